This is an optimization exercise on Yosys and OpenROAD, whose aim is small area and a short achievable clock period, not a production implementation. In this exercise RTL edits were held to simulation tests only and were not proved equivalent to the original. Runs are listed by start time; runs that overlapped did not see each other's results, and the first one shown may already differ from the original design. The series may have gaps, and a smaller design here may also do less where the tests do not look. Power and IR drop assume default switching activity.

==> design/flow/design.v <==
module Adder (
input  wire [31:0] A ,
input  wire [31:0] B ,
output wire [31:0] C
) ;
assign C = A + B ;
endmodule 
module MUX #(
parameter	M_WIDTH = 32
)(
input	wire sel ,
input	wire [M_WIDTH-1:0] in1 ,
input	wire [M_WIDTH-1:0] in2 ,
output  reg  [M_WIDTH-1:0] out ) ;
always @ (*)
	begin 
		case (sel)
			1'b0 : out = in1 ;
			1'b1 : out = in2 ;
		endcase 
    end
endmodule
module Shift_Left #(
parameter	I_WIDTH = 32
)(
input	wire  [I_WIDTH-1:0] in ,
output  wire  [I_WIDTH-1:0] out  ) ;
assign	out = in << 2;
endmodule
module Sign_Extend (
input  wire [15:0] Instr ,
output reg  [31:0] SignImm
);
wire result ;
assign result = Instr [15] ; 
always @ (*)
	begin
		if (result==1)
			SignImm = {16'hFFFF,Instr} ;
		else 
			SignImm = {16'h0000,Instr} ;
	end
endmodule 
module PC (
input wire CLK ,
input wire RST ,
input wire [31:0] i_PC ,
output reg [31:0] o_pc
);
reg [31:0] reg_pc ;
always @ ( posedge CLK or negedge RST )
	begin
		if (!RST)
			o_pc <= 32'h0000;
		else 
			o_pc <= i_PC ;
	end
endmodule
module ALU (
input	wire [31:0]	SrcA ,
input	wire [31:0]	SrcB ,
input	wire [2:0]	ALUControl ,
output	reg  [31:0]	ALUResult ,
output	wire	    zero
);
wire  [31:0] and_o;
wire  [31:0] or_o;
wire  [31:0] add_o;
wire  [31:0] sub_o;
wire  [31:0] mul_o;
wire SLT_o;
assign and_o = SrcA & SrcB ; 
assign or_o  = SrcA | SrcB ;
assign add_o = SrcA + SrcB ;
assign sub_o = SrcA - SrcB ;
assign mul_o = SrcA * SrcB ;
assign SLT_o = sub_o[31] ;
always @ (*)
	begin
		case (ALUControl)
			3'b000 : ALUResult = and_o;
			3'b001 : ALUResult = or_o;
			3'b010 : ALUResult = add_o;
			3'b100 : ALUResult = sub_o;
			3'b101 : ALUResult = mul_o;
			3'b110 : ALUResult = SLT_o;
			default : ALUResult = 32'd4;
        endcase
    end
assign zero = (ALUResult == 32'h0000);
endmodule 
module Register_File	#(
parameter	WIDTH = 32,
parameter	DEPTH = 100
)(
input	wire	Clk,
input 	wire 	Rst,
input	wire	WE3,
input	wire	[$clog2 (DEPTH)-1:0]	A1,
input	wire	[$clog2 (DEPTH)-1:0]	A2,
input	wire	[$clog2 (DEPTH)-1:0]	A3,
input	wire	[WIDTH-1:0]	WD3,
output	reg		[WIDTH-1:0]	RD1,
output	reg		[WIDTH-1:0]	RD2 	) ;
reg	[WIDTH-1:0]	Reg_File [0:DEPTH-1];
integer i;
always @ (*)
	begin
		RD1 = Reg_File	[A1] ;
		RD2 = Reg_File	[A2];
	end
always @ (posedge Clk or negedge Rst)
	begin
		i=0;
		if (!Rst)
			begin
				for (i=0 ; i < DEPTH;i=i+1)
					begin
						Reg_File [i] <= { (WIDTH) {1'b0} };
					end
			end
		else if (WE3)
			Reg_File[A3] <= WD3;
	end
endmodule
module Control_Unit (
input	wire	[5:0]	Opcode , 
input	wire	[5:0]	Funct  ,
output	reg     [2:0]	ALUControl ,
output	reg     MemtoReg,
output	reg     MemtoWrite,
output	reg     Branch,
output	reg     AluSrc,
output	reg     RegDst,
output	reg     RegWrite,
output	reg     Jump				);
reg [1:0]	ALUOP;
always @ (*)
	begin
		case (Opcode) 
            6'b10_0011 :begin
							Jump=0;
							MemtoWrite=0;
							RegWrite=1'b1;
							RegDst=0;
							AluSrc=1'b1;
							MemtoReg=1'b1;
							Branch=0;
							ALUOP=2'b00;
			            end
			6'b10_1011 :begin
							Jump=0;
							MemtoWrite=1'b1;
							RegWrite=0;
							RegDst=0;
							AluSrc=1'b1;
							MemtoReg=1'b1;
							Branch=0;
							ALUOP=2'b00;
			            end
			6'b00_0000 :begin
							Jump=0;
							MemtoWrite=0;
							RegWrite=1'b1;
							RegDst=1'b1;
							AluSrc=0;
							MemtoReg=0;
							Branch=0;
							ALUOP=2'b10;
			            end
			6'b00_1000 :begin
							Jump=0;
							MemtoWrite=0;
							RegWrite=1'b1;
							RegDst=0;
							AluSrc=1'b1;
							MemtoReg=0;
							Branch=0;
							ALUOP=2'b00;
			            end
			6'b00_0100 :begin
							Jump=0;
							MemtoWrite=0;
							RegWrite=0;
							RegDst=0;
							AluSrc=0;
							MemtoReg=0;
							Branch=1'b1;
							ALUOP=2'b01;
						end
			6'b00_0010 :begin
							Jump=1'b1;
							MemtoWrite=0;
							RegWrite=0;
							RegDst=0;
							AluSrc=0;
							MemtoReg=0;
							Branch=0;
							ALUOP=2'b00;
			            end 
            default :	begin
							Jump=0;
							MemtoWrite=0;
							RegWrite=0;
							RegDst=0;
							AluSrc=0;
							MemtoReg=0;
							Branch=0;
							ALUOP=2'b00;
						end
        endcase
	end
always @ (*)
	begin
		case (ALUOP)
			2'b00 	: ALUControl = 3'b010;
			2'b01 	: ALUControl = 3'b100;
			2'b10 	:	begin
							case (Funct)
								6'b10_0000	:	ALUControl = 3'b010 ;
								6'b10_0010	:	ALUControl = 3'b100 ;
								6'b10_1010	:	ALUControl = 3'b110 ;
								6'b01_1100	:	ALUControl = 3'b101 ;
								default : ALUControl = 3'b010;
							endcase
						end
			default : ALUControl = 3'b010;
		endcase
	end
endmodule 
module Data_Path (
input  wire          Clk_DP,
input  wire          Reset_DP,
input  wire          RegWrite_DP,
input  wire          RegDst_DP,
input  wire          ALUSrc_DP,
input  wire          MemtoReg_DP,
input  wire          PCSrc_DP,
input  wire          Jump_DP,
input  wire  [2:0]   ALUControl_DP,
input  wire  [31:0]  Instr_DP,
input  wire  [31:0]  ReadData_DP,
output wire          Zero_DP,
output wire  [31:0]  PC_DP,
output wire  [31:0]  ALUOut_DP,
output wire  [31:0]  WriteData_DP
);
wire [31:0] RD1_SrcA;
wire [4:0]  Mux1_OUT_A3;
wire [31:0] MUX0_SrcB;
wire [31:0] SignImm_MUX0_Sleft;
wire [31:0] Sleft_Adder0;
wire [31:0] PCBranch;
wire [31:0] PCPlus4;
wire [31:0] PCJump;
wire [27:0] Instr_shift;
wire [27:0] Out_shift0;
wire [31:0] MUX2_OUT;
wire [31:0] MUX3_OUT;
wire [31:0] Result_ReadData;
assign Instr_shift = {2'b00,Instr_DP[25:0]};
assign PCJump = {PCPlus4[31:28],Out_shift0};
Register_File #(.WIDTH(32),.DEPTH(32)) R_File(
	.Clk(Clk_DP),
    .Rst(Reset_DP),
	.WE3(RegWrite_DP),
	.A1 (Instr_DP[25:21]),
	.A2 (Instr_DP[20:16]),
	.A3 (Mux1_OUT_A3),
	.WD3(Result_ReadData),
	.RD1(RD1_SrcA),
	.RD2(WriteData_DP)
);
MUX #(.M_WIDTH(32)) Mux0(
	.sel (ALUSrc_DP) ,
	.in1 (WriteData_DP) ,
	.in2 (SignImm_MUX0_Sleft) ,
	.out (MUX0_SrcB)
);
MUX #(.M_WIDTH(5)) Mux1(
	.sel (RegDst_DP) ,
	.in1 (Instr_DP[20:16]) ,
	.in2 (Instr_DP[15:11]) ,
	.out (Mux1_OUT_A3)
);
MUX #(.M_WIDTH(32)) Mux2(
	.sel (PCSrc_DP) ,
	.in1 (PCPlus4) ,
	.in2 (PCBranch) ,
	.out (MUX2_OUT)
);
MUX #(.M_WIDTH(32)) Mux3(
	.sel (Jump_DP) ,
	.in1 (MUX2_OUT) ,
	.in2 (PCJump) ,
	.out (MUX3_OUT)
);
MUX #(.M_WIDTH(32)) Mux4(
	.sel (MemtoReg_DP) ,
	.in1 (ALUOut_DP) ,
	.in2 (ReadData_DP) ,
	.out (Result_ReadData)
);
ALU  Alu (
	.SrcA(RD1_SrcA),
	.SrcB(MUX0_SrcB),
	.ALUControl(ALUControl_DP),
	.ALUResult(ALUOut_DP),
	.zero(Zero_DP)
);
Sign_Extend S_Extend (
	.Instr(Instr_DP[15:0]),
	.SignImm(SignImm_MUX0_Sleft)
);
Shift_Left #(.I_WIDTH(28)) S_Left0 (
	.in(Instr_shift),
	.out(Out_shift0)
);
Shift_Left #(.I_WIDTH(32)) S_Left1 (
	.in(SignImm_MUX0_Sleft),
	.out(Sleft_Adder0)
);
Adder Add0 (
	.A(Sleft_Adder0),
	.B(PCPlus4),
	.C(PCBranch)
);
Adder Add1 (
	.A(PC_DP),
	.B(32'd4),
	.C(PCPlus4)
);
PC Pc1 (
	.CLK(Clk_DP),
	.RST(Reset_DP),
	.i_PC(MUX3_OUT),
	.o_pc(PC_DP)
);
endmodule
module MIPS_Core (
input  wire          Clk_M,
input  wire          Reset_M,
output wire  [31:0]  PC_M,
input  wire  [31:0]  Instr_M,
output wire          MemWrite_M,
output wire  [31:0]  ALUOut_M,
output wire  [31:0]  WriteData_M,
input  wire  [31:0]  ReadData_M
);
wire MemtoReg_M;
wire Branch_M;
wire ALUSrc_M;
wire Zero_M;
wire PCSrc_M;
wire RegDst_M;
wire RegWrite_M;
wire Jump_M;
wire [2:0] ALUControl_M;
assign PCSrc_M = Zero_M & Branch_M;
Control_Unit C_Unit(
    .Opcode(Instr_M[31:26]) ,
    .Funct(Instr_M[5:0])  ,
    .ALUControl(ALUControl_M) ,
    .MemtoReg(MemtoReg_M),
    .MemtoWrite(MemWrite_M),
    .Branch(Branch_M),
    .AluSrc(ALUSrc_M),
    .RegDst(RegDst_M),
    .RegWrite(RegWrite_M),
    .Jump(Jump_M)
);
Data_Path D_Path(
    .Clk_DP(Clk_M),
    .Reset_DP(Reset_M),
    .RegWrite_DP(RegWrite_M),
    .RegDst_DP(RegDst_M),
    .ALUSrc_DP(ALUSrc_M),
    .MemtoReg_DP(MemtoReg_M),
    .PCSrc_DP(PCSrc_M),
    .Jump_DP(Jump_M),
    .ALUControl_DP(ALUControl_M),
    .Instr_DP(Instr_M),
    .ReadData_DP(ReadData_M),
    .Zero_DP(Zero_M),
    .PC_DP(PC_M),
    .ALUOut_DP(ALUOut_M),
    .WriteData_DP(WriteData_M)
);
endmodule
==> design/flow/run.sh <==
#!/bin/bash
# synth_recipe.tcl (not shown) runs the flow's synth.tcl, then flattens the netlist and writes it again
# the make line also repeats each setting of config.mk as NAME=value (left out here)
make -C /OpenROAD-flow-scripts/flow DESIGN_CONFIG=/design/flow/config.mk WORK_HOME=/design/flow/orfs CLKGATE_MAP_FILE= SYNTH_SCRIPT=/design/flow/synth_recipe.tcl finish
==> design/flow/config.mk <==
export PLATFORM = sky130hd
export DESIGN_NAME = MIPS_Core
export DESIGN_NICKNAME = MIPS_Core
export VERILOG_FILES = /design/flow/design.v
export SDC_FILE = /design/flow/constraint.sdc
export NUM_CORES = 4
export LEC_CHECK = 0
export CAP_MARGIN = 20
export CORE_MARGIN = 2
export CORE_UTILIZATION = 30
export SLEW_MARGIN = 20
==> design/flow/constraint.sdc <==
create_clock -name core_clock -period 22.0 [get_ports {Clk_M}]
set_input_delay 4.4000 -clock core_clock [delete_from_list [all_inputs] [get_ports {Clk_M}]]
set_output_delay 4.4000 -clock core_clock [all_outputs]
set_load 0.01 [all_outputs]
==> results of run 1 <==
==> synthesized netlist by cell type, drive strengths merged, types with 26 or more instances <==
cell type / count / area share
nor3: 76 / 0.0052
mux2i: 68 / 0.0092
buf: 185 / 0.013
nor2b: 26 / 0.0022
a221oi: 66 / 0.0078
nor4: 39 / 0.0034
nand3: 192 / 0.013
clkbuf: 474 / 0.024
xnor2: 115 / 0.014
a21oi: 239 / 0.017
o21ai: 1116 / 0.076
inv: 643 / 0.033
dfrtp: 1054 / 0.36
nand2: 1532 / 0.078
nor2: 553 / 0.029
mux2: 49 / 0.0076
nand2b: 43 / 0.0037
nand4: 138 / 0.012
fa: 411 / 0.11
xor2: 28 / 0.0033
ha: 250 / 0.042
a22o: 64 / 0.0076
and3: 85 / 0.0072
a22oi: 684 / 0.070
a21o: 50 / 0.0051
==> sequential cells by signal, summed over array words and instances (netlist names) <==
| name | flops |
|---|---|
| D_Path.Pc1.o_pc | 30 |
| D_Path.R_File.Reg_File | 1024 |
==> per-stage QoR <==
step           std cells  power, W
3_3_place_gp       11800   0.00275
4_1_cts            12000   0.00479
2_1_floorplan       8607   0.00242
5_1_grt            12000   0.00494
3_5_place_dp       11800   0.00277
6_report           12000   0.00483
==> where the power goes <==
part           internal, W  total, W  switching [W]
Combinational     0.000245  0.000736       0.000490
Sequential         0.00198   0.00203      0.0000503
Clock              0.00116   0.00207       0.000904
==> worst paths after layout <==
check | depth (start not counted) | slack (ps) | to | from
worst max-delay path | 39 | 410 | ALUOut_M[31] | Instr_M[19]
worst min-delay path | 2 | 510 | D_Path.R_File.Reg_File[10][29] | D_Path.R_File.Reg_File[10][29]
worst max register to register | 37 | 9950 | D_Path.Pc1.o_pc[26] | D_Path.R_File.Reg_File[2][8]
worst min register to register | 2 | 510 | D_Path.R_File.Reg_File[10][29] | D_Path.R_File.Reg_File[10][29]
max in group asynchronous | 4 | 14920 | D_Path.Pc1.o_pc[2] | Reset_M
min in group asynchronous | 1 | 3650 | D_Path.R_File.Reg_File[18][19] | Reset_M
==> worst reg2reg max path: cells and delay by family, from the launching register on <==
kind                     cells  cell delay [ps]
buffers and inverters        8             1320
multiplexers                 1              310
AND/OR/NAND/NOR              6             1420
flip-flops                   1              640
adder cells (fa/ha/maj)      9             4020
XOR/XNOR                     1              470
AO/OA/AOI/OAI               12             3680
==> routing by layer <==
metal	vias to the layer above	routed length, µm	track usage
met4	60	33800	0.205
met1	37000	162000	0.437
met2	6594	166000	0.452
met3	1758	66100	0.142
met5	-	394	0.00232
li1	29900	-	-
==> area by class of cell <==
class	count	area [µm²]	share of cell area
clock inverters	47	732	0.00859
well taps	3202	4010	0.0470
multi-input cells	6239	43100	0.505
inverters	655	2460	0.0289
clock buffers	156	3140	0.0368
diodes	32	80.1	0.000940
flip-flops and latches	1054	26400	0.309
repair buffers	618	5380	0.0631
==> cell families (layout without fill, tap and decap cells) <==
| logic type | Yosys count | after routing |
|---|---|---|
| AOI/OAI and AO/OA | 2487 | 2487 |
| DFF | 1054 | 1054 |
| other | 1 | 34 |
| xor gates and xnor gates | 151 | 151 |
| buffers and inverters | 1314 | 1476 |
| muxes | 117 | 117 |
| adders and majority gates | 661 | 661 |
| and+or+nand+nor | 2821 | 2821 |
==> results.json, run 1 <==
{
  "cp_max_fo": 25,
  "vias": 75300,
  "status": "no timing/DRC/antenna violations",
  "maxSlewViolCount": 0,
  "rows": 181,
  "wl_per_cell_um": 35.7,
  "synth_top_family_by_area": "compound AO/OA/AOI/OAI gates",
  "skew_ps": 50.0,
  "clock_sinks": 1054,
  "endpoint_kind": "output pin",
  "p_leak_nw": 38.1,
  "maxSlewHeadroom": 0.0909,
  "slowest_stage": "a21oi_1",
  "cts_setup_buffers": 0,
  "top_level_ports": 163,
  "dp_hpwl_um": 299000,
  "synth_area_mm2": 0.0736,
  "start_util": 0.302,
  "synth_edf_count": 0,
  "core_area_mm2": 0.244,
  "postSynthCellCount": 8606,
  "routed_wl_um": 429000,
  "die_area_mm2": 0.249,
  "antenna_left": 0,
  "htreeDepth": 3,
  "rsz0062_at_grt": "no",
  "port_buffers": 160,
  "finalSetupViolations": 0,
  "synthFlopType": "dfrtp_1",
  "postPlaceCellArea_mm2": 0.0812,
  "final_cell_mix": "1496 x nand2_1, 1095 x o21ai_0, 1054 x dfrtp_1",
  "place_congestion": 1.06,
  "yosys-mux-area-fraction": 0.0168,
  "worstPathRequired_ps": 17600,
  "grt_pass1_vias": 71600,
  "grt_util_all_layers": 0.335,
  "area_growth_pct": 15.7,
  "cts_made_buffers": 109,
  "cts_resized": 0,
  "drt_iter0_drc": 13100,
  "hp-class": "reg -> reg",
  "n_fill_cell": 25000,
  "tns_ps": 0,
  "drc_errors": 0,
  "cp_common_cell": "fa_1",
  "cp_data_arrival_time_ps": 17190,
  "worst_pin_slew_ps": 1360,
  "cts.root.buffer_cell": "clkbuf_16",
  "peakVddDrop_v": 0.0000654,
  "path_delay_family": "adder cells",
  "grt_antenna_before_repair": 42,
  "synthXorXnorAreaFrac": 0.0195,
  "ys_types": 98,
  "cp_num_buf_inv": 12,
  "synth-compound-area-share": 0.213,
  "post-place-ws_ps": 817,
  "synth_warnings": 8,
  "power_density_mw_per_mm2": 56.7,
  "ys_seq_elements": 1054,
  "maxCapViolCount": 0,
  "final_layout_size_suffix_gt1_frac": 0.101,
  "cpPeakStageDelay_ps": 880,
  "cts_hold_buf": 0,
  "cts_tree": "built",
  "critPathKind": "in -> out",
  "vias_per_cell": 6.28,
  "die_h_um": 499,
  "nNetsFinal": 9404,
  "setup_ws_ps": 410,
  "die_w_um": 499,
  "clock_path_buffers": 3,
  "grt_max_degree": 172,
  "postLayoutCellArea_mm2": 0.0852,
  "fin_crit_sh": 0.981,
  "clock_latency_ps": 810,
  "finalHoldViolations": 0,
  "syn_avg_cell_area_um2": 8.56,
  "async_flop_share": 1.00,
  "overflow": 0,
  "final_common_cell": "nand2_1",
  "grt_pass1_wl_um": 588000,
  "max_freq_ghz": 0.0463,
  "synth-simple-area-share": 0.168,
  "synthAdderAreaFrac": 0.154,
  "cts.reportedPaths.clkPinSlew_ps": 70,
  "ys_seq_area_frac": 0.358,
  "fin_hold_ws_ps": 508,
  "period_minus_slack_ps": 21590,
  "dr.pass1.iters": 10,
  "worst_setup_path_start_kind": "primary input",
  "final_util": 0.350
}
==> run 2: too many edits to list; what changed since run 1 <==
design/flow/design.v: 389 -> 1521 lines; modules unchanged: 5
  Adder: edited, 7 -> 30 lines
  MUX: edited, 15 -> 9 lines
  AOI222: new, 6 lines
  AOI22: new, 6 lines
  NAND4: new, 6 lines
  NAND3: new, 6 lines
  OR3: new, 6 lines
  FA: new, 7 lines
  HA: new, 7 lines
  BENC: new, 8 lines
  BPP: new, 6 lines
  ALU: edited, 33 -> 14 lines
  Multiplier: new, 553 lines, not shown
  RF_Decode: new, 14 lines
  RF_Read: new, 518 lines, shown in part
  MIPS_Core: edited, 50 -> 75 lines
  removed: Register_File
==> module Adder as of run 2 <==
module Adder #(
parameter W = 32
)(
input  wire [W-1:0] A ,
input  wire [W-1:0] B ,
input  wire         Cin ,
output wire [W-1:0] C
) ;
localparam L = $clog2(W);
wire [W-1:0] g [0:L];
wire [W-1:0] p [0:L];
assign g[0] = (A & B) | {{(W-1){1'b0}}, Cin & (A[0] ^ B[0])};
assign p[0] = A ^ B;
genvar l, k;
generate
    for (l = 0; l < L; l = l + 1) begin : lvl
        for (k = 0; k < W; k = k + 1) begin : bit_
            if (((k >> l) & 1) == 1) begin : comb
                localparam integer J = ((k >> l) << l) - 1;
                assign g[l+1][k] = g[l][k] | (p[l][k] & g[l][J]);
                assign p[l+1][k] = p[l][k] & p[l][J];
            end else begin : pass
                assign g[l+1][k] = g[l][k];
                assign p[l+1][k] = p[l][k];
            end
        end
    end
endgenerate
assign C = p[0] ^ {g[L][W-2:0], Cin};
endmodule
==> module MUX as of run 2 <==
module MUX #(
parameter	M_WIDTH = 32
)(
input	wire sel ,
input	wire [M_WIDTH-1:0] in1 ,
input	wire [M_WIDTH-1:0] in2 ,
output  wire [M_WIDTH-1:0] out ) ;
assign out = sel ? in2 : in1 ;
endmodule
==> module AOI222 as of run 2 <==
module AOI222 (
input  wire a0, b0, a1, b1, a2, b2,
output wire y
);
assign y = ~((a0 & b0) | (a1 & b1) | (a2 & b2));
endmodule
==> module AOI22 as of run 2 <==
module AOI22 (
input  wire a0, b0, a1, b1,
output wire y
);
assign y = ~((a0 & b0) | (a1 & b1));
endmodule
==> module NAND4 as of run 2 <==
module NAND4 (
input  wire a, b, c, d,
output wire y
);
assign y = ~(a & b & c & d);
endmodule
==> module NAND3 as of run 2 <==
module NAND3 (
input  wire a, b, c,
output wire y
);
assign y = ~(a & b & c);
endmodule
==> module OR3 as of run 2 <==
module OR3 (
input  wire a, b, c,
output wire y
);
assign y = a | b | c;
endmodule
==> module FA as of run 2 <==
module FA (
input  wire a, b, c,
output wire s, co
);
assign s  = a ^ b ^ c;
assign co = (a & b) | (a & c) | (b & c);
endmodule
==> module HA as of run 2 <==
module HA (
input  wire a, b,
output wire s, co
);
assign s  = a ^ b;
assign co = a & b;
endmodule
==> module BENC as of run 2 <==
module BENC (
input  wire b2, b1, b0,
output wire one, two, neg
);
assign one = b1 ^ b0;
assign two = (b2 & ~b1 & ~b0) | (~b2 & b1 & b0);
assign neg = b2;
endmodule
==> module BPP as of run 2 <==
module BPP (
input  wire one, two, neg, a, am,
output wire p
);
assign p = ((one & a) | (two & am)) ^ neg;
endmodule
==> module ALU as of run 2 <==
module ALU (
input  wire [31:0] SrcA,
input  wire [31:0] SrcB,
input  wire        Sub,
output wire [31:0] Sum,
output wire [31:0] Prod
);
Adder #(.W(32)) AddSub (.A(SrcA), .B(SrcB ^ {32{Sub}}), .Cin(Sub), .C(Sum));
Multiplier Mul (
    .A(SrcB),
    .B(SrcA),
    .P(Prod)
);
endmodule
==> module RF_Decode as of run 2 <==
module RF_Decode (
input  wire [4:0]  A,
input  wire [31:0] V,
output wire [31:0] Sel
);
wire [3:0] lo = 4'd1 << A[1:0];
wire [7:0] hi = 8'd1 << A[4:2];
genvar i;
generate
    for (i = 0; i < 32; i = i + 1) begin : s_
        assign Sel[i] = V[i] & lo[i % 4] & hi[i / 4];
    end
endgenerate
endmodule
==> module RF_Read as of run 2, first 22 of 518 lines <==
module RF_Read (
input  wire [1023:0] Q,
input  wire [31:0]   Sel,
output wire [31:0]   RD
);
wire g0_0; AOI222 u0_0 (.a0(Sel[0]), .b0(Q[0]), .a1(Sel[1]), .b1(Q[32]), .a2(Sel[2]), .b2(Q[64]), .y(g0_0));
wire g0_1; AOI222 u0_1 (.a0(Sel[3]), .b0(Q[96]), .a1(Sel[4]), .b1(Q[128]), .a2(Sel[5]), .b2(Q[160]), .y(g0_1));
wire g0_2; AOI222 u0_2 (.a0(Sel[6]), .b0(Q[192]), .a1(Sel[7]), .b1(Q[224]), .a2(Sel[8]), .b2(Q[256]), .y(g0_2));
wire g0_3; AOI222 u0_3 (.a0(Sel[9]), .b0(Q[288]), .a1(Sel[10]), .b1(Q[320]), .a2(Sel[11]), .b2(Q[352]), .y(g0_3));
wire g0_4; AOI222 u0_4 (.a0(Sel[12]), .b0(Q[384]), .a1(Sel[13]), .b1(Q[416]), .a2(Sel[14]), .b2(Q[448]), .y(g0_4));
wire g0_5; AOI222 u0_5 (.a0(Sel[15]), .b0(Q[480]), .a1(Sel[16]), .b1(Q[512]), .a2(Sel[17]), .b2(Q[544]), .y(g0_5));
wire g0_6; AOI222 u0_6 (.a0(Sel[18]), .b0(Q[576]), .a1(Sel[19]), .b1(Q[608]), .a2(Sel[20]), .b2(Q[640]), .y(g0_6));
wire g0_7; AOI222 u0_7 (.a0(Sel[21]), .b0(Q[672]), .a1(Sel[22]), .b1(Q[704]), .a2(Sel[23]), .b2(Q[736]), .y(g0_7));
wire g0_8; AOI222 u0_8 (.a0(Sel[24]), .b0(Q[768]), .a1(Sel[25]), .b1(Q[800]), .a2(Sel[26]), .b2(Q[832]), .y(g0_8));
wire g0_9; AOI222 u0_9 (.a0(Sel[27]), .b0(Q[864]), .a1(Sel[28]), .b1(Q[896]), .a2(Sel[29]), .b2(Q[928]), .y(g0_9));
wire g0_10; AOI22 u0_10 (.a0(Sel[30]), .b0(Q[960]), .a1(Sel[31]), .b1(Q[992]), .y(g0_10));
wire h0_0, h0_1, h0_2;
NAND4 n0_0 (.a(g0_0), .b(g0_1), .c(g0_2), .d(g0_3), .y(h0_0));
NAND4 n0_1 (.a(g0_4), .b(g0_5), .c(g0_6), .d(g0_7), .y(h0_1));
NAND3 n0_2 (.a(g0_8), .b(g0_9), .c(g0_10), .y(h0_2));
OR3 o0 (.a(h0_0), .b(h0_1), .c(h0_2), .y(RD[0]));
wire g1_0; AOI222 u1_0 (.a0(Sel[0]), .b0(Q[1]), .a1(Sel[1]), .b1(Q[33]), .a2(Sel[2]), .b2(Q[65]), .y(g1_0));
==> module MIPS_Core as of run 2 <==
module MIPS_Core (
input  wire          Clk_M,
input  wire          Reset_M,
output wire  [31:0]  PC_M,
input  wire  [31:0]  Instr_M,
output wire          MemWrite_M,
output wire  [31:0]  ALUOut_M,
output wire  [31:0]  WriteData_M,
input  wire  [31:0]  ReadData_M
);
wire [5:0]  op    = Instr_M[31:26];
wire [5:0]  funct = Instr_M[5:0];
wire [31:0] simm  = {{16{Instr_M[15]}}, Instr_M[15:0]};
wire is_r    = (op == 6'b00_0000);
wire is_addi = (op == 6'b00_1000);
wire is_lw   = (op == 6'b10_0011);
wire is_sw   = (op == 6'b10_1011);
wire is_beq  = (op == 6'b00_0100);
wire is_j    = (op == 6'b00_0010);
wire f_sub = (funct == 6'b10_0010);
wire f_slt = (funct == 6'b10_1010);
wire f_mul = (funct == 6'b01_1100);
wire        reg_write = is_r | is_addi | is_lw;
wire [4:0]  wr_addr   = is_r ? Instr_M[15:11] : Instr_M[20:16];
wire [31:0] rs_val, rt_val;
wire [31:0] wr_data;
reg [31:0] mem [0:31];
reg [31:0] valid;
always @(posedge Clk_M or negedge Reset_M)
    if (!Reset_M)
        valid <= 32'd0;
    else if (reg_write)
        valid[wr_addr] <= 1'b1;
always @(posedge Clk_M)
    if (reg_write)
        mem[wr_addr] <= wr_data;
wire [1023:0] mem_q;
genvar gi;
generate
    for (gi = 0; gi < 32; gi = gi + 1) begin : q_
        assign mem_q[32*gi +: 32] = mem[gi];
    end
endgenerate
wire [31:0] sel1, sel2;
RF_Decode Dec1 (.A(Instr_M[25:21]), .V(valid), .Sel(sel1));
RF_Decode Dec2 (.A(Instr_M[20:16]), .V(valid), .Sel(sel2));
RF_Read Rd1 (.Q(mem_q), .Sel(sel1), .RD(rs_val));
RF_Read Rd2 (.Q(mem_q), .Sel(sel2), .RD(rt_val));
wire [31:0] addr;
Adder #(.W(32)) AddrAdd (.A(rs_val), .B(simm), .Cin(1'b0), .C(addr));
wire        r_sub = f_sub | f_slt;
wire [31:0] sum, prod;
ALU Alu (
    .SrcA(rs_val),
    .SrcB(rt_val),
    .Sub(r_sub),
    .Sum(sum),
    .Prod(prod)
);
wire [31:0] other = is_lw ? ReadData_M : is_r ? (f_slt ? {31'd0, sum[31]} : sum) : addr;
assign ALUOut_M    = addr;
assign WriteData_M = rt_val;
assign MemWrite_M  = is_sw;
assign wr_data     = (is_r & f_mul) ? prod : other;
reg  [31:0] pc;
wire [31:0] pc4     = pc + 32'd4;
wire [31:0] pc_br   = pc4 + {simm[29:0], 2'b00};
wire        take_br = is_beq & (rs_val == rt_val);
wire [31:0] pc_next = is_j    ? {pc4[31:28], Instr_M[25:0], 2'b00} :
                      take_br ? pc_br : pc4;
always @(posedge Clk_M or negedge Reset_M)
    if (!Reset_M) pc <= 32'd0;
    else          pc <= pc_next;
assign PC_M = pc;
endmodule
--- a/design/flow/config.mk
+++ b/design/flow/config.mk
@@ -9,3 +9,4 @@
 export CORE_MARGIN = 2
 export CORE_UTILIZATION = 30
 export SLEW_MARGIN = 20
+export SYNTH_HIERARCHICAL = 1
==> run 2 against run 1 <==
  * Critical endpoint is now ALUOut_M[27]
  * Core utilization grew 0.24 points
  * Still clean
  * Critical path depth shrank 19
  * Final cell count shrank 37%
  * Worst hold slack gained 6.4 ps
  * Non-clock buffer count shrank 239
==> results.json, run 2 <==
{
  "grt_antenna_before_repair": 21,
  "drt_iter0_drc": 9910,
  "overflow": 0,
  "clock_sinks": 1086,
  "place_congestion": 0.915,
  "slowest_stage": "clkdlybuf4s50_1",
  "setup_ws_ps": 6280,
  "endpoint_kind": "output pin",
  "synth_area_mm2": 0.0617,
  "cp_num_buf_inv": 6,
  "fin_crit_sh": 0.714,
  "rows": 166,
  "power_density_mw_per_mm2": 79.0,
  "worst_pin_slew_ps": 1240,
  "synthFlopType": "edfxtp_1",
  "core_area_mm2": 0.205,
  "post-place-ws_ps": 6400,
  "syn_avg_cell_area_um2": 14.3,
  "ys_seq_area_frac": 0.523,
  "area_growth_pct": 16.7,
  "cts.reportedPaths.clkPinSlew_ps": 60,
  "cp_cell_sequence": "clkdlybuf4s50_1, and3b_2, and3_1, buf_4, a222oi_1, nand4_1, or3_1, inv_1, fa_1, inv_1, fa_1, a211oi_1, o211ai_1, a32oi_1, o21ai_2, a21boi_2, inv_2, a41o_1, xor2_1, clkdlybuf4s50_1",
  "synth_area_leaders": "edfxtp_1 50%, a222oi_1 10%, fa_1 7.0%, a22oi_2 6.5%, xnor2_1 5.2%",
  "period_minus_slack_ps": 15720,
  "cp_data_arrival_time_ps": 11320,
  "top_level_ports": 163,
  "clock_path_buffers": 3,
  "final_layout_size_suffix_gt1_frac": 0.192,
  "vias": 49000,
  "finalSetupViolations": 0,
  "maxSlewViolCount": 0,
  "rr_worst_depth": 24,
  "cts_hold_buf": 0,
  "status": "no timing/DRC/antenna violations",
  "grt_util_all_layers": 0.238,
  "fin_hold_ws_ps": 515,
  "max_freq_ghz": 0.0636,
  "die_h_um": 458,
  "antenna_left": 0,
  "worstHoldPathCells": 1,
  "die_w_um": 458,
  "worst_setup_path_start_kind": "primary input",
  "cts_made_buffers": 105,
  "start_util": 0.302,
  "final_common_cell": "edfxtp_1",
  "synth_top_area_frac": 0.498,
  "tns_ps": 0,
  "postSynthCellCount": 4323,
  "path_delay_family": "compound AO/OA/AOI/OAI gates",
  "hp-class": "reg -> reg",
  "cp_max_fo": 17,
  "final_util": 0.352,
  "finalHoldViolations": 0,
  "cts_resized": 0,
  "maxSlewHeadroom": 0.173,
  "rsz0062_at_grt": "no",
  "port_buffers": 160,
  "worstPathRequired_ps": 17600,
  "clock_latency_ps": 770,
  "yosysTopAreaCell": "edfxtp_1",
  "routed_wl_um": 259000,
  "ys_top_cells_by_count": "1024 x edfxtp_1, 640 x a222oi_1, 367 x xnor2_1, 320 x a22oi_2, 215 x fa_1",
  "skew_ps": 65.3,
  "cts.root.buffer_cell": "clkbuf_16",
  "grt_pass1_vias": 47900,
  "htreeDepth": 3,
  "cts_tree": "built",
  "maxCapViolCount": 0,
  "dp_hpwl_um": 166000,
  "wl_per_cell_um": 34.4,
  "ys_seq_elements": 1086,
  "cts_setup_buffers": 0,
  "synth_edf_count": 1024,
  "n_fill_cell": 19500,
  "nNetsFinal": 5183,
  "critPathKind": "in -> out",
  "drc_errors": 0,
  "largest_reg_flops": 1024,
  "grt_pass1_wl_um": 358000,
  "async_flop_share": 0.0571,
  "cpPeakStageDelay_ps": 830,
  "vias_per_cell": 6.51,
  "p_leak_nw": 24.7,
  "peakVddDrop_v": 0.0000650,
  "yosysMostFrequentCell": "edfxtp_1",
  "top_register": "mem",
  "dr.pass1.iters": 15,
  "final_cell_mix": "1024 x edfxtp_1, 640 x a222oi_1, 366 x xnor2_1",
  "ys_types": 89,
  "reg.largest.list": "mem x1024, valid x32, pc x30",
  "cp.depth": 20,
  "die_area_mm2": 0.209,
  "grt_max_degree": 63,
  "synth_warnings": 8
}
-- run 2: cell count changes after synthesis, moves of 576 or more --
cell	previous run	this run
a22oi_1	683	2
o21ai_0	1105	42
nand2_1	1530	155
inv_1	639	63
a222oi_1	12	640
edfxtp_1	0	1024
dfrtp_1	1054	62
-- run 2: per-module statistics from Yosys, one instance, submodules excluded, a selection --
module,times used,cells,flops+latches
ALU,1,36,0
AOI22,64,1,0
AOI222,640,1,0
BENC,16,5,0
BPP,256,2,0
FA,196,1,0
HA,29,1,0
Multiplier,1,61,0
NAND3,64,1,0
-- run 2: cell type report --
type,count,area (µm²),share of cell area
sequential,1086,32300,0.448
multi-input combinational,3107,29400,0.409
tap,2688,3360,0.0467
timing repair buffer,379,3240,0.0449
clock buffer,132,2750,0.0382
clock inverter,61,687,0.00953
inverter,66,248,0.00344
antenna,8,20.0,0.000278
-- run 2: cell families (layout without fill, tap and decap cells) --
logic type	Yosys count	in the layout	synth area share
flops	1086	1086	0.523
buf+inv	136	638	0.0108
other cells	2	16	0.000122
compound gates	1356	1356	0.215
simple gates	858	858	0.0749
fa+ha+maj	372	372	0.102
mux	16	16	0.00272
xor+xnor	497	497	0.0713
-- run 2: per-layer routing --
metal	global-route usage	share of wire
met1	0.291	0.35
met2	0.375	0.45
met3	0.0628	0.13
met4	0.144	0.072
met5	0	0.00011
-- run 2: power by group --
part	total (W)	internal [W]	switching, W
Combinational	0.00144	0.000519	0.000919
Sequential	0.00243	0.00237	0.0000549
Clock	0.00182	0.00100	0.000823
-- run 2: through the flow --
step / instances / cell area (µm²) / total power (W)
after floorplan: 4329 / 61800 / 0.00331
after global placement: 7326 / 68600 / 0.00386
after CTS: 7519 / 72000 / 0.00568
after detailed placement: 7326 / 68600 / 0.00388
final: 7527 / 72000 / 0.00569
after global routing: 7520 / 72000 / 0.00588
-- run 2: worst paths after layout --
check	to	from	slack [ps]
min	valid[22]	valid[22]	510
max	ALUOut_M[27]	Instr_M[25]	6280
max in group asynchronous	valid[1]	Reset_M	17450
min in group asynchronous	pc[13]	Reset_M	3840
max reg2reg	mem[0][26]	valid[15]	12110
min reg2reg	valid[22]	valid[22]	510
==> run 3: changes to the inputs <==
--- a/design/flow/design.v
+++ b/design/flow/design.v
@@ -9,24 +9,34 @@
 localparam L = $clog2(W);
 wire [W-1:0] g [0:L];
 wire [W-1:0] p [0:L];
-assign g[0] = (A & B) | {{(W-1){1'b0}}, Cin & (A[0] ^ B[0])};
-assign p[0] = A ^ B;
+FA fa0 (.a(A[0]), .b(B[0]), .c(Cin), .s(C[0]), .co(g[0][0]));
+assign p[0][0] = 1'b0;
 genvar l, k;
 generate
+    for (k = 1; k < W; k = k + 1) begin : pg
+        HA ha (.a(A[k]), .b(B[k]), .s(p[0][k]), .co(g[0][k]));
+    end
     for (l = 0; l < L; l = l + 1) begin : lvl
         for (k = 0; k < W; k = k + 1) begin : bit_
             if (((k >> l) & 1) == 1) begin : comb
                 localparam integer J = ((k >> l) << l) - 1;
-                assign g[l+1][k] = g[l][k] | (p[l][k] & g[l][J]);
-                assign p[l+1][k] = p[l][k] & p[l][J];
+                if (J < (1 << l)) begin : last
+                    GCELL gc (.gh(g[l][k]), .ph(p[l][k]), .gl(g[l][J]), .g(g[l+1][k]));
+                    assign p[l+1][k] = 1'b0;
+                end else begin : mid
+                    PGCELL pgc (.gh(g[l][k]), .ph(p[l][k]), .gl(g[l][J]), .pl(p[l][J]),
+                                .g(g[l+1][k]), .p(p[l+1][k]));
+                end
             end else begin : pass
                 assign g[l+1][k] = g[l][k];
                 assign p[l+1][k] = p[l][k];
             end
         end
     end
+    for (k = 1; k < W; k = k + 1) begin : sum
+        XOR2 x (.a(p[0][k]), .b(g[L][k-1]), .y(C[k]));
+    end
 endgenerate
-assign C = p[0] ^ {g[L][W-2:0], Cin};
 endmodule
 module MUX #(
 parameter	M_WIDTH = 32
@@ -95,6 +105,37 @@
 );
 assign p = ((one & a) | (two & am)) ^ neg;
 endmodule
+module PGCELL (
+input  wire gh, ph, gl, pl,
+output wire g, p
+);
+assign g = gh | (ph & gl);
+assign p = ph & pl;
+endmodule
+module GCELL (
+input  wire gh, ph, gl,
+output wire g
+);
+assign g = gh | (ph & gl);
+endmodule
+module XOR2 (
+input  wire a, b,
+output wire y
+);
+assign y = a ^ b;
+endmodule
+module AND4 (
+input  wire a, b, c, d,
+output wire y
+);
+assign y = a & b & c & d;
+endmodule
+module AND3 (
+input  wire a, b, c,
+output wire y
+);
+assign y = a & b & c;
+endmodule
 module Shift_Left #(
 parameter	I_WIDTH = 32
 )(
@@ -729,10 +770,10 @@
 wire g0_9; AOI222 u0_9 (.a0(Sel[27]), .b0(Q[864]), .a1(Sel[28]), .b1(Q[896]), .a2(Sel[29]), .b2(Q[928]), .y(g0_9));
 wire g0_10; AOI22 u0_10 (.a0(Sel[30]), .b0(Q[960]), .a1(Sel[31]), .b1(Q[992]), .y(g0_10));
 wire h0_0, h0_1, h0_2;
-NAND4 n0_0 (.a(g0_0), .b(g0_1), .c(g0_2), .d(g0_3), .y(h0_0));
-NAND4 n0_1 (.a(g0_4), .b(g0_5), .c(g0_6), .d(g0_7), .y(h0_1));
-NAND3 n0_2 (.a(g0_8), .b(g0_9), .c(g0_10), .y(h0_2));
-OR3 o0 (.a(h0_0), .b(h0_1), .c(h0_2), .y(RD[0]));
+AND4 n0_0 (.a(g0_0), .b(g0_1), .c(g0_2), .d(g0_3), .y(h0_0));
+AND4 n0_1 (.a(g0_4), .b(g0_5), .c(g0_6), .d(g0_7), .y(h0_1));
+AND3 n0_2 (.a(g0_8), .b(g0_9), .c(g0_10), .y(h0_2));
+NAND3 o0 (.a(h0_0), .b(h0_1), .c(h0_2), .y(RD[0]));
 wire g1_0; AOI222 u1_0 (.a0(Sel[0]), .b0(Q[1]), .a1(Sel[1]), .b1(Q[33]), .a2(Sel[2]), .b2(Q[65]), .y(g1_0));
 wire g1_1; AOI222 u1_1 (.a0(Sel[3]), .b0(Q[97]), .a1(Sel[4]), .b1(Q[129]), .a2(Sel[5]), .b2(Q[161]), .y(g1_1));
 wire g1_2; AOI222 u1_2 (.a0(Sel[6]), .b0(Q[193]), .a1(Sel[7]), .b1(Q[225]), .a2(Sel[8]), .b2(Q[257]), .y(g1_2));
@@ -745,10 +786,10 @@
 wire g1_9; AOI222 u1_9 (.a0(Sel[27]), .b0(Q[865]), .a1(Sel[28]), .b1(Q[897]), .a2(Sel[29]), .b2(Q[929]), .y(g1_9));
 wire g1_10; AOI22 u1_10 (.a0(Sel[30]), .b0(Q[961]), .a1(Sel[31]), .b1(Q[993]), .y(g1_10));
 wire h1_0, h1_1, h1_2;
-NAND4 n1_0 (.a(g1_0), .b(g1_1), .c(g1_2), .d(g1_3), .y(h1_0));
-NAND4 n1_1 (.a(g1_4), .b(g1_5), .c(g1_6), .d(g1_7), .y(h1_1));
-NAND3 n1_2 (.a(g1_8), .b(g1_9), .c(g1_10), .y(h1_2));
-OR3 o1 (.a(h1_0), .b(h1_1), .c(h1_2), .y(RD[1]));
+AND4 n1_0 (.a(g1_0), .b(g1_1), .c(g1_2), .d(g1_3), .y(h1_0));
+AND4 n1_1 (.a(g1_4), .b(g1_5), .c(g1_6), .d(g1_7), .y(h1_1));
+AND3 n1_2 (.a(g1_8), .b(g1_9), .c(g1_10), .y(h1_2));
+NAND3 o1 (.a(h1_0), .b(h1_1), .c(h1_2), .y(RD[1]));
 wire g2_0; AOI222 u2_0 (.a0(Sel[0]), .b0(Q[2]), .a1(Sel[1]), .b1(Q[34]), .a2(Sel[2]), .b2(Q[66]), .y(g2_0));
 wire g2_1; AOI222 u2_1 (.a0(Sel[3]), .b0(Q[98]), .a1(Sel[4]), .b1(Q[130]), .a2(Sel[5]), .b2(Q[162]), .y(g2_1));
 wire g2_2; AOI222 u2_2 (.a0(Sel[6]), .b0(Q[194]), .a1(Sel[7]), .b1(Q[226]), .a2(Sel[8]), .b2(Q[258]), .y(g2_2));
@@ -761,10 +802,10 @@
 wire g2_9; AOI222 u2_9 (.a0(Sel[27]), .b0(Q[866]), .a1(Sel[28]), .b1(Q[898]), .a2(Sel[29]), .b2(Q[930]), .y(g2_9));
 wire g2_10; AOI22 u2_10 (.a0(Sel[30]), .b0(Q[962]), .a1(Sel[31]), .b1(Q[994]), .y(g2_10));
 wire h2_0, h2_1, h2_2;
-NAND4 n2_0 (.a(g2_0), .b(g2_1), .c(g2_2), .d(g2_3), .y(h2_0));
-NAND4 n2_1 (.a(g2_4), .b(g2_5), .c(g2_6), .d(g2_7), .y(h2_1));
-NAND3 n2_2 (.a(g2_8), .b(g2_9), .c(g2_10), .y(h2_2));
-OR3 o2 (.a(h2_0), .b(h2_1), .c(h2_2), .y(RD[2]));
+AND4 n2_0 (.a(g2_0), .b(g2_1), .c(g2_2), .d(g2_3), .y(h2_0));
+AND4 n2_1 (.a(g2_4), .b(g2_5), .c(g2_6), .d(g2_7), .y(h2_1));
+AND3 n2_2 (.a(g2_8), .b(g2_9), .c(g2_10), .y(h2_2));
+NAND3 o2 (.a(h2_0), .b(h2_1), .c(h2_2), .y(RD[2]));
 wire g3_0; AOI222 u3_0 (.a0(Sel[0]), .b0(Q[3]), .a1(Sel[1]), .b1(Q[35]), .a2(Sel[2]), .b2(Q[67]), .y(g3_0));
 wire g3_1; AOI222 u3_1 (.a0(Sel[3]), .b0(Q[99]), .a1(Sel[4]), .b1(Q[131]), .a2(Sel[5]), .b2(Q[163]), .y(g3_1));
 wire g3_2; AOI222 u3_2 (.a0(Sel[6]), .b0(Q[195]), .a1(Sel[7]), .b1(Q[227]), .a2(Sel[8]), .b2(Q[259]), .y(g3_2));
@@ -777,10 +818,10 @@
 wire g3_9; AOI222 u3_9 (.a0(Sel[27]), .b0(Q[867]), .a1(Sel[28]), .b1(Q[899]), .a2(Sel[29]), .b2(Q[931]), .y(g3_9));
 wire g3_10; AOI22 u3_10 (.a0(Sel[30]), .b0(Q[963]), .a1(Sel[31]), .b1(Q[995]), .y(g3_10));
 wire h3_0, h3_1, h3_2;
-NAND4 n3_0 (.a(g3_0), .b(g3_1), .c(g3_2), .d(g3_3), .y(h3_0));
-NAND4 n3_1 (.a(g3_4), .b(g3_5), .c(g3_6), .d(g3_7), .y(h3_1));
-NAND3 n3_2 (.a(g3_8), .b(g3_9), .c(g3_10), .y(h3_2));
-OR3 o3 (.a(h3_0), .b(h3_1), .c(h3_2), .y(RD[3]));
+AND4 n3_0 (.a(g3_0), .b(g3_1), .c(g3_2), .d(g3_3), .y(h3_0));
+AND4 n3_1 (.a(g3_4), .b(g3_5), .c(g3_6), .d(g3_7), .y(h3_1));
+AND3 n3_2 (.a(g3_8), .b(g3_9), .c(g3_10), .y(h3_2));
+NAND3 o3 (.a(h3_0), .b(h3_1), .c(h3_2), .y(RD[3]));
 wire g4_0; AOI222 u4_0 (.a0(Sel[0]), .b0(Q[4]), .a1(Sel[1]), .b1(Q[36]), .a2(Sel[2]), .b2(Q[68]), .y(g4_0));
 wire g4_1; AOI222 u4_1 (.a0(Sel[3]), .b0(Q[100]), .a1(Sel[4]), .b1(Q[132]), .a2(Sel[5]), .b2(Q[164]), .y(g4_1));
 wire g4_2; AOI222 u4_2 (.a0(Sel[6]), .b0(Q[196]), .a1(Sel[7]), .b1(Q[228]), .a2(Sel[8]), .b2(Q[260]), .y(g4_2));
@@ -793,10 +834,10 @@
 wire g4_9; AOI222 u4_9 (.a0(Sel[27]), .b0(Q[868]), .a1(Sel[28]), .b1(Q[900]), .a2(Sel[29]), .b2(Q[932]), .y(g4_9));
 wire g4_10; AOI22 u4_10 (.a0(Sel[30]), .b0(Q[964]), .a1(Sel[31]), .b1(Q[996]), .y(g4_10));
 wire h4_0, h4_1, h4_2;
-NAND4 n4_0 (.a(g4_0), .b(g4_1), .c(g4_2), .d(g4_3), .y(h4_0));
-NAND4 n4_1 (.a(g4_4), .b(g4_5), .c(g4_6), .d(g4_7), .y(h4_1));
-NAND3 n4_2 (.a(g4_8), .b(g4_9), .c(g4_10), .y(h4_2));
-OR3 o4 (.a(h4_0), .b(h4_1), .c(h4_2), .y(RD[4]));
+AND4 n4_0 (.a(g4_0), .b(g4_1), .c(g4_2), .d(g4_3), .y(h4_0));
+AND4 n4_1 (.a(g4_4), .b(g4_5), .c(g4_6), .d(g4_7), .y(h4_1));
+AND3 n4_2 (.a(g4_8), .b(g4_9), .c(g4_10), .y(h4_2));
+NAND3 o4 (.a(h4_0), .b(h4_1), .c(h4_2), .y(RD[4]));
 wire g5_0; AOI222 u5_0 (.a0(Sel[0]), .b0(Q[5]), .a1(Sel[1]), .b1(Q[37]), .a2(Sel[2]), .b2(Q[69]), .y(g5_0));
 wire g5_1; AOI222 u5_1 (.a0(Sel[3]), .b0(Q[101]), .a1(Sel[4]), .b1(Q[133]), .a2(Sel[5]), .b2(Q[165]), .y(g5_1));
 wire g5_2; AOI222 u5_2 (.a0(Sel[6]), .b0(Q[197]), .a1(Sel[7]), .b1(Q[229]), .a2(Sel[8]), .b2(Q[261]), .y(g5_2));
@@ -809,10 +850,10 @@
 wire g5_9; AOI222 u5_9 (.a0(Sel[27]), .b0(Q[869]), .a1(Sel[28]), .b1(Q[901]), .a2(Sel[29]), .b2(Q[933]), .y(g5_9));
 wire g5_10; AOI22 u5_10 (.a0(Sel[30]), .b0(Q[965]), .a1(Sel[31]), .b1(Q[997]), .y(g5_10));
 wire h5_0, h5_1, h5_2;
-NAND4 n5_0 (.a(g5_0), .b(g5_1), .c(g5_2), .d(g5_3), .y(h5_0));
-NAND4 n5_1 (.a(g5_4), .b(g5_5), .c(g5_6), .d(g5_7), .y(h5_1));
-NAND3 n5_2 (.a(g5_8), .b(g5_9), .c(g5_10), .y(h5_2));
-OR3 o5 (.a(h5_0), .b(h5_1), .c(h5_2), .y(RD[5]));
+AND4 n5_0 (.a(g5_0), .b(g5_1), .c(g5_2), .d(g5_3), .y(h5_0));
+AND4 n5_1 (.a(g5_4), .b(g5_5), .c(g5_6), .d(g5_7), .y(h5_1));
+AND3 n5_2 (.a(g5_8), .b(g5_9), .c(g5_10), .y(h5_2));
+NAND3 o5 (.a(h5_0), .b(h5_1), .c(h5_2), .y(RD[5]));
 wire g6_0; AOI222 u6_0 (.a0(Sel[0]), .b0(Q[6]), .a1(Sel[1]), .b1(Q[38]), .a2(Sel[2]), .b2(Q[70]), .y(g6_0));
 wire g6_1; AOI222 u6_1 (.a0(Sel[3]), .b0(Q[102]), .a1(Sel[4]), .b1(Q[134]), .a2(Sel[5]), .b2(Q[166]), .y(g6_1));
 wire g6_2; AOI222 u6_2 (.a0(Sel[6]), .b0(Q[198]), .a1(Sel[7]), .b1(Q[230]), .a2(Sel[8]), .b2(Q[262]), .y(g6_2));
@@ -825,10 +866,10 @@
 wire g6_9; AOI222 u6_9 (.a0(Sel[27]), .b0(Q[870]), .a1(Sel[28]), .b1(Q[902]), .a2(Sel[29]), .b2(Q[934]), .y(g6_9));
 wire g6_10; AOI22 u6_10 (.a0(Sel[30]), .b0(Q[966]), .a1(Sel[31]), .b1(Q[998]), .y(g6_10));
 wire h6_0, h6_1, h6_2;
-NAND4 n6_0 (.a(g6_0), .b(g6_1), .c(g6_2), .d(g6_3), .y(h6_0));
-NAND4 n6_1 (.a(g6_4), .b(g6_5), .c(g6_6), .d(g6_7), .y(h6_1));
-NAND3 n6_2 (.a(g6_8), .b(g6_9), .c(g6_10), .y(h6_2));
-OR3 o6 (.a(h6_0), .b(h6_1), .c(h6_2), .y(RD[6]));
+AND4 n6_0 (.a(g6_0), .b(g6_1), .c(g6_2), .d(g6_3), .y(h6_0));
+AND4 n6_1 (.a(g6_4), .b(g6_5), .c(g6_6), .d(g6_7), .y(h6_1));
+AND3 n6_2 (.a(g6_8), .b(g6_9), .c(g6_10), .y(h6_2));
+NAND3 o6 (.a(h6_0), .b(h6_1), .c(h6_2), .y(RD[6]));
 wire g7_0; AOI222 u7_0 (.a0(Sel[0]), .b0(Q[7]), .a1(Sel[1]), .b1(Q[39]), .a2(Sel[2]), .b2(Q[71]), .y(g7_0));
 wire g7_1; AOI222 u7_1 (.a0(Sel[3]), .b0(Q[103]), .a1(Sel[4]), .b1(Q[135]), .a2(Sel[5]), .b2(Q[167]), .y(g7_1));
 wire g7_2; AOI222 u7_2 (.a0(Sel[6]), .b0(Q[199]), .a1(Sel[7]), .b1(Q[231]), .a2(Sel[8]), .b2(Q[263]), .y(g7_2));
@@ -841,10 +882,10 @@
 wire g7_9; AOI222 u7_9 (.a0(Sel[27]), .b0(Q[871]), .a1(Sel[28]), .b1(Q[903]), .a2(Sel[29]), .b2(Q[935]), .y(g7_9));
 wire g7_10; AOI22 u7_10 (.a0(Sel[30]), .b0(Q[967]), .a1(Sel[31]), .b1(Q[999]), .y(g7_10));
 wire h7_0, h7_1, h7_2;
-NAND4 n7_0 (.a(g7_0), .b(g7_1), .c(g7_2), .d(g7_3), .y(h7_0));
-NAND4 n7_1 (.a(g7_4), .b(g7_5), .c(g7_6), .d(g7_7), .y(h7_1));
-NAND3 n7_2 (.a(g7_8), .b(g7_9), .c(g7_10), .y(h7_2));
-OR3 o7 (.a(h7_0), .b(h7_1), .c(h7_2), .y(RD[7]));
+AND4 n7_0 (.a(g7_0), .b(g7_1), .c(g7_2), .d(g7_3), .y(h7_0));
+AND4 n7_1 (.a(g7_4), .b(g7_5), .c(g7_6), .d(g7_7), .y(h7_1));
+AND3 n7_2 (.a(g7_8), .b(g7_9), .c(g7_10), .y(h7_2));
+NAND3 o7 (.a(h7_0), .b(h7_1), .c(h7_2), .y(RD[7]));
 wire g8_0; AOI222 u8_0 (.a0(Sel[0]), .b0(Q[8]), .a1(Sel[1]), .b1(Q[40]), .a2(Sel[2]), .b2(Q[72]), .y(g8_0));
 wire g8_1; AOI222 u8_1 (.a0(Sel[3]), .b0(Q[104]), .a1(Sel[4]), .b1(Q[136]), .a2(Sel[5]), .b2(Q[168]), .y(g8_1));
 wire g8_2; AOI222 u8_2 (.a0(Sel[6]), .b0(Q[200]), .a1(Sel[7]), .b1(Q[232]), .a2(Sel[8]), .b2(Q[264]), .y(g8_2));
@@ -857,10 +898,10 @@
 wire g8_9; AOI222 u8_9 (.a0(Sel[27]), .b0(Q[872]), .a1(Sel[28]), .b1(Q[904]), .a2(Sel[29]), .b2(Q[936]), .y(g8_9));
 wire g8_10; AOI22 u8_10 (.a0(Sel[30]), .b0(Q[968]), .a1(Sel[31]), .b1(Q[1000]), .y(g8_10));
 wire h8_0, h8_1, h8_2;
-NAND4 n8_0 (.a(g8_0), .b(g8_1), .c(g8_2), .d(g8_3), .y(h8_0));
-NAND4 n8_1 (.a(g8_4), .b(g8_5), .c(g8_6), .d(g8_7), .y(h8_1));
-NAND3 n8_2 (.a(g8_8), .b(g8_9), .c(g8_10), .y(h8_2));
-OR3 o8 (.a(h8_0), .b(h8_1), .c(h8_2), .y(RD[8]));
+AND4 n8_0 (.a(g8_0), .b(g8_1), .c(g8_2), .d(g8_3), .y(h8_0));
+AND4 n8_1 (.a(g8_4), .b(g8_5), .c(g8_6), .d(g8_7), .y(h8_1));
+AND3 n8_2 (.a(g8_8), .b(g8_9), .c(g8_10), .y(h8_2));
+NAND3 o8 (.a(h8_0), .b(h8_1), .c(h8_2), .y(RD[8]));
 wire g9_0; AOI222 u9_0 (.a0(Sel[0]), .b0(Q[9]), .a1(Sel[1]), .b1(Q[41]), .a2(Sel[2]), .b2(Q[73]), .y(g9_0));
 wire g9_1; AOI222 u9_1 (.a0(Sel[3]), .b0(Q[105]), .a1(Sel[4]), .b1(Q[137]), .a2(Sel[5]), .b2(Q[169]), .y(g9_1));
 wire g9_2; AOI222 u9_2 (.a0(Sel[6]), .b0(Q[201]), .a1(Sel[7]), .b1(Q[233]), .a2(Sel[8]), .b2(Q[265]), .y(g9_2));
@@ -873,10 +914,10 @@
 wire g9_9; AOI222 u9_9 (.a0(Sel[27]), .b0(Q[873]), .a1(Sel[28]), .b1(Q[905]), .a2(Sel[29]), .b2(Q[937]), .y(g9_9));
 wire g9_10; AOI22 u9_10 (.a0(Sel[30]), .b0(Q[969]), .a1(Sel[31]), .b1(Q[1001]), .y(g9_10));
 wire h9_0, h9_1, h9_2;
-NAND4 n9_0 (.a(g9_0), .b(g9_1), .c(g9_2), .d(g9_3), .y(h9_0));
-NAND4 n9_1 (.a(g9_4), .b(g9_5), .c(g9_6), .d(g9_7), .y(h9_1));
-NAND3 n9_2 (.a(g9_8), .b(g9_9), .c(g9_10), .y(h9_2));
-OR3 o9 (.a(h9_0), .b(h9_1), .c(h9_2), .y(RD[9]));
+AND4 n9_0 (.a(g9_0), .b(g9_1), .c(g9_2), .d(g9_3), .y(h9_0));
+AND4 n9_1 (.a(g9_4), .b(g9_5), .c(g9_6), .d(g9_7), .y(h9_1));
+AND3 n9_2 (.a(g9_8), .b(g9_9), .c(g9_10), .y(h9_2));
+NAND3 o9 (.a(h9_0), .b(h9_1), .c(h9_2), .y(RD[9]));
 wire g10_0; AOI222 u10_0 (.a0(Sel[0]), .b0(Q[10]), .a1(Sel[1]), .b1(Q[42]), .a2(Sel[2]), .b2(Q[74]), .y(g10_0));
 wire g10_1; AOI222 u10_1 (.a0(Sel[3]), .b0(Q[106]), .a1(Sel[4]), .b1(Q[138]), .a2(Sel[5]), .b2(Q[170]), .y(g10_1));
 wire g10_2; AOI222 u10_2 (.a0(Sel[6]), .b0(Q[202]), .a1(Sel[7]), .b1(Q[234]), .a2(Sel[8]), .b2(Q[266]), .y(g10_2));
@@ -889,10 +930,10 @@
 wire g10_9; AOI222 u10_9 (.a0(Sel[27]), .b0(Q[874]), .a1(Sel[28]), .b1(Q[906]), .a2(Sel[29]), .b2(Q[938]), .y(g10_9));
 wire g10_10; AOI22 u10_10 (.a0(Sel[30]), .b0(Q[970]), .a1(Sel[31]), .b1(Q[1002]), .y(g10_10));
 wire h10_0, h10_1, h10_2;
-NAND4 n10_0 (.a(g10_0), .b(g10_1), .c(g10_2), .d(g10_3), .y(h10_0));
-NAND4 n10_1 (.a(g10_4), .b(g10_5), .c(g10_6), .d(g10_7), .y(h10_1));
-NAND3 n10_2 (.a(g10_8), .b(g10_9), .c(g10_10), .y(h10_2));
-OR3 o10 (.a(h10_0), .b(h10_1), .c(h10_2), .y(RD[10]));
+AND4 n10_0 (.a(g10_0), .b(g10_1), .c(g10_2), .d(g10_3), .y(h10_0));
+AND4 n10_1 (.a(g10_4), .b(g10_5), .c(g10_6), .d(g10_7), .y(h10_1));
+AND3 n10_2 (.a(g10_8), .b(g10_9), .c(g10_10), .y(h10_2));
+NAND3 o10 (.a(h10_0), .b(h10_1), .c(h10_2), .y(RD[10]));
 wire g11_0; AOI222 u11_0 (.a0(Sel[0]), .b0(Q[11]), .a1(Sel[1]), .b1(Q[43]), .a2(Sel[2]), .b2(Q[75]), .y(g11_0));
 wire g11_1; AOI222 u11_1 (.a0(Sel[3]), .b0(Q[107]), .a1(Sel[4]), .b1(Q[139]), .a2(Sel[5]), .b2(Q[171]), .y(g11_1));
 wire g11_2; AOI222 u11_2 (.a0(Sel[6]), .b0(Q[203]), .a1(Sel[7]), .b1(Q[235]), .a2(Sel[8]), .b2(Q[267]), .y(g11_2));
@@ -905,10 +946,10 @@
 wire g11_9; AOI222 u11_9 (.a0(Sel[27]), .b0(Q[875]), .a1(Sel[28]), .b1(Q[907]), .a2(Sel[29]), .b2(Q[939]), .y(g11_9));
 wire g11_10; AOI22 u11_10 (.a0(Sel[30]), .b0(Q[971]), .a1(Sel[31]), .b1(Q[1003]), .y(g11_10));
 wire h11_0, h11_1, h11_2;
-NAND4 n11_0 (.a(g11_0), .b(g11_1), .c(g11_2), .d(g11_3), .y(h11_0));
-NAND4 n11_1 (.a(g11_4), .b(g11_5), .c(g11_6), .d(g11_7), .y(h11_1));
-NAND3 n11_2 (.a(g11_8), .b(g11_9), .c(g11_10), .y(h11_2));
-OR3 o11 (.a(h11_0), .b(h11_1), .c(h11_2), .y(RD[11]));
+AND4 n11_0 (.a(g11_0), .b(g11_1), .c(g11_2), .d(g11_3), .y(h11_0));
+AND4 n11_1 (.a(g11_4), .b(g11_5), .c(g11_6), .d(g11_7), .y(h11_1));
+AND3 n11_2 (.a(g11_8), .b(g11_9), .c(g11_10), .y(h11_2));
+NAND3 o11 (.a(h11_0), .b(h11_1), .c(h11_2), .y(RD[11]));
 wire g12_0; AOI222 u12_0 (.a0(Sel[0]), .b0(Q[12]), .a1(Sel[1]), .b1(Q[44]), .a2(Sel[2]), .b2(Q[76]), .y(g12_0));
 wire g12_1; AOI222 u12_1 (.a0(Sel[3]), .b0(Q[108]), .a1(Sel[4]), .b1(Q[140]), .a2(Sel[5]), .b2(Q[172]), .y(g12_1));
 wire g12_2; AOI222 u12_2 (.a0(Sel[6]), .b0(Q[204]), .a1(Sel[7]), .b1(Q[236]), .a2(Sel[8]), .b2(Q[268]), .y(g12_2));
@@ -921,10 +962,10 @@
 wire g12_9; AOI222 u12_9 (.a0(Sel[27]), .b0(Q[876]), .a1(Sel[28]), .b1(Q[908]), .a2(Sel[29]), .b2(Q[940]), .y(g12_9));
 wire g12_10; AOI22 u12_10 (.a0(Sel[30]), .b0(Q[972]), .a1(Sel[31]), .b1(Q[1004]), .y(g12_10));
 wire h12_0, h12_1, h12_2;
-NAND4 n12_0 (.a(g12_0), .b(g12_1), .c(g12_2), .d(g12_3), .y(h12_0));
-NAND4 n12_1 (.a(g12_4), .b(g12_5), .c(g12_6), .d(g12_7), .y(h12_1));
-NAND3 n12_2 (.a(g12_8), .b(g12_9), .c(g12_10), .y(h12_2));
-OR3 o12 (.a(h12_0), .b(h12_1), .c(h12_2), .y(RD[12]));
+AND4 n12_0 (.a(g12_0), .b(g12_1), .c(g12_2), .d(g12_3), .y(h12_0));
+AND4 n12_1 (.a(g12_4), .b(g12_5), .c(g12_6), .d(g12_7), .y(h12_1));
+AND3 n12_2 (.a(g12_8), .b(g12_9), .c(g12_10), .y(h12_2));
+NAND3 o12 (.a(h12_0), .b(h12_1), .c(h12_2), .y(RD[12]));
 wire g13_0; AOI222 u13_0 (.a0(Sel[0]), .b0(Q[13]), .a1(Sel[1]), .b1(Q[45]), .a2(Sel[2]), .b2(Q[77]), .y(g13_0));
 wire g13_1; AOI222 u13_1 (.a0(Sel[3]), .b0(Q[109]), .a1(Sel[4]), .b1(Q[141]), .a2(Sel[5]), .b2(Q[173]), .y(g13_1));
 wire g13_2; AOI222 u13_2 (.a0(Sel[6]), .b0(Q[205]), .a1(Sel[7]), .b1(Q[237]), .a2(Sel[8]), .b2(Q[269]), .y(g13_2));
@@ -937,10 +978,10 @@
 wire g13_9; AOI222 u13_9 (.a0(Sel[27]), .b0(Q[877]), .a1(Sel[28]), .b1(Q[909]), .a2(Sel[29]), .b2(Q[941]), .y(g13_9));
 wire g13_10; AOI22 u13_10 (.a0(Sel[30]), .b0(Q[973]), .a1(Sel[31]), .b1(Q[1005]), .y(g13_10));
 wire h13_0, h13_1, h13_2;
-NAND4 n13_0 (.a(g13_0), .b(g13_1), .c(g13_2), .d(g13_3), .y(h13_0));
-NAND4 n13_1 (.a(g13_4), .b(g13_5), .c(g13_6), .d(g13_7), .y(h13_1));
-NAND3 n13_2 (.a(g13_8), .b(g13_9), .c(g13_10), .y(h13_2));
-OR3 o13 (.a(h13_0), .b(h13_1), .c(h13_2), .y(RD[13]));
+AND4 n13_0 (.a(g13_0), .b(g13_1), .c(g13_2), .d(g13_3), .y(h13_0));
+AND4 n13_1 (.a(g13_4), .b(g13_5), .c(g13_6), .d(g13_7), .y(h13_1));
+AND3 n13_2 (.a(g13_8), .b(g13_9), .c(g13_10), .y(h13_2));
+NAND3 o13 (.a(h13_0), .b(h13_1), .c(h13_2), .y(RD[13]));
 wire g14_0; AOI222 u14_0 (.a0(Sel[0]), .b0(Q[14]), .a1(Sel[1]), .b1(Q[46]), .a2(Sel[2]), .b2(Q[78]), .y(g14_0));
 wire g14_1; AOI222 u14_1 (.a0(Sel[3]), .b0(Q[110]), .a1(Sel[4]), .b1(Q[142]), .a2(Sel[5]), .b2(Q[174]), .y(g14_1));
 wire g14_2; AOI222 u14_2 (.a0(Sel[6]), .b0(Q[206]), .a1(Sel[7]), .b1(Q[238]), .a2(Sel[8]), .b2(Q[270]), .y(g14_2));
@@ -953,10 +994,10 @@
 wire g14_9; AOI222 u14_9 (.a0(Sel[27]), .b0(Q[878]), .a1(Sel[28]), .b1(Q[910]), .a2(Sel[29]), .b2(Q[942]), .y(g14_9));
 wire g14_10; AOI22 u14_10 (.a0(Sel[30]), .b0(Q[974]), .a1(Sel[31]), .b1(Q[1006]), .y(g14_10));
 wire h14_0, h14_1, h14_2;
-NAND4 n14_0 (.a(g14_0), .b(g14_1), .c(g14_2), .d(g14_3), .y(h14_0));
-NAND4 n14_1 (.a(g14_4), .b(g14_5), .c(g14_6), .d(g14_7), .y(h14_1));
-NAND3 n14_2 (.a(g14_8), .b(g14_9), .c(g14_10), .y(h14_2));
-OR3 o14 (.a(h14_0), .b(h14_1), .c(h14_2), .y(RD[14]));
+AND4 n14_0 (.a(g14_0), .b(g14_1), .c(g14_2), .d(g14_3), .y(h14_0));
+AND4 n14_1 (.a(g14_4), .b(g14_5), .c(g14_6), .d(g14_7), .y(h14_1));
+AND3 n14_2 (.a(g14_8), .b(g14_9), .c(g14_10), .y(h14_2));
+NAND3 o14 (.a(h14_0), .b(h14_1), .c(h14_2), .y(RD[14]));
 wire g15_0; AOI222 u15_0 (.a0(Sel[0]), .b0(Q[15]), .a1(Sel[1]), .b1(Q[47]), .a2(Sel[2]), .b2(Q[79]), .y(g15_0));
 wire g15_1; AOI222 u15_1 (.a0(Sel[3]), .b0(Q[111]), .a1(Sel[4]), .b1(Q[143]), .a2(Sel[5]), .b2(Q[175]), .y(g15_1));
 wire g15_2; AOI222 u15_2 (.a0(Sel[6]), .b0(Q[207]), .a1(Sel[7]), .b1(Q[239]), .a2(Sel[8]), .b2(Q[271]), .y(g15_2));
@@ -969,10 +1010,10 @@
 wire g15_9; AOI222 u15_9 (.a0(Sel[27]), .b0(Q[879]), .a1(Sel[28]), .b1(Q[911]), .a2(Sel[29]), .b2(Q[943]), .y(g15_9));
 wire g15_10; AOI22 u15_10 (.a0(Sel[30]), .b0(Q[975]), .a1(Sel[31]), .b1(Q[1007]), .y(g15_10));
 wire h15_0, h15_1, h15_2;
-NAND4 n15_0 (.a(g15_0), .b(g15_1), .c(g15_2), .d(g15_3), .y(h15_0));
-NAND4 n15_1 (.a(g15_4), .b(g15_5), .c(g15_6), .d(g15_7), .y(h15_1));
-NAND3 n15_2 (.a(g15_8), .b(g15_9), .c(g15_10), .y(h15_2));
-OR3 o15 (.a(h15_0), .b(h15_1), .c(h15_2), .y(RD[15]));
+AND4 n15_0 (.a(g15_0), .b(g15_1), .c(g15_2), .d(g15_3), .y(h15_0));
+AND4 n15_1 (.a(g15_4), .b(g15_5), .c(g15_6), .d(g15_7), .y(h15_1));
+AND3 n15_2 (.a(g15_8), .b(g15_9), .c(g15_10), .y(h15_2));
+NAND3 o15 (.a(h15_0), .b(h15_1), .c(h15_2), .y(RD[15]));
 wire g16_0; AOI222 u16_0 (.a0(Sel[0]), .b0(Q[16]), .a1(Sel[1]), .b1(Q[48]), .a2(Sel[2]), .b2(Q[80]), .y(g16_0));
 wire g16_1; AOI222 u16_1 (.a0(Sel[3]), .b0(Q[112]), .a1(Sel[4]), .b1(Q[144]), .a2(Sel[5]), .b2(Q[176]), .y(g16_1));
 wire g16_2; AOI222 u16_2 (.a0(Sel[6]), .b0(Q[208]), .a1(Sel[7]), .b1(Q[240]), .a2(Sel[8]), .b2(Q[272]), .y(g16_2));
@@ -985,10 +1026,10 @@
 wire g16_9; AOI222 u16_9 (.a0(Sel[27]), .b0(Q[880]), .a1(Sel[28]), .b1(Q[912]), .a2(Sel[29]), .b2(Q[944]), .y(g16_9));
 wire g16_10; AOI22 u16_10 (.a0(Sel[30]), .b0(Q[976]), .a1(Sel[31]), .b1(Q[1008]), .y(g16_10));
 wire h16_0, h16_1, h16_2;
-NAND4 n16_0 (.a(g16_0), .b(g16_1), .c(g16_2), .d(g16_3), .y(h16_0));
-NAND4 n16_1 (.a(g16_4), .b(g16_5), .c(g16_6), .d(g16_7), .y(h16_1));
-NAND3 n16_2 (.a(g16_8), .b(g16_9), .c(g16_10), .y(h16_2));
-OR3 o16 (.a(h16_0), .b(h16_1), .c(h16_2), .y(RD[16]));
+AND4 n16_0 (.a(g16_0), .b(g16_1), .c(g16_2), .d(g16_3), .y(h16_0));
+AND4 n16_1 (.a(g16_4), .b(g16_5), .c(g16_6), .d(g16_7), .y(h16_1));
+AND3 n16_2 (.a(g16_8), .b(g16_9), .c(g16_10), .y(h16_2));
+NAND3 o16 (.a(h16_0), .b(h16_1), .c(h16_2), .y(RD[16]));
 wire g17_0; AOI222 u17_0 (.a0(Sel[0]), .b0(Q[17]), .a1(Sel[1]), .b1(Q[49]), .a2(Sel[2]), .b2(Q[81]), .y(g17_0));
 wire g17_1; AOI222 u17_1 (.a0(Sel[3]), .b0(Q[113]), .a1(Sel[4]), .b1(Q[145]), .a2(Sel[5]), .b2(Q[177]), .y(g17_1));
 wire g17_2; AOI222 u17_2 (.a0(Sel[6]), .b0(Q[209]), .a1(Sel[7]), .b1(Q[241]), .a2(Sel[8]), .b2(Q[273]), .y(g17_2));
@@ -1001,10 +1042,10 @@
 wire g17_9; AOI222 u17_9 (.a0(Sel[27]), .b0(Q[881]), .a1(Sel[28]), .b1(Q[913]), .a2(Sel[29]), .b2(Q[945]), .y(g17_9));
 wire g17_10; AOI22 u17_10 (.a0(Sel[30]), .b0(Q[977]), .a1(Sel[31]), .b1(Q[1009]), .y(g17_10));
 wire h17_0, h17_1, h17_2;
-NAND4 n17_0 (.a(g17_0), .b(g17_1), .c(g17_2), .d(g17_3), .y(h17_0));
-NAND4 n17_1 (.a(g17_4), .b(g17_5), .c(g17_6), .d(g17_7), .y(h17_1));
-NAND3 n17_2 (.a(g17_8), .b(g17_9), .c(g17_10), .y(h17_2));
-OR3 o17 (.a(h17_0), .b(h17_1), .c(h17_2), .y(RD[17]));
+AND4 n17_0 (.a(g17_0), .b(g17_1), .c(g17_2), .d(g17_3), .y(h17_0));
+AND4 n17_1 (.a(g17_4), .b(g17_5), .c(g17_6), .d(g17_7), .y(h17_1));
+AND3 n17_2 (.a(g17_8), .b(g17_9), .c(g17_10), .y(h17_2));
+NAND3 o17 (.a(h17_0), .b(h17_1), .c(h17_2), .y(RD[17]));
 wire g18_0; AOI222 u18_0 (.a0(Sel[0]), .b0(Q[18]), .a1(Sel[1]), .b1(Q[50]), .a2(Sel[2]), .b2(Q[82]), .y(g18_0));
 wire g18_1; AOI222 u18_1 (.a0(Sel[3]), .b0(Q[114]), .a1(Sel[4]), .b1(Q[146]), .a2(Sel[5]), .b2(Q[178]), .y(g18_1));
 wire g18_2; AOI222 u18_2 (.a0(Sel[6]), .b0(Q[210]), .a1(Sel[7]), .b1(Q[242]), .a2(Sel[8]), .b2(Q[274]), .y(g18_2));
@@ -1017,10 +1058,10 @@
 wire g18_9; AOI222 u18_9 (.a0(Sel[27]), .b0(Q[882]), .a1(Sel[28]), .b1(Q[914]), .a2(Sel[29]), .b2(Q[946]), .y(g18_9));
 wire g18_10; AOI22 u18_10 (.a0(Sel[30]), .b0(Q[978]), .a1(Sel[31]), .b1(Q[1010]), .y(g18_10));
 wire h18_0, h18_1, h18_2;
-NAND4 n18_0 (.a(g18_0), .b(g18_1), .c(g18_2), .d(g18_3), .y(h18_0));
-NAND4 n18_1 (.a(g18_4), .b(g18_5), .c(g18_6), .d(g18_7), .y(h18_1));
-NAND3 n18_2 (.a(g18_8), .b(g18_9), .c(g18_10), .y(h18_2));
-OR3 o18 (.a(h18_0), .b(h18_1), .c(h18_2), .y(RD[18]));
+AND4 n18_0 (.a(g18_0), .b(g18_1), .c(g18_2), .d(g18_3), .y(h18_0));
+AND4 n18_1 (.a(g18_4), .b(g18_5), .c(g18_6), .d(g18_7), .y(h18_1));
+AND3 n18_2 (.a(g18_8), .b(g18_9), .c(g18_10), .y(h18_2));
+NAND3 o18 (.a(h18_0), .b(h18_1), .c(h18_2), .y(RD[18]));
 wire g19_0; AOI222 u19_0 (.a0(Sel[0]), .b0(Q[19]), .a1(Sel[1]), .b1(Q[51]), .a2(Sel[2]), .b2(Q[83]), .y(g19_0));
 wire g19_1; AOI222 u19_1 (.a0(Sel[3]), .b0(Q[115]), .a1(Sel[4]), .b1(Q[147]), .a2(Sel[5]), .b2(Q[179]), .y(g19_1));
 wire g19_2; AOI222 u19_2 (.a0(Sel[6]), .b0(Q[211]), .a1(Sel[7]), .b1(Q[243]), .a2(Sel[8]), .b2(Q[275]), .y(g19_2));
@@ -1033,10 +1074,10 @@
 wire g19_9; AOI222 u19_9 (.a0(Sel[27]), .b0(Q[883]), .a1(Sel[28]), .b1(Q[915]), .a2(Sel[29]), .b2(Q[947]), .y(g19_9));
 wire g19_10; AOI22 u19_10 (.a0(Sel[30]), .b0(Q[979]), .a1(Sel[31]), .b1(Q[1011]), .y(g19_10));
 wire h19_0, h19_1, h19_2;
-NAND4 n19_0 (.a(g19_0), .b(g19_1), .c(g19_2), .d(g19_3), .y(h19_0));
-NAND4 n19_1 (.a(g19_4), .b(g19_5), .c(g19_6), .d(g19_7), .y(h19_1));
-NAND3 n19_2 (.a(g19_8), .b(g19_9), .c(g19_10), .y(h19_2));
-OR3 o19 (.a(h19_0), .b(h19_1), .c(h19_2), .y(RD[19]));
+AND4 n19_0 (.a(g19_0), .b(g19_1), .c(g19_2), .d(g19_3), .y(h19_0));
+AND4 n19_1 (.a(g19_4), .b(g19_5), .c(g19_6), .d(g19_7), .y(h19_1));
+AND3 n19_2 (.a(g19_8), .b(g19_9), .c(g19_10), .y(h19_2));
+NAND3 o19 (.a(h19_0), .b(h19_1), .c(h19_2), .y(RD[19]));
 wire g20_0; AOI222 u20_0 (.a0(Sel[0]), .b0(Q[20]), .a1(Sel[1]), .b1(Q[52]), .a2(Sel[2]), .b2(Q[84]), .y(g20_0));
 wire g20_1; AOI222 u20_1 (.a0(Sel[3]), .b0(Q[116]), .a1(Sel[4]), .b1(Q[148]), .a2(Sel[5]), .b2(Q[180]), .y(g20_1));
 wire g20_2; AOI222 u20_2 (.a0(Sel[6]), .b0(Q[212]), .a1(Sel[7]), .b1(Q[244]), .a2(Sel[8]), .b2(Q[276]), .y(g20_2));
@@ -1049,10 +1090,10 @@
 wire g20_9; AOI222 u20_9 (.a0(Sel[27]), .b0(Q[884]), .a1(Sel[28]), .b1(Q[916]), .a2(Sel[29]), .b2(Q[948]), .y(g20_9));
 wire g20_10; AOI22 u20_10 (.a0(Sel[30]), .b0(Q[980]), .a1(Sel[31]), .b1(Q[1012]), .y(g20_10));
 wire h20_0, h20_1, h20_2;
-NAND4 n20_0 (.a(g20_0), .b(g20_1), .c(g20_2), .d(g20_3), .y(h20_0));
-NAND4 n20_1 (.a(g20_4), .b(g20_5), .c(g20_6), .d(g20_7), .y(h20_1));
-NAND3 n20_2 (.a(g20_8), .b(g20_9), .c(g20_10), .y(h20_2));
-OR3 o20 (.a(h20_0), .b(h20_1), .c(h20_2), .y(RD[20]));
+AND4 n20_0 (.a(g20_0), .b(g20_1), .c(g20_2), .d(g20_3), .y(h20_0));
+AND4 n20_1 (.a(g20_4), .b(g20_5), .c(g20_6), .d(g20_7), .y(h20_1));
+AND3 n20_2 (.a(g20_8), .b(g20_9), .c(g20_10), .y(h20_2));
+NAND3 o20 (.a(h20_0), .b(h20_1), .c(h20_2), .y(RD[20]));
 wire g21_0; AOI222 u21_0 (.a0(Sel[0]), .b0(Q[21]), .a1(Sel[1]), .b1(Q[53]), .a2(Sel[2]), .b2(Q[85]), .y(g21_0));
 wire g21_1; AOI222 u21_1 (.a0(Sel[3]), .b0(Q[117]), .a1(Sel[4]), .b1(Q[149]), .a2(Sel[5]), .b2(Q[181]), .y(g21_1));
 wire g21_2; AOI222 u21_2 (.a0(Sel[6]), .b0(Q[213]), .a1(Sel[7]), .b1(Q[245]), .a2(Sel[8]), .b2(Q[277]), .y(g21_2));
@@ -1065,10 +1106,10 @@
 wire g21_9; AOI222 u21_9 (.a0(Sel[27]), .b0(Q[885]), .a1(Sel[28]), .b1(Q[917]), .a2(Sel[29]), .b2(Q[949]), .y(g21_9));
 wire g21_10; AOI22 u21_10 (.a0(Sel[30]), .b0(Q[981]), .a1(Sel[31]), .b1(Q[1013]), .y(g21_10));
 wire h21_0, h21_1, h21_2;
-NAND4 n21_0 (.a(g21_0), .b(g21_1), .c(g21_2), .d(g21_3), .y(h21_0));
-NAND4 n21_1 (.a(g21_4), .b(g21_5), .c(g21_6), .d(g21_7), .y(h21_1));
-NAND3 n21_2 (.a(g21_8), .b(g21_9), .c(g21_10), .y(h21_2));
-OR3 o21 (.a(h21_0), .b(h21_1), .c(h21_2), .y(RD[21]));
+AND4 n21_0 (.a(g21_0), .b(g21_1), .c(g21_2), .d(g21_3), .y(h21_0));
+AND4 n21_1 (.a(g21_4), .b(g21_5), .c(g21_6), .d(g21_7), .y(h21_1));
+AND3 n21_2 (.a(g21_8), .b(g21_9), .c(g21_10), .y(h21_2));
+NAND3 o21 (.a(h21_0), .b(h21_1), .c(h21_2), .y(RD[21]));
 wire g22_0; AOI222 u22_0 (.a0(Sel[0]), .b0(Q[22]), .a1(Sel[1]), .b1(Q[54]), .a2(Sel[2]), .b2(Q[86]), .y(g22_0));
 wire g22_1; AOI222 u22_1 (.a0(Sel[3]), .b0(Q[118]), .a1(Sel[4]), .b1(Q[150]), .a2(Sel[5]), .b2(Q[182]), .y(g22_1));
 wire g22_2; AOI222 u22_2 (.a0(Sel[6]), .b0(Q[214]), .a1(Sel[7]), .b1(Q[246]), .a2(Sel[8]), .b2(Q[278]), .y(g22_2));
@@ -1081,10 +1122,10 @@
 wire g22_9; AOI222 u22_9 (.a0(Sel[27]), .b0(Q[886]), .a1(Sel[28]), .b1(Q[918]), .a2(Sel[29]), .b2(Q[950]), .y(g22_9));
 wire g22_10; AOI22 u22_10 (.a0(Sel[30]), .b0(Q[982]), .a1(Sel[31]), .b1(Q[1014]), .y(g22_10));
 wire h22_0, h22_1, h22_2;
-NAND4 n22_0 (.a(g22_0), .b(g22_1), .c(g22_2), .d(g22_3), .y(h22_0));
-NAND4 n22_1 (.a(g22_4), .b(g22_5), .c(g22_6), .d(g22_7), .y(h22_1));
-NAND3 n22_2 (.a(g22_8), .b(g22_9), .c(g22_10), .y(h22_2));
-OR3 o22 (.a(h22_0), .b(h22_1), .c(h22_2), .y(RD[22]));
+AND4 n22_0 (.a(g22_0), .b(g22_1), .c(g22_2), .d(g22_3), .y(h22_0));
+AND4 n22_1 (.a(g22_4), .b(g22_5), .c(g22_6), .d(g22_7), .y(h22_1));
+AND3 n22_2 (.a(g22_8), .b(g22_9), .c(g22_10), .y(h22_2));
+NAND3 o22 (.a(h22_0), .b(h22_1), .c(h22_2), .y(RD[22]));
 wire g23_0; AOI222 u23_0 (.a0(Sel[0]), .b0(Q[23]), .a1(Sel[1]), .b1(Q[55]), .a2(Sel[2]), .b2(Q[87]), .y(g23_0));
 wire g23_1; AOI222 u23_1 (.a0(Sel[3]), .b0(Q[119]), .a1(Sel[4]), .b1(Q[151]), .a2(Sel[5]), .b2(Q[183]), .y(g23_1));
 wire g23_2; AOI222 u23_2 (.a0(Sel[6]), .b0(Q[215]), .a1(Sel[7]), .b1(Q[247]), .a2(Sel[8]), .b2(Q[279]), .y(g23_2));
@@ -1097,10 +1138,10 @@
 wire g23_9; AOI222 u23_9 (.a0(Sel[27]), .b0(Q[887]), .a1(Sel[28]), .b1(Q[919]), .a2(Sel[29]), .b2(Q[951]), .y(g23_9));
 wire g23_10; AOI22 u23_10 (.a0(Sel[30]), .b0(Q[983]), .a1(Sel[31]), .b1(Q[1015]), .y(g23_10));
 wire h23_0, h23_1, h23_2;
-NAND4 n23_0 (.a(g23_0), .b(g23_1), .c(g23_2), .d(g23_3), .y(h23_0));
-NAND4 n23_1 (.a(g23_4), .b(g23_5), .c(g23_6), .d(g23_7), .y(h23_1));
-NAND3 n23_2 (.a(g23_8), .b(g23_9), .c(g23_10), .y(h23_2));
-OR3 o23 (.a(h23_0), .b(h23_1), .c(h23_2), .y(RD[23]));
+AND4 n23_0 (.a(g23_0), .b(g23_1), .c(g23_2), .d(g23_3), .y(h23_0));
+AND4 n23_1 (.a(g23_4), .b(g23_5), .c(g23_6), .d(g23_7), .y(h23_1));
+AND3 n23_2 (.a(g23_8), .b(g23_9), .c(g23_10), .y(h23_2));
+NAND3 o23 (.a(h23_0), .b(h23_1), .c(h23_2), .y(RD[23]));
 wire g24_0; AOI222 u24_0 (.a0(Sel[0]), .b0(Q[24]), .a1(Sel[1]), .b1(Q[56]), .a2(Sel[2]), .b2(Q[88]), .y(g24_0));
 wire g24_1; AOI222 u24_1 (.a0(Sel[3]), .b0(Q[120]), .a1(Sel[4]), .b1(Q[152]), .a2(Sel[5]), .b2(Q[184]), .y(g24_1));
 wire g24_2; AOI222 u24_2 (.a0(Sel[6]), .b0(Q[216]), .a1(Sel[7]), .b1(Q[248]), .a2(Sel[8]), .b2(Q[280]), .y(g24_2));
@@ -1113,10 +1154,10 @@
 wire g24_9; AOI222 u24_9 (.a0(Sel[27]), .b0(Q[888]), .a1(Sel[28]), .b1(Q[920]), .a2(Sel[29]), .b2(Q[952]), .y(g24_9));
 wire g24_10; AOI22 u24_10 (.a0(Sel[30]), .b0(Q[984]), .a1(Sel[31]), .b1(Q[1016]), .y(g24_10));
 wire h24_0, h24_1, h24_2;
-NAND4 n24_0 (.a(g24_0), .b(g24_1), .c(g24_2), .d(g24_3), .y(h24_0));
-NAND4 n24_1 (.a(g24_4), .b(g24_5), .c(g24_6), .d(g24_7), .y(h24_1));
-NAND3 n24_2 (.a(g24_8), .b(g24_9), .c(g24_10), .y(h24_2));
-OR3 o24 (.a(h24_0), .b(h24_1), .c(h24_2), .y(RD[24]));
+AND4 n24_0 (.a(g24_0), .b(g24_1), .c(g24_2), .d(g24_3), .y(h24_0));
+AND4 n24_1 (.a(g24_4), .b(g24_5), .c(g24_6), .d(g24_7), .y(h24_1));
+AND3 n24_2 (.a(g24_8), .b(g24_9), .c(g24_10), .y(h24_2));
+NAND3 o24 (.a(h24_0), .b(h24_1), .c(h24_2), .y(RD[24]));
 wire g25_0; AOI222 u25_0 (.a0(Sel[0]), .b0(Q[25]), .a1(Sel[1]), .b1(Q[57]), .a2(Sel[2]), .b2(Q[89]), .y(g25_0));
 wire g25_1; AOI222 u25_1 (.a0(Sel[3]), .b0(Q[121]), .a1(Sel[4]), .b1(Q[153]), .a2(Sel[5]), .b2(Q[185]), .y(g25_1));
 wire g25_2; AOI222 u25_2 (.a0(Sel[6]), .b0(Q[217]), .a1(Sel[7]), .b1(Q[249]), .a2(Sel[8]), .b2(Q[281]), .y(g25_2));
@@ -1129,10 +1170,10 @@
 wire g25_9; AOI222 u25_9 (.a0(Sel[27]), .b0(Q[889]), .a1(Sel[28]), .b1(Q[921]), .a2(Sel[29]), .b2(Q[953]), .y(g25_9));
 wire g25_10; AOI22 u25_10 (.a0(Sel[30]), .b0(Q[985]), .a1(Sel[31]), .b1(Q[1017]), .y(g25_10));
 wire h25_0, h25_1, h25_2;
-NAND4 n25_0 (.a(g25_0), .b(g25_1), .c(g25_2), .d(g25_3), .y(h25_0));
-NAND4 n25_1 (.a(g25_4), .b(g25_5), .c(g25_6), .d(g25_7), .y(h25_1));
-NAND3 n25_2 (.a(g25_8), .b(g25_9), .c(g25_10), .y(h25_2));
-OR3 o25 (.a(h25_0), .b(h25_1), .c(h25_2), .y(RD[25]));
+AND4 n25_0 (.a(g25_0), .b(g25_1), .c(g25_2), .d(g25_3), .y(h25_0));
+AND4 n25_1 (.a(g25_4), .b(g25_5), .c(g25_6), .d(g25_7), .y(h25_1));
+AND3 n25_2 (.a(g25_8), .b(g25_9), .c(g25_10), .y(h25_2));
+NAND3 o25 (.a(h25_0), .b(h25_1), .c(h25_2), .y(RD[25]));
 wire g26_0; AOI222 u26_0 (.a0(Sel[0]), .b0(Q[26]), .a1(Sel[1]), .b1(Q[58]), .a2(Sel[2]), .b2(Q[90]), .y(g26_0));
 wire g26_1; AOI222 u26_1 (.a0(Sel[3]), .b0(Q[122]), .a1(Sel[4]), .b1(Q[154]), .a2(Sel[5]), .b2(Q[186]), .y(g26_1));
 wire g26_2; AOI222 u26_2 (.a0(Sel[6]), .b0(Q[218]), .a1(Sel[7]), .b1(Q[250]), .a2(Sel[8]), .b2(Q[282]), .y(g26_2));
@@ -1145,10 +1186,10 @@
 wire g26_9; AOI222 u26_9 (.a0(Sel[27]), .b0(Q[890]), .a1(Sel[28]), .b1(Q[922]), .a2(Sel[29]), .b2(Q[954]), .y(g26_9));
 wire g26_10; AOI22 u26_10 (.a0(Sel[30]), .b0(Q[986]), .a1(Sel[31]), .b1(Q[1018]), .y(g26_10));
 wire h26_0, h26_1, h26_2;
-NAND4 n26_0 (.a(g26_0), .b(g26_1), .c(g26_2), .d(g26_3), .y(h26_0));
-NAND4 n26_1 (.a(g26_4), .b(g26_5), .c(g26_6), .d(g26_7), .y(h26_1));
-NAND3 n26_2 (.a(g26_8), .b(g26_9), .c(g26_10), .y(h26_2));
-OR3 o26 (.a(h26_0), .b(h26_1), .c(h26_2), .y(RD[26]));
+AND4 n26_0 (.a(g26_0), .b(g26_1), .c(g26_2), .d(g26_3), .y(h26_0));
+AND4 n26_1 (.a(g26_4), .b(g26_5), .c(g26_6), .d(g26_7), .y(h26_1));
+AND3 n26_2 (.a(g26_8), .b(g26_9), .c(g26_10), .y(h26_2));
+NAND3 o26 (.a(h26_0), .b(h26_1), .c(h26_2), .y(RD[26]));
 wire g27_0; AOI222 u27_0 (.a0(Sel[0]), .b0(Q[27]), .a1(Sel[1]), .b1(Q[59]), .a2(Sel[2]), .b2(Q[91]), .y(g27_0));
 wire g27_1; AOI222 u27_1 (.a0(Sel[3]), .b0(Q[123]), .a1(Sel[4]), .b1(Q[155]), .a2(Sel[5]), .b2(Q[187]), .y(g27_1));
 wire g27_2; AOI222 u27_2 (.a0(Sel[6]), .b0(Q[219]), .a1(Sel[7]), .b1(Q[251]), .a2(Sel[8]), .b2(Q[283]), .y(g27_2));
@@ -1161,10 +1202,10 @@
 wire g27_9; AOI222 u27_9 (.a0(Sel[27]), .b0(Q[891]), .a1(Sel[28]), .b1(Q[923]), .a2(Sel[29]), .b2(Q[955]), .y(g27_9));
 wire g27_10; AOI22 u27_10 (.a0(Sel[30]), .b0(Q[987]), .a1(Sel[31]), .b1(Q[1019]), .y(g27_10));
 wire h27_0, h27_1, h27_2;
-NAND4 n27_0 (.a(g27_0), .b(g27_1), .c(g27_2), .d(g27_3), .y(h27_0));
-NAND4 n27_1 (.a(g27_4), .b(g27_5), .c(g27_6), .d(g27_7), .y(h27_1));
-NAND3 n27_2 (.a(g27_8), .b(g27_9), .c(g27_10), .y(h27_2));
-OR3 o27 (.a(h27_0), .b(h27_1), .c(h27_2), .y(RD[27]));
+AND4 n27_0 (.a(g27_0), .b(g27_1), .c(g27_2), .d(g27_3), .y(h27_0));
+AND4 n27_1 (.a(g27_4), .b(g27_5), .c(g27_6), .d(g27_7), .y(h27_1));
+AND3 n27_2 (.a(g27_8), .b(g27_9), .c(g27_10), .y(h27_2));
+NAND3 o27 (.a(h27_0), .b(h27_1), .c(h27_2), .y(RD[27]));
 wire g28_0; AOI222 u28_0 (.a0(Sel[0]), .b0(Q[28]), .a1(Sel[1]), .b1(Q[60]), .a2(Sel[2]), .b2(Q[92]), .y(g28_0));
 wire g28_1; AOI222 u28_1 (.a0(Sel[3]), .b0(Q[124]), .a1(Sel[4]), .b1(Q[156]), .a2(Sel[5]), .b2(Q[188]), .y(g28_1));
 wire g28_2; AOI222 u28_2 (.a0(Sel[6]), .b0(Q[220]), .a1(Sel[7]), .b1(Q[252]), .a2(Sel[8]), .b2(Q[284]), .y(g28_2));
@@ -1177,10 +1218,10 @@
 wire g28_9; AOI222 u28_9 (.a0(Sel[27]), .b0(Q[892]), .a1(Sel[28]), .b1(Q[924]), .a2(Sel[29]), .b2(Q[956]), .y(g28_9));
 wire g28_10; AOI22 u28_10 (.a0(Sel[30]), .b0(Q[988]), .a1(Sel[31]), .b1(Q[1020]), .y(g28_10));
 wire h28_0, h28_1, h28_2;
-NAND4 n28_0 (.a(g28_0), .b(g28_1), .c(g28_2), .d(g28_3), .y(h28_0));
-NAND4 n28_1 (.a(g28_4), .b(g28_5), .c(g28_6), .d(g28_7), .y(h28_1));
-NAND3 n28_2 (.a(g28_8), .b(g28_9), .c(g28_10), .y(h28_2));
-OR3 o28 (.a(h28_0), .b(h28_1), .c(h28_2), .y(RD[28]));
+AND4 n28_0 (.a(g28_0), .b(g28_1), .c(g28_2), .d(g28_3), .y(h28_0));
+AND4 n28_1 (.a(g28_4), .b(g28_5), .c(g28_6), .d(g28_7), .y(h28_1));
+AND3 n28_2 (.a(g28_8), .b(g28_9), .c(g28_10), .y(h28_2));
+NAND3 o28 (.a(h28_0), .b(h28_1), .c(h28_2), .y(RD[28]));
 wire g29_0; AOI222 u29_0 (.a0(Sel[0]), .b0(Q[29]), .a1(Sel[1]), .b1(Q[61]), .a2(Sel[2]), .b2(Q[93]), .y(g29_0));
 wire g29_1; AOI222 u29_1 (.a0(Sel[3]), .b0(Q[125]), .a1(Sel[4]), .b1(Q[157]), .a2(Sel[5]), .b2(Q[189]), .y(g29_1));
 wire g29_2; AOI222 u29_2 (.a0(Sel[6]), .b0(Q[221]), .a1(Sel[7]), .b1(Q[253]), .a2(Sel[8]), .b2(Q[285]), .y(g29_2));
@@ -1193,10 +1234,10 @@
 wire g29_9; AOI222 u29_9 (.a0(Sel[27]), .b0(Q[893]), .a1(Sel[28]), .b1(Q[925]), .a2(Sel[29]), .b2(Q[957]), .y(g29_9));
 wire g29_10; AOI22 u29_10 (.a0(Sel[30]), .b0(Q[989]), .a1(Sel[31]), .b1(Q[1021]), .y(g29_10));
 wire h29_0, h29_1, h29_2;
-NAND4 n29_0 (.a(g29_0), .b(g29_1), .c(g29_2), .d(g29_3), .y(h29_0));
-NAND4 n29_1 (.a(g29_4), .b(g29_5), .c(g29_6), .d(g29_7), .y(h29_1));
-NAND3 n29_2 (.a(g29_8), .b(g29_9), .c(g29_10), .y(h29_2));
-OR3 o29 (.a(h29_0), .b(h29_1), .c(h29_2), .y(RD[29]));
+AND4 n29_0 (.a(g29_0), .b(g29_1), .c(g29_2), .d(g29_3), .y(h29_0));
+AND4 n29_1 (.a(g29_4), .b(g29_5), .c(g29_6), .d(g29_7), .y(h29_1));
+AND3 n29_2 (.a(g29_8), .b(g29_9), .c(g29_10), .y(h29_2));
+NAND3 o29 (.a(h29_0), .b(h29_1), .c(h29_2), .y(RD[29]));
 wire g30_0; AOI222 u30_0 (.a0(Sel[0]), .b0(Q[30]), .a1(Sel[1]), .b1(Q[62]), .a2(Sel[2]), .b2(Q[94]), .y(g30_0));
 wire g30_1; AOI222 u30_1 (.a0(Sel[3]), .b0(Q[126]), .a1(Sel[4]), .b1(Q[158]), .a2(Sel[5]), .b2(Q[190]), .y(g30_1));
 wire g30_2; AOI222 u30_2 (.a0(Sel[6]), .b0(Q[222]), .a1(Sel[7]), .b1(Q[254]), .a2(Sel[8]), .b2(Q[286]), .y(g30_2));
@@ -1209,10 +1250,10 @@
 wire g30_9; AOI222 u30_9 (.a0(Sel[27]), .b0(Q[894]), .a1(Sel[28]), .b1(Q[926]), .a2(Sel[29]), .b2(Q[958]), .y(g30_9));
 wire g30_10; AOI22 u30_10 (.a0(Sel[30]), .b0(Q[990]), .a1(Sel[31]), .b1(Q[1022]), .y(g30_10));
 wire h30_0, h30_1, h30_2;
-NAND4 n30_0 (.a(g30_0), .b(g30_1), .c(g30_2), .d(g30_3), .y(h30_0));
-NAND4 n30_1 (.a(g30_4), .b(g30_5), .c(g30_6), .d(g30_7), .y(h30_1));
-NAND3 n30_2 (.a(g30_8), .b(g30_9), .c(g30_10), .y(h30_2));
-OR3 o30 (.a(h30_0), .b(h30_1), .c(h30_2), .y(RD[30]));
+AND4 n30_0 (.a(g30_0), .b(g30_1), .c(g30_2), .d(g30_3), .y(h30_0));
+AND4 n30_1 (.a(g30_4), .b(g30_5), .c(g30_6), .d(g30_7), .y(h30_1));
+AND3 n30_2 (.a(g30_8), .b(g30_9), .c(g30_10), .y(h30_2));
+NAND3 o30 (.a(h30_0), .b(h30_1), .c(h30_2), .y(RD[30]));
 wire g31_0; AOI222 u31_0 (.a0(Sel[0]), .b0(Q[31]), .a1(Sel[1]), .b1(Q[63]), .a2(Sel[2]), .b2(Q[95]), .y(g31_0));
 wire g31_1; AOI222 u31_1 (.a0(Sel[3]), .b0(Q[127]), .a1(Sel[4]), .b1(Q[159]), .a2(Sel[5]), .b2(Q[191]), .y(g31_1));
 wire g31_2; AOI222 u31_2 (.a0(Sel[6]), .b0(Q[223]), .a1(Sel[7]), .b1(Q[255]), .a2(Sel[8]), .b2(Q[287]), .y(g31_2));
@@ -1225,10 +1266,10 @@
 wire g31_9; AOI222 u31_9 (.a0(Sel[27]), .b0(Q[895]), .a1(Sel[28]), .b1(Q[927]), .a2(Sel[29]), .b2(Q[959]), .y(g31_9));
 wire g31_10; AOI22 u31_10 (.a0(Sel[30]), .b0(Q[991]), .a1(Sel[31]), .b1(Q[1023]), .y(g31_10));
 wire h31_0, h31_1, h31_2;
-NAND4 n31_0 (.a(g31_0), .b(g31_1), .c(g31_2), .d(g31_3), .y(h31_0));
-NAND4 n31_1 (.a(g31_4), .b(g31_5), .c(g31_6), .d(g31_7), .y(h31_1));
-NAND3 n31_2 (.a(g31_8), .b(g31_9), .c(g31_10), .y(h31_2));
-OR3 o31 (.a(h31_0), .b(h31_1), .c(h31_2), .y(RD[31]));
+AND4 n31_0 (.a(g31_0), .b(g31_1), .c(g31_2), .d(g31_3), .y(h31_0));
+AND4 n31_1 (.a(g31_4), .b(g31_5), .c(g31_6), .d(g31_7), .y(h31_1));
+AND3 n31_2 (.a(g31_8), .b(g31_9), .c(g31_10), .y(h31_2));
+NAND3 o31 (.a(h31_0), .b(h31_1), .c(h31_2), .y(RD[31]));
 endmodule
 module Control_Unit (
 input	wire	[5:0]	Opcode , 
==> design/flow/flow/run.sh (new file) <==
#!/bin/bash
# Layout: the standard flow (standard.sh) unchanged, except that ORFS's
# timing repair aims at a setup slack of 10 ns rather than 0, so that it keeps
# speeding up the critical paths past what the 22 ns clock needs. The SDC,
# the clock period and every other step are the standard ones.
set -euo pipefail
export SETUP_SLACK_MARGIN=10
bash standard.sh > standard.log 2>&1
==> design/flow/standard.sh (new file) <==
#!/bin/bash
# synth_recipe.tcl (not shown) runs the flow's synth.tcl, then flattens the netlist and writes it again
# the make line also repeats each setting of config.mk as NAME=value (left out here)
make -C /OpenROAD-flow-scripts/flow DESIGN_CONFIG=/design/flow/config.mk WORK_HOME=/design/flow/orfs CLKGATE_MAP_FILE= SYNTH_SCRIPT=/design/flow/synth_recipe.tcl "${@:-finish}"
removed: design/flow/run.sh
==> run 3 against run 2 <==
  * Still clean on timing, DRC and antenna
  * Non-clock buffer count is 212 higher
  * Area after synthesis is 0.82% higher
  * First-iteration DRC count is 0.70% higher
  * Sequential share of layout area is 3.3 points lower
  * Die area is 0.82% higher
  * Critical endpoint is now ALUOut_M[23]
  * Combinational power hardly changed
==> results.json, run 3 <==
{
  "status": "no timing/DRC/antenna violations",
  "largest_reg_flops": 1024,
  "nNetsFinal": 5384,
  "synthFlopType": "edfxtp_1",
  "cpPeakStageDelay_ps": 390,
  "maxSlewViolCount": 0,
  "p_int_w": 0.00400,
  "placed_cells": 7303,
  "start_util": 0.301,
  "worstHoldPathCells": 1,
  "rr_worst_depth": 27,
  "synth_top_area_frac": 0.494,
  "clock_path_buffers": 3,
  "top_register": "mem",
  "htreeDepth": 3,
  "core_area_mm2": 0.207,
  "rsz0062_at_grt": "yes",
  "cts_hold_buf": 0,
  "antenna_left": 0,
  "cp_data_arrival_time_ps": 8110,
  "final_layout_size_suffix_gt1_frac": 0.268,
  "die_h_um": 459,
  "wl_per_cell_um": 34.8,
  "cts.root.buffer_cell": "clkbuf_16",
  "synth_edf_count": 1024,
  "yosysMostFrequentCell": "edfxtp_1",
  "p_leak_nw": 28.5,
  "synth_area_mm2": 0.0622,
  "final_cell_mix": "1024 x edfxtp_1, 671 x a222oi_1, 331 x xnor2_1",
  "cp_common_cell": "a21o_4",
  "pwr-share-seq": 0.420,
  "dr.pass1.iters": 13,
  "ys_seq_area_frac": 0.519,
  "clock_sinks": 1086,
  "yosysTopAreaCell": "edfxtp_1",
  "n_fill_cell": 19200,
  "power_density_mw_per_mm2": 73.9,
  "swShare": 0.305,
  "die_area_mm2": 0.211,
  "drc_errors": 0,
  "die_w_um": 459,
  "area_growth_pct": 24.9,
  "ys_types": 83,
  "postLayoutCellArea_mm2": 0.0778,
  "vias": 50400,
  "grt_pass1_wl_um": 370000,
  "async_flop_share": 0.0571,
  "endpoint_kind": "output pin",
  "finalHoldViolations": 0,
  "skew_ps": 46.0,
  "port_buffers": 160,
  "cts.reportedPaths.clkPinSlew_ps": 60,
  "syn_avg_cell_area_um2": 14.5,
  "top_level_ports": 163,
  "ys_seq_elements": 1086,
  "cts_made_buffers": 110,
  "maxCapViolCount": 0,
  "vias_per_cell": 6.50,
  "critPathKind": "in -> out",
  "peakVddDrop_v": 0.0000689,
  "routed_wl_um": 270000,
  "clock_latency_ps": 770,
  "reg.largest.list": "mem x1024, valid x32, pc x30",
  "overflow": 0,
  "finalSetupViolations": 0,
  "grt_max_degree": 63,
  "p_sw_w": 0.00175,
  "cp_max_fo": 5,
  "period_minus_slack_ps": 12510,
  "dp_hpwl_um": 158000,
  "postSynthCellCount": 4280,
  "pwr-share-clk": 0.334,
  "grt_antenna_before_repair": 7,
  "comb_power_share": 0.246,
  "max_freq_ghz": 0.0799,
  "final_util": 0.376,
  "drt_iter0_drc": 9979,
  "tns_ps": 0,
  "synth_warnings": 8,
  "slowest_stage": "a222oi_1",
  "fin_crit_sh": 0.569,
  "postPlaceCellArea_mm2": 0.0693,
  "final_common_cell": "edfxtp_1",
  "grt_pass1_vias": 49200,
  "ys_top_cells_by_count": "1024 x edfxtp_1, 671 x a222oi_1, 332 x xnor2_1, 320 x a22oi_2, 262 x a21o_1",
  "grt_util_all_layers": 0.244,
  "rows": 167,
  "instances_no_fill": 7758,
  "place_congestion": 0.919,
  "synth_area_leaders": "edfxtp_1 49%, a222oi_1 11%, a22oi_2 6.4%, fa_1 6.4%, xnor2_1 4.7%",
  "cts_tree": "built",
  "maxSlewHeadroom": 0.205,
  "cp_cell_sequence": "buf_12, and3b_2, buf_12, and3_4, a222oi_1, and4_4, nand3_4, fa_2, a21o_1, a21o_4, a21o_4, a21o_4, buf_6, a21o_1, xor2_2, buf_2",
  "worstPathRequired_ps": 17600,
  "worst_pin_slew_ps": 1190,
  "hp-class": "reg -> reg",
  "worst_setup_path_start_kind": "primary input"
}
## run 3: cell types whose count changed in the layout (fill, tap and decap cells not counted), moves of 43 or more
cell / previous run / this run
a21o_1: 33 / 255
a21oi_1: 93 / 32
and2_1: 9 / 131
and3_4: 0 / 43
and4_1: 11 / 91
buf_12: 0 / 53
buf_4: 219 / 275
buf_6: 0 / 65
inv_1: 63 / 12
nand2_1: 155 / 83
nand3_1: 97 / 41
nand4_1: 148 / 7
nor2_1: 132 / 76
or3_1: 49 / 2
## run 3: final timing paths
check                            start           end  slack, ps
max                        Instr_M[22]  ALUOut_M[23]       9490
min                          valid[31]     valid[31]        490
max reg2reg                   valid[2]    mem[1][29]      13640
min reg2reg                  valid[31]     valid[31]        490
max in group asynchronous      Reset_M      valid[0]      17500
min in group asynchronous      Reset_M        pc[11]       3830
## run 3: power by group through the flow
stage                     sequential (W)  combinational [W]  clock [W]
after CTS                        0.00241            0.00135    0.00193
after global placement           0.00245            0.00127          0
final                            0.00242            0.00141    0.00192
after floorplan                  0.00245           0.000794          0
after global routing             0.00242            0.00151    0.00201
after detailed placement         0.00245            0.00128          0
## run 3: cell type report
class	count	area, µm²	share of cell area
Antenna cell	5	12.5	0.000161
Clock buffer	125	2830	0.0364
Clock inverter	81	826	0.0106
Inverter	12	45.0	0.000579
Multi-Input combinational cell	3154	32000	0.411
Sequential cell	1086	32300	0.415
Tap cell	2704	3380	0.0435
Timing Repair Buffer	591	6410	0.0824
## run 3: what timing repair did
item,CTS,global route
endpoints found under the setup margin,672,338
setup buffers,146,49
resized for setup,581,97
cloned,42,7
pin swaps,182,75
hold endpoints to repair,0,0
## run 3: logic make-up after synthesis
group	count (synthesis)	share of synthesized area
AO/OA/AOI/OAI	1434	0.224
XOR/XNOR	529	0.0752
adder cells (fa/ha/maj)	363	0.0971
buffers and inverters	65	0.00659
flip-flops	1086	0.519
multiplexers	5	0.000804
other	2	0.000121
AND/OR/NAND/NOR	796	0.0771
## run 3: critical path, delay by kind of cell
family	cells	cell delay, ps
buffers and inverters	4	580
adder cells (fa/ha/maj)	1	360
AO/OA/AOI/OAI	6	1560
XOR/XNOR	1	180
AND/OR/NAND/NOR	4	960
## run 3: layer usage
metal,GRT usage,vias to the layer above,wire [µm]
li1,-,20000,-
met1,0.294,25400,94200
met2,0.380,4065,119000
met3,0.0802,938,36500
met4,0.142,8,19600
met5,0,-,42
## run 3: metrics by stage
step / setup WS [ps] / total power (W) / hold WS [ps]
5_1_grt: 9420 / 0.00594 / 503
2_1_floorplan: 9940 / 0.00325 / 432
6_report: 9490 / 0.00575 / 488
4_1_cts: 9590 / 0.00569 / 510
3_3_place_gp: 7370 / 0.00372 / 499
3_5_place_dp: 7300 / 0.00374 / 496
## run 3: Yosys stat by module (local to each module, per instance), excerpt
module | flip-flops and latches | copies in the design | area, µm² | cells
MIPS_Core | 1086 | 1 | 36800 | 1761
RF_Decode | 0 | 2 | 327 | 48
BPP | 0 | 256 | 21.3 | 2
HA | 0 | 122 | 12.5 | 1
AOI22 | 0 | 64 | 12.5 | 1
AOI222 | 0 | 640 | 10.0 | 1
AND3 | 0 | 64 | 6.26 | 1
NAND3 | 0 | 64 | 5.00 | 1
==> run 4: changes to the inputs <==
--- a/design/flow/design.v
+++ b/design/flow/design.v
@@ -6,37 +6,224 @@
 input  wire         Cin ,
 output wire [W-1:0] C
 ) ;
-localparam L = $clog2(W);
-wire [W-1:0] g [0:L];
-wire [W-1:0] p [0:L];
-FA fa0 (.a(A[0]), .b(B[0]), .c(Cin), .s(C[0]), .co(g[0][0]));
-assign p[0][0] = 1'b0;
-genvar l, k;
-generate
-    for (k = 1; k < W; k = k + 1) begin : pg
-        HA ha (.a(A[k]), .b(B[k]), .s(p[0][k]), .co(g[0][k]));
-    end
-    for (l = 0; l < L; l = l + 1) begin : lvl
-        for (k = 0; k < W; k = k + 1) begin : bit_
-            if (((k >> l) & 1) == 1) begin : comb
-                localparam integer J = ((k >> l) << l) - 1;
-                if (J < (1 << l)) begin : last
-                    GCELL gc (.gh(g[l][k]), .ph(p[l][k]), .gl(g[l][J]), .g(g[l+1][k]));
-                    assign p[l+1][k] = 1'b0;
-                end else begin : mid
-                    PGCELL pgc (.gh(g[l][k]), .ph(p[l][k]), .gl(g[l][J]), .pl(p[l][J]),
-                                .g(g[l+1][k]), .p(p[l+1][k]));
-                end
-            end else begin : pass
-                assign g[l+1][k] = g[l][k];
-                assign p[l+1][k] = p[l][k];
-            end
-        end
-    end
-    for (k = 1; k < W; k = k + 1) begin : sum
-        XOR2 x (.a(p[0][k]), .b(g[L][k-1]), .y(C[k]));
-    end
-endgenerate
+wire g1; FA fa0 (.a(A[0]), .b(B[0]), .c(Cin), .s(C[0]), .co(g1));
+wire g2, p3; HA ha1 (.a(A[1]), .b(B[1]), .s(p3), .co(g2));
+wire g4, p5; HA ha2 (.a(A[2]), .b(B[2]), .s(p5), .co(g4));
+wire g6, p7; HA ha3 (.a(A[3]), .b(B[3]), .s(p7), .co(g6));
+wire g8, p9; HA ha4 (.a(A[4]), .b(B[4]), .s(p9), .co(g8));
+wire g10, p11; HA ha5 (.a(A[5]), .b(B[5]), .s(p11), .co(g10));
+wire g12, p13; HA ha6 (.a(A[6]), .b(B[6]), .s(p13), .co(g12));
+wire g14, p15; HA ha7 (.a(A[7]), .b(B[7]), .s(p15), .co(g14));
+wire g16, p17; HA ha8 (.a(A[8]), .b(B[8]), .s(p17), .co(g16));
+wire g18, p19; HA ha9 (.a(A[9]), .b(B[9]), .s(p19), .co(g18));
+wire g20, p21; HA ha10 (.a(A[10]), .b(B[10]), .s(p21), .co(g20));
+wire g22, p23; HA ha11 (.a(A[11]), .b(B[11]), .s(p23), .co(g22));
+wire g24, p25; HA ha12 (.a(A[12]), .b(B[12]), .s(p25), .co(g24));
+wire g26, p27; HA ha13 (.a(A[13]), .b(B[13]), .s(p27), .co(g26));
+wire g28, p29; HA ha14 (.a(A[14]), .b(B[14]), .s(p29), .co(g28));
+wire g30, p31; HA ha15 (.a(A[15]), .b(B[15]), .s(p31), .co(g30));
+wire g32, p33; HA ha16 (.a(A[16]), .b(B[16]), .s(p33), .co(g32));
+wire g34, p35; HA ha17 (.a(A[17]), .b(B[17]), .s(p35), .co(g34));
+wire g36, p37; HA ha18 (.a(A[18]), .b(B[18]), .s(p37), .co(g36));
+wire g38, p39; HA ha19 (.a(A[19]), .b(B[19]), .s(p39), .co(g38));
+wire g40, p41; HA ha20 (.a(A[20]), .b(B[20]), .s(p41), .co(g40));
+wire g42, p43; HA ha21 (.a(A[21]), .b(B[21]), .s(p43), .co(g42));
+wire g44, p45; HA ha22 (.a(A[22]), .b(B[22]), .s(p45), .co(g44));
+wire g46, p47; HA ha23 (.a(A[23]), .b(B[23]), .s(p47), .co(g46));
+wire g48, p49; HA ha24 (.a(A[24]), .b(B[24]), .s(p49), .co(g48));
+wire g50, p51; HA ha25 (.a(A[25]), .b(B[25]), .s(p51), .co(g50));
+wire g52, p53; HA ha26 (.a(A[26]), .b(B[26]), .s(p53), .co(g52));
+wire g54, p55; HA ha27 (.a(A[27]), .b(B[27]), .s(p55), .co(g54));
+wire g56, p57; HA ha28 (.a(A[28]), .b(B[28]), .s(p57), .co(g56));
+wire g58, p59; HA ha29 (.a(A[29]), .b(B[29]), .s(p59), .co(g58));
+wire g60, p61; HA ha30 (.a(A[30]), .b(B[30]), .s(p61), .co(g60));
+wire g62, p63; HA ha31 (.a(A[31]), .b(B[31]), .s(p63), .co(g62));
+wire g64; AOI21 cg64 (.a1(p3), .a2(g1), .b(g2), .y(g64));
+wire g65; AOI21 cg65 (.a1(p7), .a2(g4), .b(g6), .y(g65));
+wire p66; NAND2 cp66 (.a(p7), .b(p5), .y(p66));
+wire g67; AOI21 cg67 (.a1(p11), .a2(g8), .b(g10), .y(g67));
+wire p68; NAND2 cp68 (.a(p11), .b(p9), .y(p68));
+wire g69; AOI21 cg69 (.a1(p15), .a2(g12), .b(g14), .y(g69));
+wire p70; NAND2 cp70 (.a(p15), .b(p13), .y(p70));
+wire g71; AOI21 cg71 (.a1(p19), .a2(g16), .b(g18), .y(g71));
+wire p72; NAND2 cp72 (.a(p19), .b(p17), .y(p72));
+wire g73; AOI21 cg73 (.a1(p23), .a2(g20), .b(g22), .y(g73));
+wire p74; NAND2 cp74 (.a(p23), .b(p21), .y(p74));
+wire g75; AOI21 cg75 (.a1(p27), .a2(g24), .b(g26), .y(g75));
+wire p76; NAND2 cp76 (.a(p27), .b(p25), .y(p76));
+wire g77; AOI21 cg77 (.a1(p31), .a2(g28), .b(g30), .y(g77));
+wire p78; NAND2 cp78 (.a(p31), .b(p29), .y(p78));
+wire g79; AOI21 cg79 (.a1(p35), .a2(g32), .b(g34), .y(g79));
+wire p80; NAND2 cp80 (.a(p35), .b(p33), .y(p80));
+wire g81; AOI21 cg81 (.a1(p39), .a2(g36), .b(g38), .y(g81));
+wire p82; NAND2 cp82 (.a(p39), .b(p37), .y(p82));
+wire g83; AOI21 cg83 (.a1(p43), .a2(g40), .b(g42), .y(g83));
+wire p84; NAND2 cp84 (.a(p43), .b(p41), .y(p84));
+wire g85; AOI21 cg85 (.a1(p47), .a2(g44), .b(g46), .y(g85));
+wire p86; NAND2 cp86 (.a(p47), .b(p45), .y(p86));
+wire g87; AOI21 cg87 (.a1(p51), .a2(g48), .b(g50), .y(g87));
+wire p88; NAND2 cp88 (.a(p51), .b(p49), .y(p88));
+wire g89; AOI21 cg89 (.a1(p55), .a2(g52), .b(g54), .y(g89));
+wire p90; NAND2 cp90 (.a(p55), .b(p53), .y(p90));
+wire g91; AOI21 cg91 (.a1(p59), .a2(g56), .b(g58), .y(g91));
+wire p92; NAND2 cp92 (.a(p59), .b(p57), .y(p92));
+wire g93; AOI21 cg93 (.a1(p63), .a2(g60), .b(g62), .y(g93));
+wire p94; NAND2 cp94 (.a(p63), .b(p61), .y(p94));
+wire i95; INV ivi95 (.a(g64), .y(i95));
+wire g96; AOI21 cg96 (.a1(p5), .a2(i95), .b(g4), .y(g96));
+wire g97; OAI21 cg97 (.a1(p66), .a2(g64), .b(g65), .y(g97));
+wire i98; INV ivi98 (.a(g67), .y(i98));
+wire i99; INV ivi99 (.a(p68), .y(i99));
+wire g100; AOI21 cg100 (.a1(p13), .a2(i98), .b(g12), .y(g100));
+wire p101; NAND2 cp101 (.a(p13), .b(i99), .y(p101));
+wire g102; OAI21 cg102 (.a1(p70), .a2(g67), .b(g69), .y(g102));
+wire p103; NOR2 cp103 (.a(p70), .b(p68), .y(p103));
+wire i104; INV ivi104 (.a(g71), .y(i104));
+wire i105; INV ivi105 (.a(p72), .y(i105));
+wire g106; AOI21 cg106 (.a1(p21), .a2(i104), .b(g20), .y(g106));
+wire p107; NAND2 cp107 (.a(p21), .b(i105), .y(p107));
+wire g108; OAI21 cg108 (.a1(p74), .a2(g71), .b(g73), .y(g108));
+wire p109; NOR2 cp109 (.a(p74), .b(p72), .y(p109));
+wire i110; INV ivi110 (.a(g75), .y(i110));
+wire i111; INV ivi111 (.a(p76), .y(i111));
+wire g112; AOI21 cg112 (.a1(p29), .a2(i110), .b(g28), .y(g112));
+wire p113; NAND2 cp113 (.a(p29), .b(i111), .y(p113));
+wire g114; OAI21 cg114 (.a1(p78), .a2(g75), .b(g77), .y(g114));
+wire p115; NOR2 cp115 (.a(p78), .b(p76), .y(p115));
+wire i116; INV ivi116 (.a(g79), .y(i116));
+wire i117; INV ivi117 (.a(p80), .y(i117));
+wire g118; AOI21 cg118 (.a1(p37), .a2(i116), .b(g36), .y(g118));
+wire p119; NAND2 cp119 (.a(p37), .b(i117), .y(p119));
+wire g120; OAI21 cg120 (.a1(p82), .a2(g79), .b(g81), .y(g120));
+wire p121; NOR2 cp121 (.a(p82), .b(p80), .y(p121));
+wire i122; INV ivi122 (.a(g83), .y(i122));
+wire i123; INV ivi123 (.a(p84), .y(i123));
+wire g124; AOI21 cg124 (.a1(p45), .a2(i122), .b(g44), .y(g124));
+wire p125; NAND2 cp125 (.a(p45), .b(i123), .y(p125));
+wire g126; OAI21 cg126 (.a1(p86), .a2(g83), .b(g85), .y(g126));
+wire p127; NOR2 cp127 (.a(p86), .b(p84), .y(p127));
+wire i128; INV ivi128 (.a(g87), .y(i128));
+wire i129; INV ivi129 (.a(p88), .y(i129));
+wire g130; AOI21 cg130 (.a1(p53), .a2(i128), .b(g52), .y(g130));
+wire p131; NAND2 cp131 (.a(p53), .b(i129), .y(p131));
+wire g132; OAI21 cg132 (.a1(p90), .a2(g87), .b(g89), .y(g132));
+wire p133; NOR2 cp133 (.a(p90), .b(p88), .y(p133));
+wire i134; INV ivi134 (.a(g91), .y(i134));
+wire i135; INV ivi135 (.a(p92), .y(i135));
+wire g136; AOI21 cg136 (.a1(p61), .a2(i134), .b(g60), .y(g136));
+wire p137; NAND2 cp137 (.a(p61), .b(i135), .y(p137));
+wire g138; OAI21 cg138 (.a1(p94), .a2(g91), .b(g93), .y(g138));
+wire p139; NOR2 cp139 (.a(p94), .b(p92), .y(p139));
+wire g140; AOI21 cg140 (.a1(p9), .a2(g97), .b(g8), .y(g140));
+wire i141; INV ivi141 (.a(g97), .y(i141));
+wire g142; OAI21 cg142 (.a1(p68), .a2(i141), .b(g67), .y(g142));
+wire g143; OAI21 cg143 (.a1(p101), .a2(i141), .b(g100), .y(g143));
+wire g144; AOI21 cg144 (.a1(p103), .a2(g97), .b(g102), .y(g144));
+wire g145; AOI21 cg145 (.a1(p25), .a2(g108), .b(g24), .y(g145));
+wire p146; NAND2 cp146 (.a(p25), .b(p109), .y(p146));
+wire i147; INV ivi147 (.a(g108), .y(i147));
+wire i148; INV ivi148 (.a(p109), .y(i148));
+wire g149; OAI21 cg149 (.a1(p76), .a2(i147), .b(g75), .y(g149));
+wire p150; NOR2 cp150 (.a(p76), .b(i148), .y(p150));
+wire g151; OAI21 cg151 (.a1(p113), .a2(i147), .b(g112), .y(g151));
+wire p152; NOR2 cp152 (.a(p113), .b(i148), .y(p152));
+wire g153; AOI21 cg153 (.a1(p115), .a2(g108), .b(g114), .y(g153));
+wire p154; NAND2 cp154 (.a(p115), .b(p109), .y(p154));
+wire g155; AOI21 cg155 (.a1(p41), .a2(g120), .b(g40), .y(g155));
+wire p156; NAND2 cp156 (.a(p41), .b(p121), .y(p156));
+wire i157; INV ivi157 (.a(g120), .y(i157));
+wire i158; INV ivi158 (.a(p121), .y(i158));
+wire g159; OAI21 cg159 (.a1(p84), .a2(i157), .b(g83), .y(g159));
+wire p160; NOR2 cp160 (.a(p84), .b(i158), .y(p160));
+wire g161; OAI21 cg161 (.a1(p125), .a2(i157), .b(g124), .y(g161));
+wire p162; NOR2 cp162 (.a(p125), .b(i158), .y(p162));
+wire g163; AOI21 cg163 (.a1(p127), .a2(g120), .b(g126), .y(g163));
+wire p164; NAND2 cp164 (.a(p127), .b(p121), .y(p164));
+wire g165; AOI21 cg165 (.a1(p57), .a2(g132), .b(g56), .y(g165));
+wire p166; NAND2 cp166 (.a(p57), .b(p133), .y(p166));
+wire i167; INV ivi167 (.a(g132), .y(i167));
+wire i168; INV ivi168 (.a(p133), .y(i168));
+wire g169; OAI21 cg169 (.a1(p92), .a2(i167), .b(g91), .y(g169));
+wire p170; NOR2 cp170 (.a(p92), .b(i168), .y(p170));
+wire g171; OAI21 cg171 (.a1(p137), .a2(i167), .b(g136), .y(g171));
+wire p172; NOR2 cp172 (.a(p137), .b(i168), .y(p172));
+wire g173; AOI21 cg173 (.a1(p139), .a2(g132), .b(g138), .y(g173));
+wire p174; NAND2 cp174 (.a(p139), .b(p133), .y(p174));
+wire i175; INV ivi175 (.a(g144), .y(i175));
+wire g176; AOI21 cg176 (.a1(p17), .a2(i175), .b(g16), .y(g176));
+wire g177; OAI21 cg177 (.a1(p72), .a2(g144), .b(g71), .y(g177));
+wire g178; OAI21 cg178 (.a1(p107), .a2(g144), .b(g106), .y(g178));
+wire g179; AOI21 cg179 (.a1(p109), .a2(i175), .b(g108), .y(g179));
+wire g180; OAI21 cg180 (.a1(p146), .a2(g144), .b(g145), .y(g180));
+wire g181; AOI21 cg181 (.a1(p150), .a2(i175), .b(g149), .y(g181));
+wire g182; AOI21 cg182 (.a1(p152), .a2(i175), .b(g151), .y(g182));
+wire g183; OAI21 cg183 (.a1(p154), .a2(g144), .b(g153), .y(g183));
+wire i184; INV ivi184 (.a(g163), .y(i184));
+wire i185; INV ivi185 (.a(p164), .y(i185));
+wire g186; AOI21 cg186 (.a1(p49), .a2(i184), .b(g48), .y(g186));
+wire p187; NAND2 cp187 (.a(p49), .b(i185), .y(p187));
+wire g188; OAI21 cg188 (.a1(p88), .a2(g163), .b(g87), .y(g188));
+wire p189; NOR2 cp189 (.a(p88), .b(p164), .y(p189));
+wire g190; OAI21 cg190 (.a1(p131), .a2(g163), .b(g130), .y(g190));
+wire p191; NOR2 cp191 (.a(p131), .b(p164), .y(p191));
+wire g192; AOI21 cg192 (.a1(p133), .a2(i184), .b(g132), .y(g192));
+wire p193; NAND2 cp193 (.a(p133), .b(i185), .y(p193));
+wire g194; OAI21 cg194 (.a1(p166), .a2(g163), .b(g165), .y(g194));
+wire p195; NOR2 cp195 (.a(p166), .b(p164), .y(p195));
+wire g196; AOI21 cg196 (.a1(p170), .a2(i184), .b(g169), .y(g196));
+wire p197; NAND2 cp197 (.a(p170), .b(i185), .y(p197));
+wire g198; AOI21 cg198 (.a1(p172), .a2(i184), .b(g171), .y(g198));
+wire p199; NAND2 cp199 (.a(p172), .b(i185), .y(p199));
+wire g200; OAI21 cg200 (.a1(p174), .a2(g163), .b(g173), .y(g200));
+wire p201; NOR2 cp201 (.a(p174), .b(p164), .y(p201));
+wire g202; AOI21 cg202 (.a1(p33), .a2(g183), .b(g32), .y(g202));
+wire i203; INV ivi203 (.a(g183), .y(i203));
+wire g204; OAI21 cg204 (.a1(p80), .a2(i203), .b(g79), .y(g204));
+wire g205; OAI21 cg205 (.a1(p119), .a2(i203), .b(g118), .y(g205));
+wire g206; AOI21 cg206 (.a1(p121), .a2(g183), .b(g120), .y(g206));
+wire g207; OAI21 cg207 (.a1(p156), .a2(i203), .b(g155), .y(g207));
+wire g208; AOI21 cg208 (.a1(p160), .a2(g183), .b(g159), .y(g208));
+wire g209; AOI21 cg209 (.a1(p162), .a2(g183), .b(g161), .y(g209));
+wire g210; OAI21 cg210 (.a1(p164), .a2(i203), .b(g163), .y(g210));
+wire g211; OAI21 cg211 (.a1(p187), .a2(i203), .b(g186), .y(g211));
+wire g212; AOI21 cg212 (.a1(p189), .a2(g183), .b(g188), .y(g212));
+wire g213; AOI21 cg213 (.a1(p191), .a2(g183), .b(g190), .y(g213));
+wire g214; OAI21 cg214 (.a1(p193), .a2(i203), .b(g192), .y(g214));
+wire g215; AOI21 cg215 (.a1(p195), .a2(g183), .b(g194), .y(g215));
+wire g216; OAI21 cg216 (.a1(p197), .a2(i203), .b(g196), .y(g216));
+wire g217; OAI21 cg217 (.a1(p199), .a2(i203), .b(g198), .y(g217));
+wire g218; AOI21 cg218 (.a1(p201), .a2(g183), .b(g200), .y(g218));
+XOR2 x1 (.a(p3), .b(g1), .y(C[1]));
+XNOR2 x2 (.a(p5), .b(g64), .y(C[2]));
+XNOR2 x3 (.a(p7), .b(g96), .y(C[3]));
+XOR2 x4 (.a(p9), .b(g97), .y(C[4]));
+XNOR2 x5 (.a(p11), .b(g140), .y(C[5]));
+XOR2 x6 (.a(p13), .b(g142), .y(C[6]));
+XOR2 x7 (.a(p15), .b(g143), .y(C[7]));
+XNOR2 x8 (.a(p17), .b(g144), .y(C[8]));
+XNOR2 x9 (.a(p19), .b(g176), .y(C[9]));
+XOR2 x10 (.a(p21), .b(g177), .y(C[10]));
+XOR2 x11 (.a(p23), .b(g178), .y(C[11]));
+XNOR2 x12 (.a(p25), .b(g179), .y(C[12]));
+XOR2 x13 (.a(p27), .b(g180), .y(C[13]));
+XNOR2 x14 (.a(p29), .b(g181), .y(C[14]));
+XNOR2 x15 (.a(p31), .b(g182), .y(C[15]));
+XOR2 x16 (.a(p33), .b(g183), .y(C[16]));
+XNOR2 x17 (.a(p35), .b(g202), .y(C[17]));
+XOR2 x18 (.a(p37), .b(g204), .y(C[18]));
+XOR2 x19 (.a(p39), .b(g205), .y(C[19]));
+XNOR2 x20 (.a(p41), .b(g206), .y(C[20]));
+XOR2 x21 (.a(p43), .b(g207), .y(C[21]));
+XNOR2 x22 (.a(p45), .b(g208), .y(C[22]));
+XNOR2 x23 (.a(p47), .b(g209), .y(C[23]));
+XOR2 x24 (.a(p49), .b(g210), .y(C[24]));
+XOR2 x25 (.a(p51), .b(g211), .y(C[25]));
+XNOR2 x26 (.a(p53), .b(g212), .y(C[26]));
+XNOR2 x27 (.a(p55), .b(g213), .y(C[27]));
+XOR2 x28 (.a(p57), .b(g214), .y(C[28]));
+XNOR2 x29 (.a(p59), .b(g215), .y(C[29]));
+XOR2 x30 (.a(p61), .b(g216), .y(C[30]));
+XOR2 x31 (.a(p63), .b(g217), .y(C[31]));
 endmodule
 module MUX #(
 parameter	M_WIDTH = 32
@@ -136,6 +323,42 @@
 );
 assign y = a & b & c;
 endmodule
+module AOI21 (
+input  wire a1, a2, b,
+output wire y
+);
+assign y = ~((a1 & a2) | b);
+endmodule
+module OAI21 (
+input  wire a1, a2, b,
+output wire y
+);
+assign y = ~((a1 | a2) & b);
+endmodule
+module NAND2 (
+input  wire a, b,
+output wire y
+);
+assign y = ~(a & b);
+endmodule
+module NOR2 (
+input  wire a, b,
+output wire y
+);
+assign y = ~(a | b);
+endmodule
+module INV (
+input  wire a,
+output wire y
+);
+assign y = ~a;
+endmodule
+module XNOR2 (
+input  wire a, b,
+output wire y
+);
+assign y = ~(a ^ b);
+endmodule
 module Shift_Left #(
 parameter	I_WIDTH = 32
 )(
--- a/design/flow/config.mk
+++ b/design/flow/config.mk
@@ -8,5 +8,7 @@
 export CAP_MARGIN = 20
 export CORE_MARGIN = 2
 export CORE_UTILIZATION = 30
+export CTS_CLUSTER_DIAMETER = 60
+export CTS_CLUSTER_SIZE = 25
 export SLEW_MARGIN = 20
 export SYNTH_HIERARCHICAL = 1
==> run 4 against run 3 <==
  * Non-clock buffer count decreased by 81
  * Fmax increased by 0.59%
  * Synthesized cell count increased by 3.1%
  * Still clean on timing, DRC and antenna
  * Critical endpoint is now ALUOut_M[20]
  * Largest cell class unchanged
  * Highest routed layer unchanged
  * Critical path depth increased by 3
  * Largest power group unchanged
==> results.json, run 4 <==
{
  "worstPathRequired_ps": 17600,
  "p_leak_nw": 25.1,
  "postSynthCellCount": 4413,
  "port_buffers": 160,
  "routed_wl_um": 266000,
  "yosysTopAreaCell": "edfxtp_1",
  "worst_pin_slew_ps": 1070,
  "htreeDepth": 3,
  "synth_warnings": 7,
  "top_register": "mem",
  "maxSlewViolCount": 0,
  "maxCapViolCount": 0,
  "dr.pass1.iters": 16,
  "drt_iter0_drc": 9799,
  "grt_antenna_before_repair": 9,
  "finalSetupViolations": 0,
  "antenna_left": 0,
  "rows": 167,
  "critPathKind": "in -> out",
  "top_level_ports": 163,
  "pwr-share-seq": 0.462,
  "vias": 50200,
  "cts_made_buffers": 66,
  "ys_types": 82,
  "die_h_um": 460,
  "synthFlopType": "edfxtp_1",
  "ys_top_cells_by_count": "1024 x edfxtp_1, 672 x a222oi_1, 398 x xnor2_1, 320 x a22oi_2, 200 x fa_1",
  "hp-class": "reg -> reg",
  "postPlaceCellArea_mm2": 0.0695,
  "yosysMostFrequentCell": "edfxtp_1",
  "worst_setup_path_start_kind": "primary input",
  "die_w_um": 460,
  "comb_power_share": 0.270,
  "p_sw_w": 0.00169,
  "largest_reg_flops": 1024,
  "post-place-ws_ps": 6950,
  "final_layout_size_suffix_gt1_frac": 0.267,
  "grt_pass1_vias": 49000,
  "setup_ws_ps": 9560,
  "grt_pass1_wl_um": 368000,
  "wl_per_cell_um": 34.0,
  "dp_hpwl_um": 153000,
  "maxSlewHeadroom": 0.283,
  "final_common_cell": "edfxtp_1",
  "synth_area_mm2": 0.0625,
  "synth_top_area_frac": 0.492,
  "synth_edf_count": 1024,
  "ys_seq_elements": 1086,
  "final_cell_mix": "1024 x edfxtp_1, 672 x a222oi_1, 382 x xnor2_1",
  "grt_util_all_layers": 0.242,
  "finalHoldViolations": 0,
  "power_density_mw_per_mm2": 69.2,
  "placed_cells": 7511,
  "grt_max_degree": 63,
  "peakVddDrop_v": 0.0000505,
  "overflow": 0,
  "status": "no timing/DRC/antenna violations",
  "clock_latency_ps": 710,
  "async_flop_share": 0.0571,
  "ys_seq_area_frac": 0.517,
  "clock_path_buffers": 3,
  "synth_area_leaders": "edfxtp_1 49%, a222oi_1 11%, a22oi_2 6.4%, fa_1 6.4%, xnor2_1 5.6%",
  "cts.root.buffer_cell": "clkbuf_16",
  "period_minus_slack_ps": 12440,
  "tns_ps": 0,
  "endpoint_kind": "output pin",
  "syn_avg_cell_area_um2": 14.2,
  "core_area_mm2": 0.207,
  "reg.largest.list": "mem x1024, valid x32, pc x30",
  "cts_hold_buf": 0,
  "fin_crit_sh": 0.565,
  "clock_sinks": 1086,
  "max_freq_ghz": 0.0804,
  "die_area_mm2": 0.212,
  "instances_no_fill": 7805,
  "cts.reportedPaths.clkPinSlew_ps": 80,
  "swShare": 0.324,
  "place_congestion": 0.907,
  "skew_ps": 63.1,
  "rsz0062_at_grt": "yes",
  "postLayoutCellArea_mm2": 0.0756,
  "nNetsFinal": 5393,
  "cts_tree": "built",
  "pwr-share-clk": 0.268,
  "drc_errors": 0,
  "start_util": 0.302,
  "cp_data_arrival_time_ps": 8040,
  "p_int_w": 0.00354,
  "cp_max_fo": 16,
  "vias_per_cell": 6.44,
  "area_growth_pct": 21.0
}
==> run 4: cell count changes after synthesis, moves of 6 or more <==
cell | before | now
inv_1 | 12 | 87
xor2_1 | 193 | 123
a31oi_1 | 3 | 9
xnor2_1 | 332 | 398
nor2_1 | 114 | 167
a21oi_2 | 1 | 136
a31o_2 | 9 | 2
and2_1 | 142 | 6
nand2_1 | 83 | 190
o21ai_1 | 2 | 97
a21o_1 | 262 | 46
nand4_1 | 7 | 14
==> run 4: routing by layer <==
layer	vias up	track usage	share of wire
li1	20000	-	-
met1	25400	0.291	0.35
met2	3859	0.378	0.45
met3	956	0.0622	0.13
met4	4	0.167	0.079
met5	-	0	0.00017
==> run 4: worst paths after layout <==
check / start / endpoint / slack [ps] / cells after the start
max: Instr_M[25] / ALUOut_M[20] / 9560 / 19
min in group asynchronous: Reset_M / pc[26] / 3900 / 2
max in group asynchronous: Reset_M / valid[3] / 17510 / 2
max reg2reg: valid[15] / mem[0][31] / 13440 / 28
min reg2reg: valid[17] / valid[17] / 520 / 1
min: valid[17] / valid[17] / 520 / 1
==> run 4: critical path, cell delays in order <==
cell      delay (ps)
buf_12           120
buf_4            140
nor3b_4          300
buf_4            240
and3_4           470
a222oi_1         170
and4_4           250
nand3_4          160
ha_4             240
a21oi_2          190
o21ai_4           90
a21oi_4          240
o21ai_4           80
buf_12           160
buf_4            140
buf_12           150
a21oi_4          140
xnor2_2          150
buf_2            170
==> run 4: timing repair <==
item,CTS,global route
cloned,42,0
gates resized for setup,568,61
endpoints found under the setup margin,672,438
setup buffers,113,18
pin swaps,175,20
==> run 4: modules after synthesis, one instance, submodules excluded, excerpt <==
module	area, µm²	cells	copies in the design	flip-flops and latches
XOR2	8.76	1	48	0
BPP	21.3	2	256	0
NOR2	3.75	1	45	0
NAND3	5.00	1	64	0
XNOR2	8.76	1	45	0
HA	12.5	1	122	0
ALU	352	36	1	0
AND4	8.76	1	128	0
AOI21	8.76	1	135	0
==> run 4: metrics by stage <==
stage / hold WS [ps] / total power [W] / utilization
CTS: 509 / 0.00520 / 0.363
detailed placement: 479 / 0.00376 / 0.336
floorplan: 432 / 0.00327 / -
global route: 520 / 0.00541 / 0.365
finish: 516 / 0.00523 / 0.365
global placement: 486 / 0.00375 / 0.336
==> run 4: cell families (layout without fill, tap and decap cells) <==
group,count (synthesis),in the layout,share of synthesized area
AOI/OAI and AO/OA,1450,1450,0.224
other,2,16,0.000120
buffers and inverters,143,710,0.0109
adders and majority gates,363,363,0.0967
xor gates and xnor gates,526,526,0.0746
muxes,11,11,0.00222
and+or+nand+nor,832,855,0.0745
DFF,1086,1086,0.517
==> run 4: final cells by class <==
| cell class | instances | area (µm²) |
|---|---|---|
| inverters | 87 | 330 |
| multi-input cells | 3213 | 31900 |
| flip-flops and latches | 1086 | 32300 |
| fillers | 19500 | 131000 |
| clock buffers | 76 | 1740 |
| diodes | 8 | 20.0 |
| well taps | 2788 | 3490 |
| clock inverters | 37 | 499 |
| repair buffers | 510 | 5310 |
==> run 4: power groups by stage <==
stage	clock network, W	registers (W)	logic (W)
6_report	0.00140	0.00242	0.00141
3_3_place_gp	0	0.00245	0.00130
3_5_place_dp	0	0.00245	0.00131
2_1_floorplan	0	0.00245	0.000821
5_1_grt	0.00148	0.00242	0.00152
4_1_cts	0.00140	0.00241	0.00138
==> run 5: changes to the inputs <==
--- a/design/flow/design.v
+++ b/design/flow/design.v
@@ -1758,7 +1758,7 @@
 RF_Read Rd2 (.Q(mem_q), .Sel(sel2), .RD(rt_val));
 wire [31:0] addr;
 Adder #(.W(32)) AddrAdd (.A(rs_val), .B(simm), .Cin(1'b0), .C(addr));
-wire        r_sub = f_sub | f_slt;
+wire        r_sub = is_beq | (is_r & (f_sub | f_slt));
 wire [31:0] sum, prod;
 ALU Alu (
     .SrcA(rs_val),
@@ -1767,11 +1767,13 @@
     .Sum(sum),
     .Prod(prod)
 );
-wire [31:0] other = is_lw ? ReadData_M : is_r ? (f_slt ? {31'd0, sum[31]} : sum) : addr;
-assign ALUOut_M    = addr;
+wire        use_addr = is_lw | is_sw | is_addi;
+wire [31:0] other = use_addr ? addr : (is_r & f_slt) ? {31'd0, sum[31]} : sum;
+wire [31:0] alu_out = (is_r & f_mul) ? prod : other;
+assign ALUOut_M    = alu_out;
 assign WriteData_M = rt_val;
 assign MemWrite_M  = is_sw;
-assign wr_data     = (is_r & f_mul) ? prod : other;
+assign wr_data     = (is_r & f_mul) ? prod : is_lw ? ReadData_M : other;
 reg  [31:0] pc;
 wire [31:0] pc4     = pc + 32'd4;
 wire [31:0] pc_br   = pc4 + {simm[29:0], 2'b00};
==> design/flow/flow/run.sh (replaced) <==
#!/bin/bash
# Layout: the standard flow (standard.sh) unchanged, except that ORFS's
# timing repair aims at a setup slack of 6 ns rather than 0, so that it keeps
# speeding up the critical paths past what the 22 ns clock needs. The SDC,
# the clock period and every other step are the standard ones.
set -euo pipefail
export SETUP_SLACK_MARGIN=6
bash standard.sh > standard.log 2>&1
==> run 5 against run 4 <==
  * Via count up 0.14%
  * Core utilization up 0.83 points
  * Area after synthesis up 0.40%
  * Sequential cell count unchanged
  * Clock power up 28%
  * Clock skew down 9.4 ps
  * Critical endpoint is now ALUOut_M[31]
  * Largest power group unchanged
==> results.json, run 5 <==
{
  "cpPeakStageDelay_ps": 550,
  "top_register": "mem",
  "dp_hpwl_um": 158000,
  "syn_avg_cell_area_um2": 13.9,
  "worst_pin_slew_ps": 1120,
  "ys_seq_area_frac": 0.515,
  "peakVddDrop_v": 0.0000587,
  "ys_seq_elements": 1086,
  "dr.pass1.iters": 13,
  "fin_crit_sh": 0.730,
  "die_w_um": 461,
  "nNetsFinal": 5534,
  "p_sw_w": 0.00189,
  "cp_data_arrival_time_ps": 11650,
  "reg.largest.list": "mem x1024, valid x32, pc x30",
  "skew_ps": 53.7,
  "comb_power_share": 0.270,
  "start_util": 0.302,
  "cts.reportedPaths.clkPinSlew_ps": 80,
  "grt_pass1_wl_um": 355000,
  "synth_area_mm2": 0.0627,
  "final_layout_size_suffix_gt1_frac": 0.279,
  "port_buffers": 160,
  "worstPathRequired_ps": 17600,
  "swShare": 0.329,
  "p_leak_nw": 26.7,
  "top_level_ports": 163,
  "pwr-share-clk": 0.312,
  "vias": 50300,
  "postSynthCellCount": 4501,
  "power_density_mw_per_mm2": 74.0,
  "area_growth_pct": 23.5,
  "drt_iter0_drc": 9646,
  "largest_reg_flops": 1024,
  "finalHoldViolations": 0,
  "routed_wl_um": 254000,
  "tns_ps": 0,
  "postPlaceCellArea_mm2": 0.0698,
  "use_met2": 0.351,
  "finalSetupViolations": 0,
  "period_minus_slack_ps": 16050,
  "place_congestion": 0.905,
  "synth_edf_count": 1024,
  "fin_hold_ws_ps": 508,
  "grt.busiest_layer": "met2",
  "synth_top_area_frac": 0.490,
  "placed_cells": 7605,
  "instances_no_fill": 7973,
  "grtUsageMet1": 0.292,
  "cts.root.buffer_cell": "clkbuf_16",
  "ys_types": 77,
  "hp-class": "reg -> reg",
  "global_route.usage.met3": 0.0711,
  "worst_setup_path_start_kind": "primary input",
  "cp_common_cell": "fa_1",
  "yosysMostFrequentCell": "edfxtp_1",
  "path_delay_family": "adder cells",
  "rsz0062_at_grt": "yes",
  "maxCapViolCount": 0,
  "synth_area_leaders": "edfxtp_1 49%, a222oi_1 10%, a22oi_2 6.4%, fa_1 6.4%, xnor2_1 5.3%",
  "status": "no timing/DRC/antenna violations",
  "die_area_mm2": 0.213,
  "cts_hold_buf": 0,
  "maxSlewViolCount": 0,
  "ys_top_cells_by_count": "1024 x edfxtp_1, 640 x a222oi_1, 380 x xnor2_1, 320 x a22oi_2, 207 x nand2_1",
  "cp_num_buf_inv": 8,
  "yosysTopAreaCell": "edfxtp_1",
  "grt_antenna_before_repair": 9,
  "synth_warnings": 7,
  "antenna_left": 0,
  "overflow": 0,
  "cts_made_buffers": 90,
  "final_cell_mix": "1024 x edfxtp_1, 640 x a222oi_1, 347 x xnor2_1",
  "grt_max_degree": 63,
  "postLayoutCellArea_mm2": 0.0775,
  "grt_util_all_layers": 0.229,
  "endpoint_kind": "output pin",
  "synthFlopType": "edfxtp_1",
  "cp_max_fo": 16,
  "pwr-share-seq": 0.418,
  "p_int_w": 0.00384,
  "rows": 167,
  "slowest_stage": "fa_1",
  "clock_latency_ps": 710,
  "wl_per_cell_um": 31.8,
  "clock_sinks": 1086,
  "htreeDepth": 3,
  "maxSlewHeadroom": 0.251,
  "die_h_um": 461,
  "grt_pass1_vias": 48800,
  "rrSetupSlack_ps": 14060,
  "async_flop_share": 0.0571,
  "max_freq_ghz": 0.0623,
  "vias_per_cell": 6.31,
  "final_common_cell": "edfxtp_1",
  "critPathKind": "in -> out",
  "clock_path_buffers": 3,
  "drc_errors": 0,
  "core_area_mm2": 0.207,
  "cts_tree": "built"
}
## run 5: layer usage
metal | up-vias | routed length (µm)
li1 | 20400 | -
met5 | - | 100
met1 | 25300 | 92700
met2 | 3806 | 112000
met4 | 12 | 14100
met3 | 706 | 35300
## run 5: worst register-to-register path: cells and delay by family (launching register included)
family | cells | cell delay, ps
buffers and inverters | 8 | 1630
xor gates and xnor gates | 2 | 430
adders and majority gates | 7 | 3210
and+or+nand+nor | 7 | 1090
AOI/OAI and AO/OA | 5 | 880
DFF | 1 | 440
## run 5: cells by family after synthesis
logic type / synth area share
AOI/OAI and AO/OA: 0.224
DFF: 0.515
and+or+nand+nor: 0.0768
xor gates and xnor gates: 0.0749
adders and majority gates: 0.0963
buffers and inverters: 0.0111
muxes: 0.00191
other: 0.000120
## run 5: power groups by stage
stage / clock [W] / sequential, W / combinational (W)
floorplan: 0 / 0.00244 / 0.000807
global placement: 0 / 0.00244 / 0.00130
detailed placement: 0 / 0.00244 / 0.00131
CTS: 0.00180 / 0.00239 / 0.00143
global route: 0.00188 / 0.00240 / 0.00165
finish: 0.00179 / 0.00239 / 0.00155
## run 5: area by class of cell
cell class,count,area (µm²)
Fill cell,19600,130000
Timing Repair Buffer,567,6170
Multi-Input combinational cell,3271,31800
Clock buffer,95,2340
Clock inverter,73,993
Inverter,89,340
Antenna cell,4,10.0
Tap cell,2788,3490
Sequential cell,1086,32300
## run 5: stage by stage
stage / setup WS, ps / utilization / power (W)
floorplan: 6010 / - / 0.00325
global placement: 3290 / 0.336 / 0.00373
detailed placement: 3230 / 0.336 / 0.00374
CTS: 5930 / 0.366 / 0.00562
global route: 5840 / 0.373 / 0.00593
finish: 5950 / 0.373 / 0.00573
## run 5: worst paths after layout
path / startpoint / endpoint / depth (start not counted)
worst min register to register: valid[1] / valid[1] / 1
worst max register to register: valid[12] / mem[19][31] / 29
max in group asynchronous: Reset_M / valid[2] / 2
worst min-delay path: valid[1] / valid[1] / 1
min in group asynchronous: Reset_M / pc[11] / 2
worst max-delay path: Instr_M[24] / ALUOut_M[31] / 30
## run 5: Yosys stat by module (local to each module, per instance), excerpt
module	cells	cell area [µm²]	flip-flops and latches	times used
AOI21	1	8.76	0	135
XOR2	1	8.76	0	48
INV	1	3.75	0	78
AND3	1	6.26	0	64
MIPS_Core	1904	37400	1086	1
HA	1	12.5	0	122
NAND3	1	5.00	0	64
AOI22	1	12.5	0	64
NAND2	1	3.75	0	90
NOR2	1	3.75	0	45
BPP	2	21.3	0	256
AND4	1	8.76	0	128
ALU	36	352	0	1
## run 5: timing repair
| item | 4_1_cts | 5_1_grt |
|---|---|---|
| setup buffers | 109 | 65 |
| gates cloned | 13 | 9 |
| gates resized for setup | 454 | 201 |
| endpoints found under the setup margin | 27 | 17 |
| pin swaps | 102 | 123 |
==> run 6: changes to the inputs <==
--- a/design/flow/design.v
+++ b/design/flow/design.v
@@ -1758,7 +1758,7 @@
 RF_Read Rd2 (.Q(mem_q), .Sel(sel2), .RD(rt_val));
 wire [31:0] addr;
 Adder #(.W(32)) AddrAdd (.A(rs_val), .B(simm), .Cin(1'b0), .C(addr));
-wire        r_sub = is_beq | (is_r & (f_sub | f_slt));
+wire        r_sub = f_sub | f_slt;
 wire [31:0] sum, prod;
 ALU Alu (
     .SrcA(rs_val),
@@ -1767,13 +1767,11 @@
     .Sum(sum),
     .Prod(prod)
 );
-wire        use_addr = is_lw | is_sw | is_addi;
-wire [31:0] other = use_addr ? addr : (is_r & f_slt) ? {31'd0, sum[31]} : sum;
-wire [31:0] alu_out = (is_r & f_mul) ? prod : other;
-assign ALUOut_M    = alu_out;
+wire [31:0] other = is_lw ? ReadData_M : is_r ? (f_slt ? {31'd0, sum[31]} : sum) : addr;
+assign ALUOut_M    = addr;
 assign WriteData_M = rt_val;
 assign MemWrite_M  = is_sw;
-assign wr_data     = (is_r & f_mul) ? prod : is_lw ? ReadData_M : other;
+assign wr_data     = (is_r & f_mul) ? prod : other;
 reg  [31:0] pc;
 wire [31:0] pc4     = pc + 32'd4;
 wire [31:0] pc_br   = pc4 + {simm[29:0], 2'b00};
==> design/flow/flow/run.sh (replaced) <==
#!/bin/bash
# Layout: the standard flow (standard.sh), with three changes in how the
# layout is made. The SDC, the clock period and every step's script are the
# standard ones.
#  * ORFS's timing repair aims at a setup slack of 10 ns rather than 0, so that
#    it keeps speeding up the critical paths past what the 22 ns clock needs.
#  * Port buffering (still on every input and output) starts from buf_1; the
#    repair upsizes the ones on critical paths.
#  * After the standard synthesis, the a22oi/a21oi/o22ai gates that ABC sized
#    up to drive strength 2 start at strength 1; the repair upsizes the ones
#    on critical paths. Registers are not touched.
set -euo pipefail
ARGS=(SETUP_SLACK_MARGIN=10 "BUFFER_PORTS_ARGS=-buffer_cell sky130_fd_sc_hd__buf_1")
bash standard.sh "${ARGS[@]}" synth > synth.log 2>&1
NET=orfs/results/$FLOW_PLATFORM/MIPS_Core/base/1_2_yosys.v
sed -i -E 's/sky130_fd_sc_hd__(a22oi|a21oi|o22ai)_2 /sky130_fd_sc_hd__\1_1 /' "$NET"
touch "$NET"
bash standard.sh "${ARGS[@]}" finish > layout.log 2>&1
==> run 6 against run 5 <==
  * Design area decreased by 5.5%
  * Synthesized cell count fell by 2.0%
  * Power fell by 7.1%
  * Via count down 0.34%
  * Fmax grew 31%
  * Critical path depth is 13 lower
  * Critical endpoint is now ALUOut_M[23]
  * Largest cell class unchanged
  * Largest power group unchanged
==> results.json, run 6 <==
{
  "status": "no timing/DRC/antenna violations",
  "port_buffers": 160,
  "reg.largest.list": "mem x1024, valid x32, pc x30",
  "cpPeakStageDelay_ps": 460,
  "htreeDepth": 3,
  "start_util": 0.302,
  "cts_made_buffers": 76,
  "final_layout_size_suffix_gt1_frac": 0.181,
  "overflow": 0,
  "dr.pass1.iters": 13,
  "grt_pass1_wl_um": 353000,
  "post-place-ws_ps": 7620,
  "final_cell_mix": "1024 x edfxtp_1, 672 x a222oi_1, 386 x xnor2_1",
  "setup_ws_ps": 9730,
  "cts.root.buffer_cell": "clkbuf_16",
  "postPlaceCellArea_mm2": 0.0661,
  "maxCapViolCount": 0,
  "vias_per_cell": 6.53,
  "power_density_mw_per_mm2": 72.7,
  "skew_ps": 68.2,
  "antenna_left": 0,
  "critPathKind": "in -> out",
  "vias": 50100,
  "cp_max_fo": 7,
  "maxSlewViolCount": 0,
  "wl_per_cell_um": 33.2,
  "postSynthCellCount": 4413,
  "peakVddDrop_v": 0.0000570,
  "clock_latency_ps": 740,
  "rrSetupSlack_ps": 13800,
  "max_freq_ghz": 0.0815,
  "worstHoldPathCells": 1,
  "tns_ps": 0,
  "clock_sinks": 1086,
  "cp_common_cell": "buf_12",
  "fin_crit_sh": 0.558,
  "cts_hold_buf": 0,
  "synth_area_mm2": 0.0603,
  "p_leak_nw": 25.0,
  "grt_max_degree": 63,
  "cts.reportedPaths.clkPinSlew_ps": 70,
  "top_register": "mem",
  "grt_util_all_layers": 0.237,
  "worstPathRequired_ps": 17600,
  "worst_setup_path_start_kind": "primary input",
  "largest_reg_flops": 1024,
  "rsz0062_at_grt": "yes",
  "synth_warnings": 7,
  "grt_pass1_vias": 47700,
  "core_area_mm2": 0.200,
  "grt_antenna_before_repair": 7,
  "cp_cell_sequence": "buf_12, and3b_2, and3_4, buf_12, a222oi_1, and3_4, nand3_4, fa_2, a21oi_4, o21ai_4, a21oi_4, o21ai_4, buf_12, buf_12, a21oi_4, xnor2_2, buf_2",
  "p_total_w": 0.00532,
  "period_minus_slack_ps": 12270,
  "top_level_ports": 163,
  "endpoint_kind": "output pin",
  "die_h_um": 452,
  "area_growth_pct": 21.4,
  "rr_worst_depth": 26,
  "drc_errors": 0,
  "final_common_cell": "edfxtp_1",
  "drt_iter0_drc": 11000,
  "min_from": "valid[10]",
  "syn_avg_cell_area_um2": 13.7,
  "nNetsFinal": 5383,
  "finalSetupViolations": 0,
  "routed_wl_um": 255000,
  "place_congestion": 0.930,
  "cp_data_arrival_time_ps": 7870,
  "cts_tree": "built",
  "crit_start": "Instr_M[25]",
  "postLayoutCellArea_mm2": 0.0732,
  "dp_hpwl_um": 152000,
  "maxSlewHeadroom": 0.340,
  "hp-class": "reg -> reg",
  "n_fill_cell": 18800,
  "fin_hold_ws_ps": 502,
  "r2r_start": "valid[3]",
  "die_area_mm2": 0.205,
  "finalHoldViolations": 0,
  "die_w_um": 452,
  "slowest_stage": "a222oi_1",
  "worst_pin_slew_ps": 989,
  "clock_path_buffers": 3,
  "rows": 164
}
run 6: routing by layer:
layer	share of wire	vias to the layer above	GRT usage
met5	0.00017	-	0
met4	0.069	6	0.139
met3	0.13	886	0.0674
met2	0.45	4117	0.374
met1	0.34	25100	0.289
li1	-	20000	-
run 6: stage by stage:
stage               utilization  std cells
CTS                       0.364       7644
floorplan                     -       4419
global route              0.367       7670
global placement          0.331       7389
detailed placement        0.331       7389
finish                    0.367       7676
run 6: path summary, 6_finish.rpt:
path / endpoint
worst max-delay path: ALUOut_M[23]
worst min-delay path: valid[10]
worst max register to register: mem[1][28]
worst min register to register: valid[10]
max in group asynchronous: valid[13]
min in group asynchronous: pc[28]
run 6: final cells by class:
class | instances | area (µm²) | area share
Antenna cell | 6 | 15.0 | 0.000205
Clock buffer | 83 | 1960 | 0.0268
Clock inverter | 55 | 818 | 0.0112
Inverter | 87 | 334 | 0.00456
Multi-Input combinational cell | 3193 | 29600 | 0.404
Sequential cell | 1086 | 32300 | 0.441
Tap cell | 2656 | 3320 | 0.0454
Timing Repair Buffer | 510 | 4890 | 0.0669
run 6: where the power goes:
part	switching [W]	total (W)	internal, W
Clock	0.000829	0.00160	0.000770
Combinational	0.000835	0.00132	0.000484
Sequential	0.0000454	0.00241	0.00236
run 6: critical path: cells and delay by family:
family / cells / cell delay (ps)
adders and majority gates: 1 / 390
and+or+nand+nor: 4 / 910
buffers and inverters: 5 / 760
xor gates and xnor gates: 1 / 150
AOI/OAI and AO/OA: 6 / 1230
run 6: timing repair:
item,in CTS,in global routing
setup endpoints to repair,480,380
pin swaps,181,32
cloned,38,2
hold endpoints to repair,0,0
buffers inserted,79,23
resized for setup,478,82
==> run 7: changes to the inputs <==
--- a/design/flow/design.v
+++ b/design/flow/design.v
@@ -1758,7 +1758,7 @@
 RF_Read Rd2 (.Q(mem_q), .Sel(sel2), .RD(rt_val));
 wire [31:0] addr;
 Adder #(.W(32)) AddrAdd (.A(rs_val), .B(simm), .Cin(1'b0), .C(addr));
-wire        r_sub = f_sub | f_slt;
+wire        r_sub = is_beq | (is_r & (f_sub | f_slt));
 wire [31:0] sum, prod;
 ALU Alu (
     .SrcA(rs_val),
@@ -1767,11 +1767,13 @@
     .Sum(sum),
     .Prod(prod)
 );
-wire [31:0] other = is_lw ? ReadData_M : is_r ? (f_slt ? {31'd0, sum[31]} : sum) : addr;
-assign ALUOut_M    = addr;
+wire        use_addr = is_lw | is_sw | is_addi;
+wire [31:0] other = use_addr ? addr : (is_r & f_slt) ? {31'd0, sum[31]} : sum;
+wire [31:0] alu_out = (is_r & f_mul) ? prod : other;
+assign ALUOut_M    = alu_out;
 assign WriteData_M = rt_val;
 assign MemWrite_M  = is_sw;
-assign wr_data     = (is_r & f_mul) ? prod : other;
+assign wr_data     = (is_r & f_mul) ? prod : is_lw ? ReadData_M : other;
 reg  [31:0] pc;
 wire [31:0] pc4     = pc + 32'd4;
 wire [31:0] pc_br   = pc4 + {simm[29:0], 2'b00};
==> design/flow/flow/run.sh (replaced) <==
#!/bin/bash
# Layout: the standard flow (standard.sh), with three changes in how the
# layout is made. The SDC, the clock period and every step's script are the
# standard ones.
#  * ORFS's timing repair aims at a setup slack of 6 ns rather than 0, so that
#    it keeps speeding up the critical paths past what the 22 ns clock needs.
#  * Port buffering (still on every input and output) starts from buf_1; the
#    repair upsizes the ones on critical paths.
#  * After the standard synthesis, the a22oi/a21oi/o22ai gates that ABC sized
#    up to drive strength 2 start at strength 1; the repair upsizes the ones
#    on critical paths. Registers are not touched.
set -euo pipefail
ARGS=(SETUP_SLACK_MARGIN=6 "BUFFER_PORTS_ARGS=-buffer_cell sky130_fd_sc_hd__buf_1")
bash standard.sh "${ARGS[@]}" synth > synth.log 2>&1
NET=orfs/results/$FLOW_PLATFORM/MIPS_Core/base/1_2_yosys.v
sed -i -E 's/sky130_fd_sc_hd__(a22oi|a21oi|o22ai)_2 /sky130_fd_sc_hd__\1_1 /' "$NET"
touch "$NET"
bash standard.sh "${ARGS[@]}" finish > layout.log 2>&1
==> run 7 against run 6 <==
  * Critical path depth is 13 higher
  * Power is 0.82% higher
  * Largest power group unchanged
  * Setup slack worse by 3800 ps
  * Wire length is 1.3% higher
  * Worst hold slack got worse by 13 ps
  * Non-clock buffer count grew 87
  * Synthesized cell count up 2.0%
  * Design area up 1.6%
  * Fmax shrank 24%
==> results.json, run 7 <==
{
  "status": "no timing/DRC/antenna violations",
  "final_common_cell": "edfxtp_1",
  "clock_latency_ps": 710,
  "comb_power_share": 0.273,
  "synth_area_mm2": 0.0605,
  "routed_wl_um": 258000,
  "max_freq_ghz": 0.0622,
  "synth_warnings": 7,
  "htreeDepth": 3,
  "tns_ps": 0,
  "drc_errors": 0,
  "grt_max_degree": 63,
  "pwr-share-seq": 0.446,
  "endpoint_kind": "output pin",
  "port_buffers": 160,
  "cts.root.buffer_cell": "clkbuf_16",
  "area_growth_pct": 22.8,
  "top_level_ports": 163,
  "start_util": 0.303,
  "clock_path_buffers": 3,
  "largest_reg_flops": 1024,
  "vias_per_cell": 6.51,
  "p_sw_w": 0.00174,
  "finalSetupViolations": 0,
  "power_density_mw_per_mm2": 72.2,
  "die_h_um": 453,
  "vias": 51000,
  "worstPathRequired_ps": 17600,
  "core_area_mm2": 0.200,
  "skew_ps": 65.3,
  "grt_pass1_vias": 48800,
  "overflow": 0,
  "pwr-share-clk": 0.282,
  "cts.reportedPaths.clkPinSlew_ps": 70,
  "final_layout_size_suffix_gt1_frac": 0.194,
  "hp-class": "reg -> reg",
  "dr.pass1.iters": 13,
  "drt_iter0_drc": 10400,
  "reg.largest.list": "mem x1024, valid x32, pc x30",
  "final_cell_mix": "1024 x edfxtp_1, 640 x a222oi_1, 368 x xnor2_1",
  "p_total_w": 0.00537,
  "rows": 164,
  "period_minus_slack_ps": 16070,
  "die_area_mm2": 0.205,
  "top_register": "mem",
  "grt_util_all_layers": 0.236,
  "clock_sinks": 1086,
  "maxSlewViolCount": 0,
  "grt_antenna_before_repair": 1,
  "dp_hpwl_um": 149000,
  "fin_hold_ws_ps": 489,
  "rsz0062_at_grt": "yes",
  "postSynthCellCount": 4501,
  "grt_pass1_wl_um": 352000,
  "antenna_left": 0,
  "finalHoldViolations": 0,
  "cp_data_arrival_time_ps": 11670,
  "nNetsFinal": 5554,
  "cp_max_fo": 16,
  "ff_latch_area_mm2": 0.0323,
  "p_leak_nw": 26.0,
  "worst_pin_slew_ps": 1040,
  "cpPeakStageDelay_ps": 540,
  "instances_no_fill": 7838,
  "placed_cells": 7457,
  "wl_per_cell_um": 32.9,
  "die_w_um": 453,
  "syn_avg_cell_area_um2": 13.4,
  "cp_common_cell": "fa_1",
  "cts_tree": "built",
  "slowest_stage": "fa_1",
  "maxSlewHeadroom": 0.302,
  "fin_crit_sh": 0.731,
  "place_congestion": 0.921,
  "maxCapViolCount": 0,
  "cts_made_buffers": 71,
  "critPathKind": "in -> out",
  "n_fill_cell": 18900,
  "peakVddDrop_v": 0.0000547,
  "multi_input_area_mm2": 0.0299,
  "swShare": 0.324,
  "p_int_w": 0.00363,
  "worst_setup_path_start_kind": "primary input"
}
## run 7: timing repair
action | in CTS | in global routing
gates cloned | 31 | 17
buffers inserted | 125 | 77
endpoints found under the hold margin | 0 | 0
resized for setup | 407 | 218
setup endpoints to repair | 23 | 15
hold buffers | 0 | 0
pin swaps | 110 | 137
## run 7: path summary, 6_finish.rpt
kind | startpoint | to | slack [ps] | cells after the start
setup / recovery | Instr_M[21] | ALUOut_M[31] | 5930 | 30
hold / removal | valid[20] | valid[20] | 490 | 1
setup reg to reg | valid[8] | mem[11][31] | 14150 | 28
hold reg to reg | valid[20] | valid[20] | 490 | 1
max in group asynchronous | Reset_M | valid[12] | 17510 | 2
min in group asynchronous | Reset_M | pc[31] | 3930 | 2
## run 7: cell type report
class,count,share of cell area
diodes,3,0.000101
flip-flops and latches,1086,0.434
multi-input cells,3280,0.402
repair buffers,597,0.0791
clock inverters,50,0.00959
well taps,2656,0.0447
inverters,89,0.00454
clock buffers,77,0.0251
## run 7: power by group through the flow
stage / Combinational (W) / Clock (W) / Sequential [W]
after global routing: 0.00156 / 0.00159 / 0.00240
final: 0.00146 / 0.00151 / 0.00239
after CTS: 0.00133 / 0.00152 / 0.00239
after floorplan: 0.000758 / 0 / 0.00244
after detailed placement: 0.00118 / 0 / 0.00243
after global placement: 0.00117 / 0 / 0.00243
## run 7: worst max-delay path: cells and delay by family
kind,cells,cell delay [ps]
AO/OA/AOI/OAI,4,1070
AND/OR/NAND/NOR,9,1350
buffers and inverters,7,1100
adder cells (fa/ha/maj),7,3120
XOR/XNOR,3,590
## run 7: metrics by stage
step                      setup WS, ps  area, µm²  utilization
final                             5930      74300        0.372
after global routing              5760      74300        0.372
after CTS                         5980      72300        0.362
after detailed placement          3540      66200        0.331
after global placement            3670      66200        0.331
after floorplan                   6080      60600            -
## run 7: layer usage
layer  global-route usage  wire [µm]  vias to the layer above
met2                0.367     114000                     4105
met1                0.294      91300                    25600
li1                     -          -                    20500
met4                0.132      16300                        2
met5                    0          7                        -
met3               0.0659      35800                      842
==> run 8: too many edits to list; what changed since run 7 <==
design/flow/design.v: 1787 -> 2337 lines; modules unchanged: 30
  Multiplier: edited, 553 -> 553 lines, not shown
  RF_Read2: new, 551 lines, shown in part
  MIPS_Core: edited, 77 -> 76 lines
==> module RF_Read2 as of run 8, first 24 of 551 lines <==
module RF_Read2 (
input  wire [1023:0] Q,
input  wire [31:0]   Sel,
output wire [31:0]   RD,
output wire [31:0]   RDM
);
wire g0_0; AOI222 u0_0 (.a0(Sel[0]), .b0(Q[0]), .a1(Sel[1]), .b1(Q[32]), .a2(Sel[2]), .b2(Q[64]), .y(g0_0));
wire g0_1; AOI222 u0_1 (.a0(Sel[3]), .b0(Q[96]), .a1(Sel[4]), .b1(Q[128]), .a2(Sel[5]), .b2(Q[160]), .y(g0_1));
wire g0_2; AOI222 u0_2 (.a0(Sel[6]), .b0(Q[192]), .a1(Sel[7]), .b1(Q[224]), .a2(Sel[8]), .b2(Q[256]), .y(g0_2));
wire g0_3; AOI222 u0_3 (.a0(Sel[9]), .b0(Q[288]), .a1(Sel[10]), .b1(Q[320]), .a2(Sel[11]), .b2(Q[352]), .y(g0_3));
wire g0_4; AOI222 u0_4 (.a0(Sel[12]), .b0(Q[384]), .a1(Sel[13]), .b1(Q[416]), .a2(Sel[14]), .b2(Q[448]), .y(g0_4));
wire g0_5; AOI222 u0_5 (.a0(Sel[15]), .b0(Q[480]), .a1(Sel[16]), .b1(Q[512]), .a2(Sel[17]), .b2(Q[544]), .y(g0_5));
wire g0_6; AOI222 u0_6 (.a0(Sel[18]), .b0(Q[576]), .a1(Sel[19]), .b1(Q[608]), .a2(Sel[20]), .b2(Q[640]), .y(g0_6));
wire g0_7; AOI222 u0_7 (.a0(Sel[21]), .b0(Q[672]), .a1(Sel[22]), .b1(Q[704]), .a2(Sel[23]), .b2(Q[736]), .y(g0_7));
wire g0_8; AOI222 u0_8 (.a0(Sel[24]), .b0(Q[768]), .a1(Sel[25]), .b1(Q[800]), .a2(Sel[26]), .b2(Q[832]), .y(g0_8));
wire g0_9; AOI222 u0_9 (.a0(Sel[27]), .b0(Q[864]), .a1(Sel[28]), .b1(Q[896]), .a2(Sel[29]), .b2(Q[928]), .y(g0_9));
wire g0_10; AOI22 u0_10 (.a0(Sel[30]), .b0(Q[960]), .a1(Sel[31]), .b1(Q[992]), .y(g0_10));
wire h0_0, h0_1, h0_2;
AND4 n0_0 (.a(g0_0), .b(g0_1), .c(g0_2), .d(g0_3), .y(h0_0));
AND4 n0_1 (.a(g0_4), .b(g0_5), .c(g0_6), .d(g0_7), .y(h0_1));
AND3 n0_2 (.a(g0_8), .b(g0_9), .c(g0_10), .y(h0_2));
NAND3 o0 (.a(h0_0), .b(h0_1), .c(h0_2), .y(RD[0]));
NAND3 m0 (.a(h0_0), .b(h0_1), .c(h0_2), .y(RDM[0]));
wire g1_0; AOI222 u1_0 (.a0(Sel[0]), .b0(Q[1]), .a1(Sel[1]), .b1(Q[33]), .a2(Sel[2]), .b2(Q[65]), .y(g1_0));
==> module MIPS_Core as of run 8 <==
module MIPS_Core (
input  wire          Clk_M,
input  wire          Reset_M,
output wire  [31:0]  PC_M,
input  wire  [31:0]  Instr_M,
output wire          MemWrite_M,
output wire  [31:0]  ALUOut_M,
output wire  [31:0]  WriteData_M,
input  wire  [31:0]  ReadData_M
);
wire [5:0]  op    = Instr_M[31:26];
wire [5:0]  funct = Instr_M[5:0];
wire [31:0] simm  = {{16{Instr_M[15]}}, Instr_M[15:0]};
wire is_r    = (op == 6'b00_0000);
wire is_addi = (op == 6'b00_1000);
wire is_lw   = (op == 6'b10_0011);
wire is_sw   = (op == 6'b10_1011);
wire is_beq  = (op == 6'b00_0100);
wire is_j    = (op == 6'b00_0010);
wire f_sub = (funct == 6'b10_0010);
wire f_slt = (funct == 6'b10_1010);
wire f_mul = (funct == 6'b01_1100);
wire        reg_write = is_r | is_addi | is_lw;
wire [4:0]  wr_addr   = is_r ? Instr_M[15:11] : Instr_M[20:16];
wire [31:0] rs_val, rt_val;
wire [31:0] wr_data;
reg [31:0] mem [0:31];
reg [31:0] valid;
always @(posedge Clk_M or negedge Reset_M)
    if (!Reset_M)
        valid <= 32'd0;
    else if (reg_write)
        valid[wr_addr] <= 1'b1;
always @(posedge Clk_M)
    if (reg_write)
        mem[wr_addr] <= wr_data;
wire [1023:0] mem_q;
genvar gi;
generate
    for (gi = 0; gi < 32; gi = gi + 1) begin : q_
        assign mem_q[32*gi +: 32] = mem[gi];
    end
endgenerate
wire [31:0] sel1, sel2;
RF_Decode Dec1 (.A(Instr_M[25:21]), .V(valid), .Sel(sel1));
RF_Decode Dec2 (.A(Instr_M[20:16]), .V(valid), .Sel(sel2));
wire [31:0] rs_addr;
RF_Read2 Rd1 (.Q(mem_q), .Sel(sel1), .RD(rs_val), .RDM(rs_addr));
RF_Read Rd2 (.Q(mem_q), .Sel(sel2), .RD(rt_val));
wire [31:0] addr;
Adder #(.W(32)) AddrAdd (.A(rs_addr), .B(simm), .Cin(1'b0), .C(addr));
wire        r_sub = f_sub | f_slt;
wire [31:0] sum, prod;
ALU Alu (
    .SrcA(rs_val),
    .SrcB(rt_val),
    .Sub(r_sub),
    .Sum(sum),
    .Prod(prod)
);
wire [31:0] other = is_lw ? ReadData_M : is_r ? (f_slt ? {31'd0, sum[31]} : sum) : addr;
assign ALUOut_M    = addr;
assign WriteData_M = rt_val;
assign MemWrite_M  = is_sw;
assign wr_data     = (is_r & f_mul) ? prod : other;
reg  [31:2] pc;
wire [31:2] pc4     = pc + 30'd1;
wire [31:2] pc_br   = pc4 + simm[29:0];
wire        take_br = is_beq & (rs_val == rt_val);
wire [31:2] pc_next = is_j    ? {pc4[31:28], Instr_M[25:0]} :
                      take_br ? pc_br : pc4;
always @(posedge Clk_M or negedge Reset_M)
    if (!Reset_M) pc <= 30'd0;
    else          pc <= pc_next;
assign PC_M = {pc, 2'b00};
endmodule
==> design/flow/flow/run.sh (replaced) <==
#!/bin/bash
# Layout: the standard flow (standard.sh), with three changes in how the
# layout is made. The SDC, the clock period and every step's script are the
# standard ones.
#  * ORFS's timing repair aims at a setup slack of 10 ns rather than 0, so that
#    it keeps speeding up the critical paths past what the 22 ns clock needs.
#  * Port buffering (still on every input and output) starts from buf_1; the
#    repair upsizes the ones on critical paths.
#  * After the standard synthesis, the a22oi/a21oi/o22ai gates that ABC sized
#    up to drive strength 2 start at strength 1; the repair upsizes the ones
#    on critical paths. Registers are not touched.
set -euo pipefail
ARGS=(SETUP_SLACK_MARGIN=10 "BUFFER_PORTS_ARGS=-buffer_cell sky130_fd_sc_hd__buf_1")
bash standard.sh "${ARGS[@]}" synth > synth.log 2>&1
NET=orfs/results/$FLOW_PLATFORM/MIPS_Core/base/1_2_yosys.v
sed -i -E 's/sky130_fd_sc_hd__(a22oi|a21oi|o22ai)_2 /sky130_fd_sc_hd__\1_1 /' "$NET"
touch "$NET"
bash standard.sh "${ARGS[@]}" finish > layout.log 2>&1
==> run 8 against run 7 <==
  * Worst hold slack improved by 28 ps
  * Via count is 1.9% lower
  * Still clean on timing, DRC and antenna
  * First-iteration DRC count fell by 4.7%
  * Wire length shrank 1.9%
  * Design area down 2.5%
  * Non-clock buffer count down 150
  * Sequential share of layout area is 1.1 points higher
  * Clock skew is 19 ps lower
  * Die area is essentially flat
  * Critical endpoint unchanged
  * Count of clock-buffer cells in the layout increased by 17
==> results.json, run 8 <==
{
  "grt_max_degree": 65,
  "port_buffers": 160,
  "routed_wl_um": 253000,
  "postSynthCellCount": 4516,
  "vias": 50000,
  "rsz0062_at_grt": "yes",
  "p_leak_nw": 24.5,
  "synth_area_mm2": 0.0606,
  "fin_crit_sh": 0.562,
  "max_freq_ghz": 0.0809,
  "reg.largest.list": "mem x1024, valid x32, pc x30",
  "die_w_um": 453,
  "htreeDepth": 3,
  "path_delay_family": "simple AND/OR/NAND/NOR gates",
  "antenna_left": 0,
  "grt_antenna_before_repair": 6,
  "grt_pass1_wl_um": 354000,
  "cts_made_buffers": 87,
  "final_cell_mix": "1024 x edfxtp_1, 640 x a222oi_1, 396 x xnor2_1",
  "peakVddDrop_v": 0.0000558,
  "n_fill_cell": 19100,
  "drt_iter0_drc": 9915,
  "finalSetupViolations": 0,
  "cp_max_fo": 32,
  "postLayoutCellArea_mm2": 0.0725,
  "rows": 164,
  "cts.root.buffer_cell": "clkbuf_16",
  "cts_hold_buf": 0,
  "final_common_cell": "edfxtp_1",
  "skew_ps": 45.9,
  "slowest_stage": "a222oi_1",
  "tns_ps": 0,
  "synth_warnings": 7,
  "cts_tree": "built",
  "nNetsFinal": 5434,
  "wl_per_cell_um": 32.7,
  "area_growth_pct": 19.7,
  "grt_pass1_vias": 48300,
  "clock_latency_ps": 750,
  "postPlaceCellArea_mm2": 0.0662,
  "die_area_mm2": 0.205,
  "top_level_ports": 163,
  "grt_util_all_layers": 0.237,
  "power_density_mw_per_mm2": 75.9,
  "overflow": 0,
  "place_congestion": 0.954,
  "worst_pin_slew_ps": 1120,
  "status": "no timing/DRC/antenna violations",
  "cp_data_arrival_time_ps": 7960,
  "vias_per_cell": 6.46,
  "critPathKind": "in -> out",
  "hp-class": "reg -> reg",
  "cpPeakStageDelay_ps": 430,
  "top_register": "mem",
  "core_area_mm2": 0.200,
  "cp_cell_sequence": "buf_12, and2_4, and3_2, buf_8, a222oi_1, and4_4, nand3_4, ha_4, nand2_1, nor2_4, nand2_2, o21ai_2, buf_6, clkinvlp_4, buf_12, o21ai_2, xor2_1, buf_2",
  "maxSlewViolCount": 0,
  "clock_sinks": 1086,
  "cp_num_buf_inv": 6,
  "maxCapViolCount": 0,
  "drc_errors": 0,
  "cts.reportedPaths.clkPinSlew_ps": 70,
  "clock_path_buffers": 3,
  "start_util": 0.302,
  "final_layout_size_suffix_gt1_frac": 0.167,
  "period_minus_slack_ps": 12360,
  "dr.pass1.iters": 13,
  "worst_setup_path_start_kind": "primary input",
  "endpoint_kind": "output pin",
  "maxSlewHeadroom": 0.256,
  "dp_hpwl_um": 154000,
  "syn_avg_cell_area_um2": 13.4,
  "worstPathRequired_ps": 17600,
  "largest_reg_flops": 1024,
  "finalHoldViolations": 0,
  "die_h_um": 453
}
-- run 8: power breakdown --
part | total [W] | leakage, nW | internal [W] | switching [W]
clock | 0.00176 | 1.56 | 0.000845 | 0.000911
sequential | 0.00241 | 10.0 | 0.00236 | 0.0000483
combinational | 0.00133 | 13.0 | 0.000483 | 0.000848
-- run 8: area by class of cell --
type	count	area, µm²	share of cell area
clock inverter	69	953	0.0132
clock buffer	94	2290	0.0316
tap	2656	3320	0.0458
inverter	90	349	0.00481
multi-input combinational	3293	29700	0.410
timing repair buffer	447	3530	0.0488
sequential	1086	32300	0.446
antenna	7	17.5	0.000242
-- run 8: layer usage --
layer  vias to the layer above  share of wire  routed length (µm)  track usage
li1                      20200              -                   -            -
met1                     25100           0.35               88100        0.291
met2                      3893           0.45              114000        0.375
met3                       781           0.14               34700       0.0691
met4                         8          0.064               16100        0.126
met5                         -        0.00025                  63            0
-- run 8: worst register-to-register path, cell delays in order (launching register included) --
cell and delay [ps]:
dfrtp_1 420, and3_4 260, buf_12 170, buf_16 150
a222oi_1 380, and4_4 410, nand3_1 390, nand2b_1 300
o22ai_2 150, buf_4 360, a22oi_1 170, xnor2_1 250
fa_1 500, fa_1 490, fa_1 410, fa_1 550
fa_1 440, ha_1 340, a21oi_1 280, o21ai_1 170
a21oi_4 240, inv_1 140, a21oi_1 150, o21ai_1 100
xor2_1 340, nand2_1 120, o21ai_2 100, buf_4 340
-- run 8: metrics by stage --
step	cells	power, W	util	hold slack (ps)	setup WS (ps)
6_report	7742	0.00550	0.362	516	9640
5_1_grt	7736	0.00569	0.362	528	9540
4_1_cts	7706	0.00546	0.359	507	9790
3_5_place_dp	7475	0.00368	0.331	490	7770
3_3_place_gp	7473	0.00367	0.330	492	7990
2_1_floorplan	4522	0.00326	-	442	10000
-- run 8: path summary, 6_finish.rpt --
path | from | end | slack [ps] | depth (start not counted)
setup reg to reg | valid[3] | mem[28][28] | 13680 | 27
max in group asynchronous | Reset_M | pc[8] | 17550 | 2
setup / recovery | Instr_M[22] | ALUOut_M[31] | 9640 | 18
hold reg to reg | valid[13] | valid[13] | 520 | 1
hold / removal | valid[13] | valid[13] | 520 | 1
min in group asynchronous | Reset_M | pc[27] | 3870 | 2
-- run 8: timing repair --
item	in CTS	in global routing
endpoints found under the setup margin	579	443
setup buffers	53	24
pin swaps	162	43
gates resized for setup	390	84
gates cloned	15	4
==> run 9: changes to the inputs <==
--- a/design/flow/design.v
+++ b/design/flow/design.v
@@ -2310,7 +2310,7 @@
 RF_Read Rd2 (.Q(mem_q), .Sel(sel2), .RD(rt_val));
 wire [31:0] addr;
 Adder #(.W(32)) AddrAdd (.A(rs_addr), .B(simm), .Cin(1'b0), .C(addr));
-wire        r_sub = f_sub | f_slt;
+wire        r_sub = is_beq | (is_r & (f_sub | f_slt));
 wire [31:0] sum, prod;
 ALU Alu (
     .SrcA(rs_val),
@@ -2319,11 +2319,13 @@
     .Sum(sum),
     .Prod(prod)
 );
-wire [31:0] other = is_lw ? ReadData_M : is_r ? (f_slt ? {31'd0, sum[31]} : sum) : addr;
-assign ALUOut_M    = addr;
+wire        use_addr = is_lw | is_sw | is_addi;
+wire [31:0] other = use_addr ? addr : (is_r & f_slt) ? {31'd0, sum[31]} : sum;
+wire [31:0] alu_out = (is_r & f_mul) ? prod : other;
+assign ALUOut_M    = alu_out;
 assign WriteData_M = rt_val;
 assign MemWrite_M  = is_sw;
-assign wr_data     = (is_r & f_mul) ? prod : other;
+assign wr_data     = (is_r & f_mul) ? prod : is_lw ? ReadData_M : other;
 reg  [31:2] pc;
 wire [31:2] pc4     = pc + 30'd1;
 wire [31:2] pc_br   = pc4 + simm[29:0];
==> design/flow/flow/run.sh (replaced) <==
#!/bin/bash
# Layout: the standard flow (standard.sh), with three changes in how the
# layout is made. The SDC, the clock period and every step's script are the
# standard ones.
#  * ORFS's timing repair aims at a setup slack of 6 ns rather than 0, so that
#    it keeps speeding up the critical paths past what the 22 ns clock needs.
#  * Port buffering (still on every input and output) starts from buf_1; the
#    repair upsizes the ones on critical paths.
#  * After the standard synthesis, the a22oi/a21oi/o22ai gates that ABC sized
#    up to drive strength 2 start at strength 1; the repair upsizes the ones
#    on critical paths. Registers are not touched.
set -euo pipefail
ARGS=(SETUP_SLACK_MARGIN=6 "BUFFER_PORTS_ARGS=-buffer_cell sky130_fd_sc_hd__buf_1")
bash standard.sh "${ARGS[@]}" synth > synth.log 2>&1
NET=orfs/results/$FLOW_PLATFORM/MIPS_Core/base/1_2_yosys.v
sed -i -E 's/sky130_fd_sc_hd__(a22oi|a21oi|o22ai)_2 /sky130_fd_sc_hd__\1_1 /' "$NET"
touch "$NET"
bash standard.sh "${ARGS[@]}" finish > layout.log 2>&1
==> run 9 against run 8 <==
  * Count of clock-buffer cells in the layout is 3 higher
  * Global-route usage decreased by 0.75 points
  * First-iteration DRC count up 11%
  * Critical endpoint is now ALUOut_M[30]
  * Highest routed layer unchanged
  * Sequential cell count did not move
  * Combinational power rose by 11%
  * Sequential power is essentially flat
  * Power up 3.3%
  * Still clean on timing, DRC and antenna
==> results.json, run 9 <==
{
  "rr_worst_depth": 30,
  "postSynthCellCount": 4556,
  "start_util": 0.302,
  "instances_no_fill": 7820,
  "synth_area_mm2": 0.0611,
  "p_total_w": 0.00568,
  "cp_max_fo": 10,
  "largest_reg_flops": 1024,
  "crit_end": "ALUOut_M[30]",
  "routed_wl_um": 251000,
  "final_common_cell": "edfxtp_1",
  "p_leak_nw": 25.2,
  "clock_latency_ps": 750,
  "overflow": 0,
  "die_area_mm2": 0.207,
  "finalSetupViolations": 0,
  "worst_pin_slew_ps": 1250,
  "grt_max_degree": 67,
  "top_level_ports": 163,
  "ff_latch_area_mm2": 0.0323,
  "worst_setup_path_start_kind": "primary input",
  "htreeDepth": 3,
  "vias": 50200,
  "power_density_mw_per_mm2": 77.3,
  "tns_ps": 0,
  "dp_hpwl_um": 152000,
  "peakVddDrop_v": 0.0000755,
  "worstPathRequired_ps": 17600,
  "die_w_um": 455,
  "antenna_left": 0,
  "wl_per_cell_um": 32.1,
  "multi_input_area_mm2": 0.0299,
  "swShare": 0.329,
  "n_fill_cell": 19200,
  "grt_pass1_wl_um": 345000,
  "grt_util_all_layers": 0.229,
  "drc_errors": 0,
  "endpoint_kind": "output pin",
  "critPathKind": "in -> out",
  "hp-class": "reg -> reg",
  "pwr-share-clk": 0.320,
  "cp.depth": 31,
  "place_congestion": 0.896,
  "max_freq_ghz": 0.0627,
  "skew_ps": 70.9,
  "reg2reg_to": "mem[9][27]",
  "nNetsFinal": 5496,
  "area_growth_pct": 20.4,
  "die_h_um": 455,
  "rows": 165,
  "fin_crit_sh": 0.724,
  "syn_avg_cell_area_um2": 13.4,
  "top_register": "mem",
  "clock_path_buffers": 3,
  "cts.reportedPaths.clkPinSlew_ps": 70,
  "clock_sinks": 1086,
  "min_from": "valid[27]",
  "port_buffers": 160,
  "p_int_w": 0.00382,
  "r2r_start": "valid[8]",
  "path_delay_family": "adder cells",
  "status": "no timing/DRC/antenna violations",
  "slowest_stage": "fa_1",
  "post-place-ws_ps": 4350,
  "maxSlewHeadroom": 0.164,
  "finalHoldViolations": 0,
  "grt_pass1_vias": 48000,
  "setup_ws_ps": 6060,
  "rsz0062_at_grt": "yes",
  "maxCapViolCount": 0,
  "rrSetupSlack_ps": 14200,
  "cts_tree": "built",
  "cts_made_buffers": 92,
  "cp_data_arrival_time_ps": 11540,
  "vias_per_cell": 6.42,
  "comb_power_share": 0.258,
  "fin_hold_ws_ps": 520,
  "final_layout_size_suffix_gt1_frac": 0.163,
  "cts_hold_buf": 0,
  "cp_common_cell": "fa_1",
  "core_area_mm2": 0.202,
  "reg.largest.list": "mem x1024, valid x32, pc x30",
  "maxSlewViolCount": 0,
  "grt_antenna_before_repair": 8,
  "crit_start": "Instr_M[21]",
  "cts.root.buffer_cell": "clkbuf_16",
  "synth_warnings": 7,
  "pwr-share-seq": 0.422,
  "final_cell_mix": "1024 x edfxtp_1, 640 x a222oi_1, 388 x xnor2_1",
  "period_minus_slack_ps": 15940,
  "dr.pass1.iters": 12,
  "cpPeakStageDelay_ps": 550,
  "p_sw_w": 0.00187,
  "cp_num_buf_inv": 9,
  "drt_iter0_drc": 11000,
  "placed_cells": 7541
}
run 9: power by group through the flow:
stage          Sequential, W  Clock, W  Combinational [W]
2_1_floorplan        0.00244         0           0.000812
3_3_place_gp         0.00244         0            0.00125
3_5_place_dp         0.00244         0            0.00126
4_1_cts              0.00239   0.00183            0.00135
5_1_grt              0.00240   0.00191            0.00157
6_report             0.00240   0.00182            0.00147
run 9: per-stage QoR:
stage | instance area (µm²) | util
finish | 73500 | 0.363
global route | 73500 | 0.363
CTS | 71800 | 0.355
detailed placement | 66800 | 0.330
global placement | 66800 | 0.330
floorplan | 61100 | -
run 9: area by class of cell:
class,instances,share of cell area
multi-input combinational,3329,0.406
timing repair buffer,469,0.0581
sequential,1086,0.439
tap,2672,0.0455
clock inverter,75,0.0140
antenna,3,0.000102
inverter,89,0.00459
clock buffer,97,0.0321
run 9: worst min path at each step:
| stage | slack (ps) | depth (start not counted) | end |
|---|---|---|---|
| 2_1_floorplan | 430 | 1 | valid[10] |
| 5_1_grt | 540 | 1 | valid[27] |
| 6_report | 520 | 1 | valid[27] |
| 4_1_cts | 520 | 1 | valid[4] |
| 3_5_place_dp | 500 | 1 | valid[4] |
| 3_3_place_gp | 500 | 1 | valid[17] |
run 9: timing repair:
action | CTS | global route
setup buffers | 31 | 45
setup endpoints to repair | 23 | 14
pin swaps | 62 | 136
gates cloned | 11 | 16
resized for setup | 242 | 249
run 9: layer usage:
| metal | GRT usage | share of wire |
|---|---|---|
| met4 | 0.121 | 0.060 |
| met3 | 0.0618 | 0.13 |
| met5 | 0 | 0.000084 |
| met2 | 0.355 | 0.44 |
| met1 | 0.293 | 0.37 |

[port drivers added, routing unchanged]
The results above use ideal ports. As a check the final layouts listed here were re-extracted and re-timed, cells and wires unchanged.
Step 1: set_driving_cell puts a clkbuf_16 on Clk_M and a buf_2 on each other input, an assumption about the parent block.
Step 2 also shifts input and output timing later by t, the mid clock arrival at the registers, as if the neighbouring blocks saw the same clock.
Three values: ideal, step 1, step 2; two values: the first two.
run | shift t [ns] | slack for setup (ns) | pins driven straight from the clock port
run 1 | 0.895 | 0.410 / 0.353 / 0.353 | 1
run 2 | 0.819 | 6.284 / 6.260 / 6.260 | 1
run 3 | 0.838 | 9.492 / 9.241 / 9.203 | 1
run 4 | 0.748 | 9.565 / 9.409 / 9.146 | 1
run 5 | 0.767 | 5.949 / 5.837 / 5.837 | 1
run 6 | 0.788 | 9.727 / 9.569 / 9.349 | 1
run 7 | 0.755 | 5.925 / 5.822 / 5.822 | 1
run 8 | 0.806 | 9.636 / 9.554 / 9.232 | 1
run 9 | 0.800 | 6.062 / 5.901 / 5.901 | 1
After both steps setup and hold are still met in every run listed. The setup slack of run 4, which loses most, moves by -0.156 ns with the drivers and by -0.419 ns with both steps.
